Source: an optimization exercise on an open RTL-to-GDS flow (aim: small area, a short achievable clock period and few clock cycles). Production flows keep margins and buffers that such runs may drop. Where RTL was checked, it was by simulation tests only, not by an equivalence proof against the original. Order is by start time. A run may have started before the one above it ended, and the first run may already hold edits. The series may have gaps, and a smaller design here may also do less where the tests do not look. Function not checked in runs 2 and 3: the RTL went through the layout flow alone. No activity file was given, so power comes from the tool's default toggle rates.

<file path="constraint.sdc">
create_clock -name core_clock -period 8.0 [get_ports {clock}]
set_input_delay 1.6000 -clock core_clock [delete_from_list [all_inputs] [get_ports {clock}]]
set_output_delay 1.6000 -clock core_clock [all_outputs]
set_load 0.01 [all_outputs]
</file>
<file path="run.sh">
#!/bin/bash
# synth_recipe.tcl (not shown) runs the flow's synth.tcl, then flattens the netlist and writes it again
# the make line also repeats each setting of config.mk as NAME=value (left out here)
make -C /OpenROAD-flow-scripts/flow DESIGN_CONFIG=/design/flow/config.mk WORK_HOME=/design/flow/orfs CLKGATE_MAP_FILE= SYNTH_SCRIPT=/design/flow/synth_recipe.tcl finish
</file>
<file path="design.v">
module soma
(
    input clock, reset, start, op,
    input [31:0] data_a, data_b,
    output [31:0] data_o,
    output busy, ready
);
    reg [31:0] data_o_reg;
    wire [31:0] result;
    soma_calc calc (.op(op), .a(data_a), .b(data_b), .o(result));
    always @(posedge clock or posedge reset) begin
        if (reset)
            data_o_reg <= 32'd0;
        else if (start)
            data_o_reg <= result;
    end
    assign data_o = data_o_reg;
    assign ready = 1'b1;
    assign busy = 1'b0;
endmodule
module soma_calc
(
    input op,
    input [31:0] a, b,
    output [31:0] o
);
    wire [7:0] ea = a[30:23], eb = b[30:23];
    wire sa = a[31], sb = b[31];
    wire [8:0] dab = {1'b0, ea} - {1'b0, eb};
    wire [7:0] dba = eb - ea;
    wire e_gt = ~dab[8] & (dab[7:0] != 8'd0);
    wire e_eq = (ea == eb);
    wire f_gt = a[22:0] > b[22:0];
    wire abig = e_gt | (e_eq & f_gt);
    wire [7:0] d = e_gt ? dab[7:0] : dba;
    wire addf = (op == (sa == sb));
    wire sub = ~addf;
    wire dD = (d >= 8'd233);           
    wire sel_a = abig ^ dD;            
    wire [23:0] P = sel_a ? {1'b1, a[22:0]} : {1'b1, b[22:0]};
    wire [23:0] Q = sel_a ? {1'b1, b[22:0]} : {1'b1, a[22:0]};
    wire [7:0] eP = sel_a ? ea : eb;
    wire [7:0] eS = abig ? eb : ea;
    wire [7:0] sh = sel_a ? dab[7:0] : dba;
    reg [23:0] mask;
    integer i;
    always @* begin
        for (i = 0; i < 24; i = i + 1)
            mask[i] = dD || (d <= 8'd104) || ({1'b0, d} + i < 9'd128);
    end
    wire [23:0] Pm = P & mask;
    wire zero_p = (Pm == 24'd0);
    wire [24:0] Qx = {Q, 1'b0};
    wire [24:0] Q_al = (sh > 8'd24) ? 25'd0 : (Qx >> sh);
    wire [24:0] lost = (sh > 8'd24) ? Qx : (Qx & ~({25{1'b1}} << sh));
    wire sticky = |lost;
    wire [25:0] X = sub ? ({1'b0, Pm, 1'b0} - {1'b0, Q_al} - {25'd0, sticky})
                        : ({1'b0, Pm, 1'b0} + {1'b0, Q_al});
    wire [24:0] H = X[25:1];
    reg [4:0] m;
    reg hz;
    always @* begin
        m = 5'd0; hz = 1'b1;
        for (i = 0; i < 25; i = i + 1)
            if (H[i]) begin m = i; hz = 1'b0; end
    end
    wire [24:0] Hn = H << (5'd24 - m);
    wire [22:0] frac_n = Hn[23:1];
    wire rnd = X[0] & (d > 8'd2) & ~dD;
    wire [22:0] frac_r = frac_n + {22'd0, rnd};
    wire [7:0] exp_n = hz ? eP - 8'd24 : eP + {3'd0, m} - 8'd23;
    reg [22:0] zs;
    always @* begin
        for (i = 0; i < 23; i = i + 1)
            zs[i] = (d <= 8'd129) && ((i == 0) || ({1'b0, d} <= 9'd104 + i));
    end
    wire spec = zero_p | (dD & sub);
    wire [22:0] frac_s = sub ? (dD ? 23'h7FFFFF : zs) : 23'd0;
    wire [7:0] exp_s = sub ? eS + 8'd104 : eS;
    wire sgn = (sa == sb) ? (op ? sa : (abig ? sa : ~sb))
                          : (op ? (abig ? sa : sb) : sa);
    assign o = {sgn, spec ? exp_s : exp_n, spec ? frac_s : frac_r};
endmodule
</file>
<file path="config.mk">
export PLATFORM = sky130hd
export DESIGN_NAME = soma
export DESIGN_NICKNAME = soma
export VERILOG_FILES = /design/flow/design.v
export SDC_FILE = /design/flow/constraint.sdc
export NUM_CORES = 4
export LEC_CHECK = 0
export CAP_MARGIN = 20
export CORE_MARGIN = 2
export CORE_UTILIZATION = 40
export SLEW_MARGIN = 20
</file>
==> results of run 1 <==
==> kinds of logic (layout without fill, tap and decap cells) <==
group,after synthesis,in the layout,synth area share
adders and majority gates,133,133,0.129
AOI/OAI and AO/OA,696,696,0.357
DFF,32,32,0.0607
other,2,3,0.000569
buffers and inverters,267,1116,0.0789
muxes,56,56,0.0454
xor gates and xnor gates,77,77,0.0511
and+or+nand+nor,765,765,0.278
==> through the flow <==
stage / util / TNS (ns) / instances / setup slack [ns]
global route: 0.739 / -119.12 / 3319 / -4.39
global placement: 0.630 / -132.97 / 3187 / -4.75
CTS: 0.698 / -91.79 / 3284 / -3.40
floorplan: - / -97.11 / 2028 / -3.83
detailed placement: 0.630 / -140.73 / 3187 / -5.01
finish: 0.739 / -103.13 / 3320 / -3.87
==> critical path, delay by kind of cell <==
| kind | cells | cell delay [ns] |
|---|---|---|
| muxes | 1 | 0.20 |
| AOI/OAI and AO/OA | 20 | 3.88 |
| xor gates and xnor gates | 2 | 0.21 |
| and+or+nand+nor | 18 | 3.10 |
| adders and majority gates | 7 | 1.37 |
| buffers and inverters | 13 | 1.61 |
==> synth_stat cells (all sizes together), types with 33 or more instances <==
cell type	n	area share
nor2	240	0.068
nand2	204	0.058
a21oi	200	0.076
o21ai	153	0.059
inv	146	0.042
ha	128	0.12
clkbuf	84	0.024
nand3	84	0.033
nor3	69	0.028
xnor2	45	0.030
mux2i	43	0.033
buf	35	0.013
o211ai	33	0.020
==> repair_timing <==
action	in CTS	in global routing
setup endpoints to repair	31	31
hold endpoints to repair	0	0
hold buffers	0	0
resized for setup	320	225
pin swaps	128	154
buffers inserted	88	46
cloned	6	1
==> layer usage <==
layer  track usage  up-vias  routed length, microns
met5             0        -                       0
met4         0.190        0                    4540
met3        0.0346      294                    5080
met2         0.665     1020                   32600
met1         0.496     9356                   28700
li1              -     9108                       -
==> layout make-up <==
cell class / instances / area, sq um / share of cell area
timing repair buffer: 961 / 8060 / 0.335
antenna: 1 / 2.50 / 0.000104
inverter: 148 / 581 / 0.0241
multi-input combinational: 1729 / 13900 / 0.578
clock buffer: 7 / 153 / 0.00635
sequential: 32 / 801 / 0.0333
tap: 442 / 553 / 0.0230
==> path summary, 6_finish.rpt <==
| kind | endpoint | slack [ns] | depth (start not counted) | startpoint |
|---|---|---|---|---|
| max reg2reg | data_o_reg[21] | 6.93 | 4 | data_o_reg[21] |
| min in group asynchronous | data_o_reg[28] | 1.71 | 3 | reset |
| max | data_o_reg[8] | -3.87 | 61 | data_a[23] |
| min | data_o_reg[6] | 0.48 | 1 | data_o_reg[6] |
| min reg2reg | data_o_reg[6] | 0.48 | 1 | data_o_reg[6] |
| max in group asynchronous | data_o_reg[5] | 5.98 | 3 | reset |
==> flow_metrics.py, run 1 <==
metrics = {
    "status": {
        "status": "complete, but fails checks",
        "check.faults": "negative setup slack",
    },
    "hold_path": {
        "hp-class": "reg2reg",
    },
    "placement": {
        "finalWeightedCongestion": 1.02,
        "port_buffers": 99,
        "place_area_sq_um": 20500,
        "place_hpwl_microns": 54400,
    },
    "floorplanning": {
        "die_h_microns": 186,
        "boundaryPins": 102,
        "initial_core_util": 0.406,
        "fp-row-count": 66,
        "core_area_sq_um": 32500,
        "fp.dieW_microns": 186,
        "die_area_sq_um": 34500,
    },
    "finish": {
        "layout_commonest_cell": "buf_4",
        "syn2layout_area_growth_pct": 82.2,
        "fill_cells": 2547,
        "nets": 3078,
        "layout_common_cells": "buf_4, nor2_1, nand2_1",
        "drive_gt1_frac": 0.457,
        "largest_reg_flops": 32,
        "postLayoutCellArea_sq_um": 24000,
    },
    "worst_setup_path": {
        "cp_max_fo": 6,
        "worstSetupEndpointType": "flip-flop",
        "critical_path.max_stage_delay_ns": 0.58,
        "crit_arrival_ns": 12.01,
        "cp_slowest_cell": "o32ai_2",
        "critical_path_class": "in2reg",
        "cp.required_ns": 8.14,
        "cp-start-kind": "input pin",
    },
    "clocking": {
        "cts_buffers": 5,
        "cts-htree-levels": 2,
        "clock_latency_ns": 0.28,
        "root_buffer": "clkbuf_16",
        "clock_path_buffers": 2,
        "path_clk_slew_ns": 0.05,
        "cts_sinks": 32,
        "cts_tree": "built",
    },
    "synth": {
        "ys_seq_elements": 32,
        "yosys_warnings": 2,
        "netlist-cell-type-count": 102,
        "syn-instance-count": 2028,
        "synthesis.area_sq_um": 13200,
        "async_flop_share": 1.00,
        "synth_fp_nets": 2229,
        "ys_seq_area_frac": 0.0607,
        "synth_edf_count": 0,
        "synthFlopType": "dfrtp_1",
        "syn_area_per_cell_sq_um": 6.51,
    },
    "sta": {
        "whs_ns": 0.480,
        "period_needed_ns": 11.87,
        "final_max_slew_viol_count": 0,
        "fin_crit_sh": 1.48,
        "slew-limit-headroom": 0.414,
        "hold_viol": 0,
        "clock-skew-final_ns": 0,
        "max_freq_ghz": 0.0843,
        "rsz0062_at_grt": "yes",
        "setup_ws_ns": -3.87,
        "worstMarginPinSlew_ns": 0.873,
        "finalSetupViolCount": 31,
    },
    "grt": {
        "grt_pass1_vias": 19113,
        "gr-usage-all-layers": 0.391,
        "grt-ovfl-total": 0,
        "grt_pass1_wl_microns": 105000,
        "grt_max_degree": 53,
        "antenna_found_initial": 1,
    },
    "detailed_routing": {
        "wl_per_cell_microns": 21.4,
        "first_pass_iters": 8,
        "drt_iter0_markers": 1754,
        "drc": 0,
        "wirelength_microns": 70900,
        "via_per_inst": 5.96,
        "vias": 19778,
        "ant_nets": 0,
    },
    "job": {
        "cap_violations": 0,
    },
}
Testbench counts, summed over its fixed seeds: cycles 3,208.
Power of run 1 is left out: the tool's default activity adds up to more than one toggle a clock period on the data nets, which glitch-free logic cannot reach.
==> run 2: changes to the inputs <==
==> design.v (replaced) <==
module soma
(
    input clock, reset, start, op,
    input [31:0] data_a, data_b,
    output [31:0] data_o,
    output busy, ready
);
    reg [31:0] data_o_reg;
    wire [31:0] result;
    soma_calc calc (.op(op), .a(data_a), .b(data_b), .o(result));
    always @(posedge clock or posedge reset) begin
        if (reset)
            data_o_reg <= 32'd0;
        else if (start)
            data_o_reg <= result;
    end
    assign data_o = data_o_reg;
    assign ready = 1'b1;
    assign busy = 1'b0;
endmodule
module soma_tz23 (input [22:0] x, output reg [4:0] n);
    integer i;
    always @* begin
        n = 5'd23;
        for (i = 22; i >= 0; i = i - 1)
            if (x[i]) n = i;
    end
endmodule
module soma_lz24 (input [23:0] x, output reg [4:0] n);
    integer i;
    always @* begin
        n = 5'd24;
        for (i = 0; i < 24; i = i + 1)
            if (x[i]) n = 23 - i;
    end
endmodule
module soma_calc
(
    input op,
    input [31:0] a, b,
    output [31:0] o
);
    wire [7:0] ea = a[30:23], eb = b[30:23];
    wire sa = a[31], sb = b[31];
    wire [8:0] dab = {1'b0, ea} - {1'b0, eb};
    wire [7:0] dba = eb - ea;
    wire e_lt = dab[8];
    wire e_eq = (ea == eb);
    wire f_gt = a[22:0] > b[22:0];
    wire abig = ~e_lt & (~e_eq | f_gt);
    wire [7:0] d = e_lt ? dba : dab[7:0];
    wire sub = (op != (sa == sb));
    wire dD = (d >= 8'd233);           
    wire regB = ~dD & (d >= 8'd105);   
    wire d1 = (d == 8'd1);
    wire near = (sub & (e_eq | d1)) | regB;
    wire sel_a = abig ^ dD;            
    wire [23:0] P = sel_a ? {1'b1, a[22:0]} : {1'b1, b[22:0]};
    wire [23:0] Q = sel_a ? {1'b1, b[22:0]} : {1'b1, a[22:0]};
    wire [7:0] eP = sel_a ? ea : eb;
    wire [7:0] eS = abig ? eb : ea;
    wire [7:0] sh = sel_a ? dab[7:0] : dba;
    wire [6:0] dn = ~d[6:0];           
    reg [23:0] mask;
    integer i;
    always @* begin
        for (i = 0; i < 24; i = i + 1)
            mask[i] = ~regB | (~d[7] & (dn >= i));
    end
    wire [23:0] Pm = P & mask;
    wire zero_p = regB & ~|Pm;
    wire [24:0] Qn = e_eq ? {Q, 1'b0} : d1 ? {1'b0, Q} : {23'd0, sub, 1'b0};
    wire [24:0] Xn = {Pm, 1'b0} - Qn;
    wire [23:0] Hn = Xn[24:1];
    wire [4:0] lz;
    soma_lz24 lzc (.x(Hn), .n(lz));
    wire sh_big = |sh[7:5];
    wire [24:0] V = {Hn, 1'b0};
    reg [24:0] Vr;
    always @* begin
        for (i = 0; i < 25; i = i + 1)
            Vr[i] = V[24 - i];
    end
    wire [24:0] rin = near ? Vr : (sh_big ? 25'd0 : {Q, 1'b0});
    wire [4:0] amt = near ? lz : sh[4:0];
    wire [24:0] sout = rin >> amt;
    wire [4:0] tza, tzb;
    soma_tz23 tz_a (.x(a[22:0]), .n(tza));
    soma_tz23 tz_b (.x(b[22:0]), .n(tzb));
    wire [4:0] tzq = sel_a ? tzb : tza;
    wire sticky = sh_big | ({3'd0, sh[4:0]} >= {3'd0, tzq} + 8'd2);
    wire [25:0] X = {1'b0, P, 1'b0} + ({1'b0, sout} ^ {26{sub}})
                    + {25'd0, sub & ~sticky};
    wire [24:0] H = X[25:1];
    wire rnd = X[0] & (d > 8'd2) & ~dD;
    wire [22:0] fpre = H[24] ? H[23:1] : H[23] ? H[22:0] : {H[21:0], 1'b0};
    wire [22:0] frac_f = fpre + {22'd0, rnd};
    wire [7:0] exp_f = H[24] ? eP + 8'd1 : H[23] ? eP : eP - 8'd1;
    reg [22:0] frac_n;
    always @* begin
        for (i = 0; i < 23; i = i + 1)
            frac_n[i] = sout[23 - i];
        frac_n[0] = frac_n[0] | (regB & sub);
    end
    wire [7:0] exp_n = eP - {3'd0, lz};
    reg [22:0] zs;
    always @* begin
        zs[0] = (d <= 8'd129);
        for (i = 1; i < 23; i = i + 1)
            zs[i] = ({1'b0, d} <= 9'd104 + i);
    end
    wire spec = zero_p | (dD & sub);
    wire [22:0] frac_s = sub ? (dD ? 23'h7FFFFF : zs) : 23'd0;
    wire [7:0] exp_s = sub ? eS + 8'd104 : eS;
    wire sgn = (sa == sb) ? (op ? sa : (abig ? sa : ~sb))
                          : (op ? (abig ? sa : sb) : sa);
    assign o = {sgn, spec ? exp_s : near ? exp_n : exp_f,
                     spec ? frac_s : near ? frac_n : frac_f};
endmodule
==> flow_metrics.py, run 2 <==
metrics = {
    "worst_setup_path": {
        "worstSetupEndpointType": "flip-flop",
        "worstReg2RegEnd": "data_o_reg[20]",
        "r2r_cells": 3,
        "cp.required_ns": 8.17,
        "r2r_setup_slack_ns": 7.05,
        "endpoint": "data_o_reg[22]",
        "critical_path_class": "in2reg",
        "startpoint": "data_b[26]",
        "critical_path.max_stage_delay_ns": 0.44,
        "crit_arrival_ns": 13.41,
        "rr_startpoint": "data_o_reg[20]",
        "cp_slowest_cell": "xnor2_1",
        "cp-start-kind": "input pin",
        "critPathMostFrequentCell": "buf_4",
        "cp_max_fo": 7,
    },
    "floorplanning": {
        "die_h_microns": 179,
        "fp.dieW_microns": 179,
        "boundaryPins": 102,
        "initial_core_util": 0.404,
        "core_area_sq_um": 30400,
        "die_area_sq_um": 32200,
        "fp-row-count": 64,
    },
    "finish": {
        "nets": 2883,
        "syn2layout_area_growth_pct": 83.0,
        "postLayoutCellArea_sq_um": 22500,
        "drive_gt1_frac": 0.464,
        "antenna_cells": 0,
        "layout_common_cells": "buf_4, nor2_1, nand2_1",
        "fin_util": 0.740,
        "largest_reg_flops": 32,
        "layout_commonest_cell": "buf_4",
    },
    "clocking": {
        "clock_latency_ns": 0.28,
        "root_buffer": "clkbuf_16",
        "path_clk_slew_ns": 0.06,
        "cts-hold-fix-buffers": 0,
        "cts_buffers": 5,
        "clock_path_buffers": 2,
        "cts_tree": "built",
        "cts_sinks": 32,
        "cts-htree-levels": 2,
    },
    "hold_path": {
        "hp-class": "reg2reg",
    },
    "detailed_routing": {
        "top_layer": "met5",
        "wl_met1_microns": 26400,
        "ant_nets": 0,
        "vias": 19039,
        "drc": 0,
        "drt_iter0_markers": 2189,
        "wl_met3_microns": 6990,
        "dr_wl_met2_microns": 31700,
        "wl_per_cell_microns": 22.6,
        "wirelength_microns": 70100,
        "via_per_inst": 6.13,
        "first_pass_iters": 6,
    },
    "grt": {
        "gr-usage-all-layers": 0.407,
        "grt-ovfl-total": 0,
        "antenna_found_initial": 1,
        "grt_max_degree": 45,
        "grt_pass1_vias": 18085,
        "grt_pass1_wl_microns": 101000,
    },
    "sta": {
        "final_max_slew_viol_count": 0,
        "period_needed_ns": 13.24,
        "whs_ns": 0.484,
        "rsz0062_at_grt": "yes",
        "setup_tns_ns": -148.95,
        "clock-skew-final_ns": 0,
        "finalSetupViolCount": 31,
        "max_freq_ghz": 0.0756,
        "slew-limit-headroom": 0.361,
        "setup_ws_ns": -5.24,
        "worstMarginPinSlew_ns": 0.958,
        "hold_viol": 0,
        "fin_crit_sh": 1.65,
    },
    "synth": {
        "ys_top_cells_by_area": "ha_1, a21oi_1, dfrtp_1",
        "async_flop_share": 1.00,
        "synth_most_common_cell": "nor2_1",
        "yosys_warnings": 4,
        "syn-instance-count": 1836,
        "syn_area_per_cell_sq_um": 6.70,
        "synth_edf_count": 0,
        "synthFlopType": "dfrtp_1",
        "ys_seq_elements": 32,
        "yosysTopAreaCellShare": 0.104,
        "ys_seq_area_frac": 0.0651,
        "synth_area_leader_cell": "ha_1",
        "synthesis.area_sq_um": 12300,
        "ys_top_cells_by_count": "nor2_1, a21oi_1, nand2_1, o21ai_0, ha_1",
        "netlist-cell-type-count": 95,
        "synth_fp_nets": 2011,
    },
    "placement": {
        "place_area_sq_um": 19400,
        "finalWeightedCongestion": 1.05,
        "place_hpwl_microns": 52600,
        "port_buffers": 99,
    },
    "status": {
        "status": "complete, but fails checks",
        "check.faults": "negative setup slack",
    },
    "job": {
        "cap_violations": 0,
    },
}
[run 2: cell types whose count changed in the layout (fill, tap and decap cells not counted), sizes merged, moves of 18 or more]
cell and delta:
o22a +24, mux2i +27, clkdlybuf4s50 -28, inv -51, nand3 -31, nand2 -28
dlygate4sd2 +24, nor2 -46, xnor2 +37, o21ai -21, ha -26, mux2 +18
[run 2: what timing repair did]
action,in CTS,in global routing
endpoints found under the hold margin,0,0
pin swaps,160,115
buffers inserted,90,37
resized for setup,373,156
setup endpoints to repair,31,31
cloned,5,0
[run 2: final cells by class]
cell class | count | area [sq um]
Clock buffer | 7 | 153
Clock inverter | 1 | 30.0
Fill cell | 2363 | 7920
Inverter | 96 | 388
Multi-Input combinational cell | 1613 | 12900
Sequential cell | 32 | 801
Tap cell | 396 | 495
Timing Repair Buffer | 960 | 7760
[run 2: logic make-up (layout without fill, tap and decap cells)]
logic type,Yosys count,in the layout,share of synthesized area
buffers and inverters,194,1064,0.0655
AO/OA/AOI/OAI,618,618,0.328
other,2,2,0.000610
flip-flops,32,32,0.0651
AND/OR/NAND/NOR,669,672,0.261
adder cells (fa/ha/maj),107,107,0.112
XOR/XNOR,114,114,0.0818
multiplexers,100,100,0.0856
[run 2: worst min path at each step]
stage / start / end / slack, ns / cells past startpoint
after floorplan: data_o_reg[0] / data_o_reg[0] / 0.52 / 1
after detailed placement: data_o_reg[0] / data_o_reg[0] / 0.48 / 1
after CTS: data_o_reg[0] / data_o_reg[0] / 0.49 / 1
final: data_o_reg[0] / data_o_reg[0] / 0.48 / 1
after global routing: data_o_reg[0] / data_o_reg[0] / 0.50 / 1
after global placement: data_o_reg[0] / data_o_reg[0] / 0.46 / 1
[run 2: through the flow]
step	setup WS, ns	instances
after global routing	-5.52	3105
after detailed placement	-6.99	2971
after floorplan	-5.26	1836
after CTS	-4.76	3072
after global placement	-6.82	2971
final	-5.24	3105
[run 2: per-layer routing]
layer	vias to the layer above	GRT usage
met5	-	0
met4	2	0.222
met3	369	0.0705
met2	1253	0.675
met1	8948	0.499
li1	8467	-
[run 2: worst max-delay path, delay by kind of cell]
kind / cells / cell delay [ns]
adder cells (fa/ha/maj): 3 / 0.95
multiplexers: 2 / 0.67
buffers and inverters: 13 / 2.09
XOR/XNOR: 4 / 0.96
AO/OA/AOI/OAI: 23 / 5.21
AND/OR/NAND/NOR: 11 / 1.92
Power of run 2 is left out for the same reason.
==> run 3: changes to the inputs <==
==> design.v (replaced) <==
module soma
(
    input clock, reset, start, op,
    input [31:0] data_a, data_b,
    output [31:0] data_o,
    output busy, ready
);
    reg [31:0] data_o_reg;
    wire [31:0] result;
    soma_calc calc (.op(op), .a(data_a), .b(data_b), .o(result));
    always @(posedge clock or posedge reset) begin
        if (reset)
            data_o_reg <= 32'd0;
        else if (start)
            data_o_reg <= result;
    end
    assign data_o = data_o_reg;
    assign ready = 1'b1;
    assign busy = 1'b0;
endmodule
module soma_tz23 (input [22:0] x, output reg [4:0] n);
    integer i;
    always @* begin
        n = 5'd23;
        for (i = 22; i >= 0; i = i - 1)
            if (x[i]) n = i;
    end
endmodule
module soma_lz23 (input [22:0] x, output reg [4:0] n);
    integer i;
    always @* begin
        n = 5'd23;
        for (i = 0; i < 23; i = i + 1)
            if (x[i]) n = 22 - i;
    end
endmodule
module soma_calc
(
    input op,
    input [31:0] a, b,
    output [31:0] o
);
    wire [7:0] ea = a[30:23], eb = b[30:23];
    wire sa = a[31], sb = b[31];
    wire [8:0] dab = {1'b0, ea} - {1'b0, eb};
    wire [7:0] dba = eb - ea;
    wire e_lt = dab[8];
    wire e_eq = (ea == eb);
    wire f_gt = a[22:0] > b[22:0];
    wire abig = ~e_lt & (~e_eq | f_gt);
    wire [7:0] d = e_lt ? dba : dab[7:0];
    wire sub = (op != (sa == sb));
    wire dD = (d >= 8'd233);
    wire sel_a = abig ^ dD;            
    wire [23:0] P = sel_a ? {1'b1, a[22:0]} : {1'b1, b[22:0]};
    wire [23:0] Q = sel_a ? {1'b1, b[22:0]} : {1'b1, a[22:0]};
    wire [7:0] eP = sel_a ? ea : eb;
    wire [7:0] eS = abig ? eb : ea;
    wire [7:0] sh = sel_a ? dab[7:0] : dba;
    wire [6:0] dn = ~d[6:0];           
    reg [23:0] mask;
    integer i;
    always @* begin
        for (i = 0; i < 24; i = i + 1)
            mask[i] = dD | (~d[7] & (dn >= i));
    end
    wire [23:0] Pm = P & mask;
    wire zero_p = ~|Pm;
    wire [4:0] tza, tzb;
    soma_tz23 tz_a (.x(a[22:0]), .n(tza));
    soma_tz23 tz_b (.x(b[22:0]), .n(tzb));
    wire [4:0] tzq = sel_a ? tzb : tza;
    wire sh_big = |sh[7:5];
    wire [24:0] Q_al = sh_big ? 25'd0 : ({Q, 1'b0} >> sh[4:0]);
    wire sticky = sh_big | ({3'd0, sh[4:0]} >= {3'd0, tzq} + 8'd2);
    wire [25:0] X = {1'b0, Pm, 1'b0} + ({1'b0, Q_al} ^ {26{sub}})
                    + {25'd0, sub & ~sticky};
    wire [24:0] H = X[25:1];
    wire rnd = X[0] & (d > 8'd2) & ~dD;
    wire [22:0] inc = (H[24] ? H[23:1] : H[22:0]) + {22'd0, rnd};
    wire [4:0] lz;
    soma_lz23 lzc (.x(H[22:0]), .n(lz));
    wire [21:0] nrm = H[21:0] << lz;
    wire top = H[24] | H[23];
    wire [22:0] frac_n = top ? inc : {nrm, rnd};
    wire [7:0] exp_n = top ? eP + {7'd0, H[24]} : eP - 8'd1 - {3'd0, lz};
    reg [22:0] zs;
    always @* begin
        zs[0] = (d <= 8'd129);
        for (i = 1; i < 23; i = i + 1)
            zs[i] = ({1'b0, d} <= 9'd104 + i);
    end
    wire spec = zero_p | (dD & sub);
    wire [22:0] frac_s = sub ? (dD ? 23'h7FFFFF : zs) : 23'd0;
    wire [7:0] exp_s = sub ? eS + 8'd104 : eS;
    wire sgn = (sa == sb) ? (op ? sa : (abig ? sa : ~sb))
                          : (op ? (abig ? sa : sb) : sa);
    assign o = {sgn, spec ? exp_s : exp_n, spec ? frac_s : frac_n};
endmodule
==> flow_metrics.py, run 3 <==
metrics = {
    "status": {
        "status": "complete, but fails checks",
        "check.faults": "negative setup slack",
    },
    "clocking": {
        "root_buffer": "clkbuf_16",
        "clock_path_buffers": 2,
        "cts_buffers": 5,
        "path_clk_slew_ns": 0.05,
        "cts_tree": "built",
        "clock_latency_ns": 0.28,
        "cts-hold-fix-buffers": 0,
        "cts_sinks": 32,
        "cts-htree-levels": 2,
    },
    "synth": {
        "synth_edf_count": 0,
        "ys_seq_elements": 32,
        "synthSimpleGateAreaFrac": 0.234,
        "synth_most_common_cell": "nor2_1",
        "muxShareOfSynthArea": 0.135,
        "synthesis.area_sq_um": 12100,
        "ys_seq_area_frac": 0.0659,
        "synth_top_family_by_area": "compound AO/OA/AOI/OAI gates",
        "yosysTopAreaCellShare": 0.0824,
        "ys_top_cells_by_count": "nor2_1, nand2_1, a21oi_1, o21ai_0, mux2i_1",
        "synth_area_leader_cell": "ha_1",
        "yosys_warnings": 4,
        "synth_compound_area_frac": 0.338,
        "syn-instance-count": 1691,
        "ys_top_cells_by_area": "ha_1, mux2i_1, dfrtp_1",
        "async_flop_share": 1.00,
        "yosys.area_share.adder": 0.0890,
        "netlist-cell-type-count": 116,
        "synth-xor-area-share": 0.0685,
        "synth_fp_nets": 1843,
        "synthFlopType": "dfrtp_1",
        "syn_area_per_cell_sq_um": 7.18,
    },
    "sta": {
        "final_max_slew_viol_count": 0,
        "clock-skew-final_ns": 0,
        "rsz0062_at_grt": "yes",
        "fin_crit_sh": 1.21,
        "finalSetupViolCount": 31,
        "setup_ws_ns": -1.71,
        "setup_tns_ns": -44.65,
        "worstMarginPinSlew_ns": 0.780,
        "period_needed_ns": 9.71,
        "hold_viol": 0,
        "whs_ns": 0.520,
        "max_freq_ghz": 0.103,
        "slew-limit-headroom": 0.465,
    },
    "hold_path": {
        "whs_path_depth": 1,
        "hp-class": "reg2reg",
        "holdCritStartpoint": "data_o_reg[23]",
        "min_to": "data_o_reg[23]",
    },
    "detailed_routing": {
        "ant_nets": 0,
        "drt_iter0_markers": 1701,
        "wirelength_microns": 63500,
        "first_pass_iters": 6,
        "via_per_inst": 6.20,
        "vias": 17465,
        "wl_per_cell_microns": 22.5,
        "drc": 0,
    },
    "grt": {
        "grt_max_degree": 44,
        "gr-usage-all-layers": 0.382,
        "grt_pass1_vias": 16951,
        "grt_pass1_wl_microns": 94900,
        "grt-ovfl-total": 0,
        "antenna_found_initial": 0,
    },
    "finish": {
        "regArea_sq_um": 801,
        "largest_reg_flops": 32,
        "postLayoutCellArea_sq_um": 21300,
        "multi_input_area_sq_um": 12700,
        "nets": 2580,
        "syn2layout_area_growth_pct": 75.6,
        "layout_common_cells": "buf_4, nor2_1, nand2_1",
        "antenna_cells": 0,
        "layout_commonest_cell": "buf_4",
        "fill_cells": 2326,
        "drive_gt1_frac": 0.474,
    },
    "worst_setup_path": {
        "critical_path_class": "in2reg",
        "critical_path.max_stage_delay_ns": 0.56,
        "crit_arrival_ns": 9.88,
        "r2r_cells": 3,
        "r2r_setup_slack_ns": 7.06,
        "startpoint": "data_a[24]",
        "worstReg2RegEnd": "data_o_reg[19]",
        "cp_max_fo": 9,
        "rr_startpoint": "data_o_reg[19]",
        "cp_slowest_cell": "a311oi_1",
        "worstSetupEndpointType": "flip-flop",
        "cp-start-kind": "input pin",
        "cp.required_ns": 8.17,
        "critPathMostFrequentCell": "buf_4",
    },
    "floorplanning": {
        "fp.dieW_microns": 178,
        "core_area_sq_um": 29800,
        "die_h_microns": 178,
        "die_area_sq_um": 31800,
        "boundaryPins": 102,
        "initial_core_util": 0.408,
        "fp-row-count": 63,
    },
    "power": {
        "ir_worst_vdd_v": 0.000525,
        "power.total_mw": 9.45,
        "p_per_area_nw_per_um2": 443,
        "p_leak_nw": 9.28,
    },
    "placement": {
        "place_hpwl_microns": 48800,
        "place_area_sq_um": 18400,
        "finalWeightedCongestion": 1.02,
        "dp_worst_setup_slack_ns": -2.50,
        "port_buffers": 99,
    },
    "job": {
        "cap_violations": 0,
    },
}
==> run 3: cell count changes after synthesis, moves of 22 or more <==
cell / previous run / this run
o22a_1: 29 / 1
mux2i_1: 69 / 95
inv_1: 94 / 70
nor2_1: 193 / 163
nand2_1: 175 / 153
a21oi_1: 191 / 125
ha_1: 102 / 80
==> run 3: timing repair <==
item / 4_1_cts / 5_1_grt
cloned: 2 / 1
buffers inserted: 57 / 46
pin swaps: 115 / 119
setup endpoints to repair: 31 / 31
gates resized for setup: 253 / 223
==> run 3: worst max path at each step <==
stage,endpoint,slack (ns),cells after the start
after global routing,data_o_reg[29],-2.10,44
after floorplan,data_o_reg[22],-1.73,45
after detailed placement,data_o_reg[30],-2.50,42
after CTS,data_o_reg[29],-1.59,50
after global placement,data_o_reg[30],-2.40,42
final,data_o_reg[29],-1.71,42
==> run 3: per-layer routing <==
| layer | up-vias | routed length, microns | global-route usage |
|---|---|---|---|
| met5 | - | 0 | 0 |
| met4 | 0 | 2370 | 0.125 |
| met3 | 161 | 6180 | 0.0680 |
| met2 | 997 | 28700 | 0.619 |
| met1 | 8394 | 26200 | 0.513 |
| li1 | 7913 | - | - |
==> run 3: kinds of logic (layout without fill, tap and decap cells) <==
group / Yosys count / count (layout)
multiplexers: 136 / 136
flip-flops: 32 / 32
adder cells (fa/ha/maj): 84 / 84
AO/OA/AOI/OAI: 579 / 579
other: 2 / 2
AND/OR/NAND/NOR: 578 / 578
XOR/XNOR: 95 / 95
buffers and inverters: 185 / 922
==> run 3: cell type report <==
type,count,area share
Clock buffer,6,0.00604
Clock inverter,1,0.000235
Inverter,77,0.0150
Multi-Input combinational cell,1474,0.593
Sequential cell,32,0.0375
Tap cell,390,0.0229
Timing Repair Buffer,838,0.325
==> run 3: worst max-delay path, delay by kind of cell <==
kind            cells  cell delay [ns]
xor+xnor            2             0.29
simple gates       10             1.61
buf+inv             9             1.08
fa+ha+maj           4             1.08
mux                 4             1.18
compound gates     13             3.04
==> run 3: power breakdown <==
group	switching [mW]	internal [mW]
Clock	0.0710	0.113
Sequential	0.0867	0.247
Combinational	4.63	4.30
==> run 3: metrics by stage <==
stage / cells / util
2_1_floorplan: 1691 / -
3_3_place_gp: 2718 / 0.619
3_5_place_dp: 2718 / 0.619
4_1_cts: 2782 / 0.677
5_1_grt: 2818 / 0.716
6_report: 2818 / 0.716
==> run 4: changes to the inputs <==
==> design.v (replaced) <==
module soma
(
    input clock, reset, start, op,
    input [31:0] data_a, data_b,
    output [31:0] data_o,
    output busy, ready
);
    wire [23:0] pa_d;
    wire [24:0] qa_d;
    wire sub_d, ci_d, rc_d, rb_d, far_d, sgn_d;
    wire [7:0] e_d;
    soma_pre pre (.op(op), .a(data_a), .b(data_b), .pa(pa_d), .qa(qa_d),
                  .sub(sub_d), .ci(ci_d), .rc(rc_d), .rb(rb_d), .far(far_d),
                  .e(e_d), .sgn(sgn_d));
    reg [23:0] pa_q;
    reg [24:0] qa_q;
    reg sub_q, ci_q, rc_q, rb_q, far_q, sgn_q;
    reg [7:0] e_q;
    always @(posedge clock or posedge reset) begin
        if (reset) begin
            pa_q <= 24'd0;
            qa_q <= 25'd0;
            sub_q <= 1'b0;
            ci_q <= 1'b0;
            rc_q <= 1'b0;
            rb_q <= 1'b0;
            far_q <= 1'b0;
            e_q <= 8'd0;
            sgn_q <= 1'b0;
        end else if (start) begin
            pa_q <= pa_d;
            qa_q <= qa_d;
            sub_q <= sub_d;
            ci_q <= ci_d;
            rc_q <= rc_d;
            rb_q <= rb_d;
            far_q <= far_d;
            e_q <= e_d;
            sgn_q <= sgn_d;
        end
    end
    soma_post post (.pa(pa_q), .qa(qa_q), .sub(sub_q), .ci(ci_q), .rc(rc_q),
                    .rb(rb_q), .far(far_q), .e(e_q), .sgn(sgn_q), .o(data_o));
    assign ready = 1'b1;
    assign busy = 1'b0;
endmodule
module soma_pre
(
    input op,
    input [31:0] a, b,
    output [23:0] pa,
    output [24:0] qa,
    output sub, ci, rc, rb, far,
    output [7:0] e,
    output sgn
);
    wire [7:0] ea = a[30:23], eb = b[30:23];
    wire sa = a[31], sb = b[31];
    wire [7:0] dab = ea - eb;
    wire [7:0] dba = eb - ea;
    wire e_lt = ea < eb;
    wire e_eq = (ea == eb);
    wire f_gt = a[22:0] > b[22:0];
    wire abig = ~e_lt & (~e_eq | f_gt);
    wire [7:0] d = e_lt ? dba : dab;
    assign sub = (op != (sa == sb));
    wire dD = ({1'b0, ea} >= {1'b0, eb} + 9'd233) | ({1'b0, eb} >= {1'b0, ea} + 9'd233);
    wire regB = ~dD & (d >= 8'd105);   
    wire d1 = (d == 8'd1);
    wire near = (sub & (e_eq | d1)) | regB;
    wire sel_a = abig ^ dD;            
    wire [23:0] P = sel_a ? {1'b1, a[22:0]} : {1'b1, b[22:0]};
    wire [23:0] Q = sel_a ? {1'b1, b[22:0]} : {1'b1, a[22:0]};
    wire [7:0] sh = sel_a ? dab : dba;
    wire [6:0] dn = ~d[6:0];           
    reg [23:0] mask;
    integer i;
    always @* begin
        for (i = 0; i < 24; i = i + 1)
            mask[i] = ~regB | (~d[7] & (dn >= i));
    end
    wire [23:0] Pm = P & mask;
    wire zero_p = regB & ~|Pm;
    wire sh_big = |sh[7:5];
    wire [24:0] rin = sh_big ? 25'd0 : {Q, 1'b0};
    wire [24:0] s16 = sh[4] ? {16'd0, rin[24:16]} : rin;
    wire [24:0] s8 = sh[3] ? {8'd0, s16[24:8]} : s16;
    wire [24:0] s4 = sh[2] ? {4'd0, s8[24:4]} : s8;
    wire [24:0] s2 = sh[1] ? {2'd0, s4[24:2]} : s4;
    wire [24:0] sout = sh[0] ? {1'd0, s2[24:1]} : s2;
    wire sticky = sh_big | (sh[4] & |rin[15:0]) | (sh[3] & |s16[7:0])
                | (sh[2] & |s8[3:0]) | (sh[1] & |s4[1:0]) | (sh[0] & s2[0]);
    wire [24:0] Qn = e_eq ? {Q, 1'b0} : d1 ? {1'b0, Q} : {23'd0, sub, 1'b0};
    wire [24:0] Xn = {Pm, 1'b0} - Qn;
    reg [22:0] zs;
    always @* begin
        zs[0] = (d <= 8'd129);
        for (i = 1; i < 23; i = i + 1)
            zs[i] = ({1'b0, d} <= 9'd104 + i);
    end
    wire spec = zero_p | (dD & sub);
    wire [22:0] frac_s = sub ? (dD ? 23'h7FFFFF : zs) : 23'd0;
    wire [7:0] ea24 = ea - 8'd24, eb24 = eb - 8'd24;
    wire [7:0] ea80 = ea + 8'd80, eb80 = eb + 8'd80;
    wire [7:0] eP24 = sel_a ? ea24 : eb24;
    wire [7:0] es24 = sub ? (e_lt ? ea80 : eb80) : (e_lt ? ea24 : eb24);
    assign pa = spec ? {1'b1, frac_s} : near ? Xn[24:1] : Pm;
    assign qa = sout;
    assign ci = sub & ~sticky;
    assign rc = (d > 8'd2) & ~dD;
    assign rb = regB & sub & ~spec;
    assign far = ~(near | spec);
    assign e = spec ? es24 : eP24;
    assign sgn = (sa == sb) ? (op ? sa : (abig ? sa : ~sb))
                            : (op ? (abig ? sa : sb) : sa);
endmodule
module soma_post
(
    input [23:0] pa,
    input [24:0] qa,
    input sub, ci, rc, rb, far,
    input [7:0] e,
    input sgn,
    output [31:0] o
);
    wire [25:0] X;
    soma_ks26 adder (.x({1'b0, pa, 1'b0}), .y({1'b0, qa} ^ {26{sub}}), .ci(ci), .s(X));
    wire [24:0] H = X[25:1];
    wire [22:0] fpre = H[24] ? H[23:1] : H[23] ? H[22:0] : {H[21:0], 1'b0};
    wire [22:0] frac_f = fpre + {22'd0, X[0] & rc};
    wire [7:0] e23 = e + 8'd23, e24 = e + 8'd24, e25 = e + 8'd25;
    wire [7:0] exp_f = H[24] ? e25 : H[23] ? e24 : e23;
    wire [4:0] lz;                     
    soma_lz32 lzc (.x({pa, 8'h80}), .n(lz));
    wire [23:0] sp = pa << lz;
    wire [22:0] frac_n = {sp[22:1], sp[0] | rb};
    wire [7:0] exp_n = e24 - {3'd0, lz};
    assign o = {sgn, far ? exp_f : exp_n, far ? frac_f : frac_n};
endmodule
module soma_lz32 (input [31:0] x, output [4:0] n);
    wire [15:0] v1;
    wire [15:0] z1;
    genvar i;
    generate
        for (i = 0; i < 16; i = i + 1) begin : l1
            assign v1[i] = x[2*i+1] | x[2*i];
            assign z1[i] = ~x[2*i+1];
        end
    endgenerate
    wire [7:0] v2;
    wire [15:0] z2;
    generate
        for (i = 0; i < 8; i = i + 1) begin : l2
            assign v2[i] = v1[2*i+1] | v1[2*i];
            assign z2[2*i+1] = ~v1[2*i+1];
            assign z2[2*i] = v1[2*i+1] ? z1[2*i+1] : z1[2*i];
        end
    endgenerate
    wire [3:0] v3;
    wire [11:0] z3;
    generate
        for (i = 0; i < 4; i = i + 1) begin : l3
            assign v3[i] = v2[2*i+1] | v2[2*i];
            assign z3[3*i+2] = ~v2[2*i+1];
            assign z3[3*i+1:3*i] = v2[2*i+1] ? z2[4*i+3:4*i+2] : z2[4*i+1:4*i];
        end
    endgenerate
    wire [1:0] v4;
    wire [7:0] z4;
    generate
        for (i = 0; i < 2; i = i + 1) begin : l4
            assign v4[i] = v3[2*i+1] | v3[2*i];
            assign z4[4*i+3] = ~v3[2*i+1];
            assign z4[4*i+2:4*i] = v3[2*i+1] ? z3[6*i+5:6*i+3] : z3[6*i+2:6*i];
        end
    endgenerate
    assign n = {~v4[1], v4[1] ? z4[7:4] : z4[3:0]};
endmodule
module soma_ks26 (input [25:0] x, y, input ci, output [25:0] s);
    wire [25:0] p = x ^ y;
    wire [25:0] g0 = x & y;
    wire [25:0] G0 = {g0[25:1], g0[0] | (p[0] & ci)};
    wire [25:0] P0 = p;
    wire [25:0] G1, P1, G2, P2, G3, P3, G4, P4, G5, P5;
    genvar i;
    generate
        for (i = 0; i < 26; i = i + 1) begin : k1
            if (i >= 1) begin
                assign G1[i] = G0[i] | (P0[i] & G0[i-1]);
                assign P1[i] = P0[i] & P0[i-1];
            end else begin
                assign G1[i] = G0[i]; assign P1[i] = P0[i];
            end
            if (i >= 2) begin
                assign G2[i] = G1[i] | (P1[i] & G1[i-2]);
                assign P2[i] = P1[i] & P1[i-2];
            end else begin
                assign G2[i] = G1[i]; assign P2[i] = P1[i];
            end
            if (i >= 4) begin
                assign G3[i] = G2[i] | (P2[i] & G2[i-4]);
                assign P3[i] = P2[i] & P2[i-4];
            end else begin
                assign G3[i] = G2[i]; assign P3[i] = P2[i];
            end
            if (i >= 8) begin
                assign G4[i] = G3[i] | (P3[i] & G3[i-8]);
                assign P4[i] = P3[i] & P3[i-8];
            end else begin
                assign G4[i] = G3[i]; assign P4[i] = P3[i];
            end
            if (i >= 16) begin
                assign G5[i] = G4[i] | (P4[i] & G4[i-16]);
            end else begin
                assign G5[i] = G4[i];
            end
        end
    endgenerate
    assign s = p ^ {G5[24:0], ci};
endmodule
==> flow_metrics.py, run 4 <==
metrics = {
    "synth": {
        "synth_compound_area_frac": 0.323,
        "synthesis.area_sq_um": 14100,
        "synth-xor-area-share": 0.0780,
        "synth_edf_count": 0,
        "yosys_warnings": 2,
        "async_flop_share": 1.00,
        "synth_top_family_by_area": "compound AO/OA/AOI/OAI gates",
        "yosysTopAreaCellShare": 0.111,
        "netlist-cell-type-count": 84,
        "synthSimpleGateAreaFrac": 0.225,
        "synth_area_leader_cell": "dfrtp_1",
        "muxShareOfSynthArea": 0.0918,
        "synth_fp_nets": 2186,
        "syn-instance-count": 1993,
        "synthFlopType": "dfrtp_1",
        "yosys.area_share.adder": 0.113,
        "ys_seq_elements": 63,
        "ys_top_cells_by_count": "nand2_1, nor2_1, a21oi_1, o21ai_0, ha_1",
        "syn_area_per_cell_sq_um": 7.10,
        "ys_seq_area_frac": 0.111,
        "synth_most_common_cell": "nand2_1",
        "ys_top_cells_by_area": "dfrtp_1, ha_1, mux2i_1",
    },
    "placement": {
        "finalWeightedCongestion": 1.07,
        "dp_worst_setup_slack_ns": -0.0288,
        "place_hpwl_microns": 46100,
        "port_buffers": 99,
    },
    "finish": {
        "drive_gt1_frac": 0.0897,
        "largest_reg_flops": 25,
        "layout_common_cells": "nand2_1, nor2_1, a21oi_1",
        "nets": 2305,
        "layout_commonest_cell": "nand2_1",
        "fill_cells": 3619,
        "syn2layout_area_growth_pct": 16.9,
        "antenna_cells": 0,
    },
    "worst_setup_path": {
        "cp-start-kind": "flip-flop",
        "crit_arrival_ns": 5.95,
        "cp_max_fo": 21,
        "r2r_cells": 3,
        "worstSetupEndpointType": "primary output",
        "critical_path_class": "reg2out",
        "r2r_setup_slack_ns": 6.33,
        "cp.required_ns": 6.40,
    },
    "sta": {
        "max_freq_ghz": 0.132,
        "final_max_slew_viol_count": 0,
        "period_needed_ns": 7.55,
        "whs_ns": 0.536,
        "rsz0062_at_grt": "no",
        "finalSetupViolCount": 0,
        "setup_ws_ns": 0.445,
        "worstMarginPinSlew_ns": 1.01,
        "slew-limit-headroom": 0.318,
        "clock-skew-final_ns": 0,
        "fin_crit_sh": 0.944,
        "hold_viol": 0,
    },
    "detailed_routing": {
        "vias": 15963,
        "wirelength_microns": 56100,
        "wl_per_cell_microns": 21.8,
        "drt_iter0_markers": 1631,
        "via_per_inst": 6.21,
        "first_pass_iters": 6,
        "ant_nets": 0,
        "drc": 0,
    },
    "clocking": {
        "cts_buffers": 9,
        "post-cts-setup-buffer-count": 0,
        "clock_path_buffers": 2,
        "clock_latency_ns": 0.34,
        "cts-htree-levels": 3,
        "cts_sinks": 63,
        "root_buffer": "clkbuf_16",
        "cts_tree": "built",
        "path_clk_slew_ns": 0.05,
        "cts-hold-fix-buffers": 0,
    },
    "power": {
        "intPower_mw": 2.83,
        "p_comb_frac": 0.838,
        "p_sw_frac": 0.555,
        "ir_worst_vdd_v": 0.000317,
        "sequentialPowerShare": 0.096,
        "clkPwrFrac": 0.066,
        "p_leak_nw": 6.99,
        "p_sw_mw": 3.53,
        "p_per_area_nw_per_um2": 385,
    },
    "hold_path": {
        "whs_path_depth": 2,
        "hp-class": "reg2reg",
    },
    "status": {
        "status": "timing/DRC/antenna clean",
    },
    "grt": {
        "grt_pass1_wl_microns": 87800,
        "grt-ovfl-total": 0,
        "grt_pass1_vias": 15013,
        "gr-usage-all-layers": 0.304,
        "antenna_found_initial": 0,
        "grt_max_degree": 90,
    },
    "floorplanning": {
        "core_area_sq_um": 34700,
        "die_area_sq_um": 36900,
        "fp.dieW_microns": 192,
        "boundaryPins": 102,
        "fp-row-count": 68,
        "initial_core_util": 0.407,
        "die_h_microns": 192,
    },
    "job": {
        "cap_violations": 0,
    },
}
==> run 4: cell types whose count changed in the layout (fill, tap and decap cells not counted), sizes merged, moves of 21 or more <==
cell | previous run | this run
a21oi | 125 | 163
ha | 80 | 120
clkdlybuf4s50 | 69 | 97
nand2 | 153 | 195
nand3 | 43 | 64
o211ai | 23 | 45
xor2 | 24 | 63
dfrtp | 32 | 63
buf | 742 | 119
nor2 | 165 | 192
==> run 4: worst paths after layout <==
path / startpoint / to
max: sub_q / data_o[16]
min: e_q[7] / e_q[7]
max reg2reg: far_q / far_q
min reg2reg: e_q[7] / e_q[7]
max in group asynchronous: reset / e_q[3]
min in group asynchronous: reset / qa_q[14]
==> run 4: metal layers <==
metal | vias to the layer above | share of wire | track usage
li1 | 7681 | - | -
met1 | 7516 | 0.47 | 0.439
met4 | 0 | 0.036 | 0.104
met3 | 106 | 0.068 | 0.0296
met2 | 660 | 0.43 | 0.469
met5 | - | 0 | 0
==> run 4: cell families after synthesis <==
kind of cell / count (synthesis)
compound gates: 679
xor+xnor: 126
fa+ha+maj: 125
buf+inv: 202
flops: 63
mux: 126
other cells: 2
simple gates: 670
==> run 4: power groups by stage <==
| stage | clock [mW] | combinational, mW | sequential, mW |
|---|---|---|---|
| after floorplan | 0 | 3.57 | 0.506 |
| after global placement | 0 | 5.19 | 0.604 |
| after detailed placement | 0 | 5.23 | 0.611 |
| after CTS | 0.428 | 5.24 | 0.606 |
| after global routing | 0.440 | 5.82 | 0.619 |
| final | 0.420 | 5.33 | 0.611 |
==> run 4: what timing repair did <==
action                                  in CTS  in global routing
endpoints found under the setup margin       0                  6
hold endpoints to repair                     0                  0
resized for setup                            0                  8
==> run 4: critical path, stage by stage (launching register included) <==
cell and delay (ns):
dfrtp_1 0.34, buf_4 0.29, xor2_1 0.22, ha_1 0.24, inv_1 0.07, fa_1 0.40
nor2b_1 0.17, o31a_1 0.19, o31ai_2 0.10, a211oi_1 0.39, nor3_1 0.13, mux2_1 0.39
nand2_1 0.10, or3_1 0.30, o21ai_0 0.08, ha_1 0.19, ha_1 0.20, nand2_1 0.07
a21o_1 0.22, nand3b_1 0.32, a211oi_1 0.32, xor2_1 0.16, mux2i_1 0.15, clkdlybuf4s50_1 0.56
==> run 4: cell type report <==
type | instances | area, sq um | area share
clock inverters | 7 | 97.6 | 0.00590
clock buffers | 9 | 225 | 0.0136
well taps | 455 | 569 | 0.0344
multi-input cells | 1728 | 11800 | 0.715
repair buffers | 217 | 1900 | 0.115
inverters | 93 | 349 | 0.0211
flip-flops and latches | 63 | 1580 | 0.0953
==> run 4: stage by stage <==
stage	utilization	setup TNS, ns	std cells	power [mW]	area [sq um]
2_1_floorplan	-	0	1993	4.08	14100
4_1_cts	0.475	0	2572	6.28	16500
5_1_grt	0.476	0	2572	6.88	16500
6_report	0.476	0	2572	6.36	16500
3_5_place_dp	0.466	-0.0288	2556	5.84	16200
3_3_place_gp	0.466	0	2556	5.79	16200
Testbench counts for the RTL of run 4, summed over its fixed seeds: cycles 3,208.
==> run 5: changes to the inputs <==
==> design.v (replaced) <==
module soma
(
    input clock, reset, start, op,
    input [31:0] data_a, data_b,
    output [31:0] data_o,
    output busy, ready
);
    wire [24:0] v_d;
    wire rnd_d, sgn_d;
    wire [7:0] e_d;
    soma_add add (.op(op), .a(data_a), .b(data_b),
                  .v(v_d), .rnd(rnd_d), .e(e_d), .sgn(sgn_d));
    reg [24:0] v_q;
    reg rnd_q, sgn_q;
    reg [7:0] e_q;
    always @(posedge clock or posedge reset) begin
        if (reset) begin
            v_q <= 25'd0;
            rnd_q <= 1'b0;
            e_q <= 8'd0;
            sgn_q <= 1'b0;
        end else if (start) begin
            v_q <= v_d;
            rnd_q <= rnd_d;
            e_q <= e_d;
            sgn_q <= sgn_d;
        end
    end
    soma_norm norm (.v(v_q), .rnd(rnd_q), .e(e_q), .sgn(sgn_q), .o(data_o));
    assign ready = 1'b1;
    assign busy = 1'b0;
endmodule
module soma_add
(
    input op,
    input [31:0] a, b,
    output [24:0] v,
    output rnd,
    output [7:0] e,
    output sgn
);
    wire [7:0] ea = a[30:23], eb = b[30:23];
    wire sa = a[31], sb = b[31];
    wire [8:0] dab = {1'b0, ea} - {1'b0, eb};
    wire [7:0] dba = eb - ea;
    wire e_lt = ea < eb;
    wire e_eq = (ea == eb);
    wire f_gt = a[22:0] > b[22:0];
    wire abig = ~e_lt & (~e_eq | f_gt);
    wire [7:0] d = e_lt ? dba : dab[7:0];
    wire sub = (op != (sa == sb));
    wire dD = ({1'b0, ea} >= {1'b0, eb} + 9'd233) | ({1'b0, eb} >= {1'b0, ea} + 9'd233);
    wire regB = ~dD & (d >= 8'd105);   
    wire sel_x = ~e_lt ^ dD;
    wire sel_a = e_eq ? f_gt : sel_x;
    wire [23:0] P = sel_a ? {1'b1, a[22:0]} : {1'b1, b[22:0]};
    wire [23:0] Qx = sel_x ? {1'b1, b[22:0]} : {1'b1, a[22:0]};
    wire [23:0] Q0 = f_gt ? {1'b1, b[22:0]} : {1'b1, a[22:0]};
    wire [7:0] eP = sel_x ? ea : eb;
    wire [7:0] eS = e_lt ? ea : eb;
    wire [7:0] sh = sel_x ? dab[7:0] : dba;
    wire [6:0] dn = ~d[6:0];           
    reg [23:0] mask;
    integer i;
    always @* begin
        for (i = 0; i < 24; i = i + 1)
            mask[i] = ~regB | (~d[7] & (dn >= i));
    end
    wire [23:0] Pm = P & mask;
    wire zero_p = regB & ~|Pm;
    reg [22:0] zs;
    always @* begin
        zs[0] = (d <= 8'd129);
        for (i = 1; i < 23; i = i + 1)
            zs[i] = ({1'b0, d} <= 9'd104 + i);
    end
    wire spec = zero_p | (dD & sub);
    wire [22:0] frac_s = sub ? (dD ? 23'h7FFFFF : zs) : 23'd0;
    wire [7:0] exp_s = sub ? eS + 8'd104 : eS;
    wire sh_big = |sh[7:5];
    wire [24:0] rin = (sh_big | (dD & sub)) ? 25'd0 : {Qx, 1'b0};
    wire [24:0] s16 = sh[4] ? {16'd0, rin[24:16]} : rin;
    wire [24:0] s8 = sh[3] ? {8'd0, s16[24:8]} : s16;
    wire [24:0] s4 = sh[2] ? {4'd0, s8[24:4]} : s8;
    wire [24:0] s2 = sh[1] ? {2'd0, s4[24:2]} : s4;
    wire [24:0] s1 = sh[0] ? {1'd0, s2[24:1]} : s2;
    wire [24:0] sout = e_eq ? {Q0, 1'b0} : s1;
    wire sticky = sh_big | (sh[4] & |rin[15:0]) | (sh[3] & |s16[7:0])
                | (sh[2] & |s8[3:0]) | (sh[1] & |s4[1:0]) | (sh[0] & s2[0]);
    wire [25:0] X;
    soma_ks26 adder (.x({1'b0, spec ? {1'b1, frac_s} : Pm, 1'b0}),
                     .y({1'b0, sout} ^ {26{sub}}),
                     .ci(sub & (spec | ~sticky)), .s(X));
    assign v = X[25:1];
    assign rnd = ~spec & X[0] & (d > 8'd2) & ~dD;
    assign e = (spec ? exp_s : eP) - 8'd24;
    assign sgn = (sa == sb) ? (op ? sa : (abig ? sa : ~sb))
                            : (op ? (abig ? sa : sb) : sa);
endmodule
module soma_norm
(
    input [24:0] v,
    input rnd,
    input [7:0] e,
    input sgn,
    output [31:0] o
);
    wire [4:0] lz;                     
    soma_lz32 lzc (.x({v, 7'h40}), .n(lz));
    wire [24:0] sv = v << lz;
    wire [22:0] frac = sv[23:1] + {22'd0, rnd};
    wire [4:0] p1 = 5'd25 - lz;
    wire [7:0] ex = e + {3'd0, p1};
    assign o = {sgn, ex, frac};
endmodule
module soma_lz32 (input [31:0] x, output [4:0] n);
    wire [15:0] v1;
    wire [15:0] z1;
    genvar i;
    generate
        for (i = 0; i < 16; i = i + 1) begin : l1
            assign v1[i] = x[2*i+1] | x[2*i];
            assign z1[i] = ~x[2*i+1];
        end
    endgenerate
    wire [7:0] v2;
    wire [15:0] z2;
    generate
        for (i = 0; i < 8; i = i + 1) begin : l2
            assign v2[i] = v1[2*i+1] | v1[2*i];
            assign z2[2*i+1] = ~v1[2*i+1];
            assign z2[2*i] = v1[2*i+1] ? z1[2*i+1] : z1[2*i];
        end
    endgenerate
    wire [3:0] v3;
    wire [11:0] z3;
    generate
        for (i = 0; i < 4; i = i + 1) begin : l3
            assign v3[i] = v2[2*i+1] | v2[2*i];
            assign z3[3*i+2] = ~v2[2*i+1];
            assign z3[3*i+1:3*i] = v2[2*i+1] ? z2[4*i+3:4*i+2] : z2[4*i+1:4*i];
        end
    endgenerate
    wire [1:0] v4;
    wire [7:0] z4;
    generate
        for (i = 0; i < 2; i = i + 1) begin : l4
            assign v4[i] = v3[2*i+1] | v3[2*i];
            assign z4[4*i+3] = ~v3[2*i+1];
            assign z4[4*i+2:4*i] = v3[2*i+1] ? z3[6*i+5:6*i+3] : z3[6*i+2:6*i];
        end
    endgenerate
    assign n = {~v4[1], v4[1] ? z4[7:4] : z4[3:0]};
endmodule
module soma_ks26 (input [25:0] x, y, input ci, output [25:0] s);
    wire [25:0] p = x ^ y;
    wire [25:0] g0 = x & y;
    wire [25:0] G0 = {g0[25:1], g0[0] | (p[0] & ci)};
    wire [25:0] P0 = p;
    wire [25:0] G1, P1, G2, P2, G3, P3, G4, P4, G5, P5;
    genvar i;
    generate
        for (i = 0; i < 26; i = i + 1) begin : k1
            if (i >= 1) begin
                assign G1[i] = G0[i] | (P0[i] & G0[i-1]);
                assign P1[i] = P0[i] & P0[i-1];
            end else begin
                assign G1[i] = G0[i]; assign P1[i] = P0[i];
            end
            if (i >= 2) begin
                assign G2[i] = G1[i] | (P1[i] & G1[i-2]);
                assign P2[i] = P1[i] & P1[i-2];
            end else begin
                assign G2[i] = G1[i]; assign P2[i] = P1[i];
            end
            if (i >= 4) begin
                assign G3[i] = G2[i] | (P2[i] & G2[i-4]);
                assign P3[i] = P2[i] & P2[i-4];
            end else begin
                assign G3[i] = G2[i]; assign P3[i] = P2[i];
            end
            if (i >= 8) begin
                assign G4[i] = G3[i] | (P3[i] & G3[i-8]);
                assign P4[i] = P3[i] & P3[i-8];
            end else begin
                assign G4[i] = G3[i]; assign P4[i] = P3[i];
            end
            if (i >= 16) begin
                assign G5[i] = G4[i] | (P4[i] & G4[i-16]);
            end else begin
                assign G5[i] = G4[i];
            end
        end
    endgenerate
    assign s = p ^ {G5[24:0], ci};
endmodule
==> flow/run.sh (new file) <==
#!/bin/bash
set -euo pipefail
bash standard.sh ADDER_MAP_FILE= "BUFFER_PORTS_ARGS=-buffer_cell sky130_fd_sc_hd__buf_2" finish > make.log 2>&1
==> standard.sh (new file) <==
#!/bin/bash
# synth_recipe.tcl (not shown) runs the flow's synth.tcl, then flattens the netlist and writes it again
# the make line also repeats each setting of config.mk as NAME=value (left out here)
make -C /OpenROAD-flow-scripts/flow DESIGN_CONFIG=/design/flow/config.mk WORK_HOME=/design/flow/orfs CLKGATE_MAP_FILE= SYNTH_SCRIPT=/design/flow/synth_recipe.tcl "${@:-finish}"
--- a/config.mk
+++ b/config.mk
@@ -6,4 +6,5 @@
 export NUM_CORES = 4
 export LEC_CHECK = 0
+export ABC_AREA = 1
 export CAP_MARGIN = 20
 export CORE_MARGIN = 2
removed: run.sh
==> flow_metrics.py, run 5 <==
metrics = {
    "status": {
        "status": "timing/DRC/antenna clean",
    },
    "worst_setup_path": {
        "cp_max_fo": 28,
        "critical_path.max_stage_delay_ns": 0.47,
        "cp-start-kind": "flip-flop",
        "cp_slowest_cell": "nand2_2",
        "worstSetupEndpointType": "primary output",
        "cp.required_ns": 6.40,
        "crit_arrival_ns": 5.68,
        "critical_path_class": "reg2out",
        "critPathMostFrequentCell": "nand2_2",
    },
    "placement": {
        "finalWeightedCongestion": 1.00,
        "place_hpwl_microns": 35900,
        "dp.cells": 2699,
        "port_buffers": 99,
        "place_area_sq_um": 12000,
        "dp_worst_setup_slack_ns": 0.623,
    },
    "detailed_routing": {
        "drt_iter0_markers": 1450,
        "vias": 14896,
        "wirelength_microns": 43000,
        "dr_wl_met2_microns": 19700,
        "via_per_inst": 5.50,
        "wl_met1_microns": 19100,
        "wl_per_cell_microns": 15.9,
        "drc": 0,
        "first_pass_iters": 6,
        "ant_nets": 0,
        "top_layer": "met4",
        "wl_met3_microns": 2920,
    },
    "finish": {
        "largest_reg_flops": 25,
        "layout_common_cells": "nand2_1, nand3_1, inv_1",
        "postLayoutCellArea_sq_um": 12200,
        "syn2layout_area_growth_pct": 6.82,
        "fin_util": 0.436,
        "drive_gt1_frac": 0.120,
        "antenna_cells": 0,
        "nets": 2396,
        "layout_commonest_cell": "nand2_1",
        "layout.cells.non_filler": 2707,
    },
    "clocking": {
        "clock_path_buffers": 2,
        "root_buffer": "clkbuf_16",
        "cts.repair.resized": 0,
        "cts_buffers": 5,
        "cts_tree": "built",
        "cts_sinks": 35,
        "cts-htree-levels": 2,
        "cts-hold-fix-buffers": 0,
        "path_clk_slew_ns": 0.06,
        "post-cts-setup-buffer-count": 0,
        "clock_latency_ns": 0.28,
    },
    "synth": {
        "syn_area_per_cell_sq_um": 4.97,
        "ys_seq_area_frac": 0.0768,
        "async_flop_share": 1.00,
        "ys_top_cells_by_area": "nand2_1, nand3_1, inv_1",
        "ys_seq_elements": 35,
        "synthesis.area_sq_um": 11400,
        "yosysTopAreaCellShare": 0.276,
        "yosys_warnings": 2,
        "synth_edf_count": 0,
        "netlist-cell-type-count": 58,
        "synthFlopType": "dfrtp_1",
        "syn-instance-count": 2297,
        "synth_fp_nets": 2365,
        "synth_area_leader_cell": "nand2_1",
        "ys_top_cells_by_count": "nand2_1, nand3_1, inv_1, nor2_1, o21ai_0",
        "synth_most_common_cell": "nand2_1",
    },
    "sta": {
        "final_max_slew_viol_count": 0,
        "setup_tns_ns": 0,
        "max_freq_ghz": 0.137,
        "setup_ws_ns": 0.720,
        "worstMarginPinSlew_ns": 0.899,
        "hold_viol": 0,
        "finalSetupViolCount": 0,
        "fin_crit_sh": 0.910,
        "period_needed_ns": 7.28,
        "clock-skew-final_ns": 0,
        "slew-limit-headroom": 0.400,
        "whs_ns": 0.494,
        "rsz0062_at_grt": "no",
    },
    "grt": {
        "gr-usage-all-layers": 0.275,
        "grt_pass1_vias": 12973,
        "grt_pass1_wl_microns": 67800,
        "grt-ovfl-total": 0,
        "grt_max_degree": 59,
        "antenna_found_initial": 0,
    },
    "floorplanning": {
        "initial_core_util": 0.408,
        "core_area_sq_um": 27900,
        "die_area_sq_um": 29900,
        "die_h_microns": 173,
        "fp.dieW_microns": 173,
        "fp-row-count": 61,
        "boundaryPins": 102,
    },
    "job": {
        "cap_violations": 0,
    },
    "power": {
        "p_leak_nw": 6.75,
        "power.total_mw": 3.43,
        "p_per_area_nw_per_um2": 281,
        "ir_worst_vdd_v": 0.000155,
    },
    "hold_path": {
        "hp-class": "reg2reg",
    },
}
run 5: final timing paths:
| path | start | end | slack (ns) | cells past startpoint |
|---|---|---|---|---|
| min in group asynchronous | reset | e_q[3] | 1.40 | 3 |
| min reg2reg | sgn_q | sgn_q | 0.49 | 2 |
| min | sgn_q | sgn_q | 0.49 | 2 |
| max in group asynchronous | reset | v_q[0] | 6.26 | 3 |
| max reg2reg | v_q[3] | v_q[3] | 7.23 | 2 |
| max | v_q[24] | data_o[22] | 0.72 | 30 |
run 5: layout make-up:
class / instances / area, sq um
clock inverters: 2 / 35.0
fillers: 3290 / 15800
inverters: 287 / 1080
flip-flops and latches: 35 / 876
multi-input cells: 1886 / 8980
well taps: 378 / 473
repair buffers: 113 / 601
clock buffers: 6 / 139
run 5: worst max-delay path: cells and delay by family, from the launching register on:
kind | cells | cell delay, ns
AOI/OAI and AO/OA | 3 | 0.46
xor gates and xnor gates | 1 | 0.14
buffers and inverters | 3 | 0.73
DFF | 1 | 0.41
and+or+nand+nor | 23 | 3.64
run 5: layer usage:
layer  vias up  track usage
met3        84       0.0275
met5         -            0
met2       569        0.470
met4         0       0.0703
li1       7508            -
met1      6735        0.369
run 5: power by group:
group	total [mW]	internal, mW	switching, mW
Sequential	0.316	0.247	0.0685
Combinational	2.89	0.913	1.97
Clock	0.227	0.155	0.0721
run 5: cells by family (layout without fill, tap and decap cells):
logic type,after synthesis,count (layout),synth area share
DFF,35,35,0.0768
and+or+nand+nor,1518,1518,0.583
AOI/OAI and AO/OA,312,312,0.159
other,2,2,0.000658
muxes,7,7,0.00614
xor gates and xnor gates,47,47,0.0361
buffers and inverters,376,408,0.138
Testbench counts for the RTL of run 5, summed over its fixed seeds: cycles 3,208.
==> run 6: changes to the inputs <==
--- a/design.v
+++ b/design.v
@@ -52,12 +52,12 @@
     wire dD = ({1'b0, ea} >= {1'b0, eb} + 9'd233) | ({1'b0, eb} >= {1'b0, ea} + 9'd233);
     wire regB = ~dD & (d >= 8'd105);   
-    wire sel_x = ~e_lt ^ dD;
-    wire sel_a = e_eq ? f_gt : sel_x;
+    wire sel_a = e_eq ? f_gt : ~e_lt ^ dD;
     wire [23:0] P = sel_a ? {1'b1, a[22:0]} : {1'b1, b[22:0]};
-    wire [23:0] Qx = sel_x ? {1'b1, b[22:0]} : {1'b1, a[22:0]};
-    wire [23:0] Q0 = f_gt ? {1'b1, b[22:0]} : {1'b1, a[22:0]};
-    wire [7:0] eP = sel_x ? ea : eb;
+    wire [23:0] ai = {1'b1, a[22:0]} ^ {24{sub}};
+    wire [23:0] bi = {1'b1, b[22:0]} ^ {24{sub}};
+    wire [23:0] Qi = sel_a ? bi : ai;
+    wire [7:0] eP = sel_a ? ea : eb;
     wire [7:0] eS = e_lt ? ea : eb;
-    wire [7:0] sh = sel_x ? dab[7:0] : dba;
+    wire [7:0] sh = sel_a ? dab[7:0] : dba;
     wire [6:0] dn = ~d[6:0];           
     reg [23:0] mask;
@@ -79,17 +79,17 @@
     wire [7:0] exp_s = sub ? eS + 8'd104 : eS;
     wire sh_big = |sh[7:5];
-    wire [24:0] rin = (sh_big | (dD & sub)) ? 25'd0 : {Qx, 1'b0};
-    wire [24:0] s16 = sh[4] ? {16'd0, rin[24:16]} : rin;
-    wire [24:0] s8 = sh[3] ? {8'd0, s16[24:8]} : s16;
-    wire [24:0] s4 = sh[2] ? {4'd0, s8[24:4]} : s8;
-    wire [24:0] s2 = sh[1] ? {2'd0, s4[24:2]} : s4;
-    wire [24:0] s1 = sh[0] ? {1'd0, s2[24:1]} : s2;
-    wire [24:0] sout = e_eq ? {Q0, 1'b0} : s1;
-    wire sticky = sh_big | (sh[4] & |rin[15:0]) | (sh[3] & |s16[7:0])
-                | (sh[2] & |s8[3:0]) | (sh[1] & |s4[1:0]) | (sh[0] & s2[0]);
+    wire [24:0] fill = {25{sub}};
+    wire [24:0] rin = (sh_big | (dD & sub)) ? fill : {Qi, sub};
+    wire [24:0] s16 = sh[4] ? {fill[15:0], rin[24:16]} : rin;
+    wire [24:0] s8 = sh[3] ? {fill[7:0], s16[24:8]} : s16;
+    wire [24:0] s4 = sh[2] ? {fill[3:0], s8[24:4]} : s8;
+    wire [24:0] s2 = sh[1] ? {fill[1:0], s4[24:2]} : s4;
+    wire [24:0] sout = sh[0] ? {fill[0], s2[24:1]} : s2;
+    wire allone = ~sh_big & (~sh[4] | &rin[15:0]) & (~sh[3] | &s16[7:0])
+                & (~sh[2] | &s8[3:0]) & (~sh[1] | &s4[1:0]) & (~sh[0] | s2[0]);
     wire [25:0] X;
     soma_ks26 adder (.x({1'b0, spec ? {1'b1, frac_s} : Pm, 1'b0}),
-                     .y({1'b0, sout} ^ {26{sub}}),
-                     .ci(sub & (spec | ~sticky)), .s(X));
+                     .y({sub, sout}),
+                     .ci(sub & (spec | allone)), .s(X));
     assign v = X[25:1];
     assign rnd = ~spec & X[0] & (d > 8'd2) & ~dD;
@@ -109,5 +109,6 @@
     soma_lz32 lzc (.x({v, 7'h40}), .n(lz));
     wire [24:0] sv = v << lz;
-    wire [22:0] frac = sv[23:1] + {22'd0, rnd};
+    wire [22:0] inc = (v[24] ? v[23:1] : v[22:0]) + {22'd0, rnd};
+    wire [22:0] frac = (v[24] | v[23]) ? inc : {sv[23:2], rnd};
     wire [4:0] p1 = 5'd25 - lz;
     wire [7:0] ex = e + {3'd0, p1};
--- a/config.mk
+++ b/config.mk
@@ -10,3 +10,4 @@
 export CORE_MARGIN = 2
 export CORE_UTILIZATION = 40
+export SETUP_SLACK_MARGIN = 2.0
 export SLEW_MARGIN = 20
==> flow_metrics.py, run 6 <==
metrics = {
    "status": {
        "status": "timing/DRC/antenna clean",
    },
    "synth": {
        "synthSimpleGateAreaFrac": 0.594,
        "ys_seq_area_frac": 0.0755,
        "synth_edf_count": 0,
        "netlist-cell-type-count": 64,
        "yosys.area_share.adder": 0,
        "synthesis.area_sq_um": 11600,
        "synth_fp_nets": 2436,
        "muxShareOfSynthArea": 0.00173,
        "ys_top_cells_by_area": "nand2_1, nand3_1, inv_1",
        "ys_seq_elements": 35,
        "synth_most_common_cell": "nand2_1",
        "synth-xor-area-share": 0.0196,
        "synthFlopType": "dfrtp_1",
        "syn_area_per_cell_sq_um": 4.90,
        "synth_top_family_by_area": "simple AND/OR/NAND/NOR gates",
        "ys_top_cells_by_count": "nand2_1, nand3_1, inv_1, nor2_1, o21ai_0",
        "async_flop_share": 1.00,
        "synth_area_leader_cell": "nand2_1",
        "syn-instance-count": 2368,
        "yosys_warnings": 2,
        "synth_compound_area_frac": 0.165,
        "yosysTopAreaCellShare": 0.285,
    },
    "clocking": {
        "cts-htree-levels": 2,
        "cts_tree": "built",
        "cts_buffers": 5,
        "clock_path_buffers": 2,
        "cts-hold-fix-buffers": 0,
        "clock_latency_ns": 0.29,
        "path_clk_slew_ns": 0.06,
        "cts_sinks": 35,
        "root_buffer": "clkbuf_16",
    },
    "placement": {
        "dp.cells": 2772,
        "port_buffers": 99,
        "dp_worst_setup_slack_ns": 0.780,
        "place_area_sq_um": 12200,
        "finalWeightedCongestion": 1.00,
        "place_hpwl_microns": 36900,
    },
    "sta": {
        "final_max_slew_viol_count": 0,
        "max_freq_ghz": 0.170,
        "setup_tns_ns": 0,
        "slew-limit-headroom": 0.369,
        "finalSetupViolCount": 0,
        "rsz0062_at_grt": "yes",
        "clock-skew-final_ns": 0,
        "period_needed_ns": 5.89,
        "worstMarginPinSlew_ns": 0.940,
        "setup_ws_ns": 2.11,
        "fin_crit_sh": 0.737,
        "whs_ns": 0.483,
        "hold_viol": 0,
    },
    "floorplanning": {
        "die_area_sq_um": 30400,
        "fp.dieW_microns": 174,
        "fp-row-count": 62,
        "die_h_microns": 174,
        "core_area_sq_um": 28600,
        "boundaryPins": 102,
        "initial_core_util": 0.405,
    },
    "worst_setup_path": {
        "cp_slowest_cell": "dfrtp_2",
        "r2r_setup_slack_ns": 6.96,
        "critical_path_class": "reg2out",
        "critPathMostFrequentCell": "nor2_2",
        "critical_path.max_stage_delay_ns": 0.44,
        "cp-start-kind": "flip-flop",
        "cp.required_ns": 6.40,
        "rr_startpoint": "v_q[24]",
        "r2r_cells": 3,
        "crit_arrival_ns": 4.29,
        "worstReg2RegEnd": "v_q[24]",
        "worstSetupEndpointType": "primary output",
        "cp_max_fo": 8,
    },
    "finish": {
        "antenna_cells": 0,
        "postLayoutCellArea_sq_um": 14900,
        "fin_util": 0.520,
        "nets": 2580,
        "layout_common_cells": "nand2_1, nand3_1, inv_1",
        "layout_commonest_cell": "nand2_1",
        "syn2layout_area_growth_pct": 28.3,
        "layout.cells.non_filler": 2897,
        "drive_gt1_frac": 0.250,
        "largest_reg_flops": 25,
    },
    "detailed_routing": {
        "wl_per_cell_microns": 17.0,
        "drt_iter0_markers": 1649,
        "wirelength_microns": 49100,
        "ant_nets": 0,
        "drc": 0,
        "vias": 16263,
        "via_per_inst": 5.61,
        "first_pass_iters": 5,
    },
    "grt": {
        "antenna_found_initial": 0,
        "grt_pass1_wl_microns": 75000,
        "grt_max_degree": 50,
        "grt-ovfl-total": 0,
        "grt_pass1_vias": 14238,
        "gr-usage-all-layers": 0.304,
    },
    "power": {
        "ir_worst_vdd_v": 0.000121,
        "power.total_mw": 4.70,
        "p_leak_nw": 7.83,
        "p_per_area_nw_per_um2": 316,
    },
    "hold_path": {
        "holdCritStartpoint": "sgn_q",
        "whs_path_depth": 2,
        "hp-class": "reg2reg",
        "min_to": "sgn_q",
    },
    "job": {
        "cap_violations": 0,
    },
}
-- run 6: cell count changes after synthesis, sizes merged, moves of 6 or more --
cell    change
a21oi       -8
clkinv      +6
inv         +7
nand2      +43
nand3      +23
nand4      -28
nor2       +24
nor3        -6
o211ai      +9
xor2       -18
-- run 6: cell families after synthesis --
logic type      Yosys count
simple gates           1580
buf+inv                 397
compound gates          326
flops                    35
xor+xnor                 26
mux                       2
other cells               2
-- run 6: how the worst max path moves through the flow --
| stage | start | to | slack (ns) |
|---|---|---|---|
| floorplan | v_q[24] | data_o[30] | 2.66 |
| global placement | data_a[24] | v_q[9] | 0.81 |
| detailed placement | data_a[24] | v_q[9] | 0.78 |
| CTS | data_b[27] | v_q[18] | 2.00 |
| global route | v_q[24] | data_o[22] | 1.64 |
| finish | v_q[24] | data_o[22] | 2.11 |
-- run 6: final cells by class --
class / instances / area, sq um
inverters: 300 / 1230
multi-input cells: 1940 / 10400
clock inverters: 2 / 35.0
well taps: 384 / 480
repair buffers: 224 / 1720
repair inverters: 6 / 41.3
fillers: 3059 / 13700
flip-flops and latches: 35 / 877
clock buffers: 6 / 139
-- run 6: where the power goes --
part | internal (mW) | leakage [nW] | switching (mW)
Combinational | 1.39 | 7.32 | 2.73
Clock | 0.155 | 0.0868 | 0.0776
Sequential | 0.251 | 0.418 | 0.0948
-- run 6: critical path, delay by kind of cell, from the launching register on --
family                 cells  cell delay [ns]
AND/OR/NAND/NOR           23             2.36
buffers and inverters     12             0.91
flip-flops                 1             0.44
AO/OA/AOI/OAI              3             0.28
-- run 6: what timing repair did --
item | CTS | global route
buffers inserted | 32 | 71
endpoints found under the setup margin | 57 | 44
gates resized for setup | 93 | 322
cloned | 10 | 4
pin swaps | 16 | 96
-- run 6: per-layer routing --
| layer | wire length [microns] | global-route usage |
|---|---|---|
| met1 | 20800 | 0.413 |
| met2 | 22200 | 0.490 |
| met3 | 3750 | 0.0223 |
| met4 | 2350 | 0.136 |
| met5 | 0 | 0 |
Testbench counts for the RTL of run 6, summed over its fixed seeds: cycles 3,208.
==> run 7: changes to the inputs <==
--- a/design.v
+++ b/design.v
@@ -44,5 +44,5 @@
     wire [8:0] dab = {1'b0, ea} - {1'b0, eb};
     wire [7:0] dba = eb - ea;
-    wire e_lt = ea < eb;
+    wire e_lt = dab[8];
     wire e_eq = (ea == eb);
     wire f_gt = a[22:0] > b[22:0];
@@ -50,5 +50,5 @@
     wire [7:0] d = e_lt ? dba : dab[7:0];
     wire sub = (op != (sa == sb));
-    wire dD = ({1'b0, ea} >= {1'b0, eb} + 9'd233) | ({1'b0, eb} >= {1'b0, ea} + 9'd233);
+    wire dD = e_lt ? (dba >= 8'd233) : (dab[7:0] >= 8'd233);
     wire regB = ~dD & (d >= 8'd105);   
     wire sel_a = e_eq ? f_gt : ~e_lt ^ dD;
@@ -156,42 +156,24 @@
 module soma_ks26 (input [25:0] x, y, input ci, output [25:0] s);
     wire [25:0] p = x ^ y;
-    wire [25:0] g0 = x & y;
-    wire [25:0] G0 = {g0[25:1], g0[0] | (p[0] & ci)};
-    wire [25:0] P0 = p;
-    wire [25:0] G1, P1, G2, P2, G3, P3, G4, P4, G5, P5;
-    genvar i;
-    generate
-        for (i = 0; i < 26; i = i + 1) begin : k1
-            if (i >= 1) begin
-                assign G1[i] = G0[i] | (P0[i] & G0[i-1]);
-                assign P1[i] = P0[i] & P0[i-1];
-            end else begin
-                assign G1[i] = G0[i]; assign P1[i] = P0[i];
-            end
-            if (i >= 2) begin
-                assign G2[i] = G1[i] | (P1[i] & G1[i-2]);
-                assign P2[i] = P1[i] & P1[i-2];
-            end else begin
-                assign G2[i] = G1[i]; assign P2[i] = P1[i];
-            end
-            if (i >= 4) begin
-                assign G3[i] = G2[i] | (P2[i] & G2[i-4]);
-                assign P3[i] = P2[i] & P2[i-4];
-            end else begin
-                assign G3[i] = G2[i]; assign P3[i] = P2[i];
-            end
-            if (i >= 8) begin
-                assign G4[i] = G3[i] | (P3[i] & G3[i-8]);
-                assign P4[i] = P3[i] & P3[i-8];
-            end else begin
-                assign G4[i] = G3[i]; assign P4[i] = P3[i];
-            end
-            if (i >= 16) begin
-                assign G5[i] = G4[i] | (P4[i] & G4[i-16]);
-            end else begin
-                assign G5[i] = G4[i];
+    wire [25:0] g = x & y;
+    reg [25:0] G [0:5];
+    reg [25:0] Pp [0:5];
+    integer k, i, j;
+    always @* begin
+        G[0] = {g[25:1], g[0] | (p[0] & ci)};
+        Pp[0] = p;
+        for (k = 1; k <= 5; k = k + 1) begin
+            for (i = 0; i < 26; i = i + 1) begin
+                j = ((i >> (k - 1)) << (k - 1)) - 1;
+                if (((i >> (k - 1)) & 1) == 1) begin
+                    G[k][i] = G[k-1][i] | (Pp[k-1][i] & G[k-1][j]);
+                    Pp[k][i] = Pp[k-1][i] & Pp[k-1][j];
+                end else begin
+                    G[k][i] = G[k-1][i];
+                    Pp[k][i] = Pp[k-1][i];
+                end
             end
         end
-    endgenerate
-    assign s = p ^ {G5[24:0], ci};
+    end
+    assign s = p ^ {G[5][24:0], ci};
 endmodule
--- a/config.mk
+++ b/config.mk
@@ -10,4 +10,4 @@
 export CORE_MARGIN = 2
 export CORE_UTILIZATION = 40
-export SETUP_SLACK_MARGIN = 2.0
+export SETUP_SLACK_MARGIN = 1.4
 export SLEW_MARGIN = 20
==> flow_metrics.py, run 7 <==
metrics = {
    "detailed_routing": {
        "wl_met3_microns": 3010,
        "dr_wl_met2_microns": 17500,
        "top_layer": "met4",
        "via_per_inst": 5.51,
        "drt_iter0_markers": 1371,
        "wirelength_microns": 39700,
        "wl_per_cell_microns": 15.9,
        "drc": 0,
        "ant_nets": 0,
        "vias": 13792,
        "first_pass_iters": 6,
        "wl_met1_microns": 18400,
    },
    "worst_setup_path": {
        "r2r_cells": 3,
        "cp_max_fo": 26,
        "critical_path_class": "reg2out",
        "cp.required_ns": 6.40,
        "worstReg2RegEnd": "v_q[24]",
        "crit_arrival_ns": 4.61,
        "cp-start-kind": "flip-flop",
        "worstSetupEndpointType": "primary output",
        "r2r_setup_slack_ns": 7.13,
        "startpoint": "v_q[24]",
        "rr_startpoint": "v_q[24]",
    },
    "grt": {
        "grt_pass1_vias": 12267,
        "antenna_found_initial": 0,
        "grt-ovfl-total": 0,
        "gr-usage-all-layers": 0.274,
        "grt_pass1_wl_microns": 62900,
        "grt_max_degree": 83,
    },
    "synth": {
        "synth_edf_count": 0,
        "yosys_warnings": 5,
        "synth_area_leader_cell": "nand2_1",
        "ys_seq_area_frac": 0.0836,
        "synthFlopType": "dfrtp_1",
        "syn_area_per_cell_sq_um": 4.94,
        "netlist-cell-type-count": 62,
        "ys_top_cells_by_count": "nand2_1, nand3_1, inv_1, nor2_1, o21ai_0",
        "synth_fp_nets": 2189,
        "async_flop_share": 1.00,
        "synth_most_common_cell": "nand2_1",
        "syn-instance-count": 2121,
        "ys_seq_elements": 35,
        "synthesis.area_sq_um": 10500,
        "yosysTopAreaCellShare": 0.290,
        "ys_top_cells_by_area": "nand2_1, nand3_1, dfrtp_1",
    },
    "clocking": {
        "clock_latency_ns": 0.28,
        "cts-htree-levels": 2,
        "path_clk_slew_ns": 0.05,
        "cts_tree": "built",
        "cts_sinks": 35,
        "clock_path_buffers": 2,
        "cts_buffers": 5,
        "root_buffer": "clkbuf_16",
        "cts-hold-fix-buffers": 0,
    },
    "finish": {
        "syn2layout_area_growth_pct": 11.1,
        "layout_common_cells": "nand2_1, nand3_1, inv_1",
        "antenna_cells": 0,
        "fin_util": 0.449,
        "layout.cells.non_filler": 2503,
        "drive_gt1_frac": 0.124,
        "nets": 2236,
        "largest_reg_flops": 25,
        "layout_commonest_cell": "nand2_1",
    },
    "placement": {
        "place_hpwl_microns": 31200,
        "dp.cells": 2476,
        "port_buffers": 99,
        "dp_worst_setup_slack_ns": 0.823,
        "finalWeightedCongestion": 0.996,
    },
    "sta": {
        "final_max_slew_viol_count": 0,
        "whs_ns": 0.492,
        "max_freq_ghz": 0.161,
        "setup_tns_ns": 0,
        "rsz0062_at_grt": "yes",
        "period_needed_ns": 6.21,
        "slew-limit-headroom": 0.366,
        "fin_crit_sh": 0.776,
        "setup_ws_ns": 1.79,
        "finalSetupViolCount": 0,
        "hold_viol": 0,
        "worstMarginPinSlew_ns": 0.951,
        "clock-skew-final_ns": 0,
    },
    "hold_path": {
        "hp-class": "reg2reg",
        "min_to": "e_q[4]",
        "holdCritStartpoint": "e_q[4]",
        "whs_path_depth": 2,
    },
    "floorplanning": {
        "die_h_microns": 166,
        "die_area_sq_um": 27500,
        "fp-row-count": 59,
        "core_area_sq_um": 25900,
        "initial_core_util": 0.404,
        "boundaryPins": 102,
        "fp.dieW_microns": 166,
    },
    "job": {
        "cap_violations": 0,
    },
    "power": {
        "ir_worst_vdd_v": 0.000221,
        "p_leak_nw": 6.23,
        "p_per_area_nw_per_um2": 332,
    },
    "status": {
        "status": "timing/DRC/antenna clean",
    },
}
==> run 7: cell types whose count changed after synthesis, moves of 7 or more <==
cell / before / now
o21ai_1: 28 / 42
nor2_1: 192 / 154
xor2_1: 19 / 10
nand2_1: 882 / 808
nand3_1: 373 / 340
inv_1: 256 / 199
a21oi_1: 54 / 34
nand3_2: 10 / 3
o21ai_0: 148 / 139
nor2_2: 23 / 7
a31oi_1: 7 / 15
==> run 7: critical path, stage by stage (launching register included) <==
cell,delay (ns)
dfrtp_2,0.43
nor2_4,0.28
clkinv_1,0.10
buf_4,0.24
nor3_2,0.21
inv_1,0.09
nor4_2,0.25
inv_1,0.16
nor2_2,0.25
inv_1,0.18
o211ai_1,0.22
nand2_4,0.25
nor2_1,0.23
inv_1,0.17
nand2_1,0.12
nand2_1,0.10
xor2_1,0.15
inv_1,0.08
a21oi_1,0.09
nor2_1,0.09
nor2_1,0.04
inv_1,0.06
nand2_1,0.06
nor2_1,0.15
xor2_1,0.16
buf_2,0.15
==> run 7: how the worst max path moves through the flow <==
stage | end | slack [ns] | cells after the start
2_1_floorplan | data_o[30] | 2.72 | 23
3_3_place_gp | v_q[20] | 1.01 | 36
3_5_place_dp | v_q[22] | 0.82 | 36
4_1_cts | data_o[30] | 1.38 | 25
5_1_grt | data_o[22] | 1.30 | 41
6_report | data_o[30] | 1.79 | 25
==> run 7: cells by family (layout without fill, tap and decap cells) <==
kind of cell           count (synthesis)  after routing  share of synthesized area
AND/OR/NAND/NOR                     1412           1412                      0.581
buffers and inverters                333            379                      0.135
multiplexers                           5              5                    0.00478
flip-flops                            35             35                     0.0836
other                                  2              2                   0.000717
AO/OA/AOI/OAI                        318            319                      0.181
XOR/XNOR                              16             16                     0.0134
==> run 7: what timing repair did <==
| action | CTS | global route |
|---|---|---|
| pin swaps | 1 | 9 |
| gates cloned | 1 | 5 |
| gates resized for setup | 4 | 54 |
| endpoints found under the setup margin | 23 | 41 |
| setup buffers | 0 | 14 |
==> run 7: area by class of cell <==
cell class | instances | area [sq um]
fillers | 2917 | 14300
multi-input cells | 1754 | 8410
inverters | 238 | 906
flip-flops and latches | 35 | 877
repair buffers | 132 | 870
well taps | 335 | 419
clock buffers | 6 | 139
repair inverters | 2 | 12.5
clock inverters | 1 | 5.00
==> run 7: metal layers <==
layer	global-route usage	vias up
li1	-	7019
met1	0.391	6161
met2	0.441	550
met3	0.0398	62
met4	0.0541	0
met5	0	-
==> run 7: metrics by stage <==
stage                     total power [mW]  instance area [sq um]
after floorplan                       2.66                  10500
after global placement                3.49                  11000
after detailed placement              3.50                  11000
after CTS                             3.71                  11200
after global routing                  4.28                  11600
final                                 3.86                  11600
==> run 7: power breakdown <==
part	internal [mW]	leakage [nW]	total, mW	switching, mW
Clock	0.121	0.0727	0.194	0.0729
Sequential	0.255	0.419	0.344	0.0885
Combinational	1.09	5.74	3.32	2.23
Testbench counts for the RTL of run 7, summed over its fixed seeds: cycles 3,208.
==> run 8: changes to the inputs <==
--- a/config.mk
+++ b/config.mk
@@ -10,4 +10,4 @@
 export CORE_MARGIN = 2
 export CORE_UTILIZATION = 40
-export SETUP_SLACK_MARGIN = 1.4
+export SETUP_SLACK_MARGIN = 2.0
 export SLEW_MARGIN = 20
==> flow_metrics.py, run 8 <==
metrics = {
    "sta": {
        "max_freq_ghz": 0.167,
        "finalSetupViolCount": 0,
        "setup_ws_ns": 2.03,
        "hold_viol": 0,
        "final_max_slew_viol_count": 0,
        "setup_tns_ns": 0,
        "period_needed_ns": 5.97,
        "fin_crit_sh": 0.746,
        "worstMarginPinSlew_ns": 0.960,
        "clock-skew-final_ns": 0,
        "rsz0062_at_grt": "yes",
        "slew-limit-headroom": 0.352,
    },
    "detailed_routing": {
        "via_per_inst": 5.61,
        "drc": 0,
        "wirelength_microns": 43900,
        "drt_iter0_markers": 1383,
        "ant_nets": 0,
        "first_pass_iters": 6,
        "wl_per_cell_microns": 16.8,
        "vias": 14673,
    },
    "floorplanning": {
        "fp-row-count": 59,
        "die_h_microns": 166,
        "core_area_sq_um": 25900,
        "fp.dieW_microns": 166,
        "initial_core_util": 0.404,
        "die_area_sq_um": 27500,
        "boundaryPins": 102,
    },
    "grt": {
        "grt_pass1_wl_microns": 65000,
        "grt-ovfl-total": 0,
        "antenna_found_initial": 0,
        "gr-usage-all-layers": 0.284,
        "grt_pass1_vias": 12567,
        "grt_max_degree": 56,
    },
    "power": {
        "intPower_mw": 1.73,
        "p_sw_mw": 2.63,
        "p_sw_frac": 0.602,
        "sequentialPowerShare": 0.079,
        "ir_worst_vdd_v": 0.000241,
        "p_leak_nw": 7.15,
        "clkPwrFrac": 0.045,
        "power.total_mw": 4.36,
        "p_per_area_nw_per_um2": 316,
        "p_comb_frac": 0.876,
    },
    "placement": {
        "place_hpwl_microns": 31200,
        "finalWeightedCongestion": 0.996,
        "port_buffers": 99,
        "dp_worst_setup_slack_ns": 0.823,
    },
    "worst_setup_path": {
        "cp.required_ns": 6.40,
        "cp_max_fo": 26,
        "critPathMostFrequentCell": "inv_1",
        "critical_path.max_stage_delay_ns": 0.43,
        "worstSetupEndpointType": "primary output",
        "cp-start-kind": "flip-flop",
        "crit_arrival_ns": 4.37,
        "critical_path_class": "reg2out",
        "cp_slowest_cell": "dfrtp_2",
    },
    "synth": {
        "async_flop_share": 1.00,
        "ys_top_cells_by_area": "nand2_1, nand3_1, dfrtp_1",
        "syn-instance-count": 2121,
        "netlist-cell-type-count": 62,
        "ys_top_cells_by_count": "nand2_1, nand3_1, inv_1, nor2_1, o21ai_0",
        "synthFlopType": "dfrtp_1",
        "synthesis.area_sq_um": 10500,
        "synth_area_leader_cell": "nand2_1",
        "syn_area_per_cell_sq_um": 4.94,
        "yosys_warnings": 5,
        "synth_edf_count": 0,
        "synth_fp_nets": 2189,
        "synth_most_common_cell": "nand2_1",
        "ys_seq_elements": 35,
        "yosysTopAreaCellShare": 0.290,
        "ys_seq_area_frac": 0.0836,
    },
    "finish": {
        "layout_commonest_cell": "nand2_1",
        "fill_cells": 2709,
        "nets": 2349,
        "largest_reg_flops": 25,
        "regArea_sq_um": 877,
        "antenna_cells": 0,
        "syn2layout_area_growth_pct": 31.8,
        "multi_input_area_sq_um": 9350,
        "drive_gt1_frac": 0.249,
        "layout_common_cells": "nand2_1, nand3_1, inv_1",
    },
    "hold_path": {
        "hp-class": "reg2reg",
    },
    "clocking": {
        "cts_tree": "built",
        "cts_buffers": 5,
        "root_buffer": "clkbuf_16",
        "cts-htree-levels": 2,
        "cts-hold-fix-buffers": 0,
        "path_clk_slew_ns": 0.05,
        "clock_latency_ns": 0.28,
        "clock_path_buffers": 2,
        "cts_sinks": 35,
    },
    "job": {
        "cap_violations": 0,
    },
    "status": {
        "status": "timing/DRC/antenna clean",
    },
}
[run 8: changes by cell type in the layout (fill, tap and decap cells not counted), sizes merged]
cell	before	now
buf	129	227
clkbuf	9	16
nand2	843	846
bufbuf	0	2
clkinv	6	7
clkinvlp	4	3
inv	231	232
nand3	344	345
o21ai	190	191
[run 8: metal layers]
metal / wire length, microns / track usage
met1: 19200 / 0.400
met4: 1420 / 0.0624
met3: 3650 / 0.0417
met2: 19600 / 0.458
met5: 0 / 0
[run 8: path summary, 6_finish.rpt]
path,startpoint,to,slack (ns),depth (start not counted)
min reg2reg,e_q[4],e_q[4],0.49,2
min,e_q[4],e_q[4],0.49,2
max in group asynchronous,reset,v_q[24],6.25,3
min in group asynchronous,reset,e_q[5],1.41,3
max,v_q[24],data_o[30],2.03,26
max reg2reg,v_q[24],v_q[24],6.89,4
[run 8: cell type report]
class / count / share of cell area
Multi-Input combinational cell: 1759 / 0.677
Timing Repair Buffer: 239 / 0.148
Inverter: 238 / 0.0685
Sequential cell: 35 / 0.0636
Tap cell: 335 / 0.0304
Clock buffer: 6 / 0.0101
Timing Repair inverter: 3 / 0.00172
Clock inverter: 1 / 0.000363
[run 8: timing repair]
item | in CTS | in global routing
buffers inserted | 20 | 89
pin swaps | 15 | 106
gates resized for setup | 52 | 313
endpoints found under the setup margin | 54 | 42
cloned | 7 | 17
[run 8: stage by stage]
stage          cell area [sq um]  std cells  hold WS [ns]  utilization
2_1_floorplan              10500       2121         0.450            -
4_1_cts                    11700       2510         0.494        0.451
3_3_place_gp               11000       2476         0.472        0.425
5_1_grt                    13800       2616         0.519        0.533
6_report                   13800       2616         0.491        0.533
3_5_place_dp               11000       2476         0.481        0.425
[run 8: power groups by stage]
stage	Combinational, mW	Clock (mW)	Sequential (mW)
2_1_floorplan	2.34	0	0.313
3_3_place_gp	3.15	0	0.340
3_5_place_dp	3.16	0	0.340
4_1_cts	3.29	0.197	0.341
5_1_grt	4.21	0.207	0.356
6_report	3.82	0.195	0.344
[run 8: cell families after synthesis]
family,Yosys count,share of synthesized area
AO/OA/AOI/OAI,318,0.181
other,2,0.000717
multiplexers,5,0.00478
XOR/XNOR,16,0.0134
buffers and inverters,333,0.135
flip-flops,35,0.0836
AND/OR/NAND/NOR,1412,0.581
[run 8: critical path, delay by kind of cell, from the launching register on]
kind | cells | cell delay [ns]
AOI/OAI and AO/OA | 2 | 0.32
DFF | 1 | 0.43
and+or+nand+nor | 12 | 1.70
xor gates and xnor gates | 2 | 0.31
buffers and inverters | 10 | 1.33
==> run 9: changes to the inputs <==
--- a/config.mk
+++ b/config.mk
@@ -10,4 +10,4 @@
 export CORE_MARGIN = 2
 export CORE_UTILIZATION = 40
-export SETUP_SLACK_MARGIN = 2.0
+export SETUP_SLACK_MARGIN = 1.7
 export SLEW_MARGIN = 20
==> flow_metrics.py, run 9 <==
metrics = {
    "sta": {
        "whs_ns": 0.490,
        "fin_crit_sh": 0.767,
        "worstMarginPinSlew_ns": 0.952,
        "period_needed_ns": 6.13,
        "rsz0062_at_grt": "yes",
        "finalSetupViolCount": 0,
        "slew-limit-headroom": 0.365,
        "hold_viol": 0,
        "clock-skew-final_ns": 0,
        "final_max_slew_viol_count": 0,
        "max_freq_ghz": 0.163,
        "setup_tns_ns": 0,
    },
    "placement": {
        "place_hpwl_microns": 31200,
        "port_buffers": 99,
        "finalWeightedCongestion": 0.996,
        "place_area_sq_um": 11000,
    },
    "synth": {
        "synthesis.area_sq_um": 10500,
        "ys_seq_elements": 35,
        "ys_top_cells_by_count": "nand2_1, nand3_1, inv_1, nor2_1, o21ai_0",
        "synth_edf_count": 0,
        "ys_top_cells_by_area": "nand2_1, nand3_1, dfrtp_1",
        "synth_most_common_cell": "nand2_1",
        "yosysTopAreaCellShare": 0.290,
        "ys_seq_area_frac": 0.0836,
        "netlist-cell-type-count": 62,
        "synth_fp_nets": 2189,
        "syn-instance-count": 2121,
        "synthFlopType": "dfrtp_1",
        "yosys_warnings": 5,
        "synth_area_leader_cell": "nand2_1",
        "syn_area_per_cell_sq_um": 4.94,
        "async_flop_share": 1.00,
    },
    "grt": {
        "grt-ovfl-total": 0,
        "antenna_found_initial": 0,
        "gr-usage-all-layers": 0.276,
        "grt_pass1_vias": 12326,
        "grt_max_degree": 56,
        "grt_pass1_wl_microns": 63400,
    },
    "detailed_routing": {
        "ant_nets": 0,
        "via_per_inst": 5.54,
        "drt_iter0_markers": 1470,
        "vias": 14038,
        "drc": 0,
        "wirelength_microns": 40700,
        "first_pass_iters": 6,
        "wl_per_cell_microns": 16.1,
    },
    "clocking": {
        "cts_tree": "built",
        "clock_latency_ns": 0.28,
        "root_buffer": "clkbuf_16",
        "path_clk_slew_ns": 0.05,
        "cts-htree-levels": 2,
        "clock_path_buffers": 2,
        "cts_buffers": 5,
        "cts_sinks": 35,
        "cts-hold-fix-buffers": 0,
    },
    "worst_setup_path": {
        "worstReg2RegEnd": "v_q[24]",
        "cp_max_fo": 29,
        "cp-start-kind": "flip-flop",
        "critical_path_class": "reg2out",
        "r2r_cells": 4,
        "cp.required_ns": 6.40,
        "worstSetupEndpointType": "primary output",
        "r2r_setup_slack_ns": 7.00,
        "crit_arrival_ns": 4.53,
        "rr_startpoint": "v_q[24]",
    },
    "floorplanning": {
        "die_h_microns": 166,
        "die_area_sq_um": 27500,
        "boundaryPins": 102,
        "fp.dieW_microns": 166,
        "fp-row-count": 59,
        "initial_core_util": 0.404,
        "core_area_sq_um": 25900,
    },
    "hold_path": {
        "min_to": "e_q[4]",
        "holdCritStartpoint": "e_q[4]",
        "hp-class": "reg2reg",
        "whs_path_depth": 2,
    },
    "finish": {
        "layout_commonest_cell": "nand2_1",
        "layout_common_cells": "nand2_1, nand3_1, inv_1",
        "nets": 2268,
        "postLayoutCellArea_sq_um": 12200,
        "fin_util": 0.469,
        "drive_gt1_frac": 0.158,
        "largest_reg_flops": 25,
        "syn2layout_area_growth_pct": 16.1,
        "antenna_cells": 0,
    },
    "power": {
        "power.total_mw": 4.01,
        "p_per_area_nw_per_um2": 330,
        "p_comb_frac": 0.865,
        "p_sw_mw": 2.47,
        "p_sw_frac": 0.615,
        "ir_worst_vdd_v": 0.000220,
        "sequentialPowerShare": 0.086,
        "intPower_mw": 1.55,
        "p_leak_nw": 6.45,
        "clkPwrFrac": 0.048,
    },
    "status": {
        "status": "timing/DRC/antenna clean",
    },
    "job": {
        "cap_violations": 0,
    },
}
[run 9: routing by layer]
metal  global-route usage  vias to the layer above  share of wire  wire length, microns
met5                    0                        -              0                     0
met4               0.0571                        0          0.022                   893
met3               0.0417                       73          0.077                  3140
met2                0.446                      518           0.44                 18000
met1                0.391                     6347           0.46                 18700
li1                     -                     7100              -                     -
[run 9: worst max-delay path by stage]
| stage | slack [ns] | cells past startpoint | startpoint | end |
|---|---|---|---|---|
| 2_1_floorplan | 2.72 | 23 | v_q[24] | data_o[30] |
| 3_3_place_gp | 1.01 | 36 | data_b[23] | v_q[20] |
| 3_5_place_dp | 0.82 | 36 | data_b[23] | v_q[22] |
| 4_1_cts | 1.70 | 38 | data_b[23] | v_q[19] |
| 5_1_grt | 1.46 | 41 | v_q[24] | data_o[22] |
| 6_report | 1.87 | 20 | v_q[24] | data_o[22] |
[run 9: critical path, cell delays in order (launching register included)]
cell	delay, ns
dfrtp_2	0.41
buf_4	0.14
nor2_4	0.03
clkinv_1	0.04
buf_4	0.29
nor3_2	0.10
inv_1	0.09
nor4_2	0.05
inv_1	0.17
nor2_1	0.07
a2111oi_0	0.71
nand2_2	0.37
buf_4	0.34
o21ai_0	0.32
mux2i_1	0.12
inv_1	0.09
o21ai_0	0.14
a221oi_1	0.34
o22a_1	0.18
o211ai_1	0.08
buf_2	0.16
[run 9: cells by family after synthesis]
kind of cell    count (synthesis)  synth area share
flops                          35            0.0836
xor+xnor                       16            0.0134
other cells                     2          0.000717
buf+inv                       333             0.135
mux                             5           0.00478
simple gates                 1412             0.581
compound gates                318             0.181
[run 9: area by class of cell]
cell class	count	area (sq um)
clock buffers	6	139
clock inverters	1	5.00
fillers	2891	13800
inverters	238	908
multi-input cells	1757	8630
flip-flops and latches	35	877
well taps	335	419
repair buffers	161	1170
repair inverters	2	15.0
[run 9: what timing repair did]
| action | in CTS | in global routing |
|---|---|---|
| pin swaps | 2 | 38 |
| setup endpoints to repair | 48 | 40 |
| setup buffers | 2 | 37 |
| cloned | 3 | 10 |
| resized for setup | 21 | 111 |
[run 9: through the flow]
step / setup WS [ns] / cells
finish: 1.87 / 2535
global route: 1.46 / 2535
CTS: 1.70 / 2488
detailed placement: 0.823 / 2476
global placement: 1.01 / 2476
floorplan: 2.72 / 2121
[run 9: power by group through the flow]
stage | logic (mW) | registers (mW) | clock network [mW]
final | 3.47 | 0.347 | 0.194
after global routing | 3.87 | 0.359 | 0.206
after CTS | 3.21 | 0.341 | 0.197
after detailed placement | 3.16 | 0.340 | 0
after global placement | 3.15 | 0.340 | 0
after floorplan | 2.34 | 0.313 | 0
==> run 10: changes to the inputs <==
--- a/config.mk
+++ b/config.mk
@@ -10,4 +10,4 @@
 export CORE_MARGIN = 2
 export CORE_UTILIZATION = 40
-export SETUP_SLACK_MARGIN = 1.7
+export SETUP_SLACK_MARGIN = 1.0
 export SLEW_MARGIN = 20
==> flow_metrics.py, run 10 <==
metrics = {
    "finish": {
        "fill_cells": 2939,
        "largest_reg_flops": 25,
        "multi_input_area_sq_um": 8270,
        "postLayoutCellArea_sq_um": 11300,
        "layout.cells.non_filler": 2486,
        "syn2layout_area_growth_pct": 7.74,
        "layout_commonest_cell": "nand2_1",
        "drive_gt1_frac": 0.112,
        "antenna_cells": 0,
        "regArea_sq_um": 876,
        "fin_util": 0.436,
        "layout_common_cells": "nand2_1, nand3_1, inv_1",
        "nets": 2219,
    },
    "synth": {
        "synth_fp_nets": 2189,
        "synth_edf_count": 0,
        "ys_seq_area_frac": 0.0836,
        "syn-instance-count": 2121,
        "yosysTopAreaCellShare": 0.290,
        "synthesis.area_sq_um": 10500,
        "async_flop_share": 1.00,
        "ys_seq_elements": 35,
        "syn_area_per_cell_sq_um": 4.94,
        "synthFlopType": "dfrtp_1",
        "synth_most_common_cell": "nand2_1",
        "ys_top_cells_by_count": "nand2_1, nand3_1, inv_1, nor2_1, o21ai_0",
        "netlist-cell-type-count": 62,
        "synth_area_leader_cell": "nand2_1",
        "yosys_warnings": 5,
        "ys_top_cells_by_area": "nand2_1, nand3_1, dfrtp_1",
    },
    "clocking": {
        "cts_buffers": 5,
        "cts_sinks": 35,
        "clock_latency_ns": 0.28,
        "path_clk_slew_ns": 0.05,
        "root_buffer": "clkbuf_16",
        "cts-htree-levels": 2,
        "clock_path_buffers": 2,
        "cts_tree": "built",
    },
    "placement": {
        "port_buffers": 99,
        "dp.cells": 2476,
        "finalWeightedCongestion": 0.996,
        "place_hpwl_microns": 31200,
        "dp_worst_setup_slack_ns": 0.823,
        "place_area_sq_um": 11000,
    },
    "sta": {
        "rsz0062_at_grt": "no",
        "whs_ns": 0.490,
        "fin_crit_sh": 0.821,
        "slew-limit-headroom": 0.301,
        "setup_tns_ns": 0,
        "max_freq_ghz": 0.152,
        "clock-skew-final_ns": 0,
        "setup_ws_ns": 1.44,
        "finalSetupViolCount": 0,
        "hold_viol": 0,
        "worstMarginPinSlew_ns": 1.04,
        "period_needed_ns": 6.56,
        "final_max_slew_viol_count": 0,
    },
    "detailed_routing": {
        "first_pass_iters": 7,
        "ant_nets": 0,
        "via_per_inst": 5.47,
        "wirelength_microns": 38600,
        "drc": 0,
        "drt_iter0_markers": 1258,
        "wl_per_cell_microns": 15.5,
        "vias": 13590,
    },
    "floorplanning": {
        "die_h_microns": 166,
        "initial_core_util": 0.404,
        "fp-row-count": 59,
        "fp.dieW_microns": 166,
        "boundaryPins": 102,
        "die_area_sq_um": 27500,
        "core_area_sq_um": 25900,
    },
    "worst_setup_path": {
        "cp-start-kind": "flip-flop",
        "crit_arrival_ns": 4.96,
        "worstSetupEndpointType": "primary output",
        "cp.required_ns": 6.40,
        "cp_max_fo": 26,
        "critical_path_class": "reg2out",
    },
    "grt": {
        "grt_pass1_vias": 12268,
        "antenna_found_initial": 0,
        "grt_max_degree": 83,
        "grt_pass1_wl_microns": 62800,
        "gr-usage-all-layers": 0.273,
        "grt-ovfl-total": 0,
    },
    "job": {
        "cap_violations": 0,
    },
    "power": {
        "power.total_mw": 3.79,
        "ir_worst_vdd_v": 0.000220,
        "p_per_area_nw_per_um2": 336,
        "p_leak_nw": 6.10,
    },
    "hold_path": {
        "hp-class": "reg2reg",
    },
    "status": {
        "status": "timing/DRC/antenna clean",
    },
}
-- run 10: power breakdown --
group	leakage, nW	internal (mW)	switching, mW
combinational	5.61	1.05	2.20
sequential	0.421	0.255	0.0882
clock	0.0727	0.121	0.0728
-- run 10: timing repair --
| action | in CTS | in global routing |
|---|---|---|
| cloned | 0 | 1 |
| endpoints found under the setup margin | 1 | 30 |
| hold buffers | 0 | 0 |
| resized for setup | 2 | 19 |
| pin swaps | 0 | 2 |
| buffers inserted | 0 | 2 |
-- run 10: cells by family (layout without fill, tap and decap cells) --
group	count (synthesis)	after routing	synth area share
DFF	35	35	0.0836
buffers and inverters	333	362	0.135
xor gates and xnor gates	16	16	0.0134
muxes	5	5	0.00478
AOI/OAI and AO/OA	318	319	0.181
other	2	2	0.000717
and+or+nand+nor	1412	1412	0.581
-- run 10: area by class of cell --
type                            instances  share of cell area
Multi-Input combinational cell       1754               0.733
Inverter                              238              0.0801
Sequential cell                        35              0.0776
Timing Repair Buffer                  117              0.0595
Tap cell                              335              0.0371
Clock buffer                            6              0.0123
Clock inverter                          1            0.000444
-- run 10: path summary, 6_finish.rpt --
path	endpoint	slack, ns	from	cells after the start
hold / removal	e_q[4]	0.49	e_q[4]	2
min in group asynchronous	e_q[5]	1.41	reset	3
setup reg to reg	v_q[24]	7.12	v_q[24]	3
setup / recovery	data_o[30]	1.44	v_q[24]	25
hold reg to reg	e_q[4]	0.49	e_q[4]	2
max in group asynchronous	v_q[6]	6.27	reset	3
-- run 10: routing by layer --
metal  part of all wire  GRT usage  wire, microns
met5                  0          0              0
met4              0.018     0.0552            684
met3              0.074     0.0393           2850
met2               0.44      0.439          17100
met1               0.47      0.390          18000
-- run 10: critical path, cell delays in order, from the launching register on --
cell and delay, ns:
dfrtp_1 0.43, nor2_4 0.30, clkinv_1 0.10, buf_4 0.24, nor3_1 0.32, inv_1 0.11, nor4_2 0.25, inv_1 0.15
nor2_1 0.36, inv_1 0.21, o211ai_1 0.18, nand2_2 0.32, nor2_1 0.27, inv_1 0.18, nand2_1 0.12, nand2_1 0.10
xor2_1 0.15, inv_1 0.08, a21oi_1 0.09, nor2_1 0.09, nor2_1 0.04, inv_1 0.06, nand2_1 0.06, nor2_1 0.15
xor2_1 0.16, buf_2 0.15
==> run 11: changes to the inputs <==
--- a/config.mk
+++ b/config.mk
@@ -9,5 +9,5 @@
 export CAP_MARGIN = 20
 export CORE_MARGIN = 2
-export CORE_UTILIZATION = 40
-export SETUP_SLACK_MARGIN = 1.0
+export CORE_UTILIZATION = 55
+export SETUP_SLACK_MARGIN = 1.4
 export SLEW_MARGIN = 20
==> flow_metrics.py, run 11 <==
metrics = {
    "sta": {
        "finalSetupViolCount": 0,
        "slew-limit-headroom": 0.200,
        "max_freq_ghz": 0.162,
        "hold_viol": 0,
        "setup_tns_ns": 0,
        "rsz0062_at_grt": "no",
        "clock-skew-final_ns": 0,
        "period_needed_ns": 6.17,
        "worstMarginPinSlew_ns": 1.18,
        "setup_ws_ns": 1.83,
        "fin_crit_sh": 0.771,
        "final_max_slew_viol_count": 0,
    },
    "finish": {
        "antenna_cells": 0,
        "layout_commonest_cell": "nand2_1",
        "nets": 2234,
        "layout_common_cells": "nand2_1, nand3_1, inv_1",
        "drive_gt1_frac": 0.124,
        "syn2layout_area_growth_pct": 8.61,
        "fin_util": 0.608,
        "regArea_sq_um": 877,
        "largest_reg_flops": 25,
        "multi_input_area_sq_um": 8360,
        "fill_cells": 2036,
        "layout.cells.non_filler": 2400,
    },
    "clocking": {
        "cts_sinks": 35,
        "root_buffer": "clkbuf_16",
        "cts-hold-fix-buffers": 0,
        "clock_path_buffers": 2,
        "cts_buffers": 5,
        "path_clk_slew_ns": 0.05,
        "cts-htree-levels": 2,
        "clock_latency_ns": 0.28,
        "cts_tree": "built",
    },
    "detailed_routing": {
        "drt_iter0_markers": 1831,
        "vias": 13899,
        "ant_nets": 0,
        "via_per_inst": 5.79,
        "first_pass_iters": 8,
        "wl_per_cell_microns": 15.5,
        "drc": 0,
        "wirelength_microns": 37100,
    },
    "synth": {
        "ys_seq_elements": 35,
        "muxShareOfSynthArea": 0.00478,
        "ys_top_cells_by_area": "nand2_1, nand3_1, dfrtp_1",
        "synthesis.area_sq_um": 10500,
        "synthFlopType": "dfrtp_1",
        "synth_area_leader_cell": "nand2_1",
        "ys_seq_area_frac": 0.0836,
        "syn-instance-count": 2121,
        "synth_fp_nets": 2189,
        "synthSimpleGateAreaFrac": 0.581,
        "synth_top_family_by_area": "simple AND/OR/NAND/NOR gates",
        "synth_edf_count": 0,
        "synth_compound_area_frac": 0.181,
        "yosys_warnings": 5,
        "yosysTopAreaCellShare": 0.290,
        "ys_top_cells_by_count": "nand2_1, nand3_1, inv_1, nor2_1, o21ai_0",
        "yosys.area_share.adder": 0,
        "synth_most_common_cell": "nand2_1",
        "netlist-cell-type-count": 62,
        "async_flop_share": 1.00,
        "synth-xor-area-share": 0.0134,
        "syn_area_per_cell_sq_um": 4.94,
    },
    "grt": {
        "gr-usage-all-layers": 0.360,
        "antenna_found_initial": 0,
        "grt-ovfl-total": 0,
        "grt_max_degree": 56,
        "grt_pass1_wl_microns": 59400,
        "grt_pass1_vias": 12080,
    },
    "placement": {
        "port_buffers": 99,
        "dp_worst_setup_slack_ns": 1.03,
        "dp.cells": 2375,
        "finalWeightedCongestion": 1.00,
        "place_hpwl_microns": 29600,
    },
    "status": {
        "status": "timing/DRC/antenna clean",
    },
    "worst_setup_path": {
        "critical_path.max_stage_delay_ns": 0.44,
        "cp.required_ns": 6.40,
        "cp_slowest_cell": "dfrtp_2",
        "worstSetupEndpointType": "primary output",
        "cp_max_fo": 24,
        "cp-start-kind": "flip-flop",
        "crit_arrival_ns": 4.57,
        "critical_path_class": "reg2out",
    },
    "floorplanning": {
        "initial_core_util": 0.560,
        "core_area_sq_um": 18700,
        "fp-row-count": 50,
        "fp.dieW_microns": 142,
        "die_h_microns": 142,
        "die_area_sq_um": 20200,
        "boundaryPins": 102,
    },
    "power": {
        "p_per_area_nw_per_um2": 335,
        "ir_worst_vdd_v": 0.000129,
        "p_leak_nw": 6.19,
    },
    "job": {
        "cap_violations": 0,
    },
    "hold_path": {
        "hp-class": "reg2reg",
    },
}
## run 11: cell families (layout without fill, tap and decap cells)
group,count (synthesis),after routing
compound gates,318,319
mux,5,5
flops,35,35
simple gates,1412,1413
xor+xnor,16,16
buf+inv,333,376
other cells,2,2
## run 11: final timing paths
path	start	endpoint	slack [ns]	cells past startpoint
min	e_q[3]	e_q[3]	0.50	2
max	v_q[24]	data_o[22]	1.83	41
max reg2reg	v_q[24]	v_q[24]	6.98	4
max in group asynchronous	reset	v_q[24]	6.23	3
min reg2reg	e_q[3]	e_q[3]	0.50	2
min in group asynchronous	reset	e_q[5]	1.41	3
## run 11: layout make-up
cell class | instances | share of cell area
Clock buffer | 6 | 0.0122
Clock inverter | 1 | 0.000440
Sequential cell | 35 | 0.0771
Inverter | 238 | 0.0792
Timing Repair inverter | 1 | 0.000660
Tap cell | 234 | 0.0257
Multi-Input combinational cell | 1755 | 0.735
Timing Repair Buffer | 130 | 0.0695
## run 11: timing repair
action,4_1_cts,5_1_grt
pin swaps,0,8
setup endpoints to repair,31,44
cloned,1,3
buffers inserted,0,14
gates resized for setup,9,40
## run 11: worst max-delay path: cells and delay by family, from the launching register on
kind                   cells  cell delay (ns)
AOI/OAI and AO/OA          2             0.20
DFF                        1             0.44
buffers and inverters     16             1.41
and+or+nand+nor           23             2.24
## run 11: layer usage
metal  global-route usage  wire (microns)
met3               0.0703            3780
met4               0.0653             686
met5                    0               0
met1                0.503           16200
met2                0.581           16500
## run 11: per-stage QoR
stage               hold slack (ns)  total power, mW  instance area [sq um]
floorplan                     0.450             2.66                  10500
global placement              0.469             3.43                  10900
detailed placement            0.479             3.44                  10900
CTS                           0.492             3.66                  11100
global route                  0.525             4.23                  11400
finish                        0.497             3.81                  11400
## run 11: where the power goes
group	internal, mW	leakage, nW	total, mW	switching [mW]
Combinational	1.07	5.70	3.28	2.20
Sequential	0.255	0.419	0.343	0.0874
Clock	0.121	0.0727	0.191	0.0695
==> run 12: changes to the inputs <==
--- a/config.mk
+++ b/config.mk
@@ -9,5 +9,6 @@
 export CAP_MARGIN = 20
 export CORE_MARGIN = 2
-export CORE_UTILIZATION = 55
+export CORE_UTILIZATION = 40
+export GPL_TIMING_DRIVEN = 0
 export SETUP_SLACK_MARGIN = 1.4
 export SLEW_MARGIN = 20
==> flow_metrics.py, run 12 <==
metrics = {
    "synth": {
        "yosys.area_share.adder": 0,
        "ys_top_cells_by_count": "nand2_1, nand3_1, inv_1, nor2_1, o21ai_0",
        "netlist-cell-type-count": 62,
        "syn_area_per_cell_sq_um": 4.94,
        "ys_seq_elements": 35,
        "yosysTopAreaCellShare": 0.290,
        "synth_top_family_by_area": "simple AND/OR/NAND/NOR gates",
        "async_flop_share": 1.00,
        "synthSimpleGateAreaFrac": 0.581,
        "synth_area_leader_cell": "nand2_1",
        "synthFlopType": "dfrtp_1",
        "synthesis.area_sq_um": 10500,
        "synth_edf_count": 0,
        "muxShareOfSynthArea": 0.00478,
        "synth_most_common_cell": "nand2_1",
        "ys_top_cells_by_area": "nand2_1, nand3_1, dfrtp_1",
        "synth-xor-area-share": 0.0134,
        "synth_compound_area_frac": 0.181,
        "ys_seq_area_frac": 0.0836,
        "yosys_warnings": 5,
        "syn-instance-count": 2121,
        "synth_fp_nets": 2189,
    },
    "floorplanning": {
        "boundaryPins": 102,
        "initial_core_util": 0.404,
        "die_h_microns": 166,
        "core_area_sq_um": 25900,
        "fp.dieW_microns": 166,
        "die_area_sq_um": 27500,
        "fp-row-count": 59,
    },
    "hold_path": {
        "whs_path_depth": 2,
        "hp-class": "reg2reg",
        "min_to": "e_q[3]",
        "holdCritStartpoint": "e_q[3]",
    },
    "detailed_routing": {
        "wirelength_microns": 42300,
        "via_per_inst": 5.53,
        "drc": 0,
        "vias": 14184,
        "first_pass_iters": 7,
        "wl_per_cell_microns": 16.5,
        "drt_iter0_markers": 1384,
        "ant_nets": 0,
    },
    "finish": {
        "layout.cells.non_filler": 2563,
        "largest_reg_flops": 25,
        "syn2layout_area_growth_pct": 10.9,
        "layout_common_cells": "nand2_1, nand3_1, inv_1",
        "fill_cells": 3010,
        "fin_util": 0.448,
        "drive_gt1_frac": 0.125,
        "nets": 2296,
        "layout_commonest_cell": "nand2_1",
        "antenna_cells": 0,
        "postLayoutCellArea_sq_um": 11600,
    },
    "sta": {
        "rsz0062_at_grt": "no",
        "finalSetupViolCount": 0,
        "whs_ns": 0.497,
        "period_needed_ns": 6.13,
        "worstMarginPinSlew_ns": 0.741,
        "setup_ws_ns": 1.87,
        "fin_crit_sh": 0.766,
        "slew-limit-headroom": 0.498,
        "hold_viol": 0,
        "max_freq_ghz": 0.163,
        "final_max_slew_viol_count": 0,
        "clock-skew-final_ns": 0,
        "setup_tns_ns": 0,
    },
    "clocking": {
        "path_clk_slew_ns": 0.05,
        "cts_tree": "built",
        "cts_buffers": 5,
        "cts-htree-levels": 2,
        "clock_path_buffers": 2,
        "cts_sinks": 35,
        "clock_latency_ns": 0.28,
        "cts-hold-fix-buffers": 0,
        "root_buffer": "clkbuf_16",
    },
    "power": {
        "clkPwrFrac": 0.049,
        "p_sw_frac": 0.626,
        "ir_worst_vdd_v": 0.000235,
        "p_comb_frac": 0.863,
        "p_per_area_nw_per_um2": 336,
        "sequentialPowerShare": 0.088,
        "power.total_mw": 3.90,
        "p_sw_mw": 2.44,
        "p_leak_nw": 6.30,
        "intPower_mw": 1.46,
    },
    "grt": {
        "grt_pass1_vias": 12953,
        "grt-ovfl-total": 0,
        "antenna_found_initial": 1,
        "grt_max_degree": 36,
        "grt_pass1_wl_microns": 67800,
        "gr-usage-all-layers": 0.300,
    },
    "worst_setup_path": {
        "cp.required_ns": 6.40,
        "cp-start-kind": "flip-flop",
        "rr_startpoint": "v_q[24]",
        "cp_max_fo": 10,
        "crit_arrival_ns": 4.53,
        "critical_path_class": "reg2out",
        "r2r_setup_slack_ns": 5.80,
        "worstReg2RegEnd": "v_q[24]",
        "r2r_cells": 7,
        "worstSetupEndpointType": "primary output",
    },
    "placement": {
        "place_hpwl_microns": 35700,
        "finalWeightedCongestion": 0.982,
        "place_area_sq_um": 11400,
        "port_buffers": 98,
        "dp_worst_setup_slack_ns": 1.33,
        "dp.cells": 2554,
    },
    "status": {
        "status": "timing/DRC/antenna clean",
    },
    "job": {
        "cap_violations": 0,
    },
}
==> run 12: cell counts after synthesis <==
Identical to the previous run, type by type.
==> run 12: final cells by class <==
cell class	count	area [sq um]	share of cell area
clock inverters	1	5.00	0.000431
plain buffers	95	528	0.0455
well taps	335	419	0.0361
repair buffers	100	505	0.0435
multi-input cells	1753	8250	0.710
inverters	238	897	0.0772
clock buffers	6	139	0.0120
flip-flops and latches	35	877	0.0755
==> run 12: kinds of logic (layout without fill, tap and decap cells) <==
family / Yosys count / after routing
xor gates and xnor gates: 16 / 16
DFF: 35 / 35
buffers and inverters: 333 / 440
and+or+nand+nor: 1412 / 1412
muxes: 5 / 5
other: 2 / 2
AOI/OAI and AO/OA: 318 / 318
==> run 12: worst max-delay path, cell delays in order (launching register included) <==
cell	delay (ns)
dfrtp_2	0.44
buf_6	0.16
nor2_4	0.27
clkinv_2	0.23
nor3_2	0.25
inv_1	0.08
nor4_2	0.25
inv_1	0.19
nor2_4	0.19
nand2_1	0.08
nand2_1	0.25
clkbuf_1	0.36
o21ai_0	0.24
o21ai_0	0.34
o21ai_0	0.24
o211ai_1	0.22
nand2_1	0.08
a31o_2	0.22
buf_2	0.13
==> run 12: how the worst max path moves through the flow <==
stage          slack (ns)     from  cells after the start    endpoint
4_1_cts              1.47  v_q[24]                     24  data_o[30]
5_1_grt              1.38  v_q[24]                     40  data_o[21]
2_1_floorplan        2.72  v_q[24]                     23  data_o[30]
3_5_place_dp         1.33  v_q[24]                     25  data_o[30]
6_report             1.87  v_q[24]                     18  data_o[19]
3_3_place_gp         1.37  v_q[24]                     25  data_o[30]
==> run 12: layer usage <==
layer,share of wire,vias to the layer above,global-route usage
met3,0.078,58,0.0372
li1,-,7141,-
met5,0.00031,-,0
met4,0.019,2,0.0605
met1,0.46,6430,0.429
met2,0.44,553,0.486
==> run 12: what timing repair did <==
item / CTS / global route
setup buffers: 0 / 2
pin swaps: 0 / 2
endpoints found under the setup margin: 24 / 39
resized for setup: 3 / 27
==> run 12: power by group through the flow <==
stage / Sequential (mW) / Combinational, mW / Clock (mW)
floorplan: 0.313 / 2.34 / 0
CTS: 0.339 / 3.28 / 0.195
detailed placement: 0.341 / 3.27 / 0
finish: 0.343 / 3.37 / 0.193
global route: 0.355 / 3.77 / 0.203
global placement: 0.340 / 3.25 / 0
==> run 13: changes to the inputs <==
--- a/config.mk
+++ b/config.mk
@@ -9,6 +9,5 @@
 export CAP_MARGIN = 20
 export CORE_MARGIN = 2
-export CORE_UTILIZATION = 40
-export GPL_TIMING_DRIVEN = 0
-export SETUP_SLACK_MARGIN = 1.4
+export CORE_UTILIZATION = 55
+export SETUP_SLACK_MARGIN = 1.2
 export SLEW_MARGIN = 20
==> flow_metrics.py, run 13 <==
metrics = {
    "worst_setup_path": {
        "critPathMostFrequentCell": "nand2_1",
        "cp_slowest_cell": "o21ai_1",
        "startpoint": "data_b[23]",
        "rr_startpoint": "v_q[24]",
        "critical_path_class": "in2reg",
        "crit_arrival_ns": 6.55,
        "critical_path.max_stage_delay_ns": 0.50,
        "cp-start-kind": "input pin",
        "endpoint": "v_q[23]",
        "worstSetupEndpointType": "flip-flop",
        "cp_max_fo": 29,
        "r2r_setup_slack_ns": 7.11,
        "cp.required_ns": 8.17,
        "r2r_cells": 3,
        "worstReg2RegEnd": "v_q[24]",
    },
    "detailed_routing": {
        "vias": 13889,
        "drt_iter0_markers": 1721,
        "drc": 0,
        "via_per_inst": 5.81,
        "wl_per_cell_microns": 15.5,
        "ant_nets": 0,
        "first_pass_iters": 7,
        "wirelength_microns": 37000,
    },
    "power": {
        "intPower_mw": 1.42,
        "p_sw_frac": 0.623,
        "p_comb_frac": 0.858,
        "p_per_area_nw_per_um2": 336,
        "clkPwrFrac": 0.051,
        "ir_worst_vdd_v": 0.000125,
        "p_leak_nw": 6.11,
        "sequentialPowerShare": 0.091,
        "p_sw_mw": 2.35,
    },
    "job": {
        "cap_violations": 0,
    },
    "status": {
        "status": "timing/DRC/antenna clean",
    },
    "synth": {
        "yosysTopAreaCellShare": 0.290,
        "ys_seq_elements": 35,
        "synth_edf_count": 0,
        "ys_top_cells_by_area": "nand2_1, nand3_1, dfrtp_1",
        "netlist-cell-type-count": 62,
        "yosys_warnings": 5,
        "ys_top_cells_by_count": "nand2_1, nand3_1, inv_1, nor2_1, o21ai_0",
        "synth_most_common_cell": "nand2_1",
        "synth_area_leader_cell": "nand2_1",
        "synth_fp_nets": 2189,
        "synthesis.area_sq_um": 10500,
        "ys_seq_area_frac": 0.0836,
        "syn_area_per_cell_sq_um": 4.94,
        "syn-instance-count": 2121,
        "synthFlopType": "dfrtp_1",
        "async_flop_share": 1.00,
    },
    "sta": {
        "final_max_slew_viol_count": 0,
        "rsz0062_at_grt": "no",
        "slew-limit-headroom": 0.283,
        "hold_viol": 0,
        "period_needed_ns": 6.39,
        "fin_crit_sh": 0.798,
        "finalSetupViolCount": 0,
        "clock-skew-final_ns": 0,
        "worstMarginPinSlew_ns": 1.06,
        "max_freq_ghz": 0.157,
        "setup_tns_ns": 0,
        "whs_ns": 0.497,
    },
    "finish": {
        "drive_gt1_frac": 0.116,
        "syn2layout_area_growth_pct": 7.04,
        "nets": 2223,
        "layout_commonest_cell": "nand2_1",
        "layout_common_cells": "nand2_1, nand3_1, inv_1",
        "regArea_sq_um": 876,
        "fill_cells": 2049,
        "multi_input_area_sq_um": 8300,
        "antenna_cells": 0,
        "largest_reg_flops": 25,
    },
    "clocking": {
        "clock_path_buffers": 2,
        "cts-hold-fix-buffers": 0,
        "path_clk_slew_ns": 0.05,
        "root_buffer": "clkbuf_16",
        "cts_buffers": 5,
        "cts_tree": "built",
        "cts-htree-levels": 2,
        "clock_latency_ns": 0.28,
        "cts_sinks": 35,
    },
    "floorplanning": {
        "boundaryPins": 102,
        "die_h_microns": 142,
        "fp.dieW_microns": 142,
        "die_area_sq_um": 20200,
        "initial_core_util": 0.560,
        "fp-row-count": 50,
        "core_area_sq_um": 18700,
    },
    "placement": {
        "place_hpwl_microns": 29600,
        "port_buffers": 99,
        "finalWeightedCongestion": 1.00,
    },
    "hold_path": {
        "hp-class": "reg2reg",
        "holdCritStartpoint": "e_q[3]",
    },
    "grt": {
        "grt-ovfl-total": 0,
        "gr-usage-all-layers": 0.359,
        "grt_pass1_vias": 12049,
        "antenna_found_initial": 0,
        "grt_max_degree": 56,
        "grt_pass1_wl_microns": 59300,
    },
}
-- run 13: worst max-delay path: cells and delay by family --
kind            cells  cell delay, ns
buf+inv             5            0.71
simple gates       28            3.26
compound gates      4            0.99
-- run 13: worst min-delay path by stage --
| stage | endpoint | cells after the start | slack (ns) |
|---|---|---|---|
| after floorplan | sgn_q | 2 | 0.45 |
| after global placement | e_q[4] | 2 | 0.47 |
| after detailed placement | e_q[3] | 2 | 0.48 |
| after CTS | e_q[3] | 2 | 0.49 |
| after global routing | e_q[3] | 2 | 0.52 |
| final | e_q[3] | 2 | 0.50 |
-- run 13: final cells by class --
cell class              instances  area share
clock buffers                   6      0.0124
clock inverters                 1    0.000446
inverters                     238      0.0806
repair inverters                1    0.000670
multi-input cells            1754       0.741
well taps                     234      0.0261
flip-flops and latches         35      0.0781
repair buffers                120      0.0609
-- run 13: timing repair --
item | in CTS | in global routing
buffers inserted | 0 | 5
setup endpoints to repair | 6 | 33
cloned | 0 | 2
pin swaps | 0 | 3
resized for setup | 4 | 27
-- run 13: routing by layer --
layer	track usage	routed length [microns]	vias to the layer above
met2	0.578	16400	623
met5	0	0	-
met4	0.0653	654	0
met3	0.0703	3690	61
li1	-	-	6993
met1	0.503	16200	6212
-- run 13: cell families after synthesis --
group / Yosys count / share of synthesized area
simple gates: 1412 / 0.581
buf+inv: 333 / 0.135
mux: 5 / 0.00478
flops: 35 / 0.0836
other cells: 2 / 0.000717
compound gates: 318 / 0.181
xor+xnor: 16 / 0.0134
-- run 13: power groups by stage --
stage | Clock (mW) | Combinational (mW) | Sequential [mW]
2_1_floorplan | 0 | 2.34 | 0.313
3_3_place_gp | 0 | 3.09 | 0.335
3_5_place_dp | 0 | 3.11 | 0.338
4_1_cts | 0.194 | 3.12 | 0.337
5_1_grt | 0.200 | 3.63 | 0.354
6_report | 0.192 | 3.23 | 0.342
-- run 13: stage by stage --
stage	total power, mW	area (sq um)	setup slack [ns]	utilization	std cells
2_1_floorplan	2.66	10500	2.72	-	2121
3_3_place_gp	3.43	10900	1.21	0.582	2375
3_5_place_dp	3.44	10900	1.03	0.582	2375
4_1_cts	3.65	11000	1.32	0.591	2382
5_1_grt	4.18	11200	1.20	0.599	2389
6_report	3.77	11200	1.61	0.599	2389
==> run 14: changes to the inputs <==
--- a/config.mk
+++ b/config.mk
@@ -10,4 +10,5 @@
 export CORE_MARGIN = 2
 export CORE_UTILIZATION = 55
-export SETUP_SLACK_MARGIN = 1.2
+export GPL_TIMING_DRIVEN = 0
+export SETUP_SLACK_MARGIN = 1.4
 export SLEW_MARGIN = 20
==> flow_metrics.py, run 14 <==
metrics = {
    "status": {
        "status": "timing/DRC/antenna clean",
    },
    "finish": {
        "nets": 2300,
        "layout_commonest_cell": "nand2_1",
        "antenna_cells": 0,
        "largest_reg_flops": 25,
        "fill_cells": 2035,
        "layout_common_cells": "nand2_1, nand3_1, inv_1",
        "drive_gt1_frac": 0.127,
        "syn2layout_area_growth_pct": 9.94,
    },
    "synth": {
        "ys_seq_area_frac": 0.0836,
        "synth_edf_count": 0,
        "netlist-cell-type-count": 62,
        "async_flop_share": 1.00,
        "synth_area_leader_cell": "nand2_1",
        "ys_top_cells_by_count": "nand2_1, nand3_1, inv_1, nor2_1, o21ai_0",
        "yosysTopAreaCellShare": 0.290,
        "synth_most_common_cell": "nand2_1",
        "ys_seq_elements": 35,
        "ys_top_cells_by_area": "nand2_1, nand3_1, dfrtp_1",
        "syn_area_per_cell_sq_um": 4.94,
        "synthesis.area_sq_um": 10500,
        "synthFlopType": "dfrtp_1",
        "yosys_warnings": 5,
        "synth_fp_nets": 2189,
        "syn-instance-count": 2121,
    },
    "floorplanning": {
        "initial_core_util": 0.560,
        "fp.dieW_microns": 142,
        "core_area_sq_um": 18700,
        "boundaryPins": 102,
        "fp-row-count": 50,
        "die_h_microns": 142,
        "die_area_sq_um": 20200,
    },
    "detailed_routing": {
        "via_per_inst": 5.99,
        "drt_iter0_markers": 1887,
        "vias": 14768,
        "ant_nets": 0,
        "wl_per_cell_microns": 16.3,
        "wirelength_microns": 40100,
        "drc": 0,
        "first_pass_iters": 8,
    },
    "worst_setup_path": {
        "worstSetupEndpointType": "primary output",
        "r2r_cells": 7,
        "rr_startpoint": "v_q[24]",
        "critPathBufInv": 8,
        "cp_slowest_cell": "dfrtp_1",
        "r2r_setup_slack_ns": 5.81,
        "crit_path_cell_trace": "buf_4 > nor2_4 > clkinvlp_4 > nor3_2 > inv_1 > nor4_2 > inv_1 > nor2_2 > inv_1 > o211ai_1 > nand2_1 > inv_1 > nand2_1 > nand3_1 > nand3_1 > nand2_1 > a21oi_1 > nor2_1 > nor2_1 > inv_1 > nand2_1 > nor2_1 > xor2_1 > buf_2",
        "critical_path.max_stage_delay_ns": 0.42,
        "critPathMostFrequentCell": "inv_1",
        "cp.required_ns": 6.40,
        "path_delay_family": "simple AND/OR/NAND/NOR gates",
        "cp_max_fo": 10,
        "cp-start-kind": "flip-flop",
        "critical_path_class": "reg2out",
        "worstReg2RegEnd": "v_q[24]",
        "crit_arrival_ns": 4.64,
    },
    "clocking": {
        "cts_sinks": 35,
        "cts_tree": "built",
        "root_buffer": "clkbuf_16",
        "cts_buffers": 5,
        "clock_latency_ns": 0.28,
        "clock_path_buffers": 2,
        "path_clk_slew_ns": 0.06,
        "cts-htree-levels": 2,
        "cts-hold-fix-buffers": 0,
    },
    "job": {
        "cap_violations": 0,
    },
    "sta": {
        "clock-skew-final_ns": 0,
        "worstMarginPinSlew_ns": 0.759,
        "fin_crit_sh": 0.780,
        "setup_tns_ns": 0,
        "final_max_slew_viol_count": 0,
        "hold_viol": 0,
        "max_freq_ghz": 0.160,
        "setup_ws_ns": 1.76,
        "period_needed_ns": 6.24,
        "finalSetupViolCount": 0,
        "slew-limit-headroom": 0.494,
        "rsz0062_at_grt": "yes",
    },
    "grt": {
        "grt_pass1_wl_microns": 63100,
        "busiest_layer": "met2",
        "gr-usage-all-layers": 0.386,
        "antenna_found_initial": 0,
        "grt_use_met1": 0.541,
        "grt-ovfl-total": 0,
        "grt_use_met2": 0.623,
        "grt_pass1_vias": 12819,
        "grt_util_met3": 0.0710,
        "grt_max_degree": 36,
    },
    "placement": {
        "dp_worst_setup_slack_ns": 1.46,
        "finalWeightedCongestion": 1.02,
        "place_hpwl_microns": 33100,
        "port_buffers": 98,
    },
    "power": {
        "p_leak_nw": 6.30,
        "power.total_mw": 3.94,
        "p_per_area_nw_per_um2": 342,
        "ir_worst_vdd_v": 0.000130,
    },
    "hold_path": {
        "hp-class": "reg2reg",
        "min_to": "e_q[3]",
        "holdCritStartpoint": "e_q[3]",
        "whs_path_depth": 2,
    },
}
[run 14: cell counts after synthesis]
Identical to the previous run, type by type.
[run 14: timing repair]
item                       4_1_cts  5_1_grt
buffers inserted                 0        6
setup endpoints to repair        9       39
resized for setup                2       23
cloned                           0        0
pin swaps                        0        5
[run 14: kinds of logic after synthesis]
group | Yosys count | share of synthesized area
AO/OA/AOI/OAI | 318 | 0.181
AND/OR/NAND/NOR | 1412 | 0.581
buffers and inverters | 333 | 0.135
multiplexers | 5 | 0.00478
flip-flops | 35 | 0.0836
XOR/XNOR | 16 | 0.0134
other | 2 | 0.000717
[run 14: power by group]
group	switching [mW]	internal, mW	leakage, nW
registers	0.0891	0.255	0.421
logic	2.30	1.10	5.81
clock network	0.0795	0.116	0.0664
total	2.47	1.47	6.30
[run 14: per-stage QoR]
| stage | util | std cells | hold WS (ns) | cell area (sq um) |
|---|---|---|---|---|
| after global placement | 0.602 | 2453 | 0.468 | 11300 |
| after CTS | 0.610 | 2461 | 0.490 | 11400 |
| final | 0.616 | 2467 | 0.493 | 11500 |
| after floorplan | - | 2121 | 0.450 | 10500 |
| after global routing | 0.616 | 2467 | 0.510 | 11500 |
| after detailed placement | 0.602 | 2453 | 0.475 | 11300 |
[run 14: how the worst max path moves through the flow]
stage | endpoint | start | depth (start not counted) | slack [ns]
after floorplan | data_o[30] | v_q[24] | 23 | 2.72
after global placement | data_o[30] | v_q[24] | 25 | 1.49
after detailed placement | data_o[30] | v_q[24] | 25 | 1.46
after CTS | data_o[30] | v_q[24] | 25 | 1.47
after global routing | data_o[30] | v_q[24] | 25 | 1.36
final | data_o[30] | v_q[24] | 24 | 1.76
[run 14: layout make-up]
type                       instances  area, sq um  area share
buffer                            95          520      0.0452
clock buffer                       5          125      0.0109
clock inverter                     3         23.8     0.00206
inverter                         238          900      0.0781
multi-input combinational       1753         8240       0.716
sequential                        35          876      0.0761
tap                              234          293      0.0254
timing repair buffer             104          536      0.0465
[run 14: tightest hold or removal path, cell delays in order, from the launching register on]
cell	delay [ns]
dfrtp_1	0.34
nand2_1	0.06
o21ai_0	0.06
[run 14: metal layers]
metal / vias to the layer above / share of wire / wire, microns
li1: 7151 / - / -
met1: 6652 / 0.42 / 16800
met2: 859 / 0.44 / 17700
met3: 106 / 0.12 / 4690
met4: 0 / 0.022 / 898
met5: - / 0 / 0
==> run 15: changes to the inputs <==
--- a/config.mk
+++ b/config.mk
@@ -10,5 +10,4 @@
 export CORE_MARGIN = 2
 export CORE_UTILIZATION = 55
-export GPL_TIMING_DRIVEN = 0
-export SETUP_SLACK_MARGIN = 1.4
+export SETUP_SLACK_MARGIN = 1.6
 export SLEW_MARGIN = 20
==> flow_metrics.py, run 15 <==
metrics = {
    "sta": {
        "worstMarginPinSlew_ns": 1.10,
        "hold_viol": 0,
        "finalSetupViolCount": 0,
        "slew-limit-headroom": 0.248,
        "max_freq_ghz": 0.162,
        "rsz0062_at_grt": "yes",
        "fin_crit_sh": 0.772,
        "period_needed_ns": 6.18,
        "clock-skew-final_ns": 0,
        "final_max_slew_viol_count": 0,
        "setup_tns_ns": 0,
    },
    "floorplanning": {
        "boundaryPins": 102,
        "core_area_sq_um": 18700,
        "fp.dieW_microns": 142,
        "initial_core_util": 0.560,
        "die_area_sq_um": 20200,
        "die_h_microns": 142,
        "fp-row-count": 50,
    },
    "power": {
        "ir_worst_vdd_v": 0.000148,
        "p_leak_nw": 6.30,
        "sequentialPowerShare": 0.088,
        "p_sw_frac": 0.617,
        "intPower_mw": 1.49,
        "p_per_area_nw_per_um2": 333,
        "p_comb_frac": 0.863,
        "p_sw_mw": 2.40,
        "clkPwrFrac": 0.049,
    },
    "synth": {
        "synth_fp_nets": 2189,
        "yosys.area_share.adder": 0,
        "synth_top_family_by_area": "simple AND/OR/NAND/NOR gates",
        "syn_area_per_cell_sq_um": 4.94,
        "synth_most_common_cell": "nand2_1",
        "muxShareOfSynthArea": 0.00478,
        "yosysTopAreaCellShare": 0.290,
        "ys_seq_area_frac": 0.0836,
        "netlist-cell-type-count": 62,
        "synth-xor-area-share": 0.0134,
        "synth_compound_area_frac": 0.181,
        "synthFlopType": "dfrtp_1",
        "synth_area_leader_cell": "nand2_1",
        "synthSimpleGateAreaFrac": 0.581,
        "ys_top_cells_by_count": "nand2_1, nand3_1, inv_1, nor2_1, o21ai_0",
        "synth_edf_count": 0,
        "async_flop_share": 1.00,
        "syn-instance-count": 2121,
        "ys_seq_elements": 35,
        "synthesis.area_sq_um": 10500,
        "yosys_warnings": 5,
        "ys_top_cells_by_area": "nand2_1, nand3_1, dfrtp_1",
    },
    "grt": {
        "grt-ovfl-total": 0,
        "grt_pass1_vias": 12082,
        "grt_max_degree": 56,
        "grt_pass1_wl_microns": 59400,
        "antenna_found_initial": 0,
        "gr-usage-all-layers": 0.360,
    },
    "worst_setup_path": {
        "cp.required_ns": 6.40,
        "crit_arrival_ns": 4.58,
        "cp_max_fo": 46,
        "worstSetupEndpointType": "primary output",
        "r2r_cells": 4,
        "cp-start-kind": "flip-flop",
        "critical_path_class": "reg2out",
    },
    "detailed_routing": {
        "drc": 0,
        "wirelength_microns": 38000,
        "dr_wl_met2_microns": 17000,
        "wl_met1_microns": 16300,
        "first_pass_iters": 8,
        "vias": 14145,
        "ant_nets": 0,
        "drt_iter0_markers": 1754,
        "wl_per_cell_microns": 15.7,
        "wl_met3_microns": 3960,
        "top_layer": "met4",
        "via_per_inst": 5.85,
    },
    "finish": {
        "fin_util": 0.624,
        "fill_cells": 1987,
        "antenna_cells": 0,
        "nets": 2250,
        "layout_commonest_cell": "nand2_1",
        "multi_input_area_sq_um": 8490,
        "layout_common_cells": "nand2_1, nand3_1, inv_1",
        "largest_reg_flops": 25,
        "syn2layout_area_growth_pct": 11.4,
        "regArea_sq_um": 877,
        "drive_gt1_frac": 0.139,
    },
    "clocking": {
        "root_buffer": "clkbuf_16",
        "cts-hold-fix-buffers": 0,
        "cts_sinks": 35,
        "cts_tree": "built",
        "path_clk_slew_ns": 0.05,
        "clock_path_buffers": 2,
        "cts-htree-levels": 2,
        "cts_buffers": 5,
        "clock_latency_ns": 0.28,
    },
    "placement": {
        "port_buffers": 99,
        "finalWeightedCongestion": 1.00,
        "place_hpwl_microns": 29600,
    },
    "job": {
        "cap_violations": 0,
    },
    "hold_path": {
        "whs_path_depth": 2,
        "hp-class": "reg2reg",
    },
    "status": {
        "status": "timing/DRC/antenna clean",
    },
}
run 15: cell counts after synthesis:
Identical to the previous run, type by type.
run 15: final cells by class:
cell class                      instances  area share
Clock inverter                          1    0.000429
Timing Repair inverter                  1    0.000643
Timing Repair Buffer                  144      0.0812
Inverter                              238      0.0779
Sequential cell                        35      0.0752
Clock buffer                            6      0.0119
Tap cell                              234      0.0251
Multi-Input combinational cell       1757       0.728
run 15: timing repair:
action / CTS / global route
setup endpoints to repair: 45 / 40
buffers inserted: 0 / 26
pin swaps: 0 / 18
gates resized for setup: 15 / 76
gates cloned: 1 / 7
run 15: final timing paths:
kind / end / slack (ns) / startpoint
setup / recovery: data_o[22] / 1.82 / v_q[24]
hold / removal: e_q[4] / 0.50 / e_q[4]
setup reg to reg: v_q[24] / 6.98 / v_q[24]
max in group asynchronous: v_q[24] / 6.23 / reset
hold reg to reg: e_q[4] / 0.50 / e_q[4]
min in group asynchronous: e_q[5] / 1.41 / reset
run 15: routing by layer:
layer	GRT usage	vias up
met5	0	-
met2	0.581	680
li1	-	7042
met3	0.0703	70
met4	0.0653	0
met1	0.503	6353
run 15: logic make-up (layout without fill, tap and decap cells):
family / count (synthesis) / in the layout
AND/OR/NAND/NOR: 1412 / 1414
buffers and inverters: 333 / 390
AO/OA/AOI/OAI: 318 / 320
flip-flops: 35 / 35
XOR/XNOR: 16 / 16
multiplexers: 5 / 5
other: 2 / 2
run 15: worst max-delay path, stage by stage, from the launching register on:
cell and delay (ns):
dfrtp_2 0.38, buf_4 0.15, nor2_4 0.04, clkinv_1 0.04, buf_4 0.29, nor3_2 0.11, inv_1 0.08, nor4_2 0.05
inv_1 0.17, nor2_1 0.08, a2111oi_0 0.87, nand2_4 0.48, o21ai_0 0.43, mux2i_1 0.12, inv_1 0.08, o21ai_0 0.14
a221oi_1 0.35, o22a_1 0.18, o211ai_1 0.09, buf_2 0.16
run 15: metrics by stage:
| step | power, mW | instances | instance area, sq um | hold slack (ns) | setup slack (ns) |
|---|---|---|---|---|---|
| floorplan | 2.66 | 2121 | 10500 | 0.450 | 2.72 |
| global placement | 3.43 | 2375 | 10900 | 0.469 | 1.21 |
| detailed placement | 3.44 | 2375 | 10900 | 0.479 | 1.03 |
| CTS | 3.67 | 2383 | 11100 | 0.492 | 1.62 |
| global route | 4.30 | 2416 | 11700 | 0.525 | 1.52 |
| finish | 3.88 | 2416 | 11700 | 0.498 | 1.82 |
run 15: power by group through the flow:
stage	combinational (mW)	clock (mW)	sequential [mW]
3_5_place_dp	3.11	0	0.338
6_report	3.35	0.191	0.341
4_1_cts	3.13	0.194	0.338
2_1_floorplan	2.34	0	0.313
5_1_grt	3.74	0.201	0.354
3_3_place_gp	3.09	0	0.335
==> run 16: changes to the inputs <==
--- a/config.mk
+++ b/config.mk
@@ -9,5 +9,5 @@
 export CAP_MARGIN = 20
 export CORE_MARGIN = 2
-export CORE_UTILIZATION = 55
-export SETUP_SLACK_MARGIN = 1.6
+export CORE_UTILIZATION = 65
+export SETUP_SLACK_MARGIN = 1.4
 export SLEW_MARGIN = 20
==> flow_metrics.py, run 16 <==
metrics = {
    "floorplanning": {
        "boundaryPins": 102,
        "die_h_microns": 131,
        "fp-row-count": 46,
        "core_area_sq_um": 15800,
        "fp.dieW_microns": 131,
        "initial_core_util": 0.662,
        "die_area_sq_um": 17100,
    },
    "sta": {
        "hold_viol": 0,
        "worstMarginPinSlew_ns": 0.913,
        "max_freq_ghz": 0.162,
        "finalSetupViolCount": 0,
        "whs_ns": 0.485,
        "clock-skew-final_ns": 0,
        "final_max_slew_viol_count": 0,
        "period_needed_ns": 6.16,
        "fin_crit_sh": 0.770,
        "setup_tns_ns": 0,
        "rsz0062_at_grt": "no",
        "slew-limit-headroom": 0.391,
    },
    "grt": {
        "grt_pass1_vias": 12294,
        "antenna_found_initial": 0,
        "grt-ovfl-total": 0,
        "gr-usage-all-layers": 0.414,
        "grt_use_met2": 0.666,
        "grt_max_degree": 56,
        "grt_use_met1": 0.556,
        "busiest_layer": "met2",
        "grt_util_met3": 0.106,
        "grt_pass1_wl_microns": 57900,
    },
    "placement": {
        "finalWeightedCongestion": 1.07,
        "place_hpwl_microns": 28300,
        "port_buffers": 99,
        "dp.cells": 2357,
    },
    "clocking": {
        "root_buffer": "clkbuf_16",
        "path_clk_slew_ns": 0.05,
        "cts-htree-levels": 2,
        "cts_buffers": 5,
        "cts-hold-fix-buffers": 0,
        "cts_tree": "built",
        "clock_latency_ns": 0.28,
        "cts_sinks": 35,
        "clock_path_buffers": 2,
    },
    "worst_setup_path": {
        "critical_path_class": "reg2out",
        "r2r_cells": 4,
        "rr_startpoint": "v_q[24]",
        "cp_slowest_cell": "dfrtp_2",
        "cp.required_ns": 6.40,
        "startpoint": "v_q[24]",
        "worstSetupEndpointType": "primary output",
        "worstReg2RegEnd": "v_q[24]",
        "r2r_setup_slack_ns": 6.97,
        "endpoint": "data_o[30]",
        "crit_path_cell_trace": "nor2_4 > clkinv_1 > nor3_2 > inv_1 > nor4_2 > inv_1 > nor2_4 > nand4_1 > nand2_4 > inv_2 > nand2_1 > nand2_1 > o31ai_1 > nand3_1 > nand2_1 > a21oi_1 > nor2_1 > nor2_1 > inv_1 > nand2_1 > nor2_1 > xor2_1 > buf_2",
        "cp_max_fo": 26,
        "cp-start-kind": "flip-flop",
        "crit_arrival_ns": 4.56,
        "critical_path.max_stage_delay_ns": 0.45,
        "critPathMostFrequentCell": "nand2_1",
    },
    "detailed_routing": {
        "vias": 14428,
        "drt_iter0_markers": 1938,
        "via_per_inst": 6.06,
        "ant_nets": 0,
        "drc": 0,
        "wl_per_cell_microns": 15.4,
        "first_pass_iters": 6,
        "wirelength_microns": 36800,
    },
    "synth": {
        "syn-instance-count": 2121,
        "ys_top_cells_by_count": "nand2_1, nand3_1, inv_1, nor2_1, o21ai_0",
        "synthFlopType": "dfrtp_1",
        "async_flop_share": 1.00,
        "synth_most_common_cell": "nand2_1",
        "ys_seq_area_frac": 0.0836,
        "synth_fp_nets": 2189,
        "ys_seq_elements": 35,
        "synth_edf_count": 0,
        "yosys_warnings": 5,
        "yosysTopAreaCellShare": 0.290,
        "synthesis.area_sq_um": 10500,
        "netlist-cell-type-count": 62,
        "syn_area_per_cell_sq_um": 4.94,
        "synth_area_leader_cell": "nand2_1",
        "ys_top_cells_by_area": "nand2_1, nand3_1, dfrtp_1",
    },
    "finish": {
        "antenna_cells": 0,
        "fin_util": 0.721,
        "layout_common_cells": "nand2_1, nand3_1, inv_1",
        "syn2layout_area_growth_pct": 9.01,
        "largest_reg_flops": 25,
        "nets": 2233,
        "layout.cells.non_filler": 2382,
        "drive_gt1_frac": 0.126,
        "layout_commonest_cell": "nand2_1",
    },
    "power": {
        "ir_worst_vdd_v": 0.000171,
        "power.total_mw": 3.86,
        "p_per_area_nw_per_um2": 338,
        "p_leak_nw": 6.20,
    },
    "hold_path": {
        "holdCritStartpoint": "e_q[3]",
        "hp-class": "reg2reg",
    },
    "job": {
        "cap_violations": 0,
    },
    "status": {
        "status": "timing/DRC/antenna clean",
    },
}
==> run 16: cell counts after synthesis <==
Identical to the previous run, type by type.
==> run 16: worst min path at each step <==
stage             end  cells after the start
3_5_place_dp   e_q[3]                      2
5_1_grt        e_q[3]                      2
2_1_floorplan   sgn_q                      2
6_report       e_q[3]                      2
4_1_cts        e_q[3]                      2
3_3_place_gp   e_q[3]                      2
==> run 16: metal layers <==
metal  vias up  part of all wire
li1       6994                 -
met1      6452              0.41
met2       870              0.45
met3       112              0.12
met4         0             0.025
met5         -                 0
==> run 16: through the flow <==
step	setup slack (ns)	cell area [sq um]
after floorplan	2.72	10500
after global placement	1.21	10900
after detailed placement	1.03	10900
after CTS	1.41	11000
after global routing	1.31	11400
final	1.84	11400
==> run 16: kinds of logic (layout without fill, tap and decap cells) <==
group	count (synthesis)	in the layout	share of synthesized area
xor+xnor	16	16	0.0134
mux	5	5	0.00478
compound gates	318	320	0.181
other cells	2	2	0.000717
buf+inv	333	376	0.135
simple gates	1412	1412	0.581
flops	35	35	0.0836
==> run 16: cell type report <==
class / count / area [sq um]
inverters: 238 / 907
clock inverters: 3 / 20.0
well taps: 216 / 270
fillers: 1502 / 4410
clock buffers: 5 / 125
repair buffers: 129 / 822
flip-flops and latches: 35 / 877
multi-input cells: 1755 / 8390
repair inverters: 1 / 5.00
==> run 16: what timing repair did <==
| action | CTS | global route |
|---|---|---|
| buffers inserted | 0 | 12 |
| setup endpoints to repair | 15 | 50 |
| pin swaps | 1 | 5 |
| gates resized for setup | 6 | 54 |
| gates cloned | 1 | 4 |
==> run 16: power by group <==
| part | total [mW] | internal, mW | switching (mW) |
|---|---|---|---|
| logic | 3.32 | 1.09 | 2.23 |
| clock network | 0.194 | 0.115 | 0.0791 |
| registers | 0.349 | 0.255 | 0.0939 |
| total | 3.86 | 1.46 | 2.41 |
==> run 16: worst max-delay path: cells and delay by family (launching register included) <==
family                    cells  cell delay, ns
DFF                           1            0.45
buffers and inverters         6            0.85
xor gates and xnor gates      1            0.16
AOI/OAI and AO/OA             2            0.45
and+or+nand+nor              14            2.37
==> run 17: changes to the inputs <==
--- a/config.mk
+++ b/config.mk
@@ -7,7 +7,7 @@
 export LEC_CHECK = 0
 export ABC_AREA = 1
-export CAP_MARGIN = 20
+export CAP_MARGIN = 0
 export CORE_MARGIN = 2
 export CORE_UTILIZATION = 65
 export SETUP_SLACK_MARGIN = 1.4
-export SLEW_MARGIN = 20
+export SLEW_MARGIN = 0
==> flow_metrics.py, run 17 <==
metrics = {
    "status": {
        "status": "timing/DRC/antenna clean",
    },
    "synth": {
        "synth_area_leader_cell": "nand2_1",
        "synth_edf_count": 0,
        "synth_fp_nets": 2189,
        "syn_area_per_cell_sq_um": 4.94,
        "syn-instance-count": 2121,
        "ys_top_cells_by_area": "nand2_1, nand3_1, dfrtp_1",
        "synth_most_common_cell": "nand2_1",
        "synthFlopType": "dfrtp_1",
        "synthesis.area_sq_um": 10500,
        "netlist-cell-type-count": 62,
        "async_flop_share": 1.00,
        "ys_seq_elements": 35,
        "ys_top_cells_by_count": "nand2_1, nand3_1, inv_1, nor2_1, o21ai_0",
        "ys_seq_area_frac": 0.0836,
        "yosys_warnings": 5,
        "yosysTopAreaCellShare": 0.290,
    },
    "worst_setup_path": {
        "cp_slowest_cell": "dfrtp_2",
        "r2r_cells": 4,
        "cp_max_fo": 26,
        "path_delay_family": "simple AND/OR/NAND/NOR gates",
        "cp-start-kind": "flip-flop",
        "critPathBufInv": 6,
        "critPathMostFrequentCell": "nand2_1",
        "critical_path.max_stage_delay_ns": 0.45,
        "cp.required_ns": 6.40,
        "crit_arrival_ns": 4.56,
        "critical_path_class": "reg2out",
        "rr_startpoint": "v_q[24]",
        "worstReg2RegEnd": "v_q[24]",
        "worstSetupEndpointType": "primary output",
        "crit_path_cell_trace": "nor2_4 > clkinv_1 > nor3_2 > inv_1 > nor4_2 > inv_1 > nor2_4 > nand4_1 > nand2_4 > inv_2 > nand2_1 > nand2_1 > o31ai_1 > nand3_1 > nand2_1 > a21oi_1 > nor2_1 > nor2_1 > inv_1 > nand2_1 > nor2_1 > xor2_1 > buf_2",
        "r2r_setup_slack_ns": 6.97,
    },
    "finish": {
        "nets": 2233,
        "antenna_cells": 0,
        "syn2layout_area_growth_pct": 9.01,
        "largest_reg_flops": 25,
        "fill_cells": 1502,
        "layout.cells.non_filler": 2382,
        "fin_util": 0.721,
        "drive_gt1_frac": 0.126,
        "layout_commonest_cell": "nand2_1",
        "layout_common_cells": "nand2_1, nand3_1, inv_1",
    },
    "detailed_routing": {
        "wirelength_microns": 36800,
        "drc": 0,
        "ant_nets": 0,
        "drt_iter0_markers": 1938,
        "via_per_inst": 6.06,
        "vias": 14428,
        "wl_per_cell_microns": 15.4,
        "first_pass_iters": 6,
    },
    "sta": {
        "final_max_slew_viol_count": 0,
        "max_freq_ghz": 0.162,
        "hold_viol": 0,
        "rsz0062_at_grt": "no",
        "period_needed_ns": 6.16,
        "setup_ws_ns": 1.84,
        "fin_crit_sh": 0.770,
        "worstMarginPinSlew_ns": 0.913,
        "slew-limit-headroom": 0.391,
        "setup_tns_ns": 0,
        "clock-skew-final_ns": 0,
        "finalSetupViolCount": 0,
    },
    "hold_path": {
        "hp-class": "reg2reg",
        "holdCritStartpoint": "e_q[3]",
        "whs_path_depth": 2,
        "min_to": "e_q[3]",
    },
    "job": {
        "cap_violations": 0,
    },
    "floorplanning": {
        "die_area_sq_um": 17100,
        "boundaryPins": 102,
        "initial_core_util": 0.662,
        "fp-row-count": 46,
        "core_area_sq_um": 15800,
        "die_h_microns": 131,
        "fp.dieW_microns": 131,
    },
    "clocking": {
        "cts_buffers": 5,
        "clock_latency_ns": 0.28,
        "cts_sinks": 35,
        "clock_path_buffers": 2,
        "cts-htree-levels": 2,
        "path_clk_slew_ns": 0.05,
        "cts_tree": "built",
        "cts-hold-fix-buffers": 0,
        "root_buffer": "clkbuf_16",
    },
    "grt": {
        "grt_pass1_vias": 12294,
        "grt_max_degree": 56,
        "gr-usage-all-layers": 0.414,
        "grt_pass1_wl_microns": 57900,
        "antenna_found_initial": 0,
        "grt-ovfl-total": 0,
    },
    "placement": {
        "place_hpwl_microns": 28300,
        "dp_worst_setup_slack_ns": 1.03,
        "finalWeightedCongestion": 1.07,
        "port_buffers": 99,
        "dp.cells": 2357,
    },
    "power": {
        "p_leak_nw": 6.20,
        "ir_worst_vdd_v": 0.000171,
        "p_per_area_nw_per_um2": 338,
    },
}
[run 17: cell counts in the layout (fill, tap and decap cells not counted)]
Identical to the previous run, type by type.
[run 17: layer usage]
layer	vias to the layer above	share of wire	GRT usage	wire length [microns]
met3	112	0.12	0.106	4320
met1	6452	0.41	0.556	15000
met2	870	0.45	0.666	16600
met4	0	0.025	0.101	921
li1	6994	-	-	-
met5	-	0	0	0
[run 17: stage by stage]
step / instance area [sq um] / hold WS [ns] / power [mW]
4_1_cts: 11000 / 0.488 / 3.65
3_3_place_gp: 10900 / 0.470 / 3.38
5_1_grt: 11400 / 0.543 / 4.28
3_5_place_dp: 10900 / 0.474 / 3.43
6_report: 11400 / 0.485 / 3.86
2_1_floorplan: 10500 / 0.450 / 2.66
[run 17: worst min-delay path, delay by kind of cell (launching register included)]
kind,cells,cell delay (ns)
and+or+nand+nor,1,0.05
AOI/OAI and AO/OA,1,0.06
DFF,1,0.34
[run 17: kinds of logic (layout without fill, tap and decap cells)]
family                 after synthesis  after routing  share of synthesized area
other                                2              2                   0.000717
buffers and inverters              333            376                      0.135
AND/OR/NAND/NOR                   1412           1412                      0.581
XOR/XNOR                            16             16                     0.0134
AO/OA/AOI/OAI                      318            320                      0.181
multiplexers                         5              5                    0.00478
flip-flops                          35             35                     0.0836
[run 17: worst max-delay path by stage]
stage	startpoint	end	slack [ns]	cells after the start
final	v_q[24]	data_o[30]	1.84	23
after global routing	v_q[24]	data_o[22]	1.31	41
after CTS	v_q[24]	data_o[30]	1.41	23
after detailed placement	data_b[23]	v_q[22]	1.03	35
after global placement	data_b[23]	v_q[22]	1.21	35
after floorplan	v_q[24]	data_o[30]	2.72	23
[run 17: final cells by class]
cell class	instances	area, sq um	area share
Timing Repair Buffer	129	822	0.0720
Tap cell	216	270	0.0237
Multi-Input combinational cell	1755	8390	0.735
Clock inverter	3	20.0	0.00175
Timing Repair inverter	1	5.00	0.000438
Inverter	238	907	0.0795
Clock buffer	5	125	0.0110
Sequential cell	35	877	0.0768
[run 17: what timing repair did]
| action | in CTS | in global routing |
|---|---|---|
| gates resized for setup | 6 | 54 |
| setup endpoints to repair | 15 | 50 |
| buffers inserted | 0 | 12 |
| gates cloned | 1 | 4 |
| pin swaps | 1 | 5 |
[run 17: report_power, final]
group          total (mW)  internal, mW  switching [mW]  leakage [nW]
registers           0.349         0.255          0.0939         0.419
clock network       0.194         0.115          0.0791        0.0658
logic                3.32          1.09            2.23          5.71
==> run 18: changes to the inputs <==
--- a/config.mk
+++ b/config.mk
@@ -9,5 +9,5 @@
 export CAP_MARGIN = 0
 export CORE_MARGIN = 2
-export CORE_UTILIZATION = 65
+export CORE_UTILIZATION = 55
 export SETUP_SLACK_MARGIN = 1.4
 export SLEW_MARGIN = 0
==> flow_metrics.py, run 18 <==
metrics = {
    "power": {
        "p_per_area_nw_per_um2": 335,
        "power.total_mw": 3.81,
        "sequentialPowerShare": 0.090,
        "ir_worst_vdd_v": 0.000129,
        "intPower_mw": 1.45,
        "clkPwrFrac": 0.050,
        "p_comb_frac": 0.860,
        "p_sw_mw": 2.36,
        "p_sw_frac": 0.619,
        "p_leak_nw": 6.19,
    },
    "clocking": {
        "root_buffer": "clkbuf_16",
        "path_clk_slew_ns": 0.05,
        "clock_path_buffers": 2,
        "cts_sinks": 35,
        "cts_tree": "built",
        "cts-htree-levels": 2,
        "clock_latency_ns": 0.28,
        "cts_buffers": 5,
    },
    "sta": {
        "final_max_slew_viol_count": 0,
        "max_freq_ghz": 0.162,
        "rsz0062_at_grt": "no",
        "hold_viol": 0,
        "setup_tns_ns": 0,
        "period_needed_ns": 6.17,
        "slew-limit-headroom": 0.200,
        "finalSetupViolCount": 0,
        "setup_ws_ns": 1.83,
        "worstMarginPinSlew_ns": 1.18,
        "whs_ns": 0.497,
        "fin_crit_sh": 0.771,
        "clock-skew-final_ns": 0,
    },
    "worst_setup_path": {
        "cp-start-kind": "flip-flop",
        "cp_slowest_cell": "dfrtp_2",
        "cp_max_fo": 24,
        "critical_path.max_stage_delay_ns": 0.44,
        "worstSetupEndpointType": "primary output",
        "crit_arrival_ns": 4.57,
        "critical_path_class": "reg2out",
        "cp.required_ns": 6.40,
        "r2r_cells": 4,
    },
    "grt": {
        "grt_max_degree": 56,
        "gr-usage-all-layers": 0.360,
        "grt_pass1_vias": 12080,
        "grt-ovfl-total": 0,
        "grt_pass1_wl_microns": 59400,
        "antenna_found_initial": 0,
    },
    "floorplanning": {
        "fp.dieW_microns": 142,
        "die_h_microns": 142,
        "core_area_sq_um": 18700,
        "boundaryPins": 102,
        "die_area_sq_um": 20200,
        "initial_core_util": 0.560,
        "fp-row-count": 50,
    },
    "synth": {
        "async_flop_share": 1.00,
        "yosysTopAreaCellShare": 0.290,
        "netlist-cell-type-count": 62,
        "ys_seq_elements": 35,
        "syn_area_per_cell_sq_um": 4.94,
        "synthFlopType": "dfrtp_1",
        "synthesis.area_sq_um": 10500,
        "ys_top_cells_by_count": "nand2_1, nand3_1, inv_1, nor2_1, o21ai_0",
        "synth_most_common_cell": "nand2_1",
        "synth_edf_count": 0,
        "ys_top_cells_by_area": "nand2_1, nand3_1, dfrtp_1",
        "ys_seq_area_frac": 0.0836,
        "yosys_warnings": 5,
        "synth_area_leader_cell": "nand2_1",
        "syn-instance-count": 2121,
        "synth_fp_nets": 2189,
    },
    "detailed_routing": {
        "ant_nets": 0,
        "via_per_inst": 5.79,
        "wirelength_microns": 37100,
        "wl_per_cell_microns": 15.5,
        "vias": 13899,
        "first_pass_iters": 8,
        "drc": 0,
        "drt_iter0_markers": 1831,
    },
    "finish": {
        "syn2layout_area_growth_pct": 8.61,
        "fill_cells": 2036,
        "antenna_cells": 0,
        "layout_common_cells": "nand2_1, nand3_1, inv_1",
        "largest_reg_flops": 25,
        "multi_input_area_sq_um": 8360,
        "layout_commonest_cell": "nand2_1",
        "nets": 2234,
        "drive_gt1_frac": 0.124,
        "regArea_sq_um": 877,
    },
    "hold_path": {
        "whs_path_depth": 2,
        "hp-class": "reg2reg",
    },
    "status": {
        "status": "timing/DRC/antenna clean",
    },
    "placement": {
        "port_buffers": 99,
        "place_hpwl_microns": 29600,
        "finalWeightedCongestion": 1.00,
        "dp_worst_setup_slack_ns": 1.03,
    },
    "job": {
        "cap_violations": 0,
    },
}
==> run 18: cell counts after synthesis <==
No cell type changed its count.
==> run 18: worst paths after layout <==
check	start	endpoint	slack (ns)
min	e_q[3]	e_q[3]	0.50
max	v_q[24]	data_o[22]	1.83
max reg2reg	v_q[24]	v_q[24]	6.98
min reg2reg	e_q[3]	e_q[3]	0.50
min in group asynchronous	reset	e_q[5]	1.41
max in group asynchronous	reset	v_q[24]	6.23
==> run 18: timing repair <==
item,in CTS,in global routing
cloned,1,3
gates resized for setup,9,40
hold buffers,0,0
endpoints found under the hold margin,0,0
buffers inserted,0,14
pin swaps,0,8
endpoints found under the setup margin,31,44
==> run 18: per-stage QoR <==
step,instances,area (sq um),util
after floorplan,2121,10500,-
final,2400,11400,0.608
after detailed placement,2375,10900,0.582
after global routing,2400,11400,0.608
after CTS,2383,11100,0.592
after global placement,2375,10900,0.582
==> run 18: layer usage <==
metal / routed length (microns) / vias to the layer above / global-route usage
met4: 686 / 0 / 0.0653
met3: 3780 / 70 / 0.0703
met5: 0 / - / 0
li1: - / 7005 / -
met2: 16500 / 631 / 0.581
met1: 16200 / 6193 / 0.503
==> run 18: power by group through the flow <==
stage	clock, mW	sequential [mW]	combinational (mW)
final	0.191	0.343	3.28
after global routing	0.200	0.355	3.67
after CTS	0.194	0.337	3.13
after detailed placement	0	0.338	3.11
after global placement	0	0.335	3.09
after floorplan	0	0.313	2.34
==> run 18: layout make-up <==
type                            count  area share
Tap cell                          234      0.0257
Timing Repair Buffer              130      0.0695
Timing Repair inverter              1    0.000660
Inverter                          238      0.0792
Clock buffer                        6      0.0122
Clock inverter                      1    0.000440
Sequential cell                    35      0.0771
Multi-Input combinational cell   1755       0.735
==> run 18: kinds of logic (layout without fill, tap and decap cells) <==
family,count (synthesis),in the layout,synth area share
other cells,2,2,0.000717
buf+inv,333,376,0.135
flops,35,35,0.0836
mux,5,5,0.00478
xor+xnor,16,16,0.0134
compound gates,318,319,0.181
simple gates,1412,1413,0.581
==> run 18: worst max-delay path, delay by kind of cell, from the launching register on <==
family                 cells  cell delay, ns
and+or+nand+nor           23            2.24
DFF                        1            0.44
AOI/OAI and AO/OA          2            0.20
buffers and inverters     16            1.41

==> re-timing with driven ports <==
No port has a modelled driver above. Below, the same layouts with a new extraction and two added sets of constraints. Step 1, drivers: a clkbuf_16 drives clock and a buf_2 each remaining input, both assumed. Step 2, shift: input delay + t, output delay - t, t = (earliest + latest rising clock arrival at the registers) / 2. This alone moves slack from input paths to output paths. a / b / c = ideal / step 1 / step 2; a / b = the first two.
run	shift t [ns]	setup WS [ns]	worst setup path at the end	slew at the worst register clock pin (ns)
run 1	0.311	-3.868 / -3.879 / -4.190	input to register	0.05 / 0.05
run 2	0.322	-5.236 / -5.220 / -5.542	input to register	0.06 / 0.06
run 3	0.311	-1.709 / -1.721 / -2.033	input to register	0.05 / 0.05
run 4	0.380	0.445 / 0.401 / 0.119	input to register	0.06 / 0.06
run 5	0.315	0.720 / 0.686 / 0.462	input to register	0.06 / 0.06
run 6	0.328	2.106 / 2.068 / 1.833	input to register	0.06 / 0.06
run 7	0.323	1.795 / 1.753 / 1.620	input to register	0.06 / 0.06
run 8	0.321	2.028 / 1.989 / 1.784	input to register	0.06 / 0.06
run 9	0.321	1.868 / 1.827 / 1.665	input to register	0.06 / 0.06
run 10	0.322	1.436 / 1.394 / 1.163	input to register	0.06 / 0.06
run 11	0.314	1.834 / 1.795 / 1.595	input to register	0.05 / 0.05
run 12	0.320	1.869 / 1.829 / 1.573	input to register	0.05 / 0.05
run 13	0.317	1.614 / 1.612 / 1.312	input to register	0.05 / 0.05
run 14	0.322	1.760 / 1.723 / 1.525	input to register	0.06 / 0.06
run 15	0.315	1.824 / 1.785 / 1.657	input to register	0.05 / 0.05
run 16	0.324	1.838 / 1.799 / 1.551	input to register	0.06 / 0.06
run 17	0.324	1.838 / 1.799 / 1.551	input to register	0.06 / 0.06
run 18	0.314	1.834 / 1.795 / 1.595	input to register	0.05 / 0.05
The setup slack of run 4, which loses most, moves by -0.044 ns with the drivers and by -0.326 ns with both steps.
